This is an optimization exercise on Yosys and OpenROAD, whose aim is small area, a short achievable clock period and few clock cycles, not a production implementation. RTL that was checked went through simulation tests only; none was proved equivalent to the original. Order is by start time. A run may have started before the one above it ended, and the first run may already hold edits. The series may have gaps, and a smaller design here may also do less where the tests do not look. No functional check of the RTL was part of runs 11 to 13, 17 and 18. Power figures rest on the tool's default switching activity, not on a simulated workload.

### flow/config.mk
export PLATFORM = sky130hd
export DESIGN_NAME = base2_to_base3
export DESIGN_NICKNAME = base2_to_base3
export VERILOG_FILES = /design/flow/design.v
export SDC_FILE = /design/flow/constraint.sdc
export NUM_CORES = 4
export LEC_CHECK = 0
export CAP_MARGIN = 20
export CORE_MARGIN = 2
export CORE_UTILIZATION = 40
export SLEW_MARGIN = 20
### flow/constraint.sdc
create_clock -name core_clock -period 19.0 [get_ports {clk}]
set_input_delay 3.8000 -clock core_clock [delete_from_list [all_inputs] [get_ports {clk}]]
set_output_delay 3.8000 -clock core_clock [all_outputs]
set_load 0.01 [all_outputs]
### flow/design.v
`timescale 1ns / 1ps
module div_algo(
   Q,
   R,
   N,
   D);
parameter 							width = 16;
output   	[width - 1 : 0]   Q;
output  		[width - 1 : 0]   R;
input    	[width - 1 : 0]   N;
input    	[width - 1 : 0]   D;
integer 								i;
reg 			[width - 1 : 0] 	q;
reg 			[width - 1 : 0] 	r;
assign Q = q;
assign R = r;
always @(*) begin
	q = 0;
	r = 0;
	if (D != 0) begin
		for(i = width - 1; i >= 0; i = i-1) begin
			r = r << 1;
			r[0] = N[i];
			if(r >= D) begin
				r = r - D;
				q[i] = 1;
			end
		end
	end
end
endmodule
`timescale 1ns / 1ps
module base2_to_base3(
	base3_no,
	done,
	base2_no,
	en,
	rst,
	clk);
parameter width = 16;
output 	 	[2*width - 1 : 0]  	base3_no; 
output 		     	    			 	done;
input    	[width - 1 : 0]	 	base2_no;
input 					 			 	en;
input 					 			 	rst;
input	             	 			 	clk;
localparam READ  = 2'b00;
localparam EXEC  = 2'b01;
localparam EXEC2 = 2'b10;
localparam DONE  = 2'b11;
reg 	[width - 1 : 0] 		state;
reg 	[2*width - 1 : 0] 		base3_no_reg;
reg 	[width - 1 : 0] 			base2_no_r;
wire 	[width - 1 : 0] 		Q;
wire 	[width - 1 : 0]		R;
reg 	[width - 1 : 0] 		N;
wire 	[width - 1 : 0] 		D = 3;
reg 	[width - 1 : 0] 		count;
wire 	[2*width - 1 : 0] 		base3_next = {R[1 : 0], base3_no_reg[2*width - 1 : 2]};
div_algo #(.width(width)) DIV(
	.Q(Q),
	.R(R),
	.N(N),
	.D(D));
assign base3_no = base3_no_reg;
assign done = (state == DONE);
always @(posedge clk) begin
	if (rst) begin
		state <= READ;
		count <= 0;
		base3_no_reg <= 0;
	end else begin
		case(state)
			READ: begin
				count <= 0;
				base3_no_reg <= 0;
				if (en == 1) begin
					base2_no_r <= base2_no;
					state <= EXEC;
				end
			end
			EXEC: begin
				N <= base2_no_r;
				count <= count + 1;
				state <= EXEC2;
			end
			EXEC2: begin
				base2_no_r <= Q;
				if (Q != 0) begin
					base3_no_reg <= base3_next;
					state <= EXEC;
				end else begin
					base3_no_reg <= base3_next >> (2*width - 2*count);
					state <= DONE;
				end
			end
			DONE: begin
				state <= READ;
			end
			default: state <= READ;
		endcase
	end
end
endmodule
### flow/run.sh
#!/bin/bash
# synth_recipe.tcl (not shown) runs the flow's synth.tcl, then flattens the netlist and writes it again
# the make line also repeats each setting of config.mk as NAME=value (left out here)
make -C /OpenROAD-flow-scripts/flow DESIGN_CONFIG=/design/flow/config.mk WORK_HOME=/design/flow/orfs CLKGATE_MAP_FILE= SYNTH_SCRIPT=/design/flow/synth_recipe.tcl finish
==> results of run 1 <==
==> critical path: cells and delay by family (launching register included) <==
family	cells	cell delay, ns
multiplexers	1	0.17
buffers and inverters	8	0.79
XOR/XNOR	7	1.01
flip-flops	1	0.43
adder cells (fa/ha/maj)	13	2.68
AO/OA/AOI/OAI	19	3.65
AND/OR/NAND/NOR	40	9.33
==> report_power, final <==
part | internal, W | switching, W
clock network | 0.000111 | 0.0000759
registers | 0.000187 | 0.00000481
logic | 0.000207 | 0.000373
total | 0.000505 | 0.000454
==> stage by stage <==
| stage | setup TNS [ns] | total power [W] | hold slack (ns) |
|---|---|---|---|
| floorplan | 0 | 0.000604 | 0.400 |
| global placement | 0 | 0.000739 | 0.401 |
| detailed placement | -4.83 | 0.000735 | 0.407 |
| CTS | 0 | 0.000923 | 0.422 |
| global route | -2.24 | 0.00101 | 0.429 |
| finish | 0 | 0.000959 | 0.419 |
==> repair_timing <==
action,in CTS,in global routing
buffers inserted,2,35
gates resized for setup,1,41
hold endpoints to repair,0,0
pin swaps,2,22
setup endpoints to repair,29,34
==> synth_stat cells (28+ instances only) <==
master      n  area, µm²
nor2_1    148        556
dfxtp_1    50       1000
a21oi_1    86        430
a31oi_1    30        188
nor3_1     71        355
nand4_1    28        175
and2_1     31        194
xnor2_1    34        298
clkbuf_1   41        154
mux2i_1    39        390
nand3_1    70        350
edfxtp_1   32        961
o21ai_0    73        365
inv_1      34        128
and3_1     37        231
nand2_1   159        597
==> cell type report <==
cell class                      count  area [µm²]  share of cell area, %
Clock buffer                       10         250                   1.84
Clock inverter                      6        70.1                  0.515
Multi-Input combinational cell   1353        9550                   70.2
Inverter                           37         139                   1.02
Sequential cell                    82        1960                   14.4
Timing Repair Buffer              139        1170                   8.59
Tap cell                          378         473                   3.47
==> how the worst min path moves through the flow <==
stage	to	slack, ns
finish	N[6]$_DFFE_PP_	0.42
global route	N[7]$_DFFE_PP_	0.43
CTS	N[6]$_DFFE_PP_	0.42
detailed placement	N[12]$_DFFE_PP_	0.41
global placement	N[7]$_DFFE_PP_	0.40
floorplan	N[0]$_DFFE_PP_	0.40
==> cells by family (layout without fill, tap and decap cells) <==
family | Yosys count | after routing | share of synthesized area (%)
buffers and inverters | 110 | 192 | 4.28
xor gates and xnor gates | 55 | 55 | 4.21
DFF | 82 | 82 | 17.1
and+or+nand+nor | 696 | 696 | 31.6
muxes | 68 | 68 | 7.10
adders and majority gates | 17 | 17 | 1.86
AOI/OAI and AO/OA | 517 | 517 | 33.8
==> routing by layer <==
layer / up-vias / GRT usage (%) / wire length (µm)
li1: 6166 / - / -
met1: 6123 / 36.7 / 18300
met2: 663 / 38.8 / 17800
met3: 80 / 2.87 / 3160
met4: 0 / 7.24 / 976
met5: - / 0 / 0
==> flow_metrics.tcl, run 1 <==
set metrics [dict create \
    powerDensity_nw_per_um2 70.5 \
    cap_violations 0 \
    timing.rr.start "N[14]$_DFFE_PP_" \
    n_antenna_cell 0 \
    wl_mm 40.3 \
    crit_fanout 10 \
    slew_headroom_pct 22.2 \
    crit_required_ns 19.25 \
    critPathCapture "base3_no_reg[6]$_SDFFE_PP0P_" \
    clock_latency_ns 0.34 \
    dp.cells 1952 \
    layout_commonest_cell "nand2_1" \
    synth_seq_cells 82 \
    seq_area_frac_synth_pct 17.1 \
    fin_skew_ns 0.00983 \
    critPathLaunchType "flip-flop" \
    ir_drop_mv 0.0414 \
    hp-class "reg2reg" \
    drv_slew 0 \
    rows 61 \
    drt_iter0_drc 1349 \
    setup_ws_ns 0.826 \
    grt_pass1_vias 11700 \
    grt_antenna_before_repair 0 \
    route.vias.total 13000 \
    max_stage_delay_ns 0.58 \
    utilization_pct 48.6 \
    drcViolationCount 0 \
    synth_area_um2 11500 \
    synth-edff-count 32 \
    syn2layout_area_growth_pct 18.8 \
    ctsRootBufferMaster "clkbuf_16" \
    pre_cts_ws_ns -0.303 \
    avgSynthCellArea_um2 7.41 \
    clock-sinks 82 \
    track_usage_pct 25.1 \
    ctsLongestPathBuffers 2 \
    fmax_ghz 0.0550 \
    fin_nets 1658 \
    final_cells 2005 \
    cts_tree "built" \
    start_util_pct 40.9 \
    drt-vias-per-instance 6.50 \
    wl_per_cell_um 20.1 \
    crit_slowest_cell "or4_4" \
    fillCellCount 2756 \
    placed_cell_area_um2 12800 \
    rr_endpoint "base3_no_reg[6]$_SDFFE_PP0P_" \
    rsz0062_at_grt "yes" \
    drtAntennaViolNets 0 \
    place.detailed.hpwl_mm 30.1 \
    grt_max_degree 42 \
    layout_min_cycle_time_ns 18.17 \
    core-area_um2 28000 \
    global_route.overflow_total 0 \
    postSynth.asyncResetShare_pct 0 \
    hold_buffers 0 \
    synth-main-ff-cell "dfxtp_1" \
    setup.worst_path.end_class "flip-flop" \
    grt_pass1_wl_mm 63.2 \
    timing.reg2reg.setup_slack_ns 0.83 \
    gp_congestion 0.978 \
    hold_viol 0 \
    largest_register_ffs 32 \
    startpoint "N[14]$_DFFE_PP_" \
    die_w_um 173 \
    final_cell_mix "nand2_1, nor2_1, buf_4" \
    cp.arrival_ns 18.43 \
    place.port_buffers 51 \
    path_class "reg2reg" \
    setup_violations 0 \
    leakagePower_nw 4.86 \
    rr_worst_depth 88 \
    fin_crit_sh_pct 95.7 \
    hp-start "base2_no_r[6]$_DFFE_PP_" \
    die_h_um 173 \
    ys_types 124 \
    htree_num_levels 3 \
    yosysWarnings 2 \
    cts.clk_slew.worst_paths_ns 0.06 \
    drive_gt1_share_pct 18.1 \
    synthCells 1545 \
    postLayoutCellArea_um2 13600 \
    numCtsBuffers 9 \
    dr.pass1.iters 6 \
    ioPinCount 52 \
    status "no timing/DRC/antenna violations" \
    tightestPinTransition_ns 1.16 \
    hold_depth 0 \
    die_area_um2 30000 \
]
Testbench counts, summed over its fixed seeds: cycles 34,002.
==> run 2: changes to the inputs <==
==> flow/design.v (replaced) <==
`timescale 1ns / 1ps
module div_algo(
   Q,
   T,
   N);
parameter NW   = 16;    
parameter ROWS = 4;     
parameter QW   = 10;    
localparam ND = NW / 2;   
output   [QW - 1 : 0]     Q;
output   [2*ROWS - 1 : 0] T;
input    [NW - 1 : 0]     N;
integer k, i, a, b;
reg [4*ND - 1 : 0]   v, q;    
reg [2 : 0]          r, rn;   
reg [2*ROWS - 1 : 0] t;
reg [NW - 1 : 0]     qb;
assign T = t;
assign Q = qb[QW - 1 : 0];
always @(*) begin
	for (i = 0; i < ND; i = i + 1)
		for (b = 0; b < 4; b = b + 1)
			v[4*i + b] = (N[2*i +: 2] == b);
	t = 0;
	for (k = 0; k < ROWS; k = k + 1) begin
		r = 3'b001;
		q = 0;
		for (i = ND - 1; i >= 0; i = i - 1) begin
			rn = 3'b000;
			for (a = 0; a < 3; a = a + 1)
				for (b = 0; b < 4; b = b + 1) begin
					q[4*i + (4*a + b) / 3] = q[4*i + (4*a + b) / 3] | (r[a] & v[4*i + b]);
					rn[(a + b) % 3] = rn[(a + b) % 3] | (r[a] & v[4*i + b]);
				end
			r = rn;
		end
		t[2*k +: 2] = {r[2], r[1]};
		v = q;
	end
	for (i = 0; i < ND; i = i + 1)
		qb[2*i +: 2] = {v[4*i + 3] | v[4*i + 2], v[4*i + 3] | v[4*i + 1]};
end
endmodule
`timescale 1ns / 1ps
module base2_to_base3(
	base3_no,
	done,
	base2_no,
	en,
	rst,
	clk);
parameter width = 16;
output 	 	[2*width - 1 : 0]  	base3_no;
output 		     	    			 	done;
input    	[width - 1 : 0]	 	base2_no;
input 					 			 	en;
input 					 			 	rst;
input	             	 			 	clk;
localparam ROWS1 = 4;     
localparam QW1   = 10;    
localparam ROWS2 = 6;     
localparam QW2   = 1;     
wire 	[QW1 - 1 : 0]		q1;
wire 	[2*ROWS1 - 1 : 0]	t1;
wire 	[QW2 - 1 : 0]		q2;
wire 	[2*ROWS2 - 1 : 0]	t2;
reg 	[QW1 - 1 : 0]		q1_r;
reg 	[2*ROWS1 - 1 : 0]	t1_r;
reg 						done_r;
div_algo #(.NW(width), .ROWS(ROWS1), .QW(QW1)) DIV1(
	.Q(q1),
	.T(t1),
	.N(base2_no));
div_algo #(.NW(QW1), .ROWS(ROWS2), .QW(QW2)) DIV2(
	.Q(q2),
	.T(t2),
	.N(q1_r));
always @(posedge clk) begin
	q1_r <= q1;
	t1_r <= t1;
	if (rst)
		done_r <= 1'b0;
	else
		done_r <= en;
end
assign done = done_r;
assign base3_no = {{(2*width - 22){1'b0}}, 1'b0, q2, t2, t1_r};
endmodule
==> flow_metrics.tcl, run 2 <==
set metrics [dict create \
    status "no timing/DRC/antenna violations" \
    final_cells 1006 \
    powerDensity_nw_per_um2 85.0 \
    cap_violations 0 \
    die_area_um2 14700 \
    layout_min_cycle_time_ns 10.04 \
    setup_ws_ns 8.96 \
    setup_violations 0 \
    track_usage_pct 19.1 \
    pre_cts_ws_ns 8.89 \
    ctsRootBufferMaster "clkbuf_16" \
    p_total_w 0.000506 \
    synth_top_area_cell "o21ai_0" \
    drive_gt1_share_pct 5.54 \
    synth-main-ff-cell "dfxtp_1" \
    drcViolationCount 0 \
    postCtsSetupRepairBufs 0 \
    ctsLongestPathBuffers 2 \
    yosysMostFrequentCell "o21ai_0" \
    cp.arrival_ns 10.16 \
    grt_max_degree 34 \
    fin_crit_sh_pct 52.8 \
    drt-vias-per-instance 6.45 \
    drv_slew 0 \
    synthCells 825 \
    rows 42 \
    hold_viol 0 \
    hold_buffers 0 \
    leakagePower_nw 2.11 \
    ir_drop_mv 0.0335 \
    synth_seq_cells 19 \
    htree_num_levels 1 \
    gp_congestion 0.933 \
    syn2layout_area_growth_pct 8.50 \
    cts_tree "built" \
    path_class "in2reg" \
    drt_iter0_drc 564 \
    cts_resized 0 \
    placed_cell_area_um2 5880 \
    tightestPinTransition_ns 1.12 \
    clock-sinks 19 \
    final_cell_mix "o21ai_0, nand2_1, nor2_1" \
    avgSynthCellArea_um2 6.65 \
    wl_per_cell_um 14.5 \
    fin_nets 858 \
    n_antenna_cell 0 \
    largest_register_ffs 10 \
    die_w_um 121 \
    global_route.overflow_total 0 \
    fin_setup_tns_ns 0 \
    grt_pass1_wl_mm 24.9 \
    postLayoutCellArea_um2 5960 \
    dp.cells 1002 \
    grt_antenna_before_repair 0 \
    core-area_um2 13300 \
    numCtsBuffers 3 \
    grt_pass1_vias 5533 \
    fillCellCount 1425 \
    critPathLaunchType "input port" \
    ys_types 73 \
    place.detailed.hpwl_mm 11.3 \
    setup.worst_path.end_class "flip-flop" \
    synthTopCellsByArea "o21ai_0, dfxtp_1, a21oi_1" \
    rsz0062_at_grt "no" \
    crit_fanout 33 \
    route.vias.total 6491 \
    fmax_ghz 0.0997 \
    synth_commonest_cells "o21ai_0, nand2_1, nor2_1, a21oi_1, inv_1" \
    postSynth.asyncResetShare_pct 0 \
    slew_headroom_pct 25.1 \
    reg_top3 "q1_r x10, t1_r x8, done_r x1" \
    synth-edff-count 0 \
    dr.pass1.iters 6 \
    seq_area_frac_synth_pct 6.93 \
    synth_area_um2 5490 \
    cts.clk_slew.worst_paths_ns 0.06 \
    ioPinCount 52 \
    crit_required_ns 19.12 \
    place.port_buffers 40 \
    layout_commonest_cell "o21ai_0" \
    hp-class "in2reg" \
    drtAntennaViolNets 0 \
    yosysWarnings 3 \
    synth_top_area_share_pct 7.20 \
    wl_mm 14.6 \
    start_util_pct 41.1 \
    die_h_um 121 \
]
run 2: report_power, final:
part | switching, W | internal, W | total [W]
registers | 0.00000349 | 0.0000459 | 0.0000494
logic | 0.000254 | 0.000159 | 0.000413
clock network | 0.0000155 | 0.0000282 | 0.0000437
total | 0.000273 | 0.000233 | 0.000506
run 2: kinds of logic (layout without fill, tap and decap cells):
family                   after synthesis  after routing  synth area share [%]
multiplexers                          22             22                  4.44
adder cells (fa/ha/maj)                8              8                  1.82
AND/OR/NAND/NOR                      273            273                  24.5
buffers and inverters                 86             81                  7.48
flip-flops                            19             19                  6.93
other                                  1             11                0.0683
XOR/XNOR                               4              4                 0.638
AO/OA/AOI/OAI                        412            412                  54.1
run 2: critical path, cell delays in order:
cell             delay [ns]
clkdlybuf4s50_1        1.15
mux2_4                 0.36
a221o_1                0.39
nor2_2                 0.33
a222oi_1               0.25
a22oi_1                0.70
o32ai_1                0.21
or2_2                  0.36
a222oi_1               0.98
o22ai_1                0.21
a21o_1                 0.25
or3_1                  0.44
o32a_1                 0.44
o21ai_1                0.15
o221ai_1               0.12
run 2: cell type report:
type                    count  area [µm²]  share of cell area (%)
multi-input cells         730        4740                    79.5
repair buffers             40         400                    6.72
flip-flops and latches     19         380                    6.39
well taps                 176         220                    3.70
inverters                  37         139                    2.33
clock buffers               3        75.1                    1.26
clock inverters             1        5.00                  0.0840
run 2: worst paths after layout:
| check | depth (start not counted) | to | from | slack, ns |
|---|---|---|---|---|
| worst min-delay path | 2 | done_r$_SDFF_PP0_ | rst | 4.07 |
| worst max-delay path | 15 | t1_r[6]$_DFF_P_ | base2_no[13] | 8.96 |
run 2: through the flow:
| stage | hold WS, ns | utilization [%] |
|---|---|---|
| finish | 4.07 | 44.6 |
| global route | 4.09 | 44.6 |
| CTS | 4.08 | 44.6 |
| detailed placement | 4.34 | 44.0 |
| global placement | 4.33 | 44.0 |
| floorplan | 3.87 | - |
run 2: per-layer routing:
| metal | GRT usage (%) | part of all wire [%] | up-vias |
|---|---|---|---|
| li1 | - | - | 3293 |
| met3 | 0.987 | 3.4 | 14 |
| met4 | 3.02 | 0.98 | 0 |
| met5 | 0 | 0 | - |
| met1 | 27.5 | 49 | 3018 |
| met2 | 32.0 | 46 | 166 |
Testbench counts for the RTL of run 2, summed over its fixed seeds: cycles 3,200.
==> run 3: changes to the inputs <==
--- a/flow/config.mk
+++ b/flow/config.mk
@@ -5,6 +5,7 @@
 export SDC_FILE = /design/flow/constraint.sdc
 export NUM_CORES = 4
 export LEC_CHECK = 0
+export ABC_AREA = 1
 export CAP_MARGIN = 20
 export CORE_MARGIN = 2
 export CORE_UTILIZATION = 40
==> flow_metrics.tcl, run 3 <==
set metrics [dict create \
    status "no timing/DRC/antenna violations" \
    layout_commonest_cell "nand2_1" \
    drive_gt1_share_pct 8.33 \
    drtAntennaViolNets 0 \
    drv_slew 0 \
    cts.clk_slew.worst_paths_ns 0.06 \
    grt_max_degree 12 \
    drcViolationCount 0 \
    die_area_um2 13300 \
    final_cell_mix "nand2_1, inv_1, nand3_1" \
    synth_commonest_cells "nand2_1, inv_1, nand3_1, nor2_1, o21ai_0" \
    hold_buffers 0 \
    synth-edff-count 0 \
    drt_iter0_drc 350 \
    drt-vias-per-instance 5.01 \
    htree_num_levels 1 \
    cp.arrival_ns 4.10 \
    wl_met2_mm 5.55 \
    ir_drop_mv 0.0258 \
    dr.pass1.iters 8 \
    wl_per_cell_um 9.61 \
    fin_crit_sh_pct 41.6 \
    ctsLongestPathBuffers 2 \
    powerDensity_nw_per_um2 66.9 \
    reg_top3 "q1_r x10, t1_r x8, done_r x1" \
    numCtsBuffers 3 \
    gp_congestion 0.914 \
    wl_mm 11.8 \
    hold_viol 0 \
    dr_wl_met3_um 262 \
    largest_register_ffs 10 \
    path_class "reg2out" \
    place.detailed.hpwl_mm 9.92 \
    crit_required_ns 15.20 \
    crit_fanout 4 \
    rows 40 \
    critPathLaunchType "flip-flop" \
    max_stage_delay_ns 0.48 \
    path_common_cell "nand2_1" \
    leakagePower_nw 3.19 \
    n_antenna_cell 0 \
    grt_pass1_vias 5438 \
    crit_slowest_cell "clkdlybuf4s50_1" \
    postSynth.asyncResetShare_pct 0 \
    synthCells 1016 \
    setup.worst_path.end_class "output pin" \
    setup_violations 0 \
    seq_area_frac_synth_pct 7.67 \
    critical_path_buf_inv_count 5 \
    rsz0062_at_grt "no" \
    cap_violations 0 \
    yosysWarnings 3 \
    track_usage_pct 18.5 \
    grt_pass1_wl_mm 21.8 \
    ioPinCount 52 \
    hp-class "in2reg" \
    fin_nets 1084 \
    synth_top_area_cell "nand2_1" \
    cp_top_family "simple AND/OR/NAND/NOR gates" \
    hold_path_end "done_r$_SDFF_PP0_" \
    synth_top_area_share_pct 36.9 \
    hold_depth 3 \
    fin_setup_tns_ns 0 \
    syn2layout_area_growth_pct 12.4 \
    die_h_um 115 \
    wl_met1_mm 5.81 \
    synth_seq_cells 19 \
    hp-start "en" \
    start_util_pct 41.1 \
    highest_layer "met4" \
    layout_min_cycle_time_ns 7.90 \
    place.port_buffers 40 \
    cts_resized 0 \
    global_route.overflow_total 0 \
    synth-main-ff-cell "dfxtp_1" \
    synthTopCellsByArea "nand2_1, nand3_1, dfxtp_1" \
    route.vias.total 6128 \
    ctsRootBufferMaster "clkbuf_16" \
    ys_types 35 \
    grt_antenna_before_repair 0 \
    p_total_w 0.000373 \
    fmax_ghz 0.127 \
    yosysMostFrequentCell "nand2_1" \
    cts_tree "built" \
    die_w_um 115 \
    core-area_um2 12100 \
    clock-sinks 19 \
    critical_path.cell_chain "inv_1, ha_1, inv_1, o22ai_1, nor2_1, inv_1, a22oi_1, o21ai_1, inv_1, o21ai_0, nand2_1, nand3_1, nand2_1, nand3_1, nand2_1, nand4_1, nand2_1, nand3_1, nand2_1, nand3_1, nand2_1, nand4_1, clkdlybuf4s50_1" \
    postCtsSetupRepairBufs 0 \
    avgSynthCellArea_um2 4.88 \
    synth_area_um2 4960 \
]
-- run 3: cell types whose count changed in the layout (fill, tap and decap cells not counted), moves of 26 or more --
cell,before,now
nand2_2,1,27
nand2_1,73,488
o21ai_1,3,33
o21ai_0,79,36
a21oi_1,55,4
nand4_1,2,32
nand3_1,14,96
inv_1,37,97
nand3_2,0,31
-- run 3: final cells by class --
type | count | area, µm²
clock buffers | 3 | 75.1
fillers | 1314 | 6490
repair buffers | 40 | 400
well taps | 168 | 210
clock inverters | 1 | 5.00
flip-flops and latches | 19 | 380
inverters | 117 | 444
multi-input cells | 876 | 4060
-- run 3: how the worst max path moves through the flow --
stage	startpoint	endpoint	slack, ns	depth (start not counted)
floorplan	q1_r[8]$_DFF_P_	base3_no[20]	12.32	23
global placement	base2_no[14]	q1_r[1]$_DFF_P_	11.33	27
detailed placement	base2_no[14]	q1_r[0]$_DFF_P_	11.34	31
CTS	q1_r[8]$_DFF_P_	base3_no[20]	11.13	23
global route	q1_r[8]$_DFF_P_	base3_no[20]	10.55	23
finish	q1_r[8]$_DFF_P_	base3_no[20]	11.10	23
-- run 3: cell families (layout without fill, tap and decap cells) --
kind of cell	count (synthesis)	after routing	share of synthesized area, %
compound gates	88	88	9.74
buf+inv	131	161	11.2
other cells	1	11	0.0756
simple gates	769	769	69.3
flops	19	19	7.67
fa+ha+maj	8	8	2.02
-- run 3: metrics by stage --
stage	hold slack [ns]	setup WS, ns	cells	util, %	instance area (µm²)
floorplan	3.87	12.32	1026	-	5000
global placement	4.32	11.33	1220	45.5	5490
detailed placement	4.33	11.34	1220	45.5	5490
CTS	4.07	11.13	1224	46.2	5570
global route	4.07	10.55	1224	46.2	5570
finish	4.07	11.10	1224	46.2	5570
-- run 3: per-layer routing --
metal	up-vias	global-route usage, %
li1	3343	-
met4	0	4.50
met1	2660	24.4
met5	-	0
met3	12	0.896
met2	113	33.0
-- run 3: where the power goes --
group          leakage, nW  internal (W)  switching, W
sequential           0.154     0.0000424    0.00000142
combinational         2.99     0.0000984      0.000187
clock               0.0409     0.0000282     0.0000158
==> run 4: changes to the inputs <==
==> flow/design.v (replaced) <==
`timescale 1ns / 1ps
module div_algo(
   q,
   rn1,
   rn0,
   r1,
   r0,
   b);
output q;
output rn1;
output rn0;
input  r1;
input  r0;
input  b;
assign q   = r1 | (r0 & b);
assign rn1 = b ? r1 : r0;
assign rn0 = b ? ~(r1 | r0) : r1;
endmodule
module div_half(
   q,
   rn1,
   rn0,
   r0,
   b);
output q;
output rn1;
output rn0;
input  r0;
input  b;
assign q   = r0 & b;
assign rn1 = r0 & ~b;
assign rn0 = ~r0 & b;
endmodule
`timescale 1ns / 1ps
module base2_to_base3(
	base3_no,
	done,
	base2_no,
	en,
	rst,
	clk);
parameter width = 16;
output 	[2*width - 1 : 0]	base3_no;
output 					done;
input  	[width - 1 : 0]		base2_no;
input  					en;
input  					rst;
input  					clk;
wire [15:0] v0;    
wire [14:0] v1;    
wire [12:0] v2;    
wire [11:0] v3;    
wire [9:0] v4;    
wire [8:0] v5;    
wire [6:0] v6;    
wire [4:0] v7;    
wire [3:0] v8;    
wire [1:0] v9;    
wire [0:0] v10;    
wire [1:0] t0;
wire [1:0] t1;
wire [1:0] t2;
wire [1:0] t3;
wire [1:0] t4;
wire [1:0] t5;
wire [1:0] t6;
wire [1:0] t7;
wire [1:0] t8;
wire [1:0] t9;
reg  [9:0] v4_r;
reg  [7:0] t_r;
reg  done_r;
assign v0 = base2_no;
wire c0_14_q, c0_14_r1, c0_14_r0;
div_half c0_14 (.q(c0_14_q), .rn1(c0_14_r1), .rn0(c0_14_r0), .r0(v0[15]), .b(v0[14]));
wire c0_13_q, c0_13_r1, c0_13_r0;
div_algo c0_13 (.q(c0_13_q), .rn1(c0_13_r1), .rn0(c0_13_r0), .r1(c0_14_r1), .r0(c0_14_r0), .b(v0[13]));
wire c0_12_q, c0_12_r1, c0_12_r0;
div_algo c0_12 (.q(c0_12_q), .rn1(c0_12_r1), .rn0(c0_12_r0), .r1(c0_13_r1), .r0(c0_13_r0), .b(v0[12]));
wire c0_11_q, c0_11_r1, c0_11_r0;
div_algo c0_11 (.q(c0_11_q), .rn1(c0_11_r1), .rn0(c0_11_r0), .r1(c0_12_r1), .r0(c0_12_r0), .b(v0[11]));
wire c0_10_q, c0_10_r1, c0_10_r0;
div_algo c0_10 (.q(c0_10_q), .rn1(c0_10_r1), .rn0(c0_10_r0), .r1(c0_11_r1), .r0(c0_11_r0), .b(v0[10]));
wire c0_9_q, c0_9_r1, c0_9_r0;
div_algo c0_9 (.q(c0_9_q), .rn1(c0_9_r1), .rn0(c0_9_r0), .r1(c0_10_r1), .r0(c0_10_r0), .b(v0[9]));
wire c0_8_q, c0_8_r1, c0_8_r0;
div_algo c0_8 (.q(c0_8_q), .rn1(c0_8_r1), .rn0(c0_8_r0), .r1(c0_9_r1), .r0(c0_9_r0), .b(v0[8]));
wire c0_7_q, c0_7_r1, c0_7_r0;
div_algo c0_7 (.q(c0_7_q), .rn1(c0_7_r1), .rn0(c0_7_r0), .r1(c0_8_r1), .r0(c0_8_r0), .b(v0[7]));
wire c0_6_q, c0_6_r1, c0_6_r0;
div_algo c0_6 (.q(c0_6_q), .rn1(c0_6_r1), .rn0(c0_6_r0), .r1(c0_7_r1), .r0(c0_7_r0), .b(v0[6]));
wire c0_5_q, c0_5_r1, c0_5_r0;
div_algo c0_5 (.q(c0_5_q), .rn1(c0_5_r1), .rn0(c0_5_r0), .r1(c0_6_r1), .r0(c0_6_r0), .b(v0[5]));
wire c0_4_q, c0_4_r1, c0_4_r0;
div_algo c0_4 (.q(c0_4_q), .rn1(c0_4_r1), .rn0(c0_4_r0), .r1(c0_5_r1), .r0(c0_5_r0), .b(v0[4]));
wire c0_3_q, c0_3_r1, c0_3_r0;
div_algo c0_3 (.q(c0_3_q), .rn1(c0_3_r1), .rn0(c0_3_r0), .r1(c0_4_r1), .r0(c0_4_r0), .b(v0[3]));
wire c0_2_q, c0_2_r1, c0_2_r0;
div_algo c0_2 (.q(c0_2_q), .rn1(c0_2_r1), .rn0(c0_2_r0), .r1(c0_3_r1), .r0(c0_3_r0), .b(v0[2]));
wire c0_1_q, c0_1_r1, c0_1_r0;
div_algo c0_1 (.q(c0_1_q), .rn1(c0_1_r1), .rn0(c0_1_r0), .r1(c0_2_r1), .r0(c0_2_r0), .b(v0[1]));
wire c0_0_q, c0_0_r1, c0_0_r0;
div_algo c0_0 (.q(c0_0_q), .rn1(c0_0_r1), .rn0(c0_0_r0), .r1(c0_1_r1), .r0(c0_1_r0), .b(v0[0]));
assign t0 = {c0_0_r1, c0_0_r0};
assign v1 = {c0_14_q, c0_13_q, c0_12_q, c0_11_q, c0_10_q, c0_9_q, c0_8_q, c0_7_q, c0_6_q, c0_5_q, c0_4_q, c0_3_q, c0_2_q, c0_1_q, c0_0_q};
wire c1_13_q, c1_13_r1, c1_13_r0;
div_half c1_13 (.q(c1_13_q), .rn1(c1_13_r1), .rn0(c1_13_r0), .r0(v1[14]), .b(v1[13]));
wire c1_12_q, c1_12_r1, c1_12_r0;
div_algo c1_12 (.q(c1_12_q), .rn1(c1_12_r1), .rn0(c1_12_r0), .r1(c1_13_r1), .r0(c1_13_r0), .b(v1[12]));
wire c1_11_q, c1_11_r1, c1_11_r0;
div_algo c1_11 (.q(c1_11_q), .rn1(c1_11_r1), .rn0(c1_11_r0), .r1(c1_12_r1), .r0(c1_12_r0), .b(v1[11]));
wire c1_10_q, c1_10_r1, c1_10_r0;
div_algo c1_10 (.q(c1_10_q), .rn1(c1_10_r1), .rn0(c1_10_r0), .r1(c1_11_r1), .r0(c1_11_r0), .b(v1[10]));
wire c1_9_q, c1_9_r1, c1_9_r0;
div_algo c1_9 (.q(c1_9_q), .rn1(c1_9_r1), .rn0(c1_9_r0), .r1(c1_10_r1), .r0(c1_10_r0), .b(v1[9]));
wire c1_8_q, c1_8_r1, c1_8_r0;
div_algo c1_8 (.q(c1_8_q), .rn1(c1_8_r1), .rn0(c1_8_r0), .r1(c1_9_r1), .r0(c1_9_r0), .b(v1[8]));
wire c1_7_q, c1_7_r1, c1_7_r0;
div_algo c1_7 (.q(c1_7_q), .rn1(c1_7_r1), .rn0(c1_7_r0), .r1(c1_8_r1), .r0(c1_8_r0), .b(v1[7]));
wire c1_6_q, c1_6_r1, c1_6_r0;
div_algo c1_6 (.q(c1_6_q), .rn1(c1_6_r1), .rn0(c1_6_r0), .r1(c1_7_r1), .r0(c1_7_r0), .b(v1[6]));
wire c1_5_q, c1_5_r1, c1_5_r0;
div_algo c1_5 (.q(c1_5_q), .rn1(c1_5_r1), .rn0(c1_5_r0), .r1(c1_6_r1), .r0(c1_6_r0), .b(v1[5]));
wire c1_4_q, c1_4_r1, c1_4_r0;
div_algo c1_4 (.q(c1_4_q), .rn1(c1_4_r1), .rn0(c1_4_r0), .r1(c1_5_r1), .r0(c1_5_r0), .b(v1[4]));
wire c1_3_q, c1_3_r1, c1_3_r0;
div_algo c1_3 (.q(c1_3_q), .rn1(c1_3_r1), .rn0(c1_3_r0), .r1(c1_4_r1), .r0(c1_4_r0), .b(v1[3]));
wire c1_2_q, c1_2_r1, c1_2_r0;
div_algo c1_2 (.q(c1_2_q), .rn1(c1_2_r1), .rn0(c1_2_r0), .r1(c1_3_r1), .r0(c1_3_r0), .b(v1[2]));
wire c1_1_q, c1_1_r1, c1_1_r0;
div_algo c1_1 (.q(c1_1_q), .rn1(c1_1_r1), .rn0(c1_1_r0), .r1(c1_2_r1), .r0(c1_2_r0), .b(v1[1]));
wire c1_0_q, c1_0_r1, c1_0_r0;
div_algo c1_0 (.q(c1_0_q), .rn1(c1_0_r1), .rn0(c1_0_r0), .r1(c1_1_r1), .r0(c1_1_r0), .b(v1[0]));
assign t1 = {c1_0_r1, c1_0_r0};
assign v2 = {c1_12_q, c1_11_q, c1_10_q, c1_9_q, c1_8_q, c1_7_q, c1_6_q, c1_5_q, c1_4_q, c1_3_q, c1_2_q, c1_1_q, c1_0_q};
wire c2_11_q, c2_11_r1, c2_11_r0;
div_half c2_11 (.q(c2_11_q), .rn1(c2_11_r1), .rn0(c2_11_r0), .r0(v2[12]), .b(v2[11]));
wire c2_10_q, c2_10_r1, c2_10_r0;
div_algo c2_10 (.q(c2_10_q), .rn1(c2_10_r1), .rn0(c2_10_r0), .r1(c2_11_r1), .r0(c2_11_r0), .b(v2[10]));
wire c2_9_q, c2_9_r1, c2_9_r0;
div_algo c2_9 (.q(c2_9_q), .rn1(c2_9_r1), .rn0(c2_9_r0), .r1(c2_10_r1), .r0(c2_10_r0), .b(v2[9]));
wire c2_8_q, c2_8_r1, c2_8_r0;
div_algo c2_8 (.q(c2_8_q), .rn1(c2_8_r1), .rn0(c2_8_r0), .r1(c2_9_r1), .r0(c2_9_r0), .b(v2[8]));
wire c2_7_q, c2_7_r1, c2_7_r0;
div_algo c2_7 (.q(c2_7_q), .rn1(c2_7_r1), .rn0(c2_7_r0), .r1(c2_8_r1), .r0(c2_8_r0), .b(v2[7]));
wire c2_6_q, c2_6_r1, c2_6_r0;
div_algo c2_6 (.q(c2_6_q), .rn1(c2_6_r1), .rn0(c2_6_r0), .r1(c2_7_r1), .r0(c2_7_r0), .b(v2[6]));
wire c2_5_q, c2_5_r1, c2_5_r0;
div_algo c2_5 (.q(c2_5_q), .rn1(c2_5_r1), .rn0(c2_5_r0), .r1(c2_6_r1), .r0(c2_6_r0), .b(v2[5]));
wire c2_4_q, c2_4_r1, c2_4_r0;
div_algo c2_4 (.q(c2_4_q), .rn1(c2_4_r1), .rn0(c2_4_r0), .r1(c2_5_r1), .r0(c2_5_r0), .b(v2[4]));
wire c2_3_q, c2_3_r1, c2_3_r0;
div_algo c2_3 (.q(c2_3_q), .rn1(c2_3_r1), .rn0(c2_3_r0), .r1(c2_4_r1), .r0(c2_4_r0), .b(v2[3]));
wire c2_2_q, c2_2_r1, c2_2_r0;
div_algo c2_2 (.q(c2_2_q), .rn1(c2_2_r1), .rn0(c2_2_r0), .r1(c2_3_r1), .r0(c2_3_r0), .b(v2[2]));
wire c2_1_q, c2_1_r1, c2_1_r0;
div_algo c2_1 (.q(c2_1_q), .rn1(c2_1_r1), .rn0(c2_1_r0), .r1(c2_2_r1), .r0(c2_2_r0), .b(v2[1]));
wire c2_0_q, c2_0_r1, c2_0_r0;
div_algo c2_0 (.q(c2_0_q), .rn1(c2_0_r1), .rn0(c2_0_r0), .r1(c2_1_r1), .r0(c2_1_r0), .b(v2[0]));
assign t2 = {c2_0_r1, c2_0_r0};
assign v3 = {c2_11_q, c2_10_q, c2_9_q, c2_8_q, c2_7_q, c2_6_q, c2_5_q, c2_4_q, c2_3_q, c2_2_q, c2_1_q, c2_0_q};
wire c3_10_q, c3_10_r1, c3_10_r0;
div_half c3_10 (.q(c3_10_q), .rn1(c3_10_r1), .rn0(c3_10_r0), .r0(v3[11]), .b(v3[10]));
wire c3_9_q, c3_9_r1, c3_9_r0;
div_algo c3_9 (.q(c3_9_q), .rn1(c3_9_r1), .rn0(c3_9_r0), .r1(c3_10_r1), .r0(c3_10_r0), .b(v3[9]));
wire c3_8_q, c3_8_r1, c3_8_r0;
div_algo c3_8 (.q(c3_8_q), .rn1(c3_8_r1), .rn0(c3_8_r0), .r1(c3_9_r1), .r0(c3_9_r0), .b(v3[8]));
wire c3_7_q, c3_7_r1, c3_7_r0;
div_algo c3_7 (.q(c3_7_q), .rn1(c3_7_r1), .rn0(c3_7_r0), .r1(c3_8_r1), .r0(c3_8_r0), .b(v3[7]));
wire c3_6_q, c3_6_r1, c3_6_r0;
div_algo c3_6 (.q(c3_6_q), .rn1(c3_6_r1), .rn0(c3_6_r0), .r1(c3_7_r1), .r0(c3_7_r0), .b(v3[6]));
wire c3_5_q, c3_5_r1, c3_5_r0;
div_algo c3_5 (.q(c3_5_q), .rn1(c3_5_r1), .rn0(c3_5_r0), .r1(c3_6_r1), .r0(c3_6_r0), .b(v3[5]));
wire c3_4_q, c3_4_r1, c3_4_r0;
div_algo c3_4 (.q(c3_4_q), .rn1(c3_4_r1), .rn0(c3_4_r0), .r1(c3_5_r1), .r0(c3_5_r0), .b(v3[4]));
wire c3_3_q, c3_3_r1, c3_3_r0;
div_algo c3_3 (.q(c3_3_q), .rn1(c3_3_r1), .rn0(c3_3_r0), .r1(c3_4_r1), .r0(c3_4_r0), .b(v3[3]));
wire c3_2_q, c3_2_r1, c3_2_r0;
div_algo c3_2 (.q(c3_2_q), .rn1(c3_2_r1), .rn0(c3_2_r0), .r1(c3_3_r1), .r0(c3_3_r0), .b(v3[2]));
wire c3_1_q, c3_1_r1, c3_1_r0;
div_algo c3_1 (.q(c3_1_q), .rn1(c3_1_r1), .rn0(c3_1_r0), .r1(c3_2_r1), .r0(c3_2_r0), .b(v3[1]));
wire c3_0_q, c3_0_r1, c3_0_r0;
div_algo c3_0 (.q(c3_0_q), .rn1(c3_0_r1), .rn0(c3_0_r0), .r1(c3_1_r1), .r0(c3_1_r0), .b(v3[0]));
assign t3 = {c3_0_r1, c3_0_r0};
assign v4 = {c3_9_q, c3_8_q, c3_7_q, c3_6_q, c3_5_q, c3_4_q, c3_3_q, c3_2_q, c3_1_q, c3_0_q};
wire c4_8_q, c4_8_r1, c4_8_r0;
div_half c4_8 (.q(c4_8_q), .rn1(c4_8_r1), .rn0(c4_8_r0), .r0(v4_r[9]), .b(v4_r[8]));
wire c4_7_q, c4_7_r1, c4_7_r0;
div_algo c4_7 (.q(c4_7_q), .rn1(c4_7_r1), .rn0(c4_7_r0), .r1(c4_8_r1), .r0(c4_8_r0), .b(v4_r[7]));
wire c4_6_q, c4_6_r1, c4_6_r0;
div_algo c4_6 (.q(c4_6_q), .rn1(c4_6_r1), .rn0(c4_6_r0), .r1(c4_7_r1), .r0(c4_7_r0), .b(v4_r[6]));
wire c4_5_q, c4_5_r1, c4_5_r0;
div_algo c4_5 (.q(c4_5_q), .rn1(c4_5_r1), .rn0(c4_5_r0), .r1(c4_6_r1), .r0(c4_6_r0), .b(v4_r[5]));
wire c4_4_q, c4_4_r1, c4_4_r0;
div_algo c4_4 (.q(c4_4_q), .rn1(c4_4_r1), .rn0(c4_4_r0), .r1(c4_5_r1), .r0(c4_5_r0), .b(v4_r[4]));
wire c4_3_q, c4_3_r1, c4_3_r0;
div_algo c4_3 (.q(c4_3_q), .rn1(c4_3_r1), .rn0(c4_3_r0), .r1(c4_4_r1), .r0(c4_4_r0), .b(v4_r[3]));
wire c4_2_q, c4_2_r1, c4_2_r0;
div_algo c4_2 (.q(c4_2_q), .rn1(c4_2_r1), .rn0(c4_2_r0), .r1(c4_3_r1), .r0(c4_3_r0), .b(v4_r[2]));
wire c4_1_q, c4_1_r1, c4_1_r0;
div_algo c4_1 (.q(c4_1_q), .rn1(c4_1_r1), .rn0(c4_1_r0), .r1(c4_2_r1), .r0(c4_2_r0), .b(v4_r[1]));
wire c4_0_q, c4_0_r1, c4_0_r0;
div_algo c4_0 (.q(c4_0_q), .rn1(c4_0_r1), .rn0(c4_0_r0), .r1(c4_1_r1), .r0(c4_1_r0), .b(v4_r[0]));
assign t4 = {c4_0_r1, c4_0_r0};
assign v5 = {c4_8_q, c4_7_q, c4_6_q, c4_5_q, c4_4_q, c4_3_q, c4_2_q, c4_1_q, c4_0_q};
wire c5_7_q, c5_7_r1, c5_7_r0;
div_half c5_7 (.q(c5_7_q), .rn1(c5_7_r1), .rn0(c5_7_r0), .r0(v5[8]), .b(v5[7]));
wire c5_6_q, c5_6_r1, c5_6_r0;
div_algo c5_6 (.q(c5_6_q), .rn1(c5_6_r1), .rn0(c5_6_r0), .r1(c5_7_r1), .r0(c5_7_r0), .b(v5[6]));
wire c5_5_q, c5_5_r1, c5_5_r0;
div_algo c5_5 (.q(c5_5_q), .rn1(c5_5_r1), .rn0(c5_5_r0), .r1(c5_6_r1), .r0(c5_6_r0), .b(v5[5]));
wire c5_4_q, c5_4_r1, c5_4_r0;
div_algo c5_4 (.q(c5_4_q), .rn1(c5_4_r1), .rn0(c5_4_r0), .r1(c5_5_r1), .r0(c5_5_r0), .b(v5[4]));
wire c5_3_q, c5_3_r1, c5_3_r0;
div_algo c5_3 (.q(c5_3_q), .rn1(c5_3_r1), .rn0(c5_3_r0), .r1(c5_4_r1), .r0(c5_4_r0), .b(v5[3]));
wire c5_2_q, c5_2_r1, c5_2_r0;
div_algo c5_2 (.q(c5_2_q), .rn1(c5_2_r1), .rn0(c5_2_r0), .r1(c5_3_r1), .r0(c5_3_r0), .b(v5[2]));
wire c5_1_q, c5_1_r1, c5_1_r0;
div_algo c5_1 (.q(c5_1_q), .rn1(c5_1_r1), .rn0(c5_1_r0), .r1(c5_2_r1), .r0(c5_2_r0), .b(v5[1]));
wire c5_0_q, c5_0_r1, c5_0_r0;
div_algo c5_0 (.q(c5_0_q), .rn1(c5_0_r1), .rn0(c5_0_r0), .r1(c5_1_r1), .r0(c5_1_r0), .b(v5[0]));
assign t5 = {c5_0_r1, c5_0_r0};
assign v6 = {c5_6_q, c5_5_q, c5_4_q, c5_3_q, c5_2_q, c5_1_q, c5_0_q};
wire c6_5_q, c6_5_r1, c6_5_r0;
div_half c6_5 (.q(c6_5_q), .rn1(c6_5_r1), .rn0(c6_5_r0), .r0(v6[6]), .b(v6[5]));
wire c6_4_q, c6_4_r1, c6_4_r0;
div_algo c6_4 (.q(c6_4_q), .rn1(c6_4_r1), .rn0(c6_4_r0), .r1(c6_5_r1), .r0(c6_5_r0), .b(v6[4]));
wire c6_3_q, c6_3_r1, c6_3_r0;
div_algo c6_3 (.q(c6_3_q), .rn1(c6_3_r1), .rn0(c6_3_r0), .r1(c6_4_r1), .r0(c6_4_r0), .b(v6[3]));
wire c6_2_q, c6_2_r1, c6_2_r0;
div_algo c6_2 (.q(c6_2_q), .rn1(c6_2_r1), .rn0(c6_2_r0), .r1(c6_3_r1), .r0(c6_3_r0), .b(v6[2]));
wire c6_1_q, c6_1_r1, c6_1_r0;
div_algo c6_1 (.q(c6_1_q), .rn1(c6_1_r1), .rn0(c6_1_r0), .r1(c6_2_r1), .r0(c6_2_r0), .b(v6[1]));
wire c6_0_q, c6_0_r1, c6_0_r0;
div_algo c6_0 (.q(c6_0_q), .rn1(c6_0_r1), .rn0(c6_0_r0), .r1(c6_1_r1), .r0(c6_1_r0), .b(v6[0]));
assign t6 = {c6_0_r1, c6_0_r0};
assign v7 = {c6_4_q, c6_3_q, c6_2_q, c6_1_q, c6_0_q};
wire c7_3_q, c7_3_r1, c7_3_r0;
div_half c7_3 (.q(c7_3_q), .rn1(c7_3_r1), .rn0(c7_3_r0), .r0(v7[4]), .b(v7[3]));
wire c7_2_q, c7_2_r1, c7_2_r0;
div_algo c7_2 (.q(c7_2_q), .rn1(c7_2_r1), .rn0(c7_2_r0), .r1(c7_3_r1), .r0(c7_3_r0), .b(v7[2]));
wire c7_1_q, c7_1_r1, c7_1_r0;
div_algo c7_1 (.q(c7_1_q), .rn1(c7_1_r1), .rn0(c7_1_r0), .r1(c7_2_r1), .r0(c7_2_r0), .b(v7[1]));
wire c7_0_q, c7_0_r1, c7_0_r0;
div_algo c7_0 (.q(c7_0_q), .rn1(c7_0_r1), .rn0(c7_0_r0), .r1(c7_1_r1), .r0(c7_1_r0), .b(v7[0]));
assign t7 = {c7_0_r1, c7_0_r0};
assign v8 = {c7_3_q, c7_2_q, c7_1_q, c7_0_q};
wire c8_2_q, c8_2_r1, c8_2_r0;
div_half c8_2 (.q(c8_2_q), .rn1(c8_2_r1), .rn0(c8_2_r0), .r0(v8[3]), .b(v8[2]));
wire c8_1_q, c8_1_r1, c8_1_r0;
div_algo c8_1 (.q(c8_1_q), .rn1(c8_1_r1), .rn0(c8_1_r0), .r1(c8_2_r1), .r0(c8_2_r0), .b(v8[1]));
wire c8_0_q, c8_0_r1, c8_0_r0;
div_algo c8_0 (.q(c8_0_q), .rn1(c8_0_r1), .rn0(c8_0_r0), .r1(c8_1_r1), .r0(c8_1_r0), .b(v8[0]));
assign t8 = {c8_0_r1, c8_0_r0};
assign v9 = {c8_1_q, c8_0_q};
wire c9_0_q, c9_0_r1, c9_0_r0;
div_half c9_0 (.q(c9_0_q), .rn1(c9_0_r1), .rn0(c9_0_r0), .r0(v9[1]), .b(v9[0]));
assign t9 = {c9_0_r1, c9_0_r0};
assign v10 = {c9_0_q};
always @(posedge clk) begin
	v4_r <= v4;
	t_r <= {t3, t2, t1, t0};
	if (rst)
		done_r <= 1'b0;
	else
		done_r <= en;
end
assign done = done_r;
assign base3_no = {10'd0, v10[0], t9, t8, t7, t6, t5, t4, t_r};
endmodule
--- a/flow/config.mk
+++ b/flow/config.mk
@@ -10,3 +10,5 @@
 export CORE_MARGIN = 2
 export CORE_UTILIZATION = 40
 export SLEW_MARGIN = 20
+export SYNTH_HIERARCHICAL = 1
+export SYNTH_MINIMUM_KEEP_SIZE = 0
==> flow_metrics.tcl, run 4 <==
set metrics [dict create \
    largest_register_ffs 10 \
    grt_antenna_before_repair 0 \
    synth_area_um2 3590 \
    clock-sinks 19 \
    crit_required_ns 19.15 \
    crit_fanout 3 \
    die_h_um 98.8 \
    wl_mm 6.10 \
    rows 34 \
    fmax_ghz 0.114 \
    path_class "in2reg" \
    postCtsSetupRepairBufs 0 \
    final_cells 964 \
    dp.cells 960 \
    fin_crit_sh_pct 46.2 \
    htree_num_levels 1 \
    fin_nets 876 \
    cts.clk_slew.worst_paths_ns 0.08 \
    ctsLongestPathBuffers 2 \
    status "no timing/DRC/antenna violations" \
    reg_top3 "v4_r x10, t_r x8, done_r x1" \
    grt_pass1_vias 3344 \
    die_area_um2 9760 \
    drv_slew 0 \
    fin_setup_tns_ns 0 \
    ctsRootBufferMaster "clkbuf_8" \
    hp-class "in2reg" \
    syn2layout_area_growth_pct 12.3 \
    track_usage_pct 13.4 \
    cts_resized 0 \
    core-area_um2 8720 \
    drt_iter0_drc 91 \
    ioPinCount 52 \
    max_stage_delay_ns 0.49 \
    n_antenna_cell 0 \
    avgSynthCellArea_um2 4.35 \
    hold_viol 0 \
    fillCellCount 945 \
    rsz0062_at_grt "no" \
    layout_commonest_cell "nand2_1" \
    hold_buffers 0 \
    critPathLaunchType "input port" \
    setup_violations 0 \
    dr.pass1.iters 4 \
    grt_max_degree 13 \
    wl_per_cell_um 6.33 \
    place.detailed.hpwl_mm 5.58 \
    layout_min_cycle_time_ns 8.79 \
    gp_congestion 0.759 \
    cts_tree "built" \
    crit_slowest_cell "clkdlybuf4s50_1" \
    drcViolationCount 0 \
    start_util_pct 41.2 \
    cp.arrival_ns 8.94 \
    final_cell_mix "nand2_1, inv_1, nor2_1" \
    drtAntennaViolNets 0 \
    die_w_um 98.8 \
    place.port_buffers 40 \
    synthCells 826 \
    numCtsBuffers 3 \
    yosysWarnings 7 \
    grt_pass1_wl_mm 11.9 \
    setup.worst_path.end_class "flip-flop" \
    cap_violations 0 \
    global_route.overflow_total 0 \
    path_common_cell "inv_1" \
    route.vias.total 4123 \
    drive_gt1_share_pct 9.11 \
    drt-vias-per-instance 4.28 \
    hold_depth 3 \
]
==> run 4: cell types whose count changed in the layout (fill, tap and decap cells not counted), sizes merged, moves of 5 or more <==
cell / delta
inv: +58
nand3: -127
ha: -8
nand4: -36
nand2: -73
and3: -5
nor2: +15
==> run 4: worst max-delay path, delay by kind of cell <==
family,cells,cell delay (ns)
and+or+nand+nor,6,0.62
AOI/OAI and AO/OA,14,2.71
buffers and inverters,18,1.79
==> run 4: area by class of cell <==
cell class / instances / area [µm²] / area share (%)
flip-flops and latches: 19 / 380 / 9.43
multi-input cells: 621 / 2420 / 60.1
clock buffers: 3 / 41.3 / 1.02
repair buffers: 40 / 400 / 9.92
well taps: 108 / 135 / 3.35
inverters: 172 / 646 / 16.0
clock inverters: 1 / 7.51 / 0.186
==> run 4: final timing paths <==
check | start | to
hold / removal | en | done_r$_SDFF_PP0_
setup / recovery | base2_no[15] | t_r[7]$_DFF_P_
==> run 4: layer usage <==
layer | global-route usage (%) | share of wire (%)
met1 | 16.9 | 49
met2 | 24.8 | 48
met3 | 1.06 | 2.1
met4 | 2.95 | 0.74
met5 | 0 | 0
==> run 4: stage by stage <==
step           utilization (%)  cell area, µm²  worst slack [ns]  hold slack [ns]
6_report                  46.3            4040             10.21             4.07
5_1_grt                   46.3            4040              9.30             4.08
4_1_cts                   46.3            4040             10.18             4.06
3_5_place_dp              45.7            3990              9.92             4.34
3_3_place_gp              45.7            3990             10.12             4.33
2_1_floorplan                -            3630             11.12             3.87
Testbench counts for the RTL of run 4, summed over its fixed seeds: cycles 3,200.
Power of run 4 is not shown: default switching activity piles up to over one toggle a cycle in this logic, so the estimate is an artifact.
==> run 5: changes to the inputs <==
==> flow/design.v (replaced) <==
`timescale 1ns / 1ps
module div_algo(
   q,
   rn1,
   rn0,
   r1,
   r0,
   b);
output q;      
output rn1;    
output rn0;    
input  r1;
input  r0;
input  b;
assign q   = ~(r1 | (r0 & b));
assign rn1 = ~(b ? r1 : r0);
assign rn0 = ~(b ? ~(r1 | r0) : r1);
endmodule
module div_algo_n(
   q,
   rn1,
   rn0,
   r1,
   r0,
   b);
output q;      
output rn1;    
output rn0;    
input  r1;     
input  r0;     
input  b;      
assign q   = ~(r1 & (r0 | b));
assign rn1 = b ? ~r0 : ~r1;
assign rn0 = b ? ~r1 : (r1 & r0);
endmodule
module div_half(
   q,
   rn1,
   rn0,
   r0,
   b);
output q;      
output rn1;    
output rn0;    
input  r0;
input  b;
assign q   = ~(r0 & b);
assign rn1 = ~(r0 & ~b);
assign rn0 = ~(~r0 & b);
endmodule
module div_half_n(
   q,
   rn1,
   rn0,
   r0,
   b);
output q;      
output rn1;    
output rn0;    
input  r0;     
input  b;      
assign q   = ~(r0 | b);
assign rn1 = ~r0 & b;
assign rn0 = r0 & ~b;
endmodule
`timescale 1ns / 1ps
module base2_to_base3(
	base3_no,
	done,
	base2_no,
	en,
	rst,
	clk);
parameter width = 16;
output	[2*width - 1 : 0]	base3_no;
output				done;
input	[width - 1 : 0]		base2_no;
input				en;
input				rst;
input				clk;
reg  [18:0] cut_r;
reg  done_r;
wire c0_14_q, c0_14_r1, c0_14_r0;
div_half c0_14 (.q(c0_14_q), .rn1(c0_14_r1), .rn0(c0_14_r0), .r0(base2_no[15]), .b(base2_no[14]));
wire c0_13_q, c0_13_r1, c0_13_r0;
div_algo_n c0_13 (.q(c0_13_q), .rn1(c0_13_r1), .rn0(c0_13_r0), .r1(c0_14_r1), .r0(c0_14_r0), .b(~base2_no[13]));
wire c0_12_q, c0_12_r1, c0_12_r0;
div_algo c0_12 (.q(c0_12_q), .rn1(c0_12_r1), .rn0(c0_12_r0), .r1(c0_13_r1), .r0(c0_13_r0), .b(base2_no[12]));
wire c0_11_q, c0_11_r1, c0_11_r0;
div_algo_n c0_11 (.q(c0_11_q), .rn1(c0_11_r1), .rn0(c0_11_r0), .r1(c0_12_r1), .r0(c0_12_r0), .b(~base2_no[11]));
wire c0_10_q, c0_10_r1, c0_10_r0;
div_algo c0_10 (.q(c0_10_q), .rn1(c0_10_r1), .rn0(c0_10_r0), .r1(c0_11_r1), .r0(c0_11_r0), .b(base2_no[10]));
wire c0_9_q, c0_9_r1, c0_9_r0;
div_algo_n c0_9 (.q(c0_9_q), .rn1(c0_9_r1), .rn0(c0_9_r0), .r1(c0_10_r1), .r0(c0_10_r0), .b(~base2_no[9]));
wire c0_8_q, c0_8_r1, c0_8_r0;
div_algo c0_8 (.q(c0_8_q), .rn1(c0_8_r1), .rn0(c0_8_r0), .r1(c0_9_r1), .r0(c0_9_r0), .b(base2_no[8]));
wire c0_7_q, c0_7_r1, c0_7_r0;
div_algo_n c0_7 (.q(c0_7_q), .rn1(c0_7_r1), .rn0(c0_7_r0), .r1(c0_8_r1), .r0(c0_8_r0), .b(~base2_no[7]));
wire c0_6_q, c0_6_r1, c0_6_r0;
div_algo c0_6 (.q(c0_6_q), .rn1(c0_6_r1), .rn0(c0_6_r0), .r1(c0_7_r1), .r0(c0_7_r0), .b(base2_no[6]));
wire c0_5_q, c0_5_r1, c0_5_r0;
div_algo_n c0_5 (.q(c0_5_q), .rn1(c0_5_r1), .rn0(c0_5_r0), .r1(c0_6_r1), .r0(c0_6_r0), .b(~base2_no[5]));
wire c0_4_q, c0_4_r1, c0_4_r0;
div_algo c0_4 (.q(c0_4_q), .rn1(c0_4_r1), .rn0(c0_4_r0), .r1(c0_5_r1), .r0(c0_5_r0), .b(base2_no[4]));
wire c0_3_q, c0_3_r1, c0_3_r0;
div_algo_n c0_3 (.q(c0_3_q), .rn1(c0_3_r1), .rn0(c0_3_r0), .r1(c0_4_r1), .r0(c0_4_r0), .b(~base2_no[3]));
wire c0_2_q, c0_2_r1, c0_2_r0;
div_algo c0_2 (.q(c0_2_q), .rn1(c0_2_r1), .rn0(c0_2_r0), .r1(c0_3_r1), .r0(c0_3_r0), .b(base2_no[2]));
wire c0_1_q, c0_1_r1, c0_1_r0;
div_algo_n c0_1 (.q(c0_1_q), .rn1(c0_1_r1), .rn0(c0_1_r0), .r1(cut_r[0]), .r0(cut_r[1]), .b(~cut_r[2]));
wire c0_0_q, c0_0_r1, c0_0_r0;
div_algo c0_0 (.q(c0_0_q), .rn1(c0_0_r1), .rn0(c0_0_r0), .r1(c0_1_r1), .r0(c0_1_r0), .b(cut_r[3]));
wire c1_13_q, c1_13_r1, c1_13_r0;
div_half c1_13 (.q(c1_13_q), .rn1(c1_13_r1), .rn0(c1_13_r0), .r0(~c0_14_q), .b(c0_13_q));
wire c1_12_q, c1_12_r1, c1_12_r0;
div_algo_n c1_12 (.q(c1_12_q), .rn1(c1_12_r1), .rn0(c1_12_r0), .r1(c1_13_r1), .r0(c1_13_r0), .b(c0_12_q));
wire c1_11_q, c1_11_r1, c1_11_r0;
div_algo c1_11 (.q(c1_11_q), .rn1(c1_11_r1), .rn0(c1_11_r0), .r1(c1_12_r1), .r0(c1_12_r0), .b(c0_11_q));
wire c1_10_q, c1_10_r1, c1_10_r0;
div_algo_n c1_10 (.q(c1_10_q), .rn1(c1_10_r1), .rn0(c1_10_r0), .r1(c1_11_r1), .r0(c1_11_r0), .b(c0_10_q));
wire c1_9_q, c1_9_r1, c1_9_r0;
div_algo c1_9 (.q(c1_9_q), .rn1(c1_9_r1), .rn0(c1_9_r0), .r1(c1_10_r1), .r0(c1_10_r0), .b(c0_9_q));
wire c1_8_q, c1_8_r1, c1_8_r0;
div_algo_n c1_8 (.q(c1_8_q), .rn1(c1_8_r1), .rn0(c1_8_r0), .r1(c1_9_r1), .r0(c1_9_r0), .b(c0_8_q));
wire c1_7_q, c1_7_r1, c1_7_r0;
div_algo c1_7 (.q(c1_7_q), .rn1(c1_7_r1), .rn0(c1_7_r0), .r1(c1_8_r1), .r0(c1_8_r0), .b(c0_7_q));
wire c1_6_q, c1_6_r1, c1_6_r0;
div_algo_n c1_6 (.q(c1_6_q), .rn1(c1_6_r1), .rn0(c1_6_r0), .r1(c1_7_r1), .r0(c1_7_r0), .b(c0_6_q));
wire c1_5_q, c1_5_r1, c1_5_r0;
div_algo c1_5 (.q(c1_5_q), .rn1(c1_5_r1), .rn0(c1_5_r0), .r1(c1_6_r1), .r0(c1_6_r0), .b(c0_5_q));
wire c1_4_q, c1_4_r1, c1_4_r0;
div_algo_n c1_4 (.q(c1_4_q), .rn1(c1_4_r1), .rn0(c1_4_r0), .r1(c1_5_r1), .r0(c1_5_r0), .b(c0_4_q));
wire c1_3_q, c1_3_r1, c1_3_r0;
div_algo c1_3 (.q(c1_3_q), .rn1(c1_3_r1), .rn0(c1_3_r0), .r1(c1_4_r1), .r0(c1_4_r0), .b(c0_3_q));
wire c1_2_q, c1_2_r1, c1_2_r0;
div_algo_n c1_2 (.q(c1_2_q), .rn1(c1_2_r1), .rn0(c1_2_r0), .r1(cut_r[4]), .r0(cut_r[5]), .b(cut_r[6]));
wire c1_1_q, c1_1_r1, c1_1_r0;
div_algo c1_1 (.q(c1_1_q), .rn1(c1_1_r1), .rn0(c1_1_r0), .r1(c1_2_r1), .r0(c1_2_r0), .b(c0_1_q));
wire c1_0_q, c1_0_r1, c1_0_r0;
div_algo_n c1_0 (.q(c1_0_q), .rn1(c1_0_r1), .rn0(c1_0_r0), .r1(c1_1_r1), .r0(c1_1_r0), .b(c0_0_q));
wire c2_11_q, c2_11_r1, c2_11_r0;
div_half_n c2_11 (.q(c2_11_q), .rn1(c2_11_r1), .rn0(c2_11_r0), .r0(~c1_12_q), .b(c1_11_q));
wire c2_10_q, c2_10_r1, c2_10_r0;
div_algo c2_10 (.q(c2_10_q), .rn1(c2_10_r1), .rn0(c2_10_r0), .r1(c2_11_r1), .r0(c2_11_r0), .b(c1_10_q));
wire c2_9_q, c2_9_r1, c2_9_r0;
div_algo_n c2_9 (.q(c2_9_q), .rn1(c2_9_r1), .rn0(c2_9_r0), .r1(c2_10_r1), .r0(c2_10_r0), .b(c1_9_q));
wire c2_8_q, c2_8_r1, c2_8_r0;
div_algo c2_8 (.q(c2_8_q), .rn1(c2_8_r1), .rn0(c2_8_r0), .r1(c2_9_r1), .r0(c2_9_r0), .b(c1_8_q));
wire c2_7_q, c2_7_r1, c2_7_r0;
div_algo_n c2_7 (.q(c2_7_q), .rn1(c2_7_r1), .rn0(c2_7_r0), .r1(c2_8_r1), .r0(c2_8_r0), .b(c1_7_q));
wire c2_6_q, c2_6_r1, c2_6_r0;
div_algo c2_6 (.q(c2_6_q), .rn1(c2_6_r1), .rn0(c2_6_r0), .r1(c2_7_r1), .r0(c2_7_r0), .b(c1_6_q));
wire c2_5_q, c2_5_r1, c2_5_r0;
div_algo_n c2_5 (.q(c2_5_q), .rn1(c2_5_r1), .rn0(c2_5_r0), .r1(c2_6_r1), .r0(c2_6_r0), .b(c1_5_q));
wire c2_4_q, c2_4_r1, c2_4_r0;
div_algo c2_4 (.q(c2_4_q), .rn1(c2_4_r1), .rn0(c2_4_r0), .r1(c2_5_r1), .r0(c2_5_r0), .b(c1_4_q));
wire c2_3_q, c2_3_r1, c2_3_r0;
div_algo_n c2_3 (.q(c2_3_q), .rn1(c2_3_r1), .rn0(c2_3_r0), .r1(cut_r[7]), .r0(cut_r[8]), .b(cut_r[9]));
wire c2_2_q, c2_2_r1, c2_2_r0;
div_algo c2_2 (.q(c2_2_q), .rn1(c2_2_r1), .rn0(c2_2_r0), .r1(c2_3_r1), .r0(c2_3_r0), .b(c1_2_q));
wire c2_1_q, c2_1_r1, c2_1_r0;
div_algo_n c2_1 (.q(c2_1_q), .rn1(c2_1_r1), .rn0(c2_1_r0), .r1(c2_2_r1), .r0(c2_2_r0), .b(c1_1_q));
wire c2_0_q, c2_0_r1, c2_0_r0;
div_algo c2_0 (.q(c2_0_q), .rn1(c2_0_r1), .rn0(c2_0_r0), .r1(c2_1_r1), .r0(c2_1_r0), .b(c1_0_q));
wire c3_10_q, c3_10_r1, c3_10_r0;
div_half_n c3_10 (.q(c3_10_q), .rn1(c3_10_r1), .rn0(c3_10_r0), .r0(~c2_11_q), .b(c2_10_q));
wire c3_9_q, c3_9_r1, c3_9_r0;
div_algo c3_9 (.q(c3_9_q), .rn1(c3_9_r1), .rn0(c3_9_r0), .r1(c3_10_r1), .r0(c3_10_r0), .b(c2_9_q));
wire c3_8_q, c3_8_r1, c3_8_r0;
div_algo_n c3_8 (.q(c3_8_q), .rn1(c3_8_r1), .rn0(c3_8_r0), .r1(c3_9_r1), .r0(c3_9_r0), .b(c2_8_q));
wire c3_7_q, c3_7_r1, c3_7_r0;
div_algo c3_7 (.q(c3_7_q), .rn1(c3_7_r1), .rn0(c3_7_r0), .r1(c3_8_r1), .r0(c3_8_r0), .b(c2_7_q));
wire c3_6_q, c3_6_r1, c3_6_r0;
div_algo_n c3_6 (.q(c3_6_q), .rn1(c3_6_r1), .rn0(c3_6_r0), .r1(c3_7_r1), .r0(c3_7_r0), .b(c2_6_q));
wire c3_5_q, c3_5_r1, c3_5_r0;
div_algo c3_5 (.q(c3_5_q), .rn1(c3_5_r1), .rn0(c3_5_r0), .r1(c3_6_r1), .r0(c3_6_r0), .b(c2_5_q));
wire c3_4_q, c3_4_r1, c3_4_r0;
div_algo_n c3_4 (.q(c3_4_q), .rn1(c3_4_r1), .rn0(c3_4_r0), .r1(cut_r[10]), .r0(cut_r[11]), .b(cut_r[12]));
wire c3_3_q, c3_3_r1, c3_3_r0;
div_algo c3_3 (.q(c3_3_q), .rn1(c3_3_r1), .rn0(c3_3_r0), .r1(c3_4_r1), .r0(c3_4_r0), .b(c2_3_q));
wire c3_2_q, c3_2_r1, c3_2_r0;
div_algo_n c3_2 (.q(c3_2_q), .rn1(c3_2_r1), .rn0(c3_2_r0), .r1(c3_3_r1), .r0(c3_3_r0), .b(c2_2_q));
wire c3_1_q, c3_1_r1, c3_1_r0;
div_algo c3_1 (.q(c3_1_q), .rn1(c3_1_r1), .rn0(c3_1_r0), .r1(c3_2_r1), .r0(c3_2_r0), .b(c2_1_q));
wire c3_0_q, c3_0_r1, c3_0_r0;
div_algo_n c3_0 (.q(c3_0_q), .rn1(c3_0_r1), .rn0(c3_0_r0), .r1(c3_1_r1), .r0(c3_1_r0), .b(c2_0_q));
wire c4_8_q, c4_8_r1, c4_8_r0;
div_half c4_8 (.q(c4_8_q), .rn1(c4_8_r1), .rn0(c4_8_r0), .r0(~c3_9_q), .b(c3_8_q));
wire c4_7_q, c4_7_r1, c4_7_r0;
div_algo_n c4_7 (.q(c4_7_q), .rn1(c4_7_r1), .rn0(c4_7_r0), .r1(c4_8_r1), .r0(c4_8_r0), .b(c3_7_q));
wire c4_6_q, c4_6_r1, c4_6_r0;
div_algo c4_6 (.q(c4_6_q), .rn1(c4_6_r1), .rn0(c4_6_r0), .r1(c4_7_r1), .r0(c4_7_r0), .b(c3_6_q));
wire c4_5_q, c4_5_r1, c4_5_r0;
div_algo_n c4_5 (.q(c4_5_q), .rn1(c4_5_r1), .rn0(c4_5_r0), .r1(cut_r[13]), .r0(cut_r[14]), .b(cut_r[15]));
wire c4_4_q, c4_4_r1, c4_4_r0;
div_algo c4_4 (.q(c4_4_q), .rn1(c4_4_r1), .rn0(c4_4_r0), .r1(c4_5_r1), .r0(c4_5_r0), .b(c3_4_q));
wire c4_3_q, c4_3_r1, c4_3_r0;
div_algo_n c4_3 (.q(c4_3_q), .rn1(c4_3_r1), .rn0(c4_3_r0), .r1(c4_4_r1), .r0(c4_4_r0), .b(c3_3_q));
wire c4_2_q, c4_2_r1, c4_2_r0;
div_algo c4_2 (.q(c4_2_q), .rn1(c4_2_r1), .rn0(c4_2_r0), .r1(c4_3_r1), .r0(c4_3_r0), .b(c3_2_q));
wire c4_1_q, c4_1_r1, c4_1_r0;
div_algo_n c4_1 (.q(c4_1_q), .rn1(c4_1_r1), .rn0(c4_1_r0), .r1(c4_2_r1), .r0(c4_2_r0), .b(c3_1_q));
wire c4_0_q, c4_0_r1, c4_0_r0;
div_algo c4_0 (.q(c4_0_q), .rn1(c4_0_r1), .rn0(c4_0_r0), .r1(c4_1_r1), .r0(c4_1_r0), .b(c3_0_q));
wire c5_7_q, c5_7_r1, c5_7_r0;
div_half c5_7 (.q(c5_7_q), .rn1(c5_7_r1), .rn0(c5_7_r0), .r0(~c4_8_q), .b(c4_7_q));
wire c5_6_q, c5_6_r1, c5_6_r0;
div_algo_n c5_6 (.q(c5_6_q), .rn1(c5_6_r1), .rn0(c5_6_r0), .r1(cut_r[16]), .r0(cut_r[17]), .b(cut_r[18]));
wire c5_5_q, c5_5_r1, c5_5_r0;
div_algo c5_5 (.q(c5_5_q), .rn1(c5_5_r1), .rn0(c5_5_r0), .r1(c5_6_r1), .r0(c5_6_r0), .b(c4_5_q));
wire c5_4_q, c5_4_r1, c5_4_r0;
div_algo_n c5_4 (.q(c5_4_q), .rn1(c5_4_r1), .rn0(c5_4_r0), .r1(c5_5_r1), .r0(c5_5_r0), .b(c4_4_q));
wire c5_3_q, c5_3_r1, c5_3_r0;
div_algo c5_3 (.q(c5_3_q), .rn1(c5_3_r1), .rn0(c5_3_r0), .r1(c5_4_r1), .r0(c5_4_r0), .b(c4_3_q));
wire c5_2_q, c5_2_r1, c5_2_r0;
div_algo_n c5_2 (.q(c5_2_q), .rn1(c5_2_r1), .rn0(c5_2_r0), .r1(c5_3_r1), .r0(c5_3_r0), .b(c4_2_q));
wire c5_1_q, c5_1_r1, c5_1_r0;
div_algo c5_1 (.q(c5_1_q), .rn1(c5_1_r1), .rn0(c5_1_r0), .r1(c5_2_r1), .r0(c5_2_r0), .b(c4_1_q));
wire c5_0_q, c5_0_r1, c5_0_r0;
div_algo_n c5_0 (.q(c5_0_q), .rn1(c5_0_r1), .rn0(c5_0_r0), .r1(c5_1_r1), .r0(c5_1_r0), .b(c4_0_q));
wire c6_5_q, c6_5_r1, c6_5_r0;
div_half_n c6_5 (.q(c6_5_q), .rn1(c6_5_r1), .rn0(c6_5_r0), .r0(~c5_6_q), .b(c5_5_q));
wire c6_4_q, c6_4_r1, c6_4_r0;
div_algo c6_4 (.q(c6_4_q), .rn1(c6_4_r1), .rn0(c6_4_r0), .r1(c6_5_r1), .r0(c6_5_r0), .b(c5_4_q));
wire c6_3_q, c6_3_r1, c6_3_r0;
div_algo_n c6_3 (.q(c6_3_q), .rn1(c6_3_r1), .rn0(c6_3_r0), .r1(c6_4_r1), .r0(c6_4_r0), .b(c5_3_q));
wire c6_2_q, c6_2_r1, c6_2_r0;
div_algo c6_2 (.q(c6_2_q), .rn1(c6_2_r1), .rn0(c6_2_r0), .r1(c6_3_r1), .r0(c6_3_r0), .b(c5_2_q));
wire c6_1_q, c6_1_r1, c6_1_r0;
div_algo_n c6_1 (.q(c6_1_q), .rn1(c6_1_r1), .rn0(c6_1_r0), .r1(c6_2_r1), .r0(c6_2_r0), .b(c5_1_q));
wire c6_0_q, c6_0_r1, c6_0_r0;
div_algo c6_0 (.q(c6_0_q), .rn1(c6_0_r1), .rn0(c6_0_r0), .r1(c6_1_r1), .r0(c6_1_r0), .b(c5_0_q));
wire c7_3_q, c7_3_r1, c7_3_r0;
div_half c7_3 (.q(c7_3_q), .rn1(c7_3_r1), .rn0(c7_3_r0), .r0(~c6_4_q), .b(c6_3_q));
wire c7_2_q, c7_2_r1, c7_2_r0;
div_algo_n c7_2 (.q(c7_2_q), .rn1(c7_2_r1), .rn0(c7_2_r0), .r1(c7_3_r1), .r0(c7_3_r0), .b(c6_2_q));
wire c7_1_q, c7_1_r1, c7_1_r0;
div_algo c7_1 (.q(c7_1_q), .rn1(c7_1_r1), .rn0(c7_1_r0), .r1(c7_2_r1), .r0(c7_2_r0), .b(c6_1_q));
wire c7_0_q, c7_0_r1, c7_0_r0;
div_algo_n c7_0 (.q(c7_0_q), .rn1(c7_0_r1), .rn0(c7_0_r0), .r1(c7_1_r1), .r0(c7_1_r0), .b(c6_0_q));
wire c8_2_q, c8_2_r1, c8_2_r0;
div_half c8_2 (.q(c8_2_q), .rn1(c8_2_r1), .rn0(c8_2_r0), .r0(~c7_3_q), .b(c7_2_q));
wire c8_1_q, c8_1_r1, c8_1_r0;
div_algo_n c8_1 (.q(c8_1_q), .rn1(c8_1_r1), .rn0(c8_1_r0), .r1(c8_2_r1), .r0(c8_2_r0), .b(c7_1_q));
wire c8_0_q, c8_0_r1, c8_0_r0;
div_algo c8_0 (.q(c8_0_q), .rn1(c8_0_r1), .rn0(c8_0_r0), .r1(c8_1_r1), .r0(c8_1_r0), .b(c7_0_q));
wire c9_0_q, c9_0_r1, c9_0_r0;
div_half_n c9_0 (.q(c9_0_q), .rn1(c9_0_r1), .rn0(c9_0_r0), .r0(~c8_1_q), .b(c8_0_q));
always @(posedge clk) begin
	cut_r <= {c4_6_q, c5_7_r0, c5_7_r1, c3_5_q, c4_6_r0, c4_6_r1, c2_4_q, c3_5_r0, c3_5_r1, c1_3_q, c2_4_r0, c2_4_r1, c0_2_q, c1_3_r0, c1_3_r1, base2_no[0], base2_no[1], c0_2_r0, c0_2_r1};
	if (rst)
		done_r <= 1'b0;
	else
		done_r <= en;
end
assign done = done_r;
assign base3_no = {10'd0, c9_0_q, {c9_0_r1, c9_0_r0}, {~c8_0_r1, ~c8_0_r0}, {c7_0_r1, c7_0_r0}, {~c6_0_r1, ~c6_0_r0}, {c5_0_r1, c5_0_r0}, {~c4_0_r1, ~c4_0_r0}, {c3_0_r1, c3_0_r0}, {~c2_0_r1, ~c2_0_r0}, {c1_0_r1, c1_0_r0}, {~c0_0_r1, ~c0_0_r0}};
endmodule
--- a/flow/config.mk
+++ b/flow/config.mk
@@ -5,7 +5,6 @@
 export SDC_FILE = /design/flow/constraint.sdc
 export NUM_CORES = 4
 export LEC_CHECK = 0
-export ABC_AREA = 1
 export CAP_MARGIN = 20
 export CORE_MARGIN = 2
 export CORE_UTILIZATION = 40
==> flow_metrics.tcl, run 5 <==
set metrics [dict create \
    status "no timing/DRC/antenna violations" \
    reg_top3 "cut_r x19, done_r x1" \
    die_h_um 89.7 \
    clock-sinks 20 \
    drt_iter0_drc 70 \
    place.detailed.hpwl_mm 3.78 \
    layout_min_cycle_time_ns 8.35 \
    hold_path_end "cut_r[3]$_DFF_P_" \
    start_util_pct 40.9 \
    numCtsBuffers 3 \
    gp_congestion 0.691 \
    dr.pass1.iters 4 \
    critPathLaunchType "flip-flop" \
    ctsRootBufferMaster "clkbuf_8" \
    crit_required_ns 15.20 \
    crit_fanout 4 \
    slew_headroom_pct 66.8 \
    cts_tree "built" \
    hold_viol 0 \
    fillCellCount 706 \
    drt-vias-per-instance 4.73 \
    global_route.overflow_total 0 \
    final_cell_mix "mux2i_1, nand2_1, clkdlybuf4s50_1" \
    route.vias.total 2448 \
    fin_crit_sh_pct 43.9 \
    cts.clk_slew.worst_paths_ns 0.07 \
    setup_ws_ns 10.65 \
    fin_setup_tns_ns 0 \
    hp-start "base2_no[0]" \
    pre_cts_ws_ns 10.89 \
    path_class "reg2out" \
    drive_gt1_share_pct 2.15 \
    postCtsSetupRepairBufs 0 \
    avgSynthCellArea_um2 7.58 \
    fmax_ghz 0.120 \
    cts_resized 0 \
    tightestPinTransition_ns 0.493 \
    setup.worst_path.end_class "output pin" \
    drv_slew 0 \
    startpoint "cut_r[2]$_DFF_P_" \
    hp-class "in2reg" \
    ctsLongestPathBuffers 2 \
    cp.arrival_ns 4.55 \
    rows 31 \
    drtAntennaViolNets 0 \
    largest_register_ffs 19 \
    grt_pass1_vias 1909 \
    hold_depth 1 \
    drcViolationCount 0 \
    cap_violations 0 \
    synth_area_um2 2940 \
    grt_antenna_before_repair 0 \
    synthCells 387 \
    setup_violations 0 \
    ioPinCount 52 \
    yosysWarnings 7 \
    place.port_buffers 40 \
    die_w_um 89.7 \
    die_area_um2 8040 \
    syn2layout_area_growth_pct 15.4 \
    n_antenna_cell 0 \
    grt_pass1_wl_mm 7.31 \
    core-area_um2 7180 \
    grt_max_degree 12 \
    wl_mm 4.31 \
    htree_num_levels 1 \
    rsz0062_at_grt "no" \
    layout_commonest_cell "mux2i_1" \
    fin_nets 439 \
    wl_per_cell_um 8.31 \
    track_usage_pct 10.7 \
    hold_buffers 0 \
]
-- run 5: per-layer routing --
metal	GRT usage (%)	part of all wire, %	up-vias
met2	19.8	47	31
met5	0	0	-
li1	-	-	1389
met4	1.22	0.35	0
met1	13.3	49	1026
met3	1.65	3.1	2
-- run 5: layout make-up --
cell class,count,area (µm²),share of cell area (%)
multi-input cells,329,2310,68.2
clock buffers,4,55.1,1.63
inverters,26,97.6,2.88
flip-flops and latches,20,400,11.8
repair buffers,40,400,11.8
well taps,99,124,3.66
-- run 5: through the flow --
step	instances	hold WS [ns]	utilization [%]	area (µm²)
after floorplan	397	3.83	-	2970
after global placement	514	4.26	46.4	3330
after detailed placement	514	4.27	46.4	3330
after CTS	518	3.99	47.2	3390
after global routing	518	4.00	47.2	3390
final	518	3.99	47.2	3390
-- run 5: worst max-delay path by stage --
stage                    to  slack, ns  depth (start not counted)
6_report       base3_no[19]      10.65                         13
5_1_grt        base3_no[19]      10.14                         13
4_1_cts        base3_no[19]      10.59                         13
3_5_place_dp   base3_no[19]      10.89                         13
3_3_place_gp   base3_no[19]      11.06                         13
2_1_floorplan  base3_no[19]      11.83                         13
-- run 5: critical path, stage by stage (launching register included) --
cell,delay (ns)
dfxtp_1,0.31
inv_1,0.07
o21ai_0,0.40
a21oi_1,0.21
o21ai_0,0.43
a21oi_1,0.22
o21ai_0,0.43
a21oi_1,0.21
o21ai_0,0.42
mux2i_1,0.36
o21ai_0,0.25
a21oi_1,0.27
and2b_2,0.17
clkdlybuf4s50_1,0.53
Testbench counts for the RTL of run 5, summed over its fixed seeds: cycles 3,200.
Power of run 5 is left out for the same reason.
==> run 6: changes to the inputs <==
==> flow/flow/run.sh (new file) <==
#!/bin/bash
# Own layout flow: the standard flow (standard synthesis unchanged), with
# the port buffers made of small, fast buffers instead of the default delay
# buffers.
set -euo pipefail
bash standard.sh BUFFER_PORTS_ARGS="-buffer_cell sky130_fd_sc_hd__buf_1" finish > standard_flow.log 2>&1
==> flow/standard.sh (new file) <==
#!/bin/bash
# synth_recipe.tcl (not shown) runs the flow's synth.tcl, then flattens the netlist and writes it again
# the make line also repeats each setting of config.mk as NAME=value (left out here)
make -C /OpenROAD-flow-scripts/flow DESIGN_CONFIG=/design/flow/config.mk WORK_HOME=/design/flow/orfs CLKGATE_MAP_FILE= SYNTH_SCRIPT=/design/flow/synth_recipe.tcl "${@:-finish}"
removed: flow/run.sh
==> flow_metrics.tcl, run 6 <==
set metrics [dict create \
    ioPinCount 52 \
    drt_iter0_drc 59 \
    cp.arrival_ns 4.14 \
    path_class "reg2out" \
    layout_min_cycle_time_ns 7.94 \
    global_route.overflow_total 0 \
    largest_register_ffs 19 \
    fin_nets 439 \
    htree_num_levels 1 \
    grt_max_degree 12 \
    fin_crit_sh_pct 41.8 \
    slew_headroom_pct 65.3 \
    rows 31 \
    place.port_buffers 40 \
    track_usage_pct 10.8 \
    die_area_um2 8040 \
    hp-class "in2reg" \
    yosysWarnings 7 \
    cap_violations 0 \
    setup.worst_path.end_class "output pin" \
    dr.pass1.iters 4 \
    rsz0062_at_grt "no" \
    drcViolationCount 0 \
    fin_setup_tns_ns 0 \
    die_h_um 89.7 \
    ctsRootBufferMaster "clkbuf_8" \
    numCtsBuffers 3 \
    drt-vias-per-instance 4.82 \
    postCtsSetupRepairBufs 0 \
    critPathLaunchType "flip-flop" \
    drtAntennaViolNets 0 \
    place.detailed.hpwl_mm 3.77 \
    hp-start "base2_no[0]" \
    fmax_ghz 0.126 \
    n_antenna_cell 0 \
    syn2layout_area_growth_pct 6.86 \
    crit_fanout 4 \
    reg_top3 "cut_r x19, done_r x1" \
    multiInputGateArea_um2 2310 \
    avgSynthCellArea_um2 7.58 \
    synth_area_um2 2940 \
    hold_depth 1 \
    seq_area_um2 400 \
    tightestPinTransition_ns 0.515 \
    setup_violations 0 \
    clock-sinks 20 \
    hold_viol 0 \
    grt_antenna_before_repair 0 \
    hold_buffers 0 \
    ctsLongestPathBuffers 2 \
    route.vias.total 2495 \
    crit_required_ns 15.20 \
    wl_per_cell_um 8.34 \
    die_w_um 89.7 \
    hold_path_end "cut_r[3]$_DFF_P_" \
    cts.clk_slew.worst_paths_ns 0.07 \
    grt_pass1_wl_mm 7.33 \
    gp_congestion 0.674 \
    start_util_pct 40.9 \
    fillCellCount 771 \
    cts_resized 0 \
    cts_tree "built" \
    final_cell_mix "mux2i_1, nand2_1, buf_1" \
    drv_slew 0 \
    synthCells 387 \
    status "no timing/DRC/antenna violations" \
    layout_commonest_cell "mux2i_1" \
    core-area_um2 7180 \
    drive_gt1_share_pct 2.15 \
    grt_pass1_vias 2018 \
    wl_mm 4.32 \
]
## run 6: routing by layer
layer,vias up,share of wire [%],track usage (%)
li1,1389,-,-
met1,1072,47,12.2
met2,30,49,20.6
met3,4,3.3,1.74
met4,0,1.1,2.99
met5,-,0,0
## run 6: area by class of cell
class / instances / area share (%)
inverter: 26 / 3.11
sequential: 20 / 12.8
timing repair buffer: 40 / 4.79
tap: 99 / 3.95
multi-input combinational: 329 / 73.6
clock buffer: 4 / 1.76
## run 6: critical path, cell delays in order, from the launching register on
cell	delay, ns
dfxtp_1	0.31
inv_1	0.06
o21ai_0	0.38
a21oi_1	0.21
o21ai_0	0.43
a21oi_1	0.21
o21ai_0	0.42
a21oi_1	0.21
o21ai_0	0.44
mux2i_1	0.35
o21ai_0	0.27
a21oi_1	0.27
and2b_2	0.17
buf_1	0.14
## run 6: how the worst max path moves through the flow
stage	startpoint	to	slack (ns)	depth (start not counted)
2_1_floorplan	cut_r[2]$_DFF_P_	base3_no[19]	11.83	13
3_3_place_gp	cut_r[2]$_DFF_P_	base3_no[19]	11.43	13
3_5_place_dp	base2_no[14]	cut_r[14]$_DFF_P_	11.27	20
4_1_cts	cut_r[2]$_DFF_P_	base3_no[19]	11.01	13
5_1_grt	cut_r[9]$_DFF_P_	base3_no[19]	10.54	13
6_report	cut_r[2]$_DFF_P_	base3_no[19]	11.06	13
## run 6: through the flow
step                      cells  hold slack, ns  worst slack, ns  area (µm²)  utilization [%]
after floorplan             397            3.83            11.83        2970                -
after global placement      514            3.90            11.43        3080             42.9
after detailed placement    514            3.90            11.27        3080             42.9
after CTS                   518            3.63            11.01        3140             43.7
after global routing        518            3.62            10.54        3140             43.7
final                       518            3.64            11.06        3140             43.7
Power of run 6 is left out for the same reason.
==> run 7: changes to the inputs <==
==> flow/flow/run.sh (replaced) <==
#!/bin/bash
# Own layout flow: the standard flow (standard synthesis unchanged), with
# the port buffers made of small, fast buffers instead of the default delay
# buffers.
set -euo pipefail
bash standard.sh BUFFER_PORTS_ARGS="-buffer_cell sky130_fd_sc_hd__buf_1" SETUP_SLACK_MARGIN=11.8 finish > standard_flow.log 2>&1
==> flow_metrics.tcl, run 7 <==
set metrics [dict create \
    crit_slowest_cell "mux2i_1" \
    core-area_um2 7180 \
    pre_cts_ws_ns 11.27 \
    wl_mm 10.1 \
    crit_fanout 4 \
    route.vias.total 3346 \
    slew_headroom_pct 67.6 \
    grt_pass1_wl_mm 12.2 \
    critPathCapture "cut_r[11]$_DFF_P_" \
    dp.cells 514 \
    hp-class "in2reg" \
    syn2layout_area_growth_pct 67.9 \
    place.detailed.hpwl_mm 3.77 \
    track_usage_pct 18.9 \
    startpoint "base2_no[14]" \
    start_util_pct 40.9 \
    fillCellCount 476 \
    grt_pass1_vias 2862 \
    synth_area_um2 2940 \
    die_w_um 89.7 \
    drv_slew 0 \
    setup_ws_ns 11.01 \
    rows 31 \
    cts.clk_slew.worst_paths_ns 0.08 \
    drive_gt1_share_pct 50.2 \
    cp.arrival_ns 8.17 \
    die_h_um 89.7 \
    rsz0062_at_grt "yes" \
    n_antenna_cell 0 \
    path_class "in2reg" \
    critPathLaunchType "input port" \
    avgSynthCellArea_um2 7.58 \
    fmax_ghz 0.125 \
    dr.pass1.iters 5 \
    seq_area_um2 418 \
    status "no timing/DRC/antenna violations" \
    ioPinCount 52 \
    grt_antenna_before_repair 0 \
    numCtsBuffers 3 \
    die_area_um2 8040 \
    drcViolationCount 0 \
    synthCells 387 \
    multiInputGateArea_um2 3400 \
    setup.worst_path.end_class "flip-flop" \
    max_stage_delay_ns 0.45 \
    fin_nets 520 \
    drt_iter0_drc 144 \
    hold_viol 0 \
    fin_crit_sh_pct 42.0 \
    final_cells 599 \
    yosysWarnings 7 \
    gp_congestion 0.674 \
    global_route.overflow_total 0 \
    cap_violations 0 \
    fin_setup_tns_ns 0 \
    drtAntennaViolNets 0 \
    drt-vias-per-instance 5.59 \
    cts_tree "built" \
    ctsLongestPathBuffers 2 \
    critical_path.cell_chain "buf_6, nand2b_4, nand2_4, mux2i_4, buf_4, mux2i_4, nand2_2, mux2i_2, buf_4, a21oi_4, o21ai_2, mux2i_2, buf_4, mux2i_2, a21oi_1, mux2i_1, nor2_1, mux2i_1, nand2_1, mux2i_1, nor2_1, mux2i_1" \
    layout_commonest_cell "buf_4" \
    place.port_buffers 40 \
    final_cell_mix "buf_4, mux2i_1, mux2i_4" \
    largest_register_ffs 19 \
    hold_buffers 0 \
    reg_top3 "cut_r x19, done_r x1" \
    setup_violations 0 \
    path_common_cell "mux2i_1" \
    layout_min_cycle_time_ns 7.99 \
    ctsRootBufferMaster "clkbuf_8" \
    grt_max_degree 12 \
    tightestPinTransition_ns 0.473 \
    crit_required_ns 19.18 \
    htree_num_levels 1 \
    clock-sinks 20 \
    wl_per_cell_um 16.9 \
]
## run 7: worst max-delay path, delay by kind of cell
kind | cells | cell delay (ns)
buffers and inverters | 4 | 0.59
AND/OR/NAND/NOR | 6 | 0.69
multiplexers | 9 | 2.34
AO/OA/AOI/OAI | 3 | 0.72
## run 7: cell type report
cell class / count / area share (%)
inverters: 26 / 1.98
clock buffers: 4 / 1.12
flip-flops and latches: 20 / 8.48
well taps: 99 / 2.51
multi-input cells: 329 / 68.9
repair buffers: 121 / 17.0
## run 7: timing repair
action                                  in CTS  in global routing
endpoints found under the setup margin      24                 27
setup buffers                               56                 25
pin swaps                                   19                 27
resized for setup                          187                 95
cloned                                       0                  0
## run 7: metal layers
layer | routed length (µm) | global-route usage [%]
met5 | 0 | 0
met4 | 399 | 6.65
met3 | 407 | 2.29
met2 | 5540 | 39.0
met1 | 3760 | 18.8
## run 7: worst min-delay path by stage
| stage | slack [ns] | end | cells after the start | start |
|---|---|---|---|---|
| finish | 3.62 | cut_r[3]$_DFF_P_ | 1 | base2_no[0] |
| global route | 3.62 | cut_r[3]$_DFF_P_ | 1 | base2_no[0] |
| CTS | 3.63 | cut_r[3]$_DFF_P_ | 1 | base2_no[0] |
| detailed placement | 3.90 | cut_r[3]$_DFF_P_ | 1 | base2_no[0] |
| global placement | 3.90 | cut_r[3]$_DFF_P_ | 1 | base2_no[0] |
| floorplan | 3.83 | cut_r[2]$_DFF_P_ | 0 | base2_no[1] |
## run 7: metrics by stage
| step | utilization (%) | hold WS [ns] | area [µm²] |
|---|---|---|---|
| 6_report | 68.7 | 3.62 | 4930 |
| 3_3_place_gp | 42.9 | 3.90 | 3080 |
| 2_1_floorplan | - | 3.83 | 2970 |
| 4_1_cts | 60.3 | 3.63 | 4330 |
| 5_1_grt | 68.7 | 3.62 | 4930 |
| 3_5_place_dp | 42.9 | 3.90 | 3080 |
Power of run 7 is left out for the same reason.
==> run 8: changes to the inputs <==
--- a/flow/design.v
+++ b/flow/design.v
@@ -107,9 +107,9 @@
 wire c0_2_q, c0_2_r1, c0_2_r0;
 div_algo c0_2 (.q(c0_2_q), .rn1(c0_2_r1), .rn0(c0_2_r0), .r1(c0_3_r1), .r0(c0_3_r0), .b(base2_no[2]));
 wire c0_1_q, c0_1_r1, c0_1_r0;
-div_algo_n c0_1 (.q(c0_1_q), .rn1(c0_1_r1), .rn0(c0_1_r0), .r1(cut_r[0]), .r0(cut_r[1]), .b(~cut_r[2]));
+div_algo_n c0_1 (.q(c0_1_q), .rn1(c0_1_r1), .rn0(c0_1_r0), .r1(c0_2_r1), .r0(c0_2_r0), .b(~base2_no[1]));
 wire c0_0_q, c0_0_r1, c0_0_r0;
-div_algo c0_0 (.q(c0_0_q), .rn1(c0_0_r1), .rn0(c0_0_r0), .r1(c0_1_r1), .r0(c0_1_r0), .b(cut_r[3]));
+div_algo c0_0 (.q(c0_0_q), .rn1(c0_0_r1), .rn0(c0_0_r0), .r1(cut_r[0]), .r0(cut_r[1]), .b(cut_r[2]));
 wire c1_13_q, c1_13_r1, c1_13_r0;
 div_half c1_13 (.q(c1_13_q), .rn1(c1_13_r1), .rn0(c1_13_r0), .r0(~c0_14_q), .b(c0_13_q));
 wire c1_12_q, c1_12_r1, c1_12_r0;
@@ -133,9 +133,9 @@
 wire c1_3_q, c1_3_r1, c1_3_r0;
 div_algo c1_3 (.q(c1_3_q), .rn1(c1_3_r1), .rn0(c1_3_r0), .r1(c1_4_r1), .r0(c1_4_r0), .b(c0_3_q));
 wire c1_2_q, c1_2_r1, c1_2_r0;
-div_algo_n c1_2 (.q(c1_2_q), .rn1(c1_2_r1), .rn0(c1_2_r0), .r1(cut_r[4]), .r0(cut_r[5]), .b(cut_r[6]));
+div_algo_n c1_2 (.q(c1_2_q), .rn1(c1_2_r1), .rn0(c1_2_r0), .r1(c1_3_r1), .r0(c1_3_r0), .b(c0_2_q));
 wire c1_1_q, c1_1_r1, c1_1_r0;
-div_algo c1_1 (.q(c1_1_q), .rn1(c1_1_r1), .rn0(c1_1_r0), .r1(c1_2_r1), .r0(c1_2_r0), .b(c0_1_q));
+div_algo c1_1 (.q(c1_1_q), .rn1(c1_1_r1), .rn0(c1_1_r0), .r1(cut_r[3]), .r0(cut_r[4]), .b(cut_r[5]));
 wire c1_0_q, c1_0_r1, c1_0_r0;
 div_algo_n c1_0 (.q(c1_0_q), .rn1(c1_0_r1), .rn0(c1_0_r0), .r1(c1_1_r1), .r0(c1_1_r0), .b(c0_0_q));
 wire c2_11_q, c2_11_r1, c2_11_r0;
@@ -155,9 +155,9 @@
 wire c2_4_q, c2_4_r1, c2_4_r0;
 div_algo c2_4 (.q(c2_4_q), .rn1(c2_4_r1), .rn0(c2_4_r0), .r1(c2_5_r1), .r0(c2_5_r0), .b(c1_4_q));
 wire c2_3_q, c2_3_r1, c2_3_r0;
-div_algo_n c2_3 (.q(c2_3_q), .rn1(c2_3_r1), .rn0(c2_3_r0), .r1(cut_r[7]), .r0(cut_r[8]), .b(cut_r[9]));
+div_algo_n c2_3 (.q(c2_3_q), .rn1(c2_3_r1), .rn0(c2_3_r0), .r1(c2_4_r1), .r0(c2_4_r0), .b(c1_3_q));
 wire c2_2_q, c2_2_r1, c2_2_r0;
-div_algo c2_2 (.q(c2_2_q), .rn1(c2_2_r1), .rn0(c2_2_r0), .r1(c2_3_r1), .r0(c2_3_r0), .b(c1_2_q));
+div_algo c2_2 (.q(c2_2_q), .rn1(c2_2_r1), .rn0(c2_2_r0), .r1(cut_r[6]), .r0(cut_r[7]), .b(cut_r[8]));
 wire c2_1_q, c2_1_r1, c2_1_r0;
 div_algo_n c2_1 (.q(c2_1_q), .rn1(c2_1_r1), .rn0(c2_1_r0), .r1(c2_2_r1), .r0(c2_2_r0), .b(c1_1_q));
 wire c2_0_q, c2_0_r1, c2_0_r0;
@@ -175,9 +175,9 @@
 wire c3_5_q, c3_5_r1, c3_5_r0;
 div_algo c3_5 (.q(c3_5_q), .rn1(c3_5_r1), .rn0(c3_5_r0), .r1(c3_6_r1), .r0(c3_6_r0), .b(c2_5_q));
 wire c3_4_q, c3_4_r1, c3_4_r0;
-div_algo_n c3_4 (.q(c3_4_q), .rn1(c3_4_r1), .rn0(c3_4_r0), .r1(cut_r[10]), .r0(cut_r[11]), .b(cut_r[12]));
+div_algo_n c3_4 (.q(c3_4_q), .rn1(c3_4_r1), .rn0(c3_4_r0), .r1(c3_5_r1), .r0(c3_5_r0), .b(c2_4_q));
 wire c3_3_q, c3_3_r1, c3_3_r0;
-div_algo c3_3 (.q(c3_3_q), .rn1(c3_3_r1), .rn0(c3_3_r0), .r1(c3_4_r1), .r0(c3_4_r0), .b(c2_3_q));
+div_algo c3_3 (.q(c3_3_q), .rn1(c3_3_r1), .rn0(c3_3_r0), .r1(cut_r[9]), .r0(cut_r[10]), .b(cut_r[11]));
 wire c3_2_q, c3_2_r1, c3_2_r0;
 div_algo_n c3_2 (.q(c3_2_q), .rn1(c3_2_r1), .rn0(c3_2_r0), .r1(c3_3_r1), .r0(c3_3_r0), .b(c2_2_q));
 wire c3_1_q, c3_1_r1, c3_1_r0;
@@ -191,9 +191,9 @@
 wire c4_6_q, c4_6_r1, c4_6_r0;
 div_algo c4_6 (.q(c4_6_q), .rn1(c4_6_r1), .rn0(c4_6_r0), .r1(c4_7_r1), .r0(c4_7_r0), .b(c3_6_q));
 wire c4_5_q, c4_5_r1, c4_5_r0;
-div_algo_n c4_5 (.q(c4_5_q), .rn1(c4_5_r1), .rn0(c4_5_r0), .r1(cut_r[13]), .r0(cut_r[14]), .b(cut_r[15]));
+div_algo_n c4_5 (.q(c4_5_q), .rn1(c4_5_r1), .rn0(c4_5_r0), .r1(c4_6_r1), .r0(c4_6_r0), .b(c3_5_q));
 wire c4_4_q, c4_4_r1, c4_4_r0;
-div_algo c4_4 (.q(c4_4_q), .rn1(c4_4_r1), .rn0(c4_4_r0), .r1(c4_5_r1), .r0(c4_5_r0), .b(c3_4_q));
+div_algo c4_4 (.q(c4_4_q), .rn1(c4_4_r1), .rn0(c4_4_r0), .r1(cut_r[12]), .r0(cut_r[13]), .b(cut_r[14]));
 wire c4_3_q, c4_3_r1, c4_3_r0;
 div_algo_n c4_3 (.q(c4_3_q), .rn1(c4_3_r1), .rn0(c4_3_r0), .r1(c4_4_r1), .r0(c4_4_r0), .b(c3_3_q));
 wire c4_2_q, c4_2_r1, c4_2_r0;
@@ -205,9 +205,9 @@
 wire c5_7_q, c5_7_r1, c5_7_r0;
 div_half c5_7 (.q(c5_7_q), .rn1(c5_7_r1), .rn0(c5_7_r0), .r0(~c4_8_q), .b(c4_7_q));
 wire c5_6_q, c5_6_r1, c5_6_r0;
-div_algo_n c5_6 (.q(c5_6_q), .rn1(c5_6_r1), .rn0(c5_6_r0), .r1(cut_r[16]), .r0(cut_r[17]), .b(cut_r[18]));
+div_algo_n c5_6 (.q(c5_6_q), .rn1(c5_6_r1), .rn0(c5_6_r0), .r1(c5_7_r1), .r0(c5_7_r0), .b(c4_6_q));
 wire c5_5_q, c5_5_r1, c5_5_r0;
-div_algo c5_5 (.q(c5_5_q), .rn1(c5_5_r1), .rn0(c5_5_r0), .r1(c5_6_r1), .r0(c5_6_r0), .b(c4_5_q));
+div_algo c5_5 (.q(c5_5_q), .rn1(c5_5_r1), .rn0(c5_5_r0), .r1(cut_r[15]), .r0(cut_r[16]), .b(cut_r[17]));
 wire c5_4_q, c5_4_r1, c5_4_r0;
 div_algo_n c5_4 (.q(c5_4_q), .rn1(c5_4_r1), .rn0(c5_4_r0), .r1(c5_5_r1), .r0(c5_5_r0), .b(c4_4_q));
 wire c5_3_q, c5_3_r1, c5_3_r0;
@@ -219,7 +219,7 @@
 wire c5_0_q, c5_0_r1, c5_0_r0;
 div_algo_n c5_0 (.q(c5_0_q), .rn1(c5_0_r1), .rn0(c5_0_r0), .r1(c5_1_r1), .r0(c5_1_r0), .b(c4_0_q));
 wire c6_5_q, c6_5_r1, c6_5_r0;
-div_half_n c6_5 (.q(c6_5_q), .rn1(c6_5_r1), .rn0(c6_5_r0), .r0(~c5_6_q), .b(c5_5_q));
+div_half_n c6_5 (.q(c6_5_q), .rn1(c6_5_r1), .rn0(c6_5_r0), .r0(~cut_r[18]), .b(c5_5_q));
 wire c6_4_q, c6_4_r1, c6_4_r0;
 div_algo c6_4 (.q(c6_4_q), .rn1(c6_4_r1), .rn0(c6_4_r0), .r1(c6_5_r1), .r0(c6_5_r0), .b(c5_4_q));
 wire c6_3_q, c6_3_r1, c6_3_r0;
@@ -247,7 +247,7 @@
 wire c9_0_q, c9_0_r1, c9_0_r0;
 div_half_n c9_0 (.q(c9_0_q), .rn1(c9_0_r1), .rn0(c9_0_r0), .r0(~c8_1_q), .b(c8_0_q));
 always @(posedge clk) begin
-	cut_r <= {c4_6_q, c5_7_r0, c5_7_r1, c3_5_q, c4_6_r0, c4_6_r1, c2_4_q, c3_5_r0, c3_5_r1, c1_3_q, c2_4_r0, c2_4_r1, c0_2_q, c1_3_r0, c1_3_r1, base2_no[0], base2_no[1], c0_2_r0, c0_2_r1};
+	cut_r <= {c5_6_q, c4_5_q, c5_6_r0, c5_6_r1, c3_4_q, c4_5_r0, c4_5_r1, c2_3_q, c3_4_r0, c3_4_r1, c1_2_q, c2_3_r0, c2_3_r1, c0_1_q, c1_2_r0, c1_2_r1, base2_no[0], c0_1_r0, c0_1_r1};
 	if (rst)
 		done_r <= 1'b0;
 	else
==> flow/flow/run.sh (replaced) <==
#!/bin/bash
# Own layout flow: the standard flow (standard synthesis unchanged), with
# the port buffers made of small, fast buffers instead of the default delay
# buffers.
set -euo pipefail
bash standard.sh BUFFER_PORTS_ARGS="-buffer_cell sky130_fd_sc_hd__buf_1" finish > standard_flow.log 2>&1
==> flow_metrics.tcl, run 8 <==
set metrics [dict create \
    crit_fanout 4 \
    cts.clk_slew.worst_paths_ns 0.07 \
    status "no timing/DRC/antenna violations" \
    drcViolationCount 0 \
    wl_mm 4.25 \
    slew_headroom_pct 66.3 \
    ctsLongestPathBuffers 2 \
    postCtsSetupRepairBufs 0 \
    setup_ws_ns 11.26 \
    crit_slowest_cell "o21ai_0" \
    die_h_um 89.7 \
    max_stage_delay_ns 0.44 \
    start_util_pct 40.9 \
    fin_nets 439 \
    critPathLaunchType "input port" \
    rsz0062_at_grt "no" \
    die_area_um2 8040 \
    crit_required_ns 19.19 \
    setup_violations 0 \
    cp.arrival_ns 7.92 \
    die_w_um 89.7 \
    layout_commonest_cell "mux2i_1" \
    numCtsBuffers 3 \
    path_common_cell "mux2i_1" \
    gp_congestion 0.661 \
    core-area_um2 7180 \
    cap_violations 0 \
    yosysWarnings 7 \
    synth_area_um2 2940 \
    syn2layout_area_growth_pct 6.86 \
    route.vias.total 2457 \
    grt_pass1_vias 2006 \
    fin_setup_tns_ns 0 \
    cts_tree "built" \
    dp.cells 514 \
    drive_gt1_share_pct 2.15 \
    final_cells 518 \
    drt_iter0_drc 56 \
    tightestPinTransition_ns 0.500 \
    fmax_ghz 0.129 \
    htree_num_levels 1 \
    dr.pass1.iters 4 \
    final_cell_mix "mux2i_1, nand2_1, buf_1" \
    hold_viol 0 \
    ioPinCount 52 \
    synthCells 387 \
    critical_path.cell_chain "buf_1, nand2b_1, mux2i_1, mux2i_1, o21ai_0, mux2i_1, nand2_1, mux2i_1, nor2_1, mux2i_1, nand2_1, mux2i_1, a21oi_1, o21ai_0, mux2i_1, o21ai_0, a21oi_1, mux2i_1" \
    hold_buffers 0 \
    place.port_buffers 40 \
    pre_cts_ws_ns 10.96 \
    fillCellCount 771 \
    fin_crit_sh_pct 40.7 \
    track_usage_pct 10.8 \
    drtAntennaViolNets 0 \
    postLayoutCellArea_um2 3140 \
    wl_per_cell_um 8.20 \
    rows 31 \
    hold_depth 1 \
    global_route.overflow_total 0 \
    path_class "in2reg" \
    clock-sinks 20 \
    reg_top3 "cut_r x19, done_r x1" \
    grt_pass1_wl_mm 7.43 \
    hp-class "in2reg" \
    placed_cell_area_um2 3080 \
    layout_min_cycle_time_ns 7.74 \
    drv_slew 0 \
    cts_resized 0 \
    place.detailed.hpwl_mm 3.70 \
    drt-vias-per-instance 4.74 \
    ctsRootBufferMaster "clkbuf_8" \
    setup.worst_path.end_class "flip-flop" \
    n_antenna_cell 0 \
    grt_antenna_before_repair 0 \
    avgSynthCellArea_um2 7.58 \
    grt_max_degree 12 \
    largest_register_ffs 19 \
]
-- run 8: cell types whose count changed in the layout (fill, tap and decap cells not counted), moves of 11 or more --
cell | previous run | this run
a21oi_1 | 17 | 36
mux2i_4 | 46 | 0
buf_4 | 72 | 0
o21ai_2 | 11 | 0
buf_1 | 29 | 40
mux2i_2 | 36 | 0
a21oi_4 | 11 | 0
o21ai_0 | 9 | 37
buf_6 | 14 | 0
mux2i_1 | 64 | 146
-- run 8: stage by stage --
step	hold WS, ns	utilization [%]
2_1_floorplan	3.83	-
3_3_place_gp	3.90	42.9
3_5_place_dp	3.92	42.9
4_1_cts	3.66	43.7
5_1_grt	3.66	43.7
6_report	3.66	43.7
-- run 8: per-layer routing --
metal / up-vias / GRT usage, % / part of all wire, %
met5: - / 0 / 0
met4: 0 / 2.04 / 0.33
met3: 2 / 1.37 / 2.7
met2: 27 / 20.3 / 47
met1: 1036 / 13.1 / 50
li1: 1392 / - / -
-- run 8: layout make-up --
type	count	area (µm²)	share of cell area, %
inverter	26	97.6	3.11
tap	99	124	3.95
multi-input combinational	329	2310	73.6
sequential	20	400	12.8
timing repair buffer	40	150	4.79
clock buffer	4	55.1	1.76
-- run 8: worst paths after layout --
check | from | to | slack, ns
max | base2_no[15] | cut_r[15]$_DFF_P_ | 11.26
min | base2_no[0] | cut_r[2]$_DFF_P_ | 3.66
-- run 8: critical path: cells and delay by family --
family | cells | cell delay (ns)
buffers and inverters | 1 | 0.09
AO/OA/AOI/OAI | 5 | 1.60
AND/OR/NAND/NOR | 4 | 0.41
multiplexers | 8 | 2.03
Testbench counts for the RTL of run 8, summed over its fixed seeds: cycles 3,200.
Power of run 8 is left out for the same reason.
==> run 9: changes to the inputs <==
--- a/flow/config.mk
+++ b/flow/config.mk
@@ -8,6 +8,7 @@
 export CAP_MARGIN = 20
 export CORE_MARGIN = 2
 export CORE_UTILIZATION = 40
+export CTS_BUF_LIST = sky130_fd_sc_hd__clkbuf_2 sky130_fd_sc_hd__clkbuf_4
 export SLEW_MARGIN = 20
 export SYNTH_HIERARCHICAL = 1
 export SYNTH_MINIMUM_KEEP_SIZE = 0
==> flow_metrics.tcl, run 9 <==
set metrics [dict create \
    largest_register_ffs 19 \
    ctsLongestPathBuffers 2 \
    slew_headroom_pct 66.2 \
    route.vias.total 2462 \
    layout_commonest_cell "mux2i_1" \
    final_cells 518 \
    seq_area_um2 400 \
    cts_tree "built" \
    fillCellCount 773 \
    numCtsBuffers 3 \
    multiInputGateArea_um2 2310 \
    fmax_ghz 0.130 \
    drive_gt1_share_pct 1.91 \
    track_usage_pct 10.9 \
    cap_violations 0 \
    reg_top3 "cut_r x19, done_r x1" \
    fin_setup_tns_ns 0 \
    grt_pass1_wl_mm 7.49 \
    drt-vias-per-instance 4.75 \
    syn2layout_area_growth_pct 5.88 \
    layout_min_cycle_time_ns 7.69 \
    yosysWarnings 7 \
    place.port_buffers 40 \
    hold_buffers 0 \
    crit_required_ns 19.23 \
    synthCells 387 \
    rows 31 \
    wl_per_cell_um 8.22 \
    cp.arrival_ns 7.92 \
    setup_violations 0 \
    dr.pass1.iters 4 \
    die_h_um 89.7 \
    drtAntennaViolNets 0 \
    grt_pass1_vias 2001 \
    fin_nets 439 \
    hold_viol 0 \
    drt_iter0_drc 52 \
    dp.cells 514 \
    ctsRootBufferMaster "clkbuf_4" \
    core-area_um2 7180 \
    place.detailed.hpwl_mm 3.70 \
    path_class "in2reg" \
    crit_fanout 4 \
    die_area_um2 8040 \
    critPathLaunchType "input port" \
    start_util_pct 40.9 \
    htree_num_levels 1 \
    avgSynthCellArea_um2 7.58 \
    drcViolationCount 0 \
    clock-sinks 20 \
    n_antenna_cell 0 \
    hp-class "in2reg" \
    drv_slew 0 \
    status "no timing/DRC/antenna violations" \
    setup.worst_path.end_class "flip-flop" \
    synth_area_um2 2940 \
    wl_mm 4.26 \
    rsz0062_at_grt "no" \
    grt_antenna_before_repair 0 \
    final_cell_mix "mux2i_1, nand2_1, buf_1" \
    fin_crit_sh_pct 40.5 \
    cts_resized 0 \
    grt_max_degree 12 \
    global_route.overflow_total 0 \
    die_w_um 89.7 \
    ioPinCount 52 \
    gp_congestion 0.661 \
    postCtsSetupRepairBufs 0 \
    tightestPinTransition_ns 0.501 \
    cts.clk_slew.worst_paths_ns 0.11 \
]
[run 9: area by class of cell]
cell class	instances	area share (%)
clock buffers	3	0.725
clock inverters	1	0.121
inverters	26	3.14
multi-input cells	329	74.3
flip-flops and latches	20	12.9
well taps	99	3.99
repair buffers	40	4.83
[run 9: per-stage QoR]
stage | instance area [µm²] | setup WS (ns) | hold slack [ns] | util, %
finish | 3110 | 11.31 | 3.61 | 43.3
global route | 3110 | 10.55 | 3.60 | 43.3
CTS | 3110 | 11.28 | 3.61 | 43.3
detailed placement | 3080 | 10.96 | 3.92 | 42.9
global placement | 3080 | 11.12 | 3.90 | 42.9
floorplan | 2970 | 11.60 | 3.83 | -
[run 9: worst max-delay path, stage by stage]
cell and delay [ns]:
buf_1 0.09, nand2b_1 0.17, mux2i_1 0.28, mux2i_1 0.16, o21ai_0 0.42, mux2i_1 0.35
nand2_1 0.08, mux2i_1 0.21, nor2_1 0.08, mux2i_1 0.23, nand2_1 0.08, mux2i_1 0.22
a21oi_1 0.17, o21ai_0 0.44, mux2i_1 0.35, o21ai_0 0.24, a21oi_1 0.33, mux2i_1 0.23
[run 9: worst paths after layout]
check	startpoint	end	slack, ns	depth (start not counted)
hold / removal	base2_no[0]	cut_r[2]$_DFF_P_	3.61	1
setup / recovery	base2_no[15]	cut_r[15]$_DFF_P_	11.31	18
[run 9: per-layer routing]
layer	track usage (%)	vias up	part of all wire, %
met5	0	-	0
li1	-	1393	-
met2	20.7	27	47
met1	13.0	1040	50
met3	1.65	2	2.5
met4	2.04	0	0.28
Power of run 9 is left out for the same reason.
==> run 10: changes to the inputs <==
--- a/flow/config.mk
+++ b/flow/config.mk
@@ -7,8 +7,7 @@
 export LEC_CHECK = 0
 export CAP_MARGIN = 20
 export CORE_MARGIN = 2
-export CORE_UTILIZATION = 40
-export CTS_BUF_LIST = sky130_fd_sc_hd__clkbuf_2 sky130_fd_sc_hd__clkbuf_4
+export CORE_UTILIZATION = 70
 export SLEW_MARGIN = 20
 export SYNTH_HIERARCHICAL = 1
 export SYNTH_MINIMUM_KEEP_SIZE = 0
==> flow_metrics.tcl, run 10 <==
set metrics [dict create \
    status "no timing/DRC/antenna violations" \
    critPathLaunchType "input port" \
    setup_violations 0 \
    critical_path.cell_chain "buf_1, nand2b_1, mux2i_1, mux2i_1, o21ai_0, mux2i_1, nand2_1, mux2i_1, nor2_1, mux2i_1, o21ai_0, a21oi_1, mux2i_1, mux2i_1, o21ai_0, mux2i_1, nand2_1, mux2i_1" \
    max_stage_delay_ns 0.41 \
    fin_crit_sh_pct 40.9 \
    yosysWarnings 7 \
    crit_fanout 4 \
    numCtsBuffers 3 \
    tightestPinTransition_ns 0.571 \
    postCtsSetupRepairBufs 0 \
    drcViolationCount 0 \
    cp.arrival_ns 7.95 \
    fillCellCount 322 \
    layout_commonest_cell "mux2i_1" \
    path_class "in2reg" \
    synthCells 387 \
    cts_resized 0 \
    syn2layout_area_growth_pct 4.77 \
    die_w_um 68.8 \
    fin_hold_ws_ns 3.66 \
    cts.clk_slew.worst_paths_ns 0.07 \
    drt-vias-per-instance 5.45 \
    cap_violations 0 \
    path_common_cell "mux2i_1" \
    drtAntennaViolNets 0 \
    die_h_um 68.8 \
    largest_register_ffs 19 \
    hold_buffers 0 \
    drt_iter0_drc 78 \
    dr.pass1.iters 4 \
    pre_cts_ws_ns 10.95 \
    hold_viol 0 \
    n_antenna_cell 0 \
    fin_setup_tns_ns 0 \
    ctsRootBufferMaster "clkbuf_8" \
    gp_congestion 0.729 \
    fin_nets 439 \
    ctsLongestPathBuffers 2 \
    global_route.overflow_total 0 \
    crit_slowest_cell "o21ai_0" \
    wl_per_cell_um 10.0 \
    setup_ws_ns 11.23 \
    synth_area_um2 2940 \
    rows 23 \
    critical_path_buf_inv_count 1 \
    reg_top3 "cut_r x19, done_r x1" \
    rsz0062_at_grt "no" \
    die_area_um2 4730 \
    grt_max_degree 12 \
    grt_pass1_vias 2055 \
    avgSynthCellArea_um2 7.58 \
    place.detailed.hpwl_mm 3.95 \
    layout_min_cycle_time_ns 7.77 \
    core-area_um2 4030 \
    track_usage_pct 20.0 \
    drv_slew 0 \
    route.vias.total 2555 \
    fmax_ghz 0.129 \
    slew_headroom_pct 61.5 \
    grt_antenna_before_repair 0 \
    crit_required_ns 19.18 \
    htree_num_levels 1 \
    cts_tree "built" \
    grt_pass1_wl_mm 7.56 \
    start_util_pct 72.9 \
    ioPinCount 52 \
    clock-sinks 20 \
    hp-class "in2reg" \
    final_cell_mix "mux2i_1, nand2_1, buf_1" \
    wl_mm 4.71 \
    setup.worst_path.end_class "flip-flop" \
    place.port_buffers 40 \
    cp_top_family "multiplexers" \
    drive_gt1_share_pct 2.15 \
]
## run 10: metal layers
layer  part of all wire [%]  track usage (%)  vias up
met5                      0                0        -
met4                   0.64             3.68        0
met3                    3.0             2.44        4
met2                     50             40.6       42
met1                     46             21.9     1117
li1                       -                -     1392
## run 10: cell type report
| cell class | count | area (µm²) | share of cell area, % |
|---|---|---|---|
| inverters | 26 | 97.6 | 3.17 |
| flip-flops and latches | 20 | 400 | 13.0 |
| clock buffers | 4 | 55.1 | 1.79 |
| repair buffers | 40 | 150 | 4.88 |
| well taps | 50 | 62.6 | 2.03 |
| multi-input cells | 329 | 2310 | 75.1 |
## run 10: path summary, 6_finish.rpt
kind / from / end / cells after the start
worst min-delay path: base2_no[0] / cut_r[2]$_DFF_P_ / 1
worst max-delay path: base2_no[15] / cut_r[13]$_DFF_P_ / 18
## run 10: through the flow
step | instance area [µm²] | utilization, % | cells
final | 3080 | 76.3 | 469
after CTS | 3080 | 76.3 | 469
after floorplan | 2970 | - | 397
after detailed placement | 3020 | 75.0 | 465
after global routing | 3080 | 76.3 | 469
after global placement | 3020 | 75.0 | 465
Power of run 10 is left out for the same reason.
==> run 11: changes to the inputs <==
--- a/flow/design.v
+++ b/flow/design.v
@@ -33,35 +33,89 @@
 assign rn1 = b ? ~r0 : ~r1;
 assign rn0 = b ? ~r1 : (r1 & r0);
 endmodule
-module div_half(
-   q,
-   rn1,
-   rn0,
+module div_algo_t(
+   q,
+   rn1,
+   rn0,
+   r1,
    r0,
    b);
 output q;      
 output rn1;    
 output rn0;    
-input  r0;
-input  b;
-assign q   = ~(r0 & b);
-assign rn1 = ~(r0 & ~b);
-assign rn0 = ~(~r0 & b);
-endmodule
-module div_half_n(
-   q,
-   rn1,
-   rn0,
-   r0,
-   b);
-output q;      
-output rn1;    
-output rn0;    
-input  r0;     
-input  b;      
-assign q   = ~(r0 | b);
-assign rn1 = ~r0 & b;
-assign rn0 = r0 & ~b;
+input  r1;
+input  r0;
+input  b;
+assign q   = ~(r1 | (r0 & b));
+assign rn1 = b ? r1 : r0;
+assign rn0 = b ? ~(r1 | r0) : r1;
+endmodule
+module div_inv(
+   y,
+   a);
+output y;
+input  a;
+assign y = ~a;
+endmodule
+module div_nor(
+   y,
+   a,
+   b);
+output y;
+input  a;
+input  b;
+assign y = ~(a | b);
+endmodule
+module div_half_n01(
+   q,
+   rn1,
+   rn0,
+   r0,
+   b);
+output q;
+output rn1;
+output rn0;
+input  r0;
+input  b;
+wire r = r0;
+wire d = ~b;
+assign q   = (r & d);
+assign rn1 = (r & ~d);
+assign rn0 = (~r & d);
+endmodule
+module div_half_p00(
+   q,
+   rn1,
+   rn0,
+   r0,
+   b);
+output q;
+output rn1;
+output rn0;
+input  r0;
+input  b;
+wire r = r0;
+wire d = b;
+assign q   = ~(r & d);
+assign rn1 = ~(r & ~d);
+assign rn0 = ~(~r & d);
+endmodule
+module div_half_p10(
+   q,
+   rn1,
+   rn0,
+   r0,
+   b);
+output q;
+output rn1;
+output rn0;
+input  r0;
+input  b;
+wire r = ~r0;
+wire d = b;
+assign q   = ~(r & d);
+assign rn1 = ~(r & ~d);
+assign rn0 = ~(~r & d);
 endmodule
 `timescale 1ns / 1ps
 module base2_to_base3(
@@ -80,8 +134,11 @@
 input				clk;
 reg  [18:0] cut_r;
 reg  done_r;
+wire en_n, start;
+div_inv START_INV (.y(en_n), .a(en));
+div_nor START_NOR (.y(start), .a(en_n), .b(rst));
 wire c0_14_q, c0_14_r1, c0_14_r0;
-div_half c0_14 (.q(c0_14_q), .rn1(c0_14_r1), .rn0(c0_14_r0), .r0(base2_no[15]), .b(base2_no[14]));
+div_half_p00 c0_14 (.q(c0_14_q), .rn1(c0_14_r1), .rn0(c0_14_r0), .r0(base2_no[15]), .b(base2_no[14]));
 wire c0_13_q, c0_13_r1, c0_13_r0;
 div_algo_n c0_13 (.q(c0_13_q), .rn1(c0_13_r1), .rn0(c0_13_r0), .r1(c0_14_r1), .r0(c0_14_r0), .b(~base2_no[13]));
 wire c0_12_q, c0_12_r1, c0_12_r0;
@@ -109,9 +166,9 @@
 wire c0_1_q, c0_1_r1, c0_1_r0;
 div_algo_n c0_1 (.q(c0_1_q), .rn1(c0_1_r1), .rn0(c0_1_r0), .r1(c0_2_r1), .r0(c0_2_r0), .b(~base2_no[1]));
 wire c0_0_q, c0_0_r1, c0_0_r0;
-div_algo c0_0 (.q(c0_0_q), .rn1(c0_0_r1), .rn0(c0_0_r0), .r1(cut_r[0]), .r0(cut_r[1]), .b(cut_r[2]));
+div_algo_t c0_0 (.q(c0_0_q), .rn1(c0_0_r1), .rn0(c0_0_r0), .r1(cut_r[0]), .r0(cut_r[1]), .b(cut_r[2]));
 wire c1_13_q, c1_13_r1, c1_13_r0;
-div_half c1_13 (.q(c1_13_q), .rn1(c1_13_r1), .rn0(c1_13_r0), .r0(~c0_14_q), .b(c0_13_q));
+div_half_p10 c1_13 (.q(c1_13_q), .rn1(c1_13_r1), .rn0(c1_13_r0), .r0(c0_14_q), .b(c0_13_q));
 wire c1_12_q, c1_12_r1, c1_12_r0;
 div_algo_n c1_12 (.q(c1_12_q), .rn1(c1_12_r1), .rn0(c1_12_r0), .r1(c1_13_r1), .r0(c1_13_r0), .b(c0_12_q));
 wire c1_11_q, c1_11_r1, c1_11_r0;
@@ -139,7 +196,7 @@
 wire c1_0_q, c1_0_r1, c1_0_r0;
 div_algo_n c1_0 (.q(c1_0_q), .rn1(c1_0_r1), .rn0(c1_0_r0), .r1(c1_1_r1), .r0(c1_1_r0), .b(c0_0_q));
 wire c2_11_q, c2_11_r1, c2_11_r0;
-div_half_n c2_11 (.q(c2_11_q), .rn1(c2_11_r1), .rn0(c2_11_r0), .r0(~c1_12_q), .b(c1_11_q));
+div_half_n01 c2_11 (.q(c2_11_q), .rn1(c2_11_r1), .rn0(c2_11_r0), .r0(c1_12_q), .b(c1_11_q));
 wire c2_10_q, c2_10_r1, c2_10_r0;
 div_algo c2_10 (.q(c2_10_q), .rn1(c2_10_r1), .rn0(c2_10_r0), .r1(c2_11_r1), .r0(c2_11_r0), .b(c1_10_q));
 wire c2_9_q, c2_9_r1, c2_9_r0;
@@ -161,9 +218,9 @@
 wire c2_1_q, c2_1_r1, c2_1_r0;
 div_algo_n c2_1 (.q(c2_1_q), .rn1(c2_1_r1), .rn0(c2_1_r0), .r1(c2_2_r1), .r0(c2_2_r0), .b(c1_1_q));
 wire c2_0_q, c2_0_r1, c2_0_r0;
-div_algo c2_0 (.q(c2_0_q), .rn1(c2_0_r1), .rn0(c2_0_r0), .r1(c2_1_r1), .r0(c2_1_r0), .b(c1_0_q));
+div_algo_t c2_0 (.q(c2_0_q), .rn1(c2_0_r1), .rn0(c2_0_r0), .r1(c2_1_r1), .r0(c2_1_r0), .b(c1_0_q));
 wire c3_10_q, c3_10_r1, c3_10_r0;
-div_half_n c3_10 (.q(c3_10_q), .rn1(c3_10_r1), .rn0(c3_10_r0), .r0(~c2_11_q), .b(c2_10_q));
+div_half_n01 c3_10 (.q(c3_10_q), .rn1(c3_10_r1), .rn0(c3_10_r0), .r0(c2_11_q), .b(c2_10_q));
 wire c3_9_q, c3_9_r1, c3_9_r0;
 div_algo c3_9 (.q(c3_9_q), .rn1(c3_9_r1), .rn0(c3_9_r0), .r1(c3_10_r1), .r0(c3_10_r0), .b(c2_9_q));
 wire c3_8_q, c3_8_r1, c3_8_r0;
@@ -185,7 +242,7 @@
 wire c3_0_q, c3_0_r1, c3_0_r0;
 div_algo_n c3_0 (.q(c3_0_q), .rn1(c3_0_r1), .rn0(c3_0_r0), .r1(c3_1_r1), .r0(c3_1_r0), .b(c2_0_q));
 wire c4_8_q, c4_8_r1, c4_8_r0;
-div_half c4_8 (.q(c4_8_q), .rn1(c4_8_r1), .rn0(c4_8_r0), .r0(~c3_9_q), .b(c3_8_q));
+div_half_p10 c4_8 (.q(c4_8_q), .rn1(c4_8_r1), .rn0(c4_8_r0), .r0(c3_9_q), .b(c3_8_q));
 wire c4_7_q, c4_7_r1, c4_7_r0;
 div_algo_n c4_7 (.q(c4_7_q), .rn1(c4_7_r1), .rn0(c4_7_r0), .r1(c4_8_r1), .r0(c4_8_r0), .b(c3_7_q));
 wire c4_6_q, c4_6_r1, c4_6_r0;
@@ -201,9 +258,9 @@
 wire c4_1_q, c4_1_r1, c4_1_r0;
 div_algo_n c4_1 (.q(c4_1_q), .rn1(c4_1_r1), .rn0(c4_1_r0), .r1(c4_2_r1), .r0(c4_2_r0), .b(c3_1_q));
 wire c4_0_q, c4_0_r1, c4_0_r0;
-div_algo c4_0 (.q(c4_0_q), .rn1(c4_0_r1), .rn0(c4_0_r0), .r1(c4_1_r1), .r0(c4_1_r0), .b(c3_0_q));
+div_algo_t c4_0 (.q(c4_0_q), .rn1(c4_0_r1), .rn0(c4_0_r0), .r1(c4_1_r1), .r0(c4_1_r0), .b(c3_0_q));
 wire c5_7_q, c5_7_r1, c5_7_r0;
-div_half c5_7 (.q(c5_7_q), .rn1(c5_7_r1), .rn0(c5_7_r0), .r0(~c4_8_q), .b(c4_7_q));
+div_half_p10 c5_7 (.q(c5_7_q), .rn1(c5_7_r1), .rn0(c5_7_r0), .r0(c4_8_q), .b(c4_7_q));
 wire c5_6_q, c5_6_r1, c5_6_r0;
 div_algo_n c5_6 (.q(c5_6_q), .rn1(c5_6_r1), .rn0(c5_6_r0), .r1(c5_7_r1), .r0(c5_7_r0), .b(c4_6_q));
 wire c5_5_q, c5_5_r1, c5_5_r0;
@@ -219,7 +276,7 @@
 wire c5_0_q, c5_0_r1, c5_0_r0;
 div_algo_n c5_0 (.q(c5_0_q), .rn1(c5_0_r1), .rn0(c5_0_r0), .r1(c5_1_r1), .r0(c5_1_r0), .b(c4_0_q));
 wire c6_5_q, c6_5_r1, c6_5_r0;
-div_half_n c6_5 (.q(c6_5_q), .rn1(c6_5_r1), .rn0(c6_5_r0), .r0(~cut_r[18]), .b(c5_5_q));
+div_half_n01 c6_5 (.q(c6_5_q), .rn1(c6_5_r1), .rn0(c6_5_r0), .r0(cut_r[18]), .b(c5_5_q));
 wire c6_4_q, c6_4_r1, c6_4_r0;
 div_algo c6_4 (.q(c6_4_q), .rn1(c6_4_r1), .rn0(c6_4_r0), .r1(c6_5_r1), .r0(c6_5_r0), .b(c5_4_q));
 wire c6_3_q, c6_3_r1, c6_3_r0;
@@ -229,9 +286,9 @@
 wire c6_1_q, c6_1_r1, c6_1_r0;
 div_algo_n c6_1 (.q(c6_1_q), .rn1(c6_1_r1), .rn0(c6_1_r0), .r1(c6_2_r1), .r0(c6_2_r0), .b(c5_1_q));
 wire c6_0_q, c6_0_r1, c6_0_r0;
-div_algo c6_0 (.q(c6_0_q), .rn1(c6_0_r1), .rn0(c6_0_r0), .r1(c6_1_r1), .r0(c6_1_r0), .b(c5_0_q));
+div_algo_t c6_0 (.q(c6_0_q), .rn1(c6_0_r1), .rn0(c6_0_r0), .r1(c6_1_r1), .r0(c6_1_r0), .b(c5_0_q));
 wire c7_3_q, c7_3_r1, c7_3_r0;
-div_half c7_3 (.q(c7_3_q), .rn1(c7_3_r1), .rn0(c7_3_r0), .r0(~c6_4_q), .b(c6_3_q));
+div_half_p10 c7_3 (.q(c7_3_q), .rn1(c7_3_r1), .rn0(c7_3_r0), .r0(c6_4_q), .b(c6_3_q));
 wire c7_2_q, c7_2_r1, c7_2_r0;
 div_algo_n c7_2 (.q(c7_2_q), .rn1(c7_2_r1), .rn0(c7_2_r0), .r1(c7_3_r1), .r0(c7_3_r0), .b(c6_2_q));
 wire c7_1_q, c7_1_r1, c7_1_r0;
@@ -239,20 +296,17 @@
 wire c7_0_q, c7_0_r1, c7_0_r0;
 div_algo_n c7_0 (.q(c7_0_q), .rn1(c7_0_r1), .rn0(c7_0_r0), .r1(c7_1_r1), .r0(c7_1_r0), .b(c6_0_q));
 wire c8_2_q, c8_2_r1, c8_2_r0;
-div_half c8_2 (.q(c8_2_q), .rn1(c8_2_r1), .rn0(c8_2_r0), .r0(~c7_3_q), .b(c7_2_q));
+div_half_p10 c8_2 (.q(c8_2_q), .rn1(c8_2_r1), .rn0(c8_2_r0), .r0(c7_3_q), .b(c7_2_q));
 wire c8_1_q, c8_1_r1, c8_1_r0;
 div_algo_n c8_1 (.q(c8_1_q), .rn1(c8_1_r1), .rn0(c8_1_r0), .r1(c8_2_r1), .r0(c8_2_r0), .b(c7_1_q));
 wire c8_0_q, c8_0_r1, c8_0_r0;
-div_algo c8_0 (.q(c8_0_q), .rn1(c8_0_r1), .rn0(c8_0_r0), .r1(c8_1_r1), .r0(c8_1_r0), .b(c7_0_q));
+div_algo_t c8_0 (.q(c8_0_q), .rn1(c8_0_r1), .rn0(c8_0_r0), .r1(c8_1_r1), .r0(c8_1_r0), .b(c7_0_q));
 wire c9_0_q, c9_0_r1, c9_0_r0;
-div_half_n c9_0 (.q(c9_0_q), .rn1(c9_0_r1), .rn0(c9_0_r0), .r0(~c8_1_q), .b(c8_0_q));
+div_half_n01 c9_0 (.q(c9_0_q), .rn1(c9_0_r1), .rn0(c9_0_r0), .r0(c8_1_q), .b(c8_0_q));
 always @(posedge clk) begin
 	cut_r <= {c5_6_q, c4_5_q, c5_6_r0, c5_6_r1, c3_4_q, c4_5_r0, c4_5_r1, c2_3_q, c3_4_r0, c3_4_r1, c1_2_q, c2_3_r0, c2_3_r1, c0_1_q, c1_2_r0, c1_2_r1, base2_no[0], c0_1_r0, c0_1_r1};
-	if (rst)
-		done_r <= 1'b0;
-	else
-		done_r <= en;
+	done_r <= start;
 end
 assign done = done_r;
-assign base3_no = {10'd0, c9_0_q, {c9_0_r1, c9_0_r0}, {~c8_0_r1, ~c8_0_r0}, {c7_0_r1, c7_0_r0}, {~c6_0_r1, ~c6_0_r0}, {c5_0_r1, c5_0_r0}, {~c4_0_r1, ~c4_0_r0}, {c3_0_r1, c3_0_r0}, {~c2_0_r1, ~c2_0_r0}, {c1_0_r1, c1_0_r0}, {~c0_0_r1, ~c0_0_r0}};
-endmodule
+assign base3_no = {10'd0, c9_0_q, {c9_0_r1, c9_0_r0}, {c8_0_r1, c8_0_r0}, {c7_0_r1, c7_0_r0}, {c6_0_r1, c6_0_r0}, {c5_0_r1, c5_0_r0}, {c4_0_r1, c4_0_r0}, {c3_0_r1, c3_0_r0}, {c2_0_r1, c2_0_r0}, {c1_0_r1, c1_0_r0}, {c0_0_r1, c0_0_r0}};
+endmodule
==> flow/flow/run.sh (replaced) <==
#!/bin/bash
# Own layout flow: the standard flow, with the standard synthesis
# unchanged, and two changes to how the layout is made:
#  - after the floorplan, the o21ai_0 gates are swapped for o21ai_1 (same
#    area and footprint, stronger drive);
#  - the port buffers are small buf_1 buffers instead of the default delay
#    buffers.
# Each step's full output goes to a log of its own in this folder.
set -euo pipefail
bash standard.sh synth floorplan > flow_1_synth_floorplan.log 2>&1
openroad -no_init -exit flow/swap.tcl > flow_2_swap.log 2>&1
bash standard.sh BUFFER_PORTS_ARGS="-buffer_cell sky130_fd_sc_hd__buf_1" finish > flow_3_place_to_finish.log 2>&1
==> flow/flow/swap.tcl (new file) <==
# Swap every o21ai_0 for an o21ai_1 in the floorplan (same function, area and
# footprint; stronger drive).
set platform $::env(FLOW_HOME)/platforms/sky130hd
set results orfs/results/sky130hd/base2_to_base3/base
read_liberty $platform/lib/sky130_fd_sc_hd__tt_025C_1v80.lib
read_db $results/2_floorplan.odb
read_sdc $results/2_floorplan.sdc
source $platform/setRC.tcl
puts "worst slack before: [sta::worst_slack -max]"
set n 0
foreach inst [get_cells *] {
  if {[get_property $inst ref_name] eq "sky130_fd_sc_hd__o21ai_0"} {
    replace_cell $inst sky130_fd_sc_hd__o21ai_1
    incr n
  }
}
puts "swapped $n o21ai_0 for o21ai_1"
puts "worst slack after: [sta::worst_slack -max]"
write_db $results/2_floorplan.odb
--- a/flow/config.mk
+++ b/flow/config.mk
@@ -7,7 +7,8 @@
 export LEC_CHECK = 0
 export CAP_MARGIN = 20
 export CORE_MARGIN = 2
-export CORE_UTILIZATION = 70
+export CORE_UTILIZATION = 40
+export CTS_BUF_LIST = sky130_fd_sc_hd__clkbuf_2 sky130_fd_sc_hd__clkbuf_4
 export SLEW_MARGIN = 20
 export SYNTH_HIERARCHICAL = 1
 export SYNTH_MINIMUM_KEEP_SIZE = 0
==> flow_metrics.tcl, run 11 <==
set metrics [dict create \
    path_common_cell "mux2i_1" \
    largest_register_ffs 19 \
    synth_area_um2 2940 \
    fillCellCount 753 \
    grt_antenna_before_repair 0 \
    die_w_um 89.8 \
    place.detailed.hpwl_mm 3.63 \
    placed_cell_area_um2 3010 \
    drive_gt1_share_pct 2.00 \
    ioPinCount 52 \
    clock-sinks 20 \
    cts_tree "built" \
    numCtsBuffers 3 \
    fmax_ghz 0.131 \
    drcViolationCount 0 \
    fin_setup_tns_ns 0 \
    status "no timing/DRC/antenna violations" \
    setup.worst_path.end_class "flip-flop" \
    setup_violations 0 \
    postCtsSetupRepairBufs 0 \
    pre_cts_ws_ns 11.02 \
    wl_mm 4.23 \
    route.vias.total 2393 \
    gp_congestion 0.686 \
    wl_per_cell_um 8.46 \
    final_cell_mix "mux2i_1, nand2_1, nor2_1" \
    track_usage_pct 10.6 \
    global_route.overflow_total 0 \
    fin_crit_sh_pct 40.3 \
    layout_commonest_cell "mux2i_1" \
    die_h_um 89.8 \
    cp.arrival_ns 7.90 \
    fin_hold_ws_ns 3.59 \
    setup_ws_ns 11.34 \
    crit_slowest_cell "mux2i_1" \
    n_antenna_cell 0 \
    drt-vias-per-instance 4.79 \
    cts.clk_slew.worst_paths_ns 0.11 \
    avgSynthCellArea_um2 7.76 \
    postLayoutCellArea_um2 3040 \
    synthCells 379 \
    startpoint "base2_no[14]" \
    hold_buffers 0 \
    crit_fanout 4 \
    dr.pass1.iters 4 \
    cap_violations 0 \
    grt_max_degree 12 \
    hp-class "in2reg" \
    cts_resized 0 \
    core-area_um2 7180 \
    path_class "in2reg" \
    yosysWarnings 7 \
    critPathLaunchType "input port" \
    reg_top3 "cut_r x19, done_r x1" \
    hold_depth 1 \
    ctsRootBufferMaster "clkbuf_4" \
    grt_pass1_vias 2067 \
    max_stage_delay_ns 0.36 \
    drt_iter0_drc 58 \
    htree_num_levels 1 \
    syn2layout_area_growth_pct 3.32 \
    grt_pass1_wl_mm 7.73 \
    rsz0062_at_grt "no" \
    crit_required_ns 19.24 \
    rows 31 \
    die_area_um2 8060 \
    layout_min_cycle_time_ns 7.66 \
    drv_slew 0 \
    critPathCapture "cut_r[7]$_DFF_P_" \
    start_util_pct 41.0 \
    drtAntennaViolNets 0 \
    fin_nets 421 \
    ctsLongestPathBuffers 2 \
    hold_viol 0 \
    place.port_buffers 40 \
]
==> run 11: worst max-delay path, delay by kind of cell <==
family | cells | cell delay, ns
buffers and inverters | 1 | 0.11
multiplexers | 11 | 2.51
AO/OA/AOI/OAI | 2 | 0.52
AND/OR/NAND/NOR | 11 | 0.96
==> run 11: area by class of cell <==
class | count | area [µm²] | share of cell area, %
clock buffer | 3 | 22.5 | 0.741
clock inverter | 1 | 3.75 | 0.124
inverter | 8 | 30.0 | 0.988
multi-input combinational | 329 | 2310 | 76.0
sequential | 20 | 400 | 13.2
tap | 99 | 124 | 4.08
timing repair buffer | 40 | 150 | 4.94
==> run 11: per-stage QoR <==
stage,utilization [%],std cells
2_1_floorplan,-,389
4_1_cts,42.4,500
6_report,42.4,500
5_1_grt,42.4,500
3_5_place_dp,42.0,496
3_3_place_gp,42.0,496
==> run 11: layer usage <==
metal	vias up	track usage [%]	wire length, µm
met2	27	19.3	1950
met5	-	0	0
li1	1356	-	-
met4	0	1.92	29
met1	1006	13.2	2130
met3	4	1.76	121
==> run 11: worst min-delay path by stage <==
stage | from | endpoint | slack [ns]
2_1_floorplan | base2_no[0] | cut_r[2]$_DFF_P_ | 3.83
3_3_place_gp | base2_no[0] | cut_r[2]$_DFF_P_ | 3.90
3_5_place_dp | base2_no[0] | cut_r[2]$_DFF_P_ | 3.91
4_1_cts | base2_no[0] | cut_r[2]$_DFF_P_ | 3.59
5_1_grt | base2_no[0] | cut_r[2]$_DFF_P_ | 3.58
6_report | base2_no[0] | cut_r[2]$_DFF_P_ | 3.59
Power of run 11 is left out for the same reason.
==> run 12: changes to the inputs <==
--- a/flow/design.v
+++ b/flow/design.v
@@ -164,9 +164,9 @@
 wire c0_2_q, c0_2_r1, c0_2_r0;
 div_algo c0_2 (.q(c0_2_q), .rn1(c0_2_r1), .rn0(c0_2_r0), .r1(c0_3_r1), .r0(c0_3_r0), .b(base2_no[2]));
 wire c0_1_q, c0_1_r1, c0_1_r0;
-div_algo_n c0_1 (.q(c0_1_q), .rn1(c0_1_r1), .rn0(c0_1_r0), .r1(c0_2_r1), .r0(c0_2_r0), .b(~base2_no[1]));
+div_algo_n c0_1 (.q(c0_1_q), .rn1(c0_1_r1), .rn0(c0_1_r0), .r1(cut_r[0]), .r0(cut_r[1]), .b(~cut_r[2]));
 wire c0_0_q, c0_0_r1, c0_0_r0;
-div_algo_t c0_0 (.q(c0_0_q), .rn1(c0_0_r1), .rn0(c0_0_r0), .r1(cut_r[0]), .r0(cut_r[1]), .b(cut_r[2]));
+div_algo_t c0_0 (.q(c0_0_q), .rn1(c0_0_r1), .rn0(c0_0_r0), .r1(c0_1_r1), .r0(c0_1_r0), .b(cut_r[3]));
 wire c1_13_q, c1_13_r1, c1_13_r0;
 div_half_p10 c1_13 (.q(c1_13_q), .rn1(c1_13_r1), .rn0(c1_13_r0), .r0(c0_14_q), .b(c0_13_q));
 wire c1_12_q, c1_12_r1, c1_12_r0;
@@ -190,9 +190,9 @@
 wire c1_3_q, c1_3_r1, c1_3_r0;
 div_algo c1_3 (.q(c1_3_q), .rn1(c1_3_r1), .rn0(c1_3_r0), .r1(c1_4_r1), .r0(c1_4_r0), .b(c0_3_q));
 wire c1_2_q, c1_2_r1, c1_2_r0;
-div_algo_n c1_2 (.q(c1_2_q), .rn1(c1_2_r1), .rn0(c1_2_r0), .r1(c1_3_r1), .r0(c1_3_r0), .b(c0_2_q));
+div_algo_n c1_2 (.q(c1_2_q), .rn1(c1_2_r1), .rn0(c1_2_r0), .r1(cut_r[4]), .r0(cut_r[5]), .b(cut_r[6]));
 wire c1_1_q, c1_1_r1, c1_1_r0;
-div_algo c1_1 (.q(c1_1_q), .rn1(c1_1_r1), .rn0(c1_1_r0), .r1(cut_r[3]), .r0(cut_r[4]), .b(cut_r[5]));
+div_algo c1_1 (.q(c1_1_q), .rn1(c1_1_r1), .rn0(c1_1_r0), .r1(c1_2_r1), .r0(c1_2_r0), .b(c0_1_q));
 wire c1_0_q, c1_0_r1, c1_0_r0;
 div_algo_n c1_0 (.q(c1_0_q), .rn1(c1_0_r1), .rn0(c1_0_r0), .r1(c1_1_r1), .r0(c1_1_r0), .b(c0_0_q));
 wire c2_11_q, c2_11_r1, c2_11_r0;
@@ -210,11 +210,11 @@
 wire c2_5_q, c2_5_r1, c2_5_r0;
 div_algo_n c2_5 (.q(c2_5_q), .rn1(c2_5_r1), .rn0(c2_5_r0), .r1(c2_6_r1), .r0(c2_6_r0), .b(c1_5_q));
 wire c2_4_q, c2_4_r1, c2_4_r0;
-div_algo c2_4 (.q(c2_4_q), .rn1(c2_4_r1), .rn0(c2_4_r0), .r1(c2_5_r1), .r0(c2_5_r0), .b(c1_4_q));
+div_algo c2_4 (.q(c2_4_q), .rn1(c2_4_r1), .rn0(c2_4_r0), .r1(cut_r[7]), .r0(cut_r[8]), .b(cut_r[9]));
 wire c2_3_q, c2_3_r1, c2_3_r0;
-div_algo_n c2_3 (.q(c2_3_q), .rn1(c2_3_r1), .rn0(c2_3_r0), .r1(c2_4_r1), .r0(c2_4_r0), .b(c1_3_q));
+div_algo_n c2_3 (.q(c2_3_q), .rn1(c2_3_r1), .rn0(c2_3_r0), .r1(c2_4_r1), .r0(c2_4_r0), .b(cut_r[10]));
 wire c2_2_q, c2_2_r1, c2_2_r0;
-div_algo c2_2 (.q(c2_2_q), .rn1(c2_2_r1), .rn0(c2_2_r0), .r1(cut_r[6]), .r0(cut_r[7]), .b(cut_r[8]));
+div_algo c2_2 (.q(c2_2_q), .rn1(c2_2_r1), .rn0(c2_2_r0), .r1(c2_3_r1), .r0(c2_3_r0), .b(c1_2_q));
 wire c2_1_q, c2_1_r1, c2_1_r0;
 div_algo_n c2_1 (.q(c2_1_q), .rn1(c2_1_r1), .rn0(c2_1_r0), .r1(c2_2_r1), .r0(c2_2_r0), .b(c1_1_q));
 wire c2_0_q, c2_0_r1, c2_0_r0;
@@ -230,11 +230,11 @@
 wire c3_6_q, c3_6_r1, c3_6_r0;
 div_algo_n c3_6 (.q(c3_6_q), .rn1(c3_6_r1), .rn0(c3_6_r0), .r1(c3_7_r1), .r0(c3_7_r0), .b(c2_6_q));
 wire c3_5_q, c3_5_r1, c3_5_r0;
-div_algo c3_5 (.q(c3_5_q), .rn1(c3_5_r1), .rn0(c3_5_r0), .r1(c3_6_r1), .r0(c3_6_r0), .b(c2_5_q));
+div_algo c3_5 (.q(c3_5_q), .rn1(c3_5_r1), .rn0(c3_5_r0), .r1(cut_r[11]), .r0(cut_r[12]), .b(cut_r[13]));
 wire c3_4_q, c3_4_r1, c3_4_r0;
 div_algo_n c3_4 (.q(c3_4_q), .rn1(c3_4_r1), .rn0(c3_4_r0), .r1(c3_5_r1), .r0(c3_5_r0), .b(c2_4_q));
 wire c3_3_q, c3_3_r1, c3_3_r0;
-div_algo c3_3 (.q(c3_3_q), .rn1(c3_3_r1), .rn0(c3_3_r0), .r1(cut_r[9]), .r0(cut_r[10]), .b(cut_r[11]));
+div_algo c3_3 (.q(c3_3_q), .rn1(c3_3_r1), .rn0(c3_3_r0), .r1(c3_4_r1), .r0(c3_4_r0), .b(c2_3_q));
 wire c3_2_q, c3_2_r1, c3_2_r0;
 div_algo_n c3_2 (.q(c3_2_q), .rn1(c3_2_r1), .rn0(c3_2_r0), .r1(c3_3_r1), .r0(c3_3_r0), .b(c2_2_q));
 wire c3_1_q, c3_1_r1, c3_1_r0;
@@ -246,11 +246,11 @@
 wire c4_7_q, c4_7_r1, c4_7_r0;
 div_algo_n c4_7 (.q(c4_7_q), .rn1(c4_7_r1), .rn0(c4_7_r0), .r1(c4_8_r1), .r0(c4_8_r0), .b(c3_7_q));
 wire c4_6_q, c4_6_r1, c4_6_r0;
-div_algo c4_6 (.q(c4_6_q), .rn1(c4_6_r1), .rn0(c4_6_r0), .r1(c4_7_r1), .r0(c4_7_r0), .b(c3_6_q));
+div_algo c4_6 (.q(c4_6_q), .rn1(c4_6_r1), .rn0(c4_6_r0), .r1(cut_r[14]), .r0(cut_r[15]), .b(cut_r[16]));
 wire c4_5_q, c4_5_r1, c4_5_r0;
 div_algo_n c4_5 (.q(c4_5_q), .rn1(c4_5_r1), .rn0(c4_5_r0), .r1(c4_6_r1), .r0(c4_6_r0), .b(c3_5_q));
 wire c4_4_q, c4_4_r1, c4_4_r0;
-div_algo c4_4 (.q(c4_4_q), .rn1(c4_4_r1), .rn0(c4_4_r0), .r1(cut_r[12]), .r0(cut_r[13]), .b(cut_r[14]));
+div_algo c4_4 (.q(c4_4_q), .rn1(c4_4_r1), .rn0(c4_4_r0), .r1(c4_5_r1), .r0(c4_5_r0), .b(c3_4_q));
 wire c4_3_q, c4_3_r1, c4_3_r0;
 div_algo_n c4_3 (.q(c4_3_q), .rn1(c4_3_r1), .rn0(c4_3_r0), .r1(c4_4_r1), .r0(c4_4_r0), .b(c3_3_q));
 wire c4_2_q, c4_2_r1, c4_2_r0;
@@ -262,9 +262,9 @@
 wire c5_7_q, c5_7_r1, c5_7_r0;
 div_half_p10 c5_7 (.q(c5_7_q), .rn1(c5_7_r1), .rn0(c5_7_r0), .r0(c4_8_q), .b(c4_7_q));
 wire c5_6_q, c5_6_r1, c5_6_r0;
-div_algo_n c5_6 (.q(c5_6_q), .rn1(c5_6_r1), .rn0(c5_6_r0), .r1(c5_7_r1), .r0(c5_7_r0), .b(c4_6_q));
+div_algo_n c5_6 (.q(c5_6_q), .rn1(c5_6_r1), .rn0(c5_6_r0), .r1(cut_r[17]), .r0(cut_r[18]), .b(c4_6_q));
 wire c5_5_q, c5_5_r1, c5_5_r0;
-div_algo c5_5 (.q(c5_5_q), .rn1(c5_5_r1), .rn0(c5_5_r0), .r1(cut_r[15]), .r0(cut_r[16]), .b(cut_r[17]));
+div_algo c5_5 (.q(c5_5_q), .rn1(c5_5_r1), .rn0(c5_5_r0), .r1(c5_6_r1), .r0(c5_6_r0), .b(c4_5_q));
 wire c5_4_q, c5_4_r1, c5_4_r0;
 div_algo_n c5_4 (.q(c5_4_q), .rn1(c5_4_r1), .rn0(c5_4_r0), .r1(c5_5_r1), .r0(c5_5_r0), .b(c4_4_q));
 wire c5_3_q, c5_3_r1, c5_3_r0;
@@ -276,7 +276,7 @@
 wire c5_0_q, c5_0_r1, c5_0_r0;
 div_algo_n c5_0 (.q(c5_0_q), .rn1(c5_0_r1), .rn0(c5_0_r0), .r1(c5_1_r1), .r0(c5_1_r0), .b(c4_0_q));
 wire c6_5_q, c6_5_r1, c6_5_r0;
-div_half_n01 c6_5 (.q(c6_5_q), .rn1(c6_5_r1), .rn0(c6_5_r0), .r0(cut_r[18]), .b(c5_5_q));
+div_half_n01 c6_5 (.q(c6_5_q), .rn1(c6_5_r1), .rn0(c6_5_r0), .r0(c5_6_q), .b(c5_5_q));
 wire c6_4_q, c6_4_r1, c6_4_r0;
 div_algo c6_4 (.q(c6_4_q), .rn1(c6_4_r1), .rn0(c6_4_r0), .r1(c6_5_r1), .r0(c6_5_r0), .b(c5_4_q));
 wire c6_3_q, c6_3_r1, c6_3_r0;
@@ -304,7 +304,7 @@
 wire c9_0_q, c9_0_r1, c9_0_r0;
 div_half_n01 c9_0 (.q(c9_0_q), .rn1(c9_0_r1), .rn0(c9_0_r0), .r0(c8_1_q), .b(c8_0_q));
 always @(posedge clk) begin
-	cut_r <= {c5_6_q, c4_5_q, c5_6_r0, c5_6_r1, c3_4_q, c4_5_r0, c4_5_r1, c2_3_q, c3_4_r0, c3_4_r1, c1_2_q, c2_3_r0, c2_3_r1, c0_1_q, c1_2_r0, c1_2_r1, base2_no[0], c0_1_r0, c0_1_r1};
+	cut_r <= {c5_7_r0, c5_7_r1, c3_6_q, c4_7_r0, c4_7_r1, c2_5_q, c3_6_r0, c3_6_r1, c1_3_q, c1_4_q, c2_5_r0, c2_5_r1, c0_2_q, c1_3_r0, c1_3_r1, base2_no[0], base2_no[1], c0_2_r0, c0_2_r1};
 	done_r <= start;
 end
 assign done = done_r;
==> flow_metrics.tcl, run 12 <==
set metrics [dict create \
    fin_crit_sh_pct 41.5 \
    setup_violations 0 \
    cts_tree "built" \
    wl_mm 4.25 \
    grt_antenna_before_repair 0 \
    critPathLaunchType "flip-flop" \
    fillCellCount 752 \
    grt_pass1_wl_mm 7.69 \
    cp.arrival_ns 4.08 \
    status "no timing/DRC/antenna violations" \
    ctsLongestPathBuffers 2 \
    drcViolationCount 0 \
    syn2layout_area_growth_pct 3.19 \
    postCtsSetupRepairBufs 0 \
    drv_slew 0 \
    die_area_um2 8060 \
    layout_min_cycle_time_ns 7.88 \
    ioPinCount 52 \
    grt_pass1_vias 2073 \
    hold_viol 0 \
    placed_cell_area_um2 3010 \
    htree_num_levels 1 \
    rsz0062_at_grt "no" \
    cts.clk_slew.worst_paths_ns 0.10 \
    path_class "reg2out" \
    synth_area_um2 2940 \
    crit_required_ns 15.20 \
    track_usage_pct 10.5 \
    wl_per_cell_um 8.53 \
    fin_nets 421 \
    dr.pass1.iters 4 \
    setup.worst_path.end_class "output pin" \
    reg_top3 "cut_r x19, done_r x1" \
    fin_setup_tns_ns 0 \
    postLayoutCellArea_um2 3040 \
    start_util_pct 41.0 \
    drt_iter0_drc 36 \
    hp-class "in2reg" \
    crit_fanout 4 \
    drt-vias-per-instance 4.87 \
    place.detailed.hpwl_mm 3.69 \
    cap_violations 0 \
    fmax_ghz 0.127 \
    yosysWarnings 7 \
    numCtsBuffers 3 \
    rows 31 \
    dp.cells 496 \
    final_cells 499 \
    clock-sinks 20 \
    die_h_um 89.8 \
    core-area_um2 7180 \
    layout_commonest_cell "mux2i_1" \
    synthCells 379 \
    global_route.overflow_total 0 \
    cts_resized 0 \
    place.port_buffers 40 \
    die_w_um 89.8 \
    ctsRootBufferMaster "clkbuf_4" \
    fin_hold_ws_ns 3.59 \
    route.vias.total 2429 \
    hold_buffers 0 \
    avgSynthCellArea_um2 7.76 \
    n_antenna_cell 0 \
    largest_register_ffs 19 \
    drtAntennaViolNets 0 \
    gp_congestion 0.703 \
    grt_max_degree 11 \
    final_cell_mix "mux2i_1, nand2_1, nor2_1" \
    drive_gt1_share_pct 2.00 \
]
-- run 12: path summary, 6_finish.rpt --
check	cells past startpoint	startpoint	slack, ns	end
hold / removal	1	base2_no[1]	3.59	cut_r[2]$_DFF_P_
setup / recovery	17	cut_r[16]$_DFF_P_	11.12	base3_no[19]
-- run 12: final cells by class --
| class | count | area [µm²] | share of cell area, % |
|---|---|---|---|
| Multi-Input combinational cell | 329 | 2310 | 76.1 |
| Sequential cell | 20 | 400 | 13.2 |
| Timing Repair Buffer | 40 | 150 | 4.95 |
| Tap cell | 99 | 124 | 4.08 |
| Inverter | 8 | 30.0 | 0.989 |
| Clock buffer | 3 | 22.5 | 0.742 |
-- run 12: per-layer routing --
metal,wire length [µm],vias to the layer above,GRT usage (%)
met4,14,0,0.769
li1,-,1354,-
met5,0,-,0
met3,152,2,2.18
met1,2060,1041,11.9
met2,2020,32,20.8
-- run 12: critical path: stages, from the launching register on --
cell	delay, ns
dfxtp_1	0.35
a21oi_1	0.29
mux2i_1	0.36
nor2_1	0.07
mux2i_1	0.22
nand2_1	0.08
mux2i_1	0.24
nor2_1	0.09
mux2i_1	0.23
o21ai_1	0.18
a21oi_1	0.32
mux2i_1	0.36
nor2_1	0.07
mux2i_1	0.22
o21ai_1	0.19
a21oi_1	0.23
and2_1	0.15
buf_1	0.15
-- run 12: metrics by stage --
step                      setup WS, ns  util [%]
final                            11.12      42.3
after floorplan                  11.65         -
after global routing             10.60      42.3
after CTS                        11.09      42.3
after detailed placement         11.36      42.0
after global placement           11.54      42.0
Power of run 12 is left out for the same reason.
==> run 13: changes to the inputs <==
--- a/flow/design.v
+++ b/flow/design.v
@@ -210,9 +210,9 @@
 wire c2_5_q, c2_5_r1, c2_5_r0;
 div_algo_n c2_5 (.q(c2_5_q), .rn1(c2_5_r1), .rn0(c2_5_r0), .r1(c2_6_r1), .r0(c2_6_r0), .b(c1_5_q));
 wire c2_4_q, c2_4_r1, c2_4_r0;
-div_algo c2_4 (.q(c2_4_q), .rn1(c2_4_r1), .rn0(c2_4_r0), .r1(cut_r[7]), .r0(cut_r[8]), .b(cut_r[9]));
+div_algo c2_4 (.q(c2_4_q), .rn1(c2_4_r1), .rn0(c2_4_r0), .r1(c2_5_r1), .r0(c2_5_r0), .b(c1_4_q));
 wire c2_3_q, c2_3_r1, c2_3_r0;
-div_algo_n c2_3 (.q(c2_3_q), .rn1(c2_3_r1), .rn0(c2_3_r0), .r1(c2_4_r1), .r0(c2_4_r0), .b(cut_r[10]));
+div_algo_n c2_3 (.q(c2_3_q), .rn1(c2_3_r1), .rn0(c2_3_r0), .r1(cut_r[7]), .r0(cut_r[8]), .b(cut_r[9]));
 wire c2_2_q, c2_2_r1, c2_2_r0;
 div_algo c2_2 (.q(c2_2_q), .rn1(c2_2_r1), .rn0(c2_2_r0), .r1(c2_3_r1), .r0(c2_3_r0), .b(c1_2_q));
 wire c2_1_q, c2_1_r1, c2_1_r0;
@@ -230,9 +230,9 @@
 wire c3_6_q, c3_6_r1, c3_6_r0;
 div_algo_n c3_6 (.q(c3_6_q), .rn1(c3_6_r1), .rn0(c3_6_r0), .r1(c3_7_r1), .r0(c3_7_r0), .b(c2_6_q));
 wire c3_5_q, c3_5_r1, c3_5_r0;
-div_algo c3_5 (.q(c3_5_q), .rn1(c3_5_r1), .rn0(c3_5_r0), .r1(cut_r[11]), .r0(cut_r[12]), .b(cut_r[13]));
+div_algo c3_5 (.q(c3_5_q), .rn1(c3_5_r1), .rn0(c3_5_r0), .r1(c3_6_r1), .r0(c3_6_r0), .b(c2_5_q));
 wire c3_4_q, c3_4_r1, c3_4_r0;
-div_algo_n c3_4 (.q(c3_4_q), .rn1(c3_4_r1), .rn0(c3_4_r0), .r1(c3_5_r1), .r0(c3_5_r0), .b(c2_4_q));
+div_algo_n c3_4 (.q(c3_4_q), .rn1(c3_4_r1), .rn0(c3_4_r0), .r1(cut_r[10]), .r0(cut_r[11]), .b(cut_r[12]));
 wire c3_3_q, c3_3_r1, c3_3_r0;
 div_algo c3_3 (.q(c3_3_q), .rn1(c3_3_r1), .rn0(c3_3_r0), .r1(c3_4_r1), .r0(c3_4_r0), .b(c2_3_q));
 wire c3_2_q, c3_2_r1, c3_2_r0;
@@ -246,9 +246,9 @@
 wire c4_7_q, c4_7_r1, c4_7_r0;
 div_algo_n c4_7 (.q(c4_7_q), .rn1(c4_7_r1), .rn0(c4_7_r0), .r1(c4_8_r1), .r0(c4_8_r0), .b(c3_7_q));
 wire c4_6_q, c4_6_r1, c4_6_r0;
-div_algo c4_6 (.q(c4_6_q), .rn1(c4_6_r1), .rn0(c4_6_r0), .r1(cut_r[14]), .r0(cut_r[15]), .b(cut_r[16]));
+div_algo c4_6 (.q(c4_6_q), .rn1(c4_6_r1), .rn0(c4_6_r0), .r1(cut_r[13]), .r0(cut_r[14]), .b(cut_r[15]));
 wire c4_5_q, c4_5_r1, c4_5_r0;
-div_algo_n c4_5 (.q(c4_5_q), .rn1(c4_5_r1), .rn0(c4_5_r0), .r1(c4_6_r1), .r0(c4_6_r0), .b(c3_5_q));
+div_algo_n c4_5 (.q(c4_5_q), .rn1(c4_5_r1), .rn0(c4_5_r0), .r1(c4_6_r1), .r0(c4_6_r0), .b(cut_r[16]));
 wire c4_4_q, c4_4_r1, c4_4_r0;
 div_algo c4_4 (.q(c4_4_q), .rn1(c4_4_r1), .rn0(c4_4_r0), .r1(c4_5_r1), .r0(c4_5_r0), .b(c3_4_q));
 wire c4_3_q, c4_3_r1, c4_3_r0;
@@ -304,7 +304,7 @@
 wire c9_0_q, c9_0_r1, c9_0_r0;
 div_half_n01 c9_0 (.q(c9_0_q), .rn1(c9_0_r1), .rn0(c9_0_r0), .r0(c8_1_q), .b(c8_0_q));
 always @(posedge clk) begin
-	cut_r <= {c5_7_r0, c5_7_r1, c3_6_q, c4_7_r0, c4_7_r1, c2_5_q, c3_6_r0, c3_6_r1, c1_3_q, c1_4_q, c2_5_r0, c2_5_r1, c0_2_q, c1_3_r0, c1_3_r1, base2_no[0], base2_no[1], c0_2_r0, c0_2_r1};
+	cut_r <= {c5_7_r0, c5_7_r1, c3_5_q, c3_6_q, c4_7_r0, c4_7_r1, c2_4_q, c3_5_r0, c3_5_r1, c1_3_q, c2_4_r0, c2_4_r1, c0_2_q, c1_3_r0, c1_3_r1, base2_no[0], base2_no[1], c0_2_r0, c0_2_r1};
 	done_r <= start;
 end
 assign done = done_r;
==> flow_metrics.tcl, run 13 <==
set metrics [dict create \
    hp-class "in2reg" \
    die_area_um2 8060 \
    rsz0062_at_grt "no" \
    drtAntennaViolNets 0 \
    syn2layout_area_growth_pct 4.21 \
    gp_congestion 0.706 \
    critical_path_buf_inv_count 1 \
    place.detailed.hpwl_mm 3.69 \
    setup_ws_ns 11.10 \
    cp_top_family "multiplexers" \
    clock-sinks 20 \
    synthCells 379 \
    path_class "reg2out" \
    use_met1_pct 12.4 \
    yosysWarnings 7 \
    reg_top3 "cut_r x19, done_r x1" \
    global_route.overflow_total 0 \
    grt_busiest_layer "met2" \
    avgSynthCellArea_um2 7.76 \
    fin_setup_tns_ns 0 \
    layout_min_cycle_time_ns 7.90 \
    largest_register_ffs 19 \
    pre_cts_ws_ns 11.37 \
    max_stage_delay_ns 0.35 \
    grt_pass1_wl_mm 7.82 \
    core-area_um2 7180 \
    cap_violations 0 \
    dr.pass1.iters 4 \
    status "no timing/DRC/antenna violations" \
    wl_mm 4.26 \
    drt-vias-per-instance 4.79 \
    drive_gt1_share_pct 2.24 \
    setup.worst_path.end_class "output pin" \
    ctsLongestPathBuffers 2 \
    start_util_pct 41.0 \
    rows 31 \
    postCtsSetupRepairBufs 0 \
    hold_viol 0 \
    fin_crit_sh_pct 41.6 \
    setup_violations 0 \
    place.port_buffers 40 \
    fin_nets 421 \
    cp.arrival_ns 4.10 \
    die_h_um 89.8 \
    final_cell_mix "mux2i_1, nand2_1, nor2_1" \
    drv_slew 0 \
    crit_fanout 4 \
    grt_pass1_vias 2113 \
    drcViolationCount 0 \
    critical_path.cell_chain "a21oi_1, mux2i_1, nor2_1, mux2i_1, nand2_1, mux2i_1, nor2_1, mux2i_1, o21ai_1, a21oi_1, mux2i_1, nor2_1, mux2i_1, o21ai_1, a21oi_1, and2_1, buf_1" \
    use_met2_pct 20.6 \
    path_common_cell "mux2i_1" \
    ctsRootBufferMaster "clkbuf_4" \
    numCtsBuffers 3 \
    hold_buffers 0 \
    layout_commonest_cell "mux2i_1" \
    synth_area_um2 2940 \
    wl_per_cell_um 8.52 \
    n_antenna_cell 0 \
    cts_tree "built" \
    fillCellCount 732 \
    htree_num_levels 1 \
    drt_iter0_drc 73 \
    critPathLaunchType "flip-flop" \
    use_met3_pct 2.26 \
    grt_max_degree 13 \
    grt_antenna_before_repair 0 \
    fmax_ghz 0.127 \
    cts_resized 0 \
    crit_required_ns 15.20 \
    die_w_um 89.8 \
    ioPinCount 52 \
    cts.clk_slew.worst_paths_ns 0.11 \
    crit_slowest_cell "dfxtp_1" \
    track_usage_pct 10.7 \
    route.vias.total 2396 \
]
==> run 13: metrics by stage <==
| step | cells | instance area (µm²) | util [%] | hold slack [ns] |
|---|---|---|---|---|
| final | 500 | 3070 | 42.7 | 3.58 |
| after global routing | 500 | 3070 | 42.7 | 3.57 |
| after CTS | 500 | 3070 | 42.7 | 3.57 |
| after detailed placement | 496 | 3010 | 42.0 | 3.90 |
| after global placement | 496 | 3010 | 42.0 | 3.90 |
| after floorplan | 389 | 2980 | - | 3.83 |
==> run 13: per-layer routing <==
layer,up-vias,wire (µm),share of wire (%)
met5,-,0,0
met4,0,13,0.31
met3,2,142,3.3
met2,25,2020,47
met1,1010,2090,49
li1,1359,-,-
==> run 13: path summary, 6_finish.rpt <==
kind               from               end  slack [ns]  cells past startpoint
max   cut_r[15]$_DFF_P_      base3_no[19]       11.10                     17
min         base2_no[1]  cut_r[2]$_DFF_P_        3.58                      1
==> run 13: final cells by class <==
type	instances	area, µm²	share of cell area, %
Sequential cell	20	400	13.1
Timing Repair Buffer	40	150	4.90
Multi-Input combinational cell	329	2310	75.3
Inverter	8	30.0	0.980
Clock inverter	1	30.0	0.980
Tap cell	99	124	4.04
Clock buffer	3	22.5	0.735
Power of run 13 is left out for the same reason.
==> run 14: changes to the inputs <==
--- a/flow/design.v
+++ b/flow/design.v
@@ -246,9 +246,9 @@
 wire c4_7_q, c4_7_r1, c4_7_r0;
 div_algo_n c4_7 (.q(c4_7_q), .rn1(c4_7_r1), .rn0(c4_7_r0), .r1(c4_8_r1), .r0(c4_8_r0), .b(c3_7_q));
 wire c4_6_q, c4_6_r1, c4_6_r0;
-div_algo c4_6 (.q(c4_6_q), .rn1(c4_6_r1), .rn0(c4_6_r0), .r1(cut_r[13]), .r0(cut_r[14]), .b(cut_r[15]));
+div_algo c4_6 (.q(c4_6_q), .rn1(c4_6_r1), .rn0(c4_6_r0), .r1(c4_7_r1), .r0(c4_7_r0), .b(c3_6_q));
 wire c4_5_q, c4_5_r1, c4_5_r0;
-div_algo_n c4_5 (.q(c4_5_q), .rn1(c4_5_r1), .rn0(c4_5_r0), .r1(c4_6_r1), .r0(c4_6_r0), .b(cut_r[16]));
+div_algo_n c4_5 (.q(c4_5_q), .rn1(c4_5_r1), .rn0(c4_5_r0), .r1(cut_r[13]), .r0(cut_r[14]), .b(cut_r[15]));
 wire c4_4_q, c4_4_r1, c4_4_r0;
 div_algo c4_4 (.q(c4_4_q), .rn1(c4_4_r1), .rn0(c4_4_r0), .r1(c4_5_r1), .r0(c4_5_r0), .b(c3_4_q));
 wire c4_3_q, c4_3_r1, c4_3_r0;
@@ -262,7 +262,7 @@
 wire c5_7_q, c5_7_r1, c5_7_r0;
 div_half_p10 c5_7 (.q(c5_7_q), .rn1(c5_7_r1), .rn0(c5_7_r0), .r0(c4_8_q), .b(c4_7_q));
 wire c5_6_q, c5_6_r1, c5_6_r0;
-div_algo_n c5_6 (.q(c5_6_q), .rn1(c5_6_r1), .rn0(c5_6_r0), .r1(cut_r[17]), .r0(cut_r[18]), .b(c4_6_q));
+div_algo_n c5_6 (.q(c5_6_q), .rn1(c5_6_r1), .rn0(c5_6_r0), .r1(cut_r[16]), .r0(cut_r[17]), .b(cut_r[18]));
 wire c5_5_q, c5_5_r1, c5_5_r0;
 div_algo c5_5 (.q(c5_5_q), .rn1(c5_5_r1), .rn0(c5_5_r0), .r1(c5_6_r1), .r0(c5_6_r0), .b(c4_5_q));
 wire c5_4_q, c5_4_r1, c5_4_r0;
@@ -304,7 +304,7 @@
 wire c9_0_q, c9_0_r1, c9_0_r0;
 div_half_n01 c9_0 (.q(c9_0_q), .rn1(c9_0_r1), .rn0(c9_0_r0), .r0(c8_1_q), .b(c8_0_q));
 always @(posedge clk) begin
-	cut_r <= {c5_7_r0, c5_7_r1, c3_5_q, c3_6_q, c4_7_r0, c4_7_r1, c2_4_q, c3_5_r0, c3_5_r1, c1_3_q, c2_4_r0, c2_4_r1, c0_2_q, c1_3_r0, c1_3_r1, base2_no[0], base2_no[1], c0_2_r0, c0_2_r1};
+	cut_r <= {c4_6_q, c5_7_r0, c5_7_r1, c3_5_q, c4_6_r0, c4_6_r1, c2_4_q, c3_5_r0, c3_5_r1, c1_3_q, c2_4_r0, c2_4_r1, c0_2_q, c1_3_r0, c1_3_r1, base2_no[0], base2_no[1], c0_2_r0, c0_2_r1};
 	done_r <= start;
 end
 assign done = done_r;
==> flow_metrics.tcl, run 14 <==
set metrics [dict create \
    status "no timing/DRC/antenna violations" \
    hold_path_end "cut_r[2]$_DFF_P_" \
    ctsRootBufferMaster "clkbuf_4" \
    yosysWarnings 7 \
    track_usage_pct 10.6 \
    syn2layout_area_growth_pct 3.32 \
    drv_slew 0 \
    wl_per_cell_um 8.60 \
    grt_antenna_before_repair 0 \
    crit_fanout 4 \
    postCtsSetupRepairBufs 0 \
    grt_pass1_vias 2102 \
    cts_tree "built" \
    hold_depth 1 \
    dr.pass1.iters 4 \
    ctsLongestPathBuffers 2 \
    critPathLaunchType "flip-flop" \
    largest_register_ffs 19 \
    cp.arrival_ns 3.84 \
    avgSynthCellArea_um2 7.76 \
    route.vias.total 2387 \
    core-area_um2 7180 \
    rsz0062_at_grt "no" \
    drive_gt1_share_pct 2.00 \
    fin_nets 421 \
    seq_area_um2 400 \
    fin_hold_ws_ns 3.60 \
    start_util_pct 41.0 \
    cts_resized 0 \
    drt_iter0_drc 46 \
    path_class "reg2out" \
    multiInputGateArea_um2 2310 \
    drt-vias-per-instance 4.77 \
    hp-class "in2reg" \
    crit_required_ns 15.20 \
    n_antenna_cell 0 \
    drtAntennaViolNets 0 \
    rows 31 \
    clock-sinks 20 \
    synthCells 379 \
    setup_violations 0 \
    final_cell_mix "mux2i_1, nand2_1, nor2_1" \
    grt_pass1_wl_mm 7.76 \
    layout_commonest_cell "mux2i_1" \
    grt_max_degree 12 \
    postLayoutCellArea_um2 3040 \
    hold_viol 0 \
    layout_min_cycle_time_ns 7.64 \
    ioPinCount 52 \
    numCtsBuffers 3 \
    fin_setup_tns_ns 0 \
    die_w_um 89.8 \
    hold_buffers 0 \
    reg_top3 "cut_r x19, done_r x1" \
    cts.clk_slew.worst_paths_ns 0.10 \
    die_area_um2 8060 \
    cap_violations 0 \
    gp_congestion 0.706 \
    wl_mm 4.30 \
    place.detailed.hpwl_mm 3.72 \
    hp-start "base2_no[1]" \
    utilization_pct 42.4 \
    synth_area_um2 2940 \
    fillCellCount 729 \
    placed_cell_area_um2 3010 \
    place.port_buffers 40 \
    global_route.overflow_total 0 \
    fmax_ghz 0.131 \
    htree_num_levels 1 \
    fin_crit_sh_pct 40.2 \
    drcViolationCount 0 \
    die_h_um 89.8 \
    setup.worst_path.end_class "output pin" \
]
[run 14: per-layer routing]
metal | up-vias | part of all wire (%) | global-route usage (%)
met5 | - | 0 | 0
met2 | 28 | 46 | 19.9
met4 | 0 | 0.30 | 1.54
li1 | 1360 | - | -
met3 | 2 | 3.3 | 2.35
met1 | 997 | 50 | 12.4
[run 14: worst max-delay path by stage]
stage | slack (ns) | cells past startpoint | to | startpoint
floorplan | 11.84 | 12 | base3_no[17] | cut_r[2]$_DFF_P_
global placement | 11.56 | 25 | cut_r[1]$_DFF_P_ | base2_no[14]
detailed placement | 11.39 | 24 | cut_r[5]$_DFF_P_ | base2_no[15]
CTS | 11.32 | 16 | base3_no[19] | cut_r[18]$_DFF_P_
global route | 10.82 | 16 | base3_no[19] | cut_r[18]$_DFF_P_
finish | 11.36 | 16 | base3_no[19] | cut_r[18]$_DFF_P_
[run 14: critical path, cell delays in order (launching register included)]
cell,delay (ns)
dfxtp_1,0.40
mux2i_1,0.33
nor2_1,0.07
mux2i_1,0.22
nand2_1,0.08
mux2i_1,0.22
nor2_1,0.08
mux2i_1,0.22
o21ai_1,0.19
a21oi_1,0.33
mux2i_1,0.38
nor2_1,0.07
mux2i_1,0.23
o21ai_1,0.18
a21oi_1,0.24
and2_1,0.16
buf_1,0.15
[run 14: cell type report]
class                   count  area share [%]
clock buffers               3           0.741
clock inverters             1           0.124
inverters                   8           0.988
multi-input cells         329            76.0
flip-flops and latches     20            13.2
well taps                  99            4.08
repair buffers             40            4.94
[run 14: per-stage QoR]
step | instances | worst slack [ns]
after global placement | 496 | 11.56
after floorplan | 389 | 11.84
after global routing | 500 | 10.82
final | 500 | 11.36
after CTS | 500 | 11.32
after detailed placement | 496 | 11.39
Testbench counts for the RTL of run 14, summed over its fixed seeds: cycles 3,200.
Power of run 14 is left out for the same reason.
==> run 15: changes to the inputs <==
--- a/flow/flow/run.sh
+++ b/flow/flow/run.sh
@@ -2,7 +2,8 @@
 # Own layout flow: the standard flow, with the standard synthesis
 # unchanged, and two changes to how the layout is made:
 #  - after the floorplan, the o21ai_0 gates are swapped for o21ai_1 (same
-#    area and footprint, stronger drive);
+#    area and footprint, stronger drive), and the constant-0 outputs share
+#    one tie cell (flow/swap.tcl);
 #  - the port buffers are small buf_1 buffers instead of the default delay
 #    buffers.
 # Each step's full output goes to a log of its own in this folder.
--- a/flow/flow/swap.tcl
+++ b/flow/flow/swap.tcl
@@ -1,5 +1,7 @@
-# Swap every o21ai_0 for an o21ai_1 in the floorplan (same function, area and
-# footprint; stronger drive).
+# Floorplan changes, made before placement:
+#  - every o21ai_0 becomes an o21ai_1 (same function, area and footprint;
+#    stronger drive);
+#  - the constant-0 outputs share one tie cell instead of one tie cell each.
 set platform $::env(FLOW_HOME)/platforms/sky130hd
 set results orfs/results/sky130hd/base2_to_base3/base
 read_liberty $platform/lib/sky130_fd_sc_hd__tt_025C_1v80.lib
@@ -15,5 +17,24 @@
   }
 }
 puts "swapped $n o21ai_0 for o21ai_1"
+
+set block [ord::get_db_block]
+set keepnet ""
+set merged 0
+foreach inst [$block getInsts] {
+  if {[[$inst getMaster] getName] ne "sky130_fd_sc_hd__conb_1"} { continue }
+  set hi [$inst findITerm HI]
+  set lo [$inst findITerm LO]
+  if {[$hi getNet] ne "NULL" || [$lo getNet] eq "NULL"} { continue }
+  set net [$lo getNet]
+  # only ties whose loads are all output ports
+  if {[llength [$net getITerms]] != 1} { continue }
+  if {$keepnet eq ""} { set keepnet $net; continue }
+  foreach bterm [$net getBTerms] { $bterm connect $keepnet }
+  odb::dbInst_destroy $inst
+  odb::dbNet_destroy $net
+  incr merged
+}
+puts "merged $merged tie cells into one"
 puts "worst slack after: [sta::worst_slack -max]"
 write_db $results/2_floorplan.odb
==> flow_metrics.tcl, run 15 <==
set metrics [dict create \
    ioPinCount 52 \
    drcViolationCount 0 \
    global_route.overflow_total 0 \
    die_h_um 89.8 \
    grt_max_degree 12 \
    fillCellCount 729 \
    crit_slowest_cell "dfxtp_1" \
    drive_gt1_share_pct 2.00 \
    drt_iter0_drc 46 \
    cap_violations 0 \
    critical_path.cell_chain "mux2i_1, nor2_1, mux2i_1, nand2_1, mux2i_1, nor2_1, mux2i_1, o21ai_1, a21oi_1, mux2i_1, nor2_1, mux2i_1, o21ai_1, a21oi_1, and2_1, buf_1" \
    layout_min_cycle_time_ns 7.64 \
    hp-class "in2reg" \
    grt_pass1_vias 2102 \
    critPathLaunchType "flip-flop" \
    postCtsSetupRepairBufs 0 \
    die_w_um 89.8 \
    drtAntennaViolNets 0 \
    n_antenna_cell 0 \
    core-area_um2 7180 \
    largest_register_ffs 19 \
    track_usage_pct 10.6 \
    dr.pass1.iters 4 \
    start_util_pct 41.0 \
    grt_pass1_wl_mm 7.76 \
    ctsRootBufferMaster "clkbuf_4" \
    synth_area_um2 2940 \
    rsz0062_at_grt "no" \
    clock-sinks 20 \
    fmax_ghz 0.131 \
    ctsLongestPathBuffers 2 \
    max_stage_delay_ns 0.40 \
    reg_top3 "cut_r x19, done_r x1" \
    wl_per_cell_um 8.60 \
    gp_congestion 0.706 \
    hold_buffers 0 \
    yosysWarnings 7 \
    die_area_um2 8060 \
    grt_antenna_before_repair 0 \
    place.port_buffers 40 \
    syn2layout_area_growth_pct 3.32 \
    cts.clk_slew.worst_paths_ns 0.10 \
    route.vias.total 2387 \
    hold_viol 0 \
    crit_fanout 4 \
    place.detailed.hpwl_mm 3.72 \
    path_class "reg2out" \
    fin_crit_sh_pct 40.2 \
    cp.arrival_ns 3.84 \
    cts_resized 0 \
    numCtsBuffers 3 \
    layout_commonest_cell "mux2i_1" \
    cts_tree "built" \
    setup_violations 0 \
    wl_mm 4.30 \
    drt-vias-per-instance 4.77 \
    setup.worst_path.end_class "output pin" \
    final_cell_mix "mux2i_1, nand2_1, nor2_1" \
    fin_nets 421 \
    avgSynthCellArea_um2 7.76 \
    htree_num_levels 1 \
    crit_required_ns 15.20 \
    path_common_cell "mux2i_1" \
    fin_setup_tns_ns 0 \
    status "no timing/DRC/antenna violations" \
    drv_slew 0 \
    rows 31 \
    synthCells 379 \
]
-- run 15: stage by stage --
step | worst slack, ns | hold slack (ns) | cells | util, % | area, µm²
global route | 10.82 | 3.58 | 500 | 42.4 | 3040
CTS | 11.32 | 3.59 | 500 | 42.4 | 3040
global placement | 11.56 | 3.90 | 496 | 42.0 | 3010
finish | 11.36 | 3.60 | 500 | 42.4 | 3040
floorplan | 11.84 | 3.83 | 389 | - | 2980
detailed placement | 11.39 | 3.89 | 496 | 42.0 | 3010
-- run 15: metal layers --
| metal | up-vias | share of wire [%] | wire length [µm] | global-route usage, % |
|---|---|---|---|---|
| li1 | 1360 | - | - | - |
| met1 | 997 | 50 | 2150 | 12.4 |
| met2 | 28 | 46 | 1990 | 19.9 |
| met3 | 2 | 3.3 | 143 | 2.35 |
| met4 | 0 | 0.30 | 13 | 1.54 |
| met5 | - | 0 | 0 | 0 |
-- run 15: worst paths after layout --
kind         startpoint  cells after the start  slack (ns)          endpoint
max   cut_r[18]$_DFF_P_                     16       11.36      base3_no[19]
min         base2_no[1]                      1        3.60  cut_r[2]$_DFF_P_
-- run 15: worst max-delay path: cells and delay by family (launching register included) --
family,cells,cell delay (ns)
muxes,6,1.60
AOI/OAI and AO/OA,4,0.94
and+or+nand+nor,5,0.46
DFF,1,0.40
buffers and inverters,1,0.15
-- run 15: cell type report --
| type | count | area [µm²] | area share, % |
|---|---|---|---|
| Clock buffer | 3 | 22.5 | 0.741 |
| Clock inverter | 1 | 3.75 | 0.124 |
| Inverter | 8 | 30.0 | 0.988 |
| Multi-Input combinational cell | 329 | 2310 | 76.0 |
| Sequential cell | 20 | 400 | 13.2 |
| Tap cell | 99 | 124 | 4.08 |
| Timing Repair Buffer | 40 | 150 | 4.94 |
Power of run 15 is left out for the same reason.
==> run 16: changes to the inputs <==
--- a/flow/flow/swap.tcl
+++ b/flow/flow/swap.tcl
@@ -19,21 +19,43 @@
 puts "swapped $n o21ai_0 for o21ai_1"
 
 set block [ord::get_db_block]
-set keepnet ""
-set merged 0
+# ties whose constant reaches only output ports, directly or through buffers
+set ties {}
 foreach inst [$block getInsts] {
   if {[[$inst getMaster] getName] ne "sky130_fd_sc_hd__conb_1"} { continue }
-  set hi [$inst findITerm HI]
-  set lo [$inst findITerm LO]
-  if {[$hi getNet] ne "NULL" || [$lo getNet] eq "NULL"} { continue }
-  set net [$lo getNet]
-  # only ties whose loads are all output ports
-  if {[llength [$net getITerms]] != 1} { continue }
-  if {$keepnet eq ""} { set keepnet $net; continue }
-  foreach bterm [$net getBTerms] { $bterm connect $keepnet }
-  odb::dbInst_destroy $inst
-  odb::dbNet_destroy $net
-  incr merged
+  if {[[$inst findITerm HI] getNet] ne "NULL" || [[$inst findITerm LO] getNet] eq "NULL"} { continue }
+  set net [[$inst findITerm LO] getNet]
+  set ok 1
+  set bterms [$net getBTerms]
+  set bufs {}
+  foreach it [$net getITerms] {
+    set i [$it getInst]
+    if {$i eq $inst} { continue }
+    if {![string match "sky130_fd_sc_hd__buf_*" [[$i getMaster] getName]]} { set ok 0; break }
+    set onet [[$i findITerm X] getNet]
+    if {$onet eq "NULL" || [llength [$onet getITerms]] != 1} { set ok 0; break }
+    lappend bufs $i
+    lappend bterms {*}[$onet getBTerms]
+  }
+  if {$ok} { lappend ties [list $inst $net $bufs $bterms] }
+}
+set merged 0
+if {[llength $ties] > 1} {
+  set keepnet [lindex [lindex $ties 0] 1]
+  foreach t $ties {
+    lassign $t inst net bufs bterms
+    foreach bt $bterms { $bt connect $keepnet }
+    foreach b $bufs {
+      set onet [[$b findITerm X] getNet]
+      odb::dbInst_destroy $b
+      odb::dbNet_destroy $onet
+    }
+    if {$net ne $keepnet} {
+      odb::dbInst_destroy $inst
+      odb::dbNet_destroy $net
+      incr merged
+    }
+  }
 }
 puts "merged $merged tie cells into one"
 puts "worst slack after: [sta::worst_slack -max]"
==> flow_metrics.tcl, run 16 <==
set metrics [dict create \
    drv_slew 0 \
    status "no timing/DRC/antenna violations" \
    cts.clk_slew.worst_paths_ns 0.11 \
    postCtsSetupRepairBufs 0 \
    setup_ws_ns 11.40 \
    avgSynthCellArea_um2 7.76 \
    reg_top3 "cut_r x19, done_r x1" \
    critPathLaunchType "flip-flop" \
    drt_iter0_drc 49 \
    drt-vias-per-instance 4.86 \
    utilization_pct 41.8 \
    crit_required_ns 15.20 \
    hold_viol 0 \
    synth_area_um2 2940 \
    place.port_buffers 40 \
    grt_pass1_vias 2078 \
    pre_cts_ws_ns 11.36 \
    dr.pass1.iters 4 \
    route.vias.total 2382 \
    core-area_um2 7180 \
    hp-class "in2reg" \
    ioPinCount 52 \
    layout_commonest_cell "mux2i_1" \
    grt_pass1_wl_mm 7.77 \
    ctsRootBufferMaster "clkbuf_4" \
    die_area_um2 8060 \
    drcViolationCount 0 \
    drive_gt1_share_pct 2.05 \
    global_route.overflow_total 0 \
    die_w_um 89.8 \
    largest_register_ffs 19 \
    setup.worst_path.end_class "output pin" \
    fin_hold_ws_ns 3.61 \
    numCtsBuffers 3 \
    grt_max_degree 12 \
    n_antenna_cell 0 \
    synthCells 379 \
    fmax_ghz 0.132 \
    clock-sinks 20 \
    drtAntennaViolNets 0 \
    cts_tree "built" \
    ctsLongestPathBuffers 2 \
    grt_antenna_before_repair 0 \
    cap_violations 0 \
    syn2layout_area_growth_pct 2.04 \
    path_class "reg2out" \
    yosysWarnings 7 \
    cp.arrival_ns 3.80 \
    htree_num_levels 1 \
    rsz0062_at_grt "no" \
    fin_setup_tns_ns 0 \
    wl_mm 4.22 \
    fin_nets 411 \
    rows 31 \
    die_h_um 89.8 \
    gp_congestion 0.690 \
    setup_violations 0 \
    hold_buffers 0 \
    final_cell_mix "mux2i_1, nand2_1, nor2_1" \
    crit_fanout 4 \
    fin_crit_sh_pct 40.0 \
    layout_min_cycle_time_ns 7.60 \
    place.detailed.hpwl_mm 3.63 \
    wl_per_cell_um 8.61 \
    start_util_pct 41.0 \
    cts_resized 0 \
    track_usage_pct 10.7 \
]
[run 16: cell count changes in the layout (fill, tap and decap cells not counted)]
cell and delta:
conb_1 -10
[run 16: area by class of cell]
| cell class | instances | area, µm² |
|---|---|---|
| fillers | 768 | 4170 |
| multi-input cells | 319 | 2270 |
| flip-flops and latches | 20 | 400 |
| repair buffers | 40 | 150 |
| well taps | 99 | 124 |
| inverters | 8 | 30.0 |
| clock buffers | 3 | 22.5 |
| clock inverters | 1 | 3.75 |
[run 16: path summary, 6_finish.rpt]
kind,from,end,cells past startpoint
setup / recovery,cut_r[18]$_DFF_P_,base3_no[19],16
hold / removal,base2_no[1],cut_r[2]$_DFF_P_,1
[run 16: critical path, stage by stage (launching register included)]
cell and delay [ns]:
dfxtp_1 0.40, mux2i_1 0.34, nor2_1 0.07, mux2i_1 0.23
nand2_1 0.08, mux2i_1 0.21, nor2_1 0.08, mux2i_1 0.22
o21ai_1 0.18, a21oi_1 0.34, mux2i_1 0.36, nor2_1 0.07
mux2i_1 0.22, o21ai_1 0.18, a21oi_1 0.24, and2_1 0.15
buf_1 0.14
[run 16: metal layers]
layer / routed length, µm / track usage (%) / share of wire (%)
met4: 19 / 2.18 / 0.45
met3: 127 / 2.18 / 3.0
met5: 0 / 0 / 0
met1: 2120 / 12.6 / 50
met2: 1950 / 19.9 / 46
[run 16: through the flow]
step	instance area, µm²	cells
2_1_floorplan	2980	389
3_3_place_gp	2980	486
3_5_place_dp	2980	486
4_1_cts	3000	490
5_1_grt	3000	490
6_report	3000	490
Power of run 16 is left out for the same reason.
==> run 17: changes to the inputs <==
--- a/flow/design.v
+++ b/flow/design.v
@@ -164,9 +164,9 @@
 wire c0_2_q, c0_2_r1, c0_2_r0;
 div_algo c0_2 (.q(c0_2_q), .rn1(c0_2_r1), .rn0(c0_2_r0), .r1(c0_3_r1), .r0(c0_3_r0), .b(base2_no[2]));
 wire c0_1_q, c0_1_r1, c0_1_r0;
-div_algo_n c0_1 (.q(c0_1_q), .rn1(c0_1_r1), .rn0(c0_1_r0), .r1(cut_r[0]), .r0(cut_r[1]), .b(~cut_r[2]));
+div_algo_n c0_1 (.q(c0_1_q), .rn1(c0_1_r1), .rn0(c0_1_r0), .r1(c0_2_r1), .r0(c0_2_r0), .b(~base2_no[1]));
 wire c0_0_q, c0_0_r1, c0_0_r0;
-div_algo_t c0_0 (.q(c0_0_q), .rn1(c0_0_r1), .rn0(c0_0_r0), .r1(c0_1_r1), .r0(c0_1_r0), .b(cut_r[3]));
+div_algo_t c0_0 (.q(c0_0_q), .rn1(c0_0_r1), .rn0(c0_0_r0), .r1(cut_r[0]), .r0(cut_r[1]), .b(cut_r[2]));
 wire c1_13_q, c1_13_r1, c1_13_r0;
 div_half_p10 c1_13 (.q(c1_13_q), .rn1(c1_13_r1), .rn0(c1_13_r0), .r0(c0_14_q), .b(c0_13_q));
 wire c1_12_q, c1_12_r1, c1_12_r0;
@@ -190,9 +190,9 @@
 wire c1_3_q, c1_3_r1, c1_3_r0;
 div_algo c1_3 (.q(c1_3_q), .rn1(c1_3_r1), .rn0(c1_3_r0), .r1(c1_4_r1), .r0(c1_4_r0), .b(c0_3_q));
 wire c1_2_q, c1_2_r1, c1_2_r0;
-div_algo_n c1_2 (.q(c1_2_q), .rn1(c1_2_r1), .rn0(c1_2_r0), .r1(cut_r[4]), .r0(cut_r[5]), .b(cut_r[6]));
+div_algo_n c1_2 (.q(c1_2_q), .rn1(c1_2_r1), .rn0(c1_2_r0), .r1(c1_3_r1), .r0(c1_3_r0), .b(c0_2_q));
 wire c1_1_q, c1_1_r1, c1_1_r0;
-div_algo c1_1 (.q(c1_1_q), .rn1(c1_1_r1), .rn0(c1_1_r0), .r1(c1_2_r1), .r0(c1_2_r0), .b(c0_1_q));
+div_algo c1_1 (.q(c1_1_q), .rn1(c1_1_r1), .rn0(c1_1_r0), .r1(cut_r[3]), .r0(cut_r[4]), .b(cut_r[5]));
 wire c1_0_q, c1_0_r1, c1_0_r0;
 div_algo_n c1_0 (.q(c1_0_q), .rn1(c1_0_r1), .rn0(c1_0_r0), .r1(c1_1_r1), .r0(c1_1_r0), .b(c0_0_q));
 wire c2_11_q, c2_11_r1, c2_11_r0;
@@ -212,9 +212,9 @@
 wire c2_4_q, c2_4_r1, c2_4_r0;
 div_algo c2_4 (.q(c2_4_q), .rn1(c2_4_r1), .rn0(c2_4_r0), .r1(c2_5_r1), .r0(c2_5_r0), .b(c1_4_q));
 wire c2_3_q, c2_3_r1, c2_3_r0;
-div_algo_n c2_3 (.q(c2_3_q), .rn1(c2_3_r1), .rn0(c2_3_r0), .r1(cut_r[7]), .r0(cut_r[8]), .b(cut_r[9]));
+div_algo_n c2_3 (.q(c2_3_q), .rn1(c2_3_r1), .rn0(c2_3_r0), .r1(cut_r[6]), .r0(cut_r[7]), .b(cut_r[8]));
 wire c2_2_q, c2_2_r1, c2_2_r0;
-div_algo c2_2 (.q(c2_2_q), .rn1(c2_2_r1), .rn0(c2_2_r0), .r1(c2_3_r1), .r0(c2_3_r0), .b(c1_2_q));
+div_algo c2_2 (.q(c2_2_q), .rn1(c2_2_r1), .rn0(c2_2_r0), .r1(c2_3_r1), .r0(c2_3_r0), .b(cut_r[9]));
 wire c2_1_q, c2_1_r1, c2_1_r0;
 div_algo_n c2_1 (.q(c2_1_q), .rn1(c2_1_r1), .rn0(c2_1_r0), .r1(c2_2_r1), .r0(c2_2_r0), .b(c1_1_q));
 wire c2_0_q, c2_0_r1, c2_0_r0;
@@ -262,9 +262,9 @@
 wire c5_7_q, c5_7_r1, c5_7_r0;
 div_half_p10 c5_7 (.q(c5_7_q), .rn1(c5_7_r1), .rn0(c5_7_r0), .r0(c4_8_q), .b(c4_7_q));
 wire c5_6_q, c5_6_r1, c5_6_r0;
-div_algo_n c5_6 (.q(c5_6_q), .rn1(c5_6_r1), .rn0(c5_6_r0), .r1(cut_r[16]), .r0(cut_r[17]), .b(cut_r[18]));
+div_algo_n c5_6 (.q(c5_6_q), .rn1(c5_6_r1), .rn0(c5_6_r0), .r1(c5_7_r1), .r0(c5_7_r0), .b(c4_6_q));
 wire c5_5_q, c5_5_r1, c5_5_r0;
-div_algo c5_5 (.q(c5_5_q), .rn1(c5_5_r1), .rn0(c5_5_r0), .r1(c5_6_r1), .r0(c5_6_r0), .b(c4_5_q));
+div_algo c5_5 (.q(c5_5_q), .rn1(c5_5_r1), .rn0(c5_5_r0), .r1(cut_r[16]), .r0(cut_r[17]), .b(c4_5_q));
 wire c5_4_q, c5_4_r1, c5_4_r0;
 div_algo_n c5_4 (.q(c5_4_q), .rn1(c5_4_r1), .rn0(c5_4_r0), .r1(c5_5_r1), .r0(c5_5_r0), .b(c4_4_q));
 wire c5_3_q, c5_3_r1, c5_3_r0;
@@ -276,7 +276,7 @@
 wire c5_0_q, c5_0_r1, c5_0_r0;
 div_algo_n c5_0 (.q(c5_0_q), .rn1(c5_0_r1), .rn0(c5_0_r0), .r1(c5_1_r1), .r0(c5_1_r0), .b(c4_0_q));
 wire c6_5_q, c6_5_r1, c6_5_r0;
-div_half_n01 c6_5 (.q(c6_5_q), .rn1(c6_5_r1), .rn0(c6_5_r0), .r0(c5_6_q), .b(c5_5_q));
+div_half_n01 c6_5 (.q(c6_5_q), .rn1(c6_5_r1), .rn0(c6_5_r0), .r0(cut_r[18]), .b(c5_5_q));
 wire c6_4_q, c6_4_r1, c6_4_r0;
 div_algo c6_4 (.q(c6_4_q), .rn1(c6_4_r1), .rn0(c6_4_r0), .r1(c6_5_r1), .r0(c6_5_r0), .b(c5_4_q));
 wire c6_3_q, c6_3_r1, c6_3_r0;
@@ -304,7 +304,7 @@
 wire c9_0_q, c9_0_r1, c9_0_r0;
 div_half_n01 c9_0 (.q(c9_0_q), .rn1(c9_0_r1), .rn0(c9_0_r0), .r0(c8_1_q), .b(c8_0_q));
 always @(posedge clk) begin
-	cut_r <= {c4_6_q, c5_7_r0, c5_7_r1, c3_5_q, c4_6_r0, c4_6_r1, c2_4_q, c3_5_r0, c3_5_r1, c1_3_q, c2_4_r0, c2_4_r1, c0_2_q, c1_3_r0, c1_3_r1, base2_no[0], base2_no[1], c0_2_r0, c0_2_r1};
+	cut_r <= {c5_6_q, c5_6_r0, c5_6_r1, c3_5_q, c4_6_r0, c4_6_r1, c2_4_q, c3_5_r0, c3_5_r1, c1_2_q, c1_3_q, c2_4_r0, c2_4_r1, c0_1_q, c1_2_r0, c1_2_r1, base2_no[0], c0_1_r0, c0_1_r1};
 	done_r <= start;
 end
 assign done = done_r;
==> flow_metrics.tcl, run 17 <==
set metrics [dict create \
    place.port_buffers 40 \
    drtAntennaViolNets 0 \
    ctsRootBufferMaster "clkbuf_4" \
    crit_fanout 4 \
    rsz0062_at_grt "no" \
    reg_top3 "cut_r x19, done_r x1" \
    multiInputGateArea_um2 2270 \
    seq_area_um2 400 \
    global_route.overflow_total 0 \
    path_class "reg2out" \
    utilization_pct 41.8 \
    hold_buffers 0 \
    drv_slew 0 \
    fin_crit_sh_pct 40.1 \
    synth_area_um2 2940 \
    dr.pass1.iters 4 \
    cap_violations 0 \
    gp_congestion 0.683 \
    avgSynthCellArea_um2 7.76 \
    cts.clk_slew.worst_paths_ns 0.11 \
    cp.arrival_ns 3.82 \
    synthCells 379 \
    rows 31 \
    wl_mm 4.25 \
    route.vias.total 2402 \
    setup_violations 0 \
    ioPinCount 52 \
    wl_per_cell_um 8.70 \
    grt_pass1_wl_mm 7.74 \
    ctsLongestPathBuffers 2 \
    fmax_ghz 0.131 \
    drcViolationCount 0 \
    numCtsBuffers 3 \
    die_area_um2 8060 \
    fin_nets 411 \
    yosysWarnings 7 \
    status "no timing/DRC/antenna violations" \
    cts_resized 0 \
    core-area_um2 7180 \
    critPathLaunchType "flip-flop" \
    setup.worst_path.end_class "output pin" \
    die_h_um 89.8 \
    fin_setup_tns_ns 0 \
    syn2layout_area_growth_pct 1.91 \
    grt_antenna_before_repair 0 \
    n_antenna_cell 0 \
    grt_pass1_vias 2070 \
    die_w_um 89.8 \
    drt-vias-per-instance 4.91 \
    layout_commonest_cell "mux2i_1" \
    layout_min_cycle_time_ns 7.62 \
    postCtsSetupRepairBufs 0 \
    largest_register_ffs 19 \
    hp-class "in2reg" \
    htree_num_levels 1 \
    grt_max_degree 12 \
    clock-sinks 20 \
    start_util_pct 41.0 \
    final_cell_mix "mux2i_1, nand2_1, nor2_1" \
    crit_required_ns 15.20 \
    drt_iter0_drc 50 \
    track_usage_pct 10.5 \
    fillCellCount 769 \
    drive_gt1_share_pct 2.05 \
    cts_tree "built" \
    place.detailed.hpwl_mm 3.69 \
    hold_viol 0 \
]
[run 17: through the flow]
stage          hold WS, ns  worst slack [ns]  area (µm²)  std cells
2_1_floorplan         3.83             11.62        2980        389
3_3_place_gp          3.90             11.27        2980        486
3_5_place_dp          3.89             11.07        2980        486
4_1_cts               3.59             11.33        3000        489
5_1_grt               3.58             10.60        3000        489
6_report              3.60             11.38        3000        489
[run 17: critical path, cell delays in order, from the launching register on]
cell and delay [ns]:
dfxtp_1 0.39, mux2i_1 0.33, nor2_1 0.07, mux2i_1 0.23
o21ai_1 0.19, a21oi_1 0.33, mux2i_1 0.37, nor2_1 0.07
mux2i_1 0.23, o21ai_1 0.18, a21oi_1 0.33, mux2i_1 0.36
nor2_1 0.07, mux2_4 0.26, buf_1 0.12
[run 17: final timing paths]
check	from	cells after the start	end
worst min-delay path	base2_no[0]	1	cut_r[2]$_DFF_P_
worst max-delay path	cut_r[15]$_DFF_P_	14	base3_no[16]
[run 17: final cells by class]
type	instances	area share, %
repair buffers	40	5.01
multi-input cells	319	75.8
flip-flops and latches	20	13.4
inverters	8	1.00
well taps	99	4.13
clock buffers	3	0.751
[run 17: metal layers]
layer	vias up	GRT usage [%]	part of all wire [%]
li1	1344	-	-
met1	1033	12.7	48
met2	21	19.9	48
met3	4	1.59	3.1
met4	0	1.92	0.71
met5	-	0	0
Power of run 17 is left out for the same reason.
==> run 18: changes to the inputs <==
--- a/flow/design.v
+++ b/flow/design.v
@@ -190,9 +190,9 @@
 wire c1_3_q, c1_3_r1, c1_3_r0;
 div_algo c1_3 (.q(c1_3_q), .rn1(c1_3_r1), .rn0(c1_3_r0), .r1(c1_4_r1), .r0(c1_4_r0), .b(c0_3_q));
 wire c1_2_q, c1_2_r1, c1_2_r0;
-div_algo_n c1_2 (.q(c1_2_q), .rn1(c1_2_r1), .rn0(c1_2_r0), .r1(c1_3_r1), .r0(c1_3_r0), .b(c0_2_q));
+div_algo_n c1_2 (.q(c1_2_q), .rn1(c1_2_r1), .rn0(c1_2_r0), .r1(cut_r[3]), .r0(cut_r[4]), .b(cut_r[5]));
 wire c1_1_q, c1_1_r1, c1_1_r0;
-div_algo c1_1 (.q(c1_1_q), .rn1(c1_1_r1), .rn0(c1_1_r0), .r1(cut_r[3]), .r0(cut_r[4]), .b(cut_r[5]));
+div_algo c1_1 (.q(c1_1_q), .rn1(c1_1_r1), .rn0(c1_1_r0), .r1(c1_2_r1), .r0(c1_2_r0), .b(cut_r[6]));
 wire c1_0_q, c1_0_r1, c1_0_r0;
 div_algo_n c1_0 (.q(c1_0_q), .rn1(c1_0_r1), .rn0(c1_0_r0), .r1(c1_1_r1), .r0(c1_1_r0), .b(c0_0_q));
 wire c2_11_q, c2_11_r1, c2_11_r0;
@@ -212,9 +212,9 @@
 wire c2_4_q, c2_4_r1, c2_4_r0;
 div_algo c2_4 (.q(c2_4_q), .rn1(c2_4_r1), .rn0(c2_4_r0), .r1(c2_5_r1), .r0(c2_5_r0), .b(c1_4_q));
 wire c2_3_q, c2_3_r1, c2_3_r0;
-div_algo_n c2_3 (.q(c2_3_q), .rn1(c2_3_r1), .rn0(c2_3_r0), .r1(cut_r[6]), .r0(cut_r[7]), .b(cut_r[8]));
+div_algo_n c2_3 (.q(c2_3_q), .rn1(c2_3_r1), .rn0(c2_3_r0), .r1(cut_r[7]), .r0(cut_r[8]), .b(cut_r[9]));
 wire c2_2_q, c2_2_r1, c2_2_r0;
-div_algo c2_2 (.q(c2_2_q), .rn1(c2_2_r1), .rn0(c2_2_r0), .r1(c2_3_r1), .r0(c2_3_r0), .b(cut_r[9]));
+div_algo c2_2 (.q(c2_2_q), .rn1(c2_2_r1), .rn0(c2_2_r0), .r1(c2_3_r1), .r0(c2_3_r0), .b(c1_2_q));
 wire c2_1_q, c2_1_r1, c2_1_r0;
 div_algo_n c2_1 (.q(c2_1_q), .rn1(c2_1_r1), .rn0(c2_1_r0), .r1(c2_2_r1), .r0(c2_2_r0), .b(c1_1_q));
 wire c2_0_q, c2_0_r1, c2_0_r0;
@@ -262,9 +262,9 @@
 wire c5_7_q, c5_7_r1, c5_7_r0;
 div_half_p10 c5_7 (.q(c5_7_q), .rn1(c5_7_r1), .rn0(c5_7_r0), .r0(c4_8_q), .b(c4_7_q));
 wire c5_6_q, c5_6_r1, c5_6_r0;
-div_algo_n c5_6 (.q(c5_6_q), .rn1(c5_6_r1), .rn0(c5_6_r0), .r1(c5_7_r1), .r0(c5_7_r0), .b(c4_6_q));
+div_algo_n c5_6 (.q(c5_6_q), .rn1(c5_6_r1), .rn0(c5_6_r0), .r1(cut_r[16]), .r0(cut_r[17]), .b(cut_r[18]));
 wire c5_5_q, c5_5_r1, c5_5_r0;
-div_algo c5_5 (.q(c5_5_q), .rn1(c5_5_r1), .rn0(c5_5_r0), .r1(cut_r[16]), .r0(cut_r[17]), .b(c4_5_q));
+div_algo c5_5 (.q(c5_5_q), .rn1(c5_5_r1), .rn0(c5_5_r0), .r1(c5_6_r1), .r0(c5_6_r0), .b(c4_5_q));
 wire c5_4_q, c5_4_r1, c5_4_r0;
 div_algo_n c5_4 (.q(c5_4_q), .rn1(c5_4_r1), .rn0(c5_4_r0), .r1(c5_5_r1), .r0(c5_5_r0), .b(c4_4_q));
 wire c5_3_q, c5_3_r1, c5_3_r0;
@@ -276,7 +276,7 @@
 wire c5_0_q, c5_0_r1, c5_0_r0;
 div_algo_n c5_0 (.q(c5_0_q), .rn1(c5_0_r1), .rn0(c5_0_r0), .r1(c5_1_r1), .r0(c5_1_r0), .b(c4_0_q));
 wire c6_5_q, c6_5_r1, c6_5_r0;
-div_half_n01 c6_5 (.q(c6_5_q), .rn1(c6_5_r1), .rn0(c6_5_r0), .r0(cut_r[18]), .b(c5_5_q));
+div_half_n01 c6_5 (.q(c6_5_q), .rn1(c6_5_r1), .rn0(c6_5_r0), .r0(c5_6_q), .b(c5_5_q));
 wire c6_4_q, c6_4_r1, c6_4_r0;
 div_algo c6_4 (.q(c6_4_q), .rn1(c6_4_r1), .rn0(c6_4_r0), .r1(c6_5_r1), .r0(c6_5_r0), .b(c5_4_q));
 wire c6_3_q, c6_3_r1, c6_3_r0;
@@ -304,7 +304,7 @@
 wire c9_0_q, c9_0_r1, c9_0_r0;
 div_half_n01 c9_0 (.q(c9_0_q), .rn1(c9_0_r1), .rn0(c9_0_r0), .r0(c8_1_q), .b(c8_0_q));
 always @(posedge clk) begin
-	cut_r <= {c5_6_q, c5_6_r0, c5_6_r1, c3_5_q, c4_6_r0, c4_6_r1, c2_4_q, c3_5_r0, c3_5_r1, c1_2_q, c1_3_q, c2_4_r0, c2_4_r1, c0_1_q, c1_2_r0, c1_2_r1, base2_no[0], c0_1_r0, c0_1_r1};
+	cut_r <= {c4_6_q, c5_7_r0, c5_7_r1, c3_5_q, c4_6_r0, c4_6_r1, c2_4_q, c3_5_r0, c3_5_r1, c1_3_q, c2_4_r0, c2_4_r1, c0_1_q, c0_2_q, c1_3_r0, c1_3_r1, base2_no[0], c0_1_r0, c0_1_r1};
 	done_r <= start;
 end
 assign done = done_r;
==> flow_metrics.tcl, run 18 <==
set metrics [dict create \
    start_util_pct 41.0 \
    ctsRootBufferMaster "clkbuf_4" \
    postCtsSetupRepairBufs 0 \
    hp-class "in2reg" \
    cts_tree "built" \
    hold_viol 0 \
    setup.worst_path.end_class "output pin" \
    cap_violations 0 \
    grt_pass1_vias 1984 \
    clock-sinks 20 \
    die_h_um 89.8 \
    drtAntennaViolNets 0 \
    synth_area_um2 2940 \
    fin_nets 411 \
    critPathLaunchType "flip-flop" \
    final_cell_mix "mux2i_1, nand2_1, nor2_1" \
    rows 31 \
    yosysWarnings 7 \
    place.port_buffers 40 \
    ioPinCount 52 \
    die_w_um 89.8 \
    reg_top3 "cut_r x19, done_r x1" \
    synthCells 379 \
    hold_buffers 0 \
    global_route.overflow_total 0 \
    die_area_um2 8060 \
    fillCellCount 709 \
    core-area_um2 7180 \
    drive_gt1_share_pct 2.05 \
    grt_max_degree 12 \
    crit_fanout 4 \
    ctsLongestPathBuffers 2 \
    seq_area_um2 400 \
    wl_per_cell_um 8.60 \
    place.detailed.hpwl_mm 3.58 \
    drt_iter0_drc 61 \
    crit_required_ns 15.20 \
    cts.clk_slew.worst_paths_ns 0.11 \
    wl_mm 4.21 \
    layout_min_cycle_time_ns 7.59 \
    setup_violations 0 \
    fin_setup_tns_ns 0 \
    avgSynthCellArea_um2 7.76 \
    grt_antenna_before_repair 0 \
    route.vias.total 2360 \
    rsz0062_at_grt "no" \
    status "no timing/DRC/antenna violations" \
    path_class "reg2out" \
    cts_resized 0 \
    fin_crit_sh_pct 40.0 \
    layout_commonest_cell "mux2i_1" \
    fmax_ghz 0.132 \
    track_usage_pct 10.3 \
    drv_slew 0 \
    grt_pass1_wl_mm 7.52 \
    drcViolationCount 0 \
    cp.arrival_ns 3.79 \
    htree_num_levels 1 \
    dr.pass1.iters 4 \
    syn2layout_area_growth_pct 1.91 \
    numCtsBuffers 3 \
    largest_register_ffs 19 \
    gp_congestion 0.683 \
    drt-vias-per-instance 4.83 \
    n_antenna_cell 0 \
    multiInputGateArea_um2 2270 \
]
==> run 18: cell counts in the layout (fill, tap and decap cells not counted) <==
Identical to the previous run, type by type.
==> run 18: final cells by class <==
cell class / count / area share (%)
repair buffers: 40 / 5.01
clock buffers: 3 / 0.751
flip-flops and latches: 20 / 13.4
well taps: 99 / 4.13
multi-input cells: 319 / 75.8
inverters: 8 / 1.00
==> run 18: metal layers <==
layer  part of all wire, %  track usage (%)
met1                    51             13.0
met2                    46             18.8
met3                   3.2             1.42
met4                  0.55             2.31
met5                     0                0
==> run 18: path summary, 6_finish.rpt <==
path	startpoint	end	slack, ns	cells after the start
worst max-delay path	cut_r[15]$_DFF_P_	base3_no[16]	11.41	14
worst min-delay path	base2_no[0]	cut_r[2]$_DFF_P_	3.61	1
==> run 18: stage by stage <==
stage | area, µm² | cells | hold slack, ns | utilization, % | setup WS, ns
finish | 3000 | 489 | 3.61 | 41.8 | 11.41
global route | 3000 | 489 | 3.60 | 41.8 | 10.73
CTS | 3000 | 489 | 3.61 | 41.8 | 11.35
detailed placement | 2980 | 486 | 3.91 | 41.5 | 11.09
global placement | 2980 | 486 | 3.90 | 41.5 | 11.36
floorplan | 2980 | 389 | 3.83 | - | 11.76
==> run 18: worst max-delay path: stages, from the launching register on <==
cell and delay (ns):
dfxtp_1 0.40, mux2i_1 0.32, nor2_1 0.07, mux2i_1 0.23, o21ai_1 0.18, a21oi_1 0.33, mux2i_1 0.36, nor2_1 0.07
mux2i_1 0.22, o21ai_1 0.18, a21oi_1 0.32, mux2i_1 0.35, nor2_1 0.07, mux2_4 0.26, buf_1 0.13
Power of run 18 is left out for the same reason.

==> what the ideal ports hide <==
The flow's constraints put no driver on any port. The routed layouts listed below were extracted and timed again, unchanged, in two steps. Step 1: set_driving_cell puts a clkbuf_16 on clk and a buf_2 on each other input, an assumption about the parent block. Step 2 moves the port delays by t, midway between the first and last clock arrival at a register: inputs arrive t later, outputs are due t later. That takes back most of the time a late clock gives input paths. Three values: ideal, step 1, step 2; two values: the first two.
run | shift t [ns] | setup slack, ns | latest minus earliest clock arrival (ns) | slew at the worst register clock pin (ns)
run 1 | 0.379 | 0.826 / 0.826 / 0.826 | 0.010 / 0.010 | 0.07 / 0.07
run 2 | 0.283 | 8.965 / 8.977 / 8.694 | 0.004 / 0.004 | 0.06 / 0.06
run 3 | 0.286 | 11.103 / 11.067 / 11.255 | 0.004 / 0.003 | 0.06 / 0.06
run 4 | 0.280 | 10.215 / 10.218 / 9.938 | 0.007 / 0.007 | 0.08 / 0.08
run 5 | 0.278 | 10.655 / 10.628 / 10.906 | 0.009 / 0.008 | 0.07 / 0.07
run 6 | 0.278 | 11.063 / 11.035 / 11.313 | 0.007 / 0.007 | 0.07 / 0.07
run 7 | 0.296 | 11.013 / 11.011 / 10.715 | 0.001 / 0.002 | 0.08 / 0.08
run 8 | 0.276 | 11.261 / 11.266 / 10.990 | 0.008 / 0.008 | 0.07 / 0.07
run 9 | 0.313 | 11.310 / 11.313 / 11.000 | 0.012 / 0.012 | 0.11 / 0.11
run 10 | 0.277 | 11.227 / 11.231 / 10.955 | 0.001 / 0.001 | 0.07 / 0.07
run 11 | 0.317 | 11.339 / 11.342 / 11.025 | 0.009 / 0.010 | 0.11 / 0.11
run 12 | 0.312 | 11.124 / 11.103 / 11.391 | 0.010 / 0.010 | 0.10 / 0.10
run 13 | 0.318 | 11.098 / 11.075 / 11.362 | 0.007 / 0.007 | 0.11 / 0.11
run 14 | 0.314 | 11.357 / 11.334 / 11.414 | 0.003 / 0.003 | 0.10 / 0.10
run 15 | 0.314 | 11.357 / 11.334 / 11.414 | 0.003 / 0.003 | 0.10 / 0.10
run 16 | 0.313 | 11.396 / 11.372 / 11.389 | 0.016 / 0.016 | 0.11 / 0.11
run 17 | 0.309 | 11.378 / 11.355 / 11.119 | 0.011 / 0.011 | 0.11 / 0.11
run 18 | 0.315 | 11.406 / 11.381 / 11.113 | 0.012 / 0.012 | 0.11 / 0.11
After both steps every run listed still meets setup and hold. For run 11, which loses most, drivers alone change the setup slack by +0.003 ns; drivers and shift together by -0.314 ns.
